Context: an optimization exercise on an open-source flow, tuned for small area. The choices shown serve that exercise and are no tape-out recipe. At most, simulation tests tie the RTL to the original design; equivalence was not proved. Order is by start time. A run may have started before the one above it ended, and the first run may already hold edits. The series may have gaps, and a smaller design here may also do less where the tests do not look. The RTL of runs 3 to 5 and 8 to 10 was laid out without a check of its function. No activity file was given, so power comes from the tool's default toggle rates.

==> flow/design.v <==
module M0_Share1(
    i_in1,
    o_out1
);
input wire [0:15] i_in1;
output wire [0:15] o_out1;
assign o_out1[ 0] = i_in1[4] ^ i_in1[ 8] ^ i_in1[12];
assign o_out1[ 1] = i_in1[1] ^ i_in1[ 9] ^ i_in1[13];
assign o_out1[ 2] = i_in1[2] ^ i_in1[ 6] ^ i_in1[14];
assign o_out1[ 3] = i_in1[3] ^ i_in1[ 7] ^ i_in1[11];
assign o_out1[ 4] = i_in1[0] ^ i_in1[ 4] ^ i_in1[ 8];
assign o_out1[ 5] = i_in1[5] ^ i_in1[ 9] ^ i_in1[13];
assign o_out1[ 6] = i_in1[2] ^ i_in1[10] ^ i_in1[14];
assign o_out1[ 7] = i_in1[3] ^ i_in1[ 7] ^ i_in1[15];
assign o_out1[ 8] = i_in1[0] ^ i_in1[ 4] ^ i_in1[12];
assign o_out1[ 9] = i_in1[1] ^ i_in1[ 5] ^ i_in1[ 9];
assign o_out1[10] = i_in1[6] ^ i_in1[10] ^ i_in1[14];
assign o_out1[11] = i_in1[3] ^ i_in1[11] ^ i_in1[15];
assign o_out1[12] = i_in1[0] ^ i_in1[ 8] ^ i_in1[12];
assign o_out1[13] = i_in1[1] ^ i_in1[ 5] ^ i_in1[13];
assign o_out1[14] = i_in1[2] ^ i_in1[ 6] ^ i_in1[10];
assign o_out1[15] = i_in1[7] ^ i_in1[11] ^ i_in1[15];
endmodule
module M1_Share1(
    i_in1,
    o_out1
);
input wire [0:15] i_in1;
output wire [0:15] o_out1;
assign o_out1[ 0] = i_in1[0] ^ i_in1[ 4] ^ i_in1[ 8];
assign o_out1[ 1] = i_in1[5] ^ i_in1[ 9] ^ i_in1[13];
assign o_out1[ 2] = i_in1[2] ^ i_in1[10] ^ i_in1[14];
assign o_out1[ 3] = i_in1[3] ^ i_in1[ 7] ^ i_in1[15];
assign o_out1[ 4] = i_in1[0] ^ i_in1[ 4] ^ i_in1[12];
assign o_out1[ 5] = i_in1[1] ^ i_in1[ 5] ^ i_in1[ 9];
assign o_out1[ 6] = i_in1[6] ^ i_in1[10] ^ i_in1[14];
assign o_out1[ 7] = i_in1[3] ^ i_in1[11] ^ i_in1[15];
assign o_out1[ 8] = i_in1[0] ^ i_in1[ 8] ^ i_in1[12];
assign o_out1[ 9] = i_in1[1] ^ i_in1[ 5] ^ i_in1[13];
assign o_out1[10] = i_in1[2] ^ i_in1[ 6] ^ i_in1[10];
assign o_out1[11] = i_in1[7] ^ i_in1[11] ^ i_in1[15];
assign o_out1[12] = i_in1[4] ^ i_in1[ 8] ^ i_in1[12];
assign o_out1[13] = i_in1[1] ^ i_in1[ 9] ^ i_in1[13];
assign o_out1[14] = i_in1[2] ^ i_in1[ 6] ^ i_in1[14];
assign o_out1[15] = i_in1[3] ^ i_in1[ 7] ^ i_in1[11];
endmodule
module Mprime_cir(
    in,
    out
);
input wire [0:63] in;
output wire [0:63] out;
M0_Share1 m00_Share1(
    .i_in1 (in[0:15]),
    .o_out1 (out[0:15])
);
M1_Share1 m10_Share1(
    .i_in1 (in[16:31]),
    .o_out1 (out[16:31])
);
M1_Share1 m11_Share1(
    .i_in1 (in[32:47]),
    .o_out1 (out[32:47])
);
M0_Share1 m01_Share1(
    .i_in1 (in[48:63]),
    .o_out1 (out[48:63])
);
endmodule
module affine_2sh(
    in1,
    in2,
    out1,
    out2
);
parameter N=64;
input wire [N - 1 : 0] in1;
input wire [N - 1 : 0] in2;
output wire [N - 1 : 0] out1;
output wire [N - 1 : 0] out2;
genvar i;
generate
for (i=0; i<16; i= i + 1) begin : SHARE1
    affine_share1 sh1(
        .i_in1 (in1[3 + i * 4  : i * 4]),
        .o_out1 (out1[3 + i * 4  : i * 4])
    );
end
endgenerate
generate
for (i=0; i<16; i= i + 1) begin : SHARE2
    affine_share2 sh2(
        .i_in2 (in2[3 + i * 4  : i * 4]),
        .o_out2 (out2[3 + i * 4  : i * 4])
    );
end
endgenerate
endmodule
module affine_share1 (
    i_in1,
    o_out1
);        
    input wire [0:3] i_in1;
    output wire [0:3] o_out1;
    wire x1, w1, v1, u1;
    assign x1 = i_in1[0];
    assign w1 = i_in1[1];
    assign v1 = i_in1[2];
    assign u1 = i_in1[3];
    assign o_out1[3] = 1 ^ v1 ;
    assign o_out1[2] = u1 ^ v1 ^ w1 ;
    assign o_out1[1] = 1 ^ x1 ;
    assign o_out1[0] = w1 ;
endmodule
module affine_share2 (
    i_in2,
    o_out2
);         
    input wire [0:3] i_in2;
    output wire [0:3] o_out2;
    wire x2, w2, v2, u2;
    assign x2 = i_in2[0];
    assign w2 = i_in2[1];
    assign v2 = i_in2[2];
    assign u2 = i_in2[3];
    assign o_out2[3] = v2 ;
    assign o_out2[2] = u2 ^ v2 ^ w2 ;
    assign o_out2[1] = x2 ;
    assign o_out2[0] = w2 ;
endmodule
module inv_sr_2sh(
    in1,
    in2,
    out1,
    out2
);
    parameter N = 64;
    input wire [N - 1 : 0] in1;
    input wire [N - 1 : 0] in2;
    output wire [N - 1 : 0] out1;
    output wire [N - 1 : 0] out2;
    inv_sr_cir sh1(
        .in   (in1),
        .out (out1)
    );
    inv_sr_cir sh2(
        .in   (in2),
        .out (out2)
    );
endmodule
module inv_sr_cir(
    in,
    out
);
input wire [0 : 63] in;
output wire [0 : 63] out;
genvar  i;
generate
  for  ( i  =  0 ;  i  <  16 ;  i  =  i + 1 )
    begin  :  mix
       assign  out[((20*i) % 64):((20*i) % 64) + 3] = in[i*4 : i*4 + 3];
    end
endgenerate
endmodule
module mprime_cir_2sh(
    in1,
    in2,
    out1,
    out2
);
    parameter N = 64;
    input wire [N - 1 : 0] in1;
    input wire [N - 1 : 0] in2;
    output wire [N - 1 : 0] out1;
    output wire [N - 1 : 0] out2;
    Mprime_cir sh1(
        .in   (in1),
        .out (out1)
    );
    Mprime_cir sh2(
        .in   (in2),
        .out (out2)
    );
endmodule
module mux_cir(
    sel,
    a,
    b,
    out
);
parameter N = 64;
input wire sel;
input wire [N - 1 : 0] a;
input wire [N - 1 : 0] b;
output wire [N - 1 : 0] out;
assign out = sel? a : b;
endmodule
module mux_cir_2sh(
    sel,
    a1,
    a2,
    b1,
    b2,
    out1,
    out2
);
    parameter N = 64;
    input wire sel;
    input wire [N - 1 : 0] a1;
    input wire [N - 1 : 0] a2;
    input wire [N - 1 : 0] b1;
    input wire [N - 1 : 0] b2;
    output wire [N - 1 : 0] out1;
    output wire [N - 1 : 0] out2;
    mux_cir sh1(
        .sel (sel),
        .a   (a1),
        .b   (b1),
        .out (out1)
    );
    mux_cir sh2(
        .sel (sel),
        .a   (a2),
        .b   (b2),
        .out (out2)
    );
endmodule
module out_key_share_flip(
    in_key,
    out_key
);
input wire [63 : 0] in_key;
output wire [63 : 0] out_key;
assign out_key = {in_key[0], in_key[63 : 2], in_key[1] ^ in_key[63]};
endmodule
module s (
  in1,
  in2,
  out1,
  out2,
  out3,
  out4
);
    input wire [3:0] in1;
    input wire [3:0] in2;
    output wire [7:0] out1;
    output wire [7:0] out2;
    output wire [7:0] out3;
    output wire [7:0] out4;
    s_bit1 sb1_inst (
      .in1 (in1),
      .in2 (in2),
      .out (out1)
    );
    s_bit2 sb2_inst (
      .in1 (in1),
      .in2 (in2),
      .out (out2)
    );
    s_bit3 sb3_inst (
      .in1 (in1),
      .in2 (in2),
      .out (out3)
    );
    s_bit4 sb4_inst (
      .in1 (in1),
      .in2 (in2),
      .out (out4)
    );
endmodule
module s_bit1 (
  in1,
  in2,
  out
);
    input wire [3:0] in1;
    input wire [3:0] in2;
    output wire [7:0] out;
    wire x1, y1, z1, w1;
    wire x2, y2, z2, w2;
    assign x1 = in1[3];
    assign x2 = in2[3];
    assign y1 = in1[2];
    assign y2 = in2[2];
    assign z1 = in1[1];
    assign z2 = in2[1];
    assign w1 = in1[0];
    assign w2 = in2[0];
    s_bit1_sh1 s_bit11_inst (
      .w1 (w1),
      .z1 (z1),
      .y1 (y1),
      .x1 (x1),
      .out1 (out[0])
    );
    s_bit1_sh2 s_bit12_inst (
      .w2 (w2),
      .z2 (z2),
      .y1 (y1),
      .x1 (x1),
      .out2 (out[1])
    );
    s_bit1_sh3 s_bit13_inst (
      .y2 (y2),
      .z1 (z1),
      .w2 (w2),
      .x1 (x1),
      .out3 (out[2])
    );
    s_bit1_sh4 s_bit14_inst (
      .y2 (y2),
      .w1 (w1),
      .z2 (z2),
      .out4 (out[3])
    );
    s_bit1_sh5 s_bit15_inst (
      .x2 (x2),
      .w2 (w2),
      .y1 (y1),
      .z1 (z1),
      .out5 (out[4])
    );
    s_bit1_sh6 s_bit16_inst (
      .x2 (x2),
      .w1 (w1),
      .y1 (y1),
      .z2 (z2),
      .out6 (out[5])
    );
    s_bit1_sh7 s_bit17_inst (
      .x2 (x2),
      .y2 (y2),
      .w1 (w1),
      .z1 (z1),
      .out7 (out[6])
    );
    s_bit1_sh8 s_bit18_inst (
      .y2 (y2),
      .w2 (w2),
      .z2 (z2),
      .out8 (out[7])
    );
endmodule
module s_bit1_sh1 (
  w1,
  z1,
  y1,
  x1,
  out1
);
    input wire w1;
    input wire z1;
    input wire y1;
    input wire x1;
    output wire out1;
    assign out1 = 1'b1 ^ y1 ^ x1 ^ z1 & w1 ^ y1 & z1 ^ x1 & w1 ^ x1 & y1 ^ y1 & z1 & w1 ;
endmodule
module s_bit1_sh2 (
  w2,
  z2,
  y1,
  x1,
  out2
);
    input wire w2;
    input wire z2;
    input wire y1;
    input wire x1;
    output wire out2;
    assign out2 = z2 & w2 ^ y1 & z2 ^ x1 & w2 ^ y1 & z2 & w2 ;
endmodule
module s_bit1_sh3 (
  y2,
  z1,
  w2,
  x1,
  out3
);
    input wire y2;
    input wire z1;
    input wire w2;
    input wire x1;
    output wire out3;
    assign out3 = y2 ^ z1 & w2 ^ y2 & z1 ^ x1 & y2 ^ y2 & z1 & w2 ;
endmodule
module s_bit1_sh4 (
  y2,
  w1,
  z2,
  out4
);
    input wire y2;
    input wire w1;
    input wire z2;
    output wire out4;
    assign out4 = z2 & w1 ^ y2 & z2 ^ y2 & z2 & w1 ;
endmodule
module s_bit1_sh5 (
  x2,
  w2,
  y1,
  z1,
  out5
);
    input wire x2;
    input wire w2;
    input wire y1;
    input wire z1;
    output wire out5;
    assign out5 = x2 ^ x2 & w2 ^ x2 & y1 ^ y1 & z1 & w2 ;
endmodule
module s_bit1_sh6 (
  x2,
  w1,
  y1,
  z2,
  out6
);
    input wire x2;
    input wire w1;
    input wire y1;
    input wire z2;
    output wire out6;
    assign out6 = x2 & w1 ^ y1 & z2 & w1 ;
endmodule
module s_bit1_sh7 (
  x2,
  y2,
  w1,
  z1,
  out7
);
    input wire x2;
    input wire y2;
    input wire w1;
    input wire z1;
    output wire out7;
    assign out7 = x2 & y2 ^ y2 & z1 & w1 ;
endmodule
module s_bit1_sh8 (
  y2,
  w2,
  z2,
  out8
);
    input wire y2;
    input wire w2;
    input wire z2;
    output wire out8;
    assign out8 = y2 & z2 & w2 ;
endmodule
module s_bit2 (
  in1,
  in2,
  out
);
    input wire [3:0] in1;
    input wire [3:0] in2;
    output wire [7:0] out;
    wire x1, y1, z1, w1;
    wire x2, y2, z2, w2;
    assign x1 = in1[3];
    assign x2 = in2[3];
    assign y1 = in1[2];
    assign y2 = in2[2];
    assign z1 = in1[1];
    assign z2 = in2[1];
    assign w1 = in1[0];
    assign w2 = in2[0];
    s_bit2_sh1 s_bit21_inst (
      .w1 (w1),
      .z1 (z1),
      .y1 (y1),
      .x1 (x1),
      .out1 (out[0])
    );
    s_bit2_sh2 s_bit22_inst (
      .w2 (w2),
      .y1 (y1),
      .z2 (z2),
      .x1 (x1),
      .out2 (out[1])
    );
    s_bit2_sh3 s_bit23_inst (
      .y2 (y2),
      .w2 (w2),
      .z1 (z1),
      .x1 (x1),
      .out3 (out[2])
    );
    s_bit2_sh4 s_bit24_inst (
      .y2 (y2),
      .w1 (w1),
      .z2 (z2),
      .x1 (x1),
      .out4 (out[3])
    );
    s_bit2_sh5 s_bit25_inst (
      .x2 (x2),
      .z1 (z1),
      .y1 (y1),
      .w2 (w2),
      .out5 (out[4])
    );
    s_bit2_sh6 s_bit26_inst (
      .x2 (x2),
      .w1 (w1),
      .z2 (z2),
      .y1 (y1),
      .out6 (out[5])
    );
    s_bit2_sh7 s_bit27_inst (
      .x2 (x2),
      .y2 (y2),
      .w1 (w1),
      .z1 (z1),
      .out7 (out[6])
    );
    s_bit2_sh8 s_bit28_inst (
      .x2 (x2),
      .y2 (y2),
      .w2 (w2),
      .z2 (z2),
      .out8 (out[7])
    );
endmodule
module s_bit2_sh1 (
  w1,
  z1,
  y1,
  x1,
  out1
);
    input wire w1;
    input wire z1;
    input wire y1;
    input wire x1;
    output wire out1;
    assign out1 = 1'b1 ^ y1 & w1 ^ y1 & z1 ^ x1 & z1 ^ y1 & z1 & w1 ^ x1 & y1 & z1 ;
endmodule
module s_bit2_sh2 (
  w2,
  y1,
  z2,
  x1,
  out2
);
    input wire w2;
    input wire y1;
    input wire z2;
    input wire x1;
    output wire out2;
    assign out2 = y1 & w2 ^ y1 & z2 ^ x1 & z2 ^ y1 & z2 & w2 ^ x1 & y1 & z2 ;
endmodule
module s_bit2_sh3 (
  y2,
  w2,
  z1,
  x1,
  out3
);
    input wire y2;
    input wire w2;
    input wire z1;
    input wire x1;
    output wire out3;
    assign out3 = y2 & w2 ^ y2 & z1 ^ y2 & z1 & w2 ^ x1 & y2 & z1 ;
endmodule
module s_bit2_sh4 (
  y2,
  w1,
  z2,
  x1,
  out4
);
    input wire y2;
    input wire w1;
    input wire z2;
    input wire x1;
    output wire out4;
    assign out4 = y2 & w1 ^ y2 & z2 ^ y2 & z2 & w1 ^ x1 & y2 & z2 ;
endmodule
module s_bit2_sh5 (
  x2,
  z1,
  y1,
  w2,
  out5
);
    input wire x2;
    input wire z1;
    input wire y1;
    input wire w2;
    output wire out5;
    assign out5 = x2 & z1 ^ y1 & z1 & w2 ^ x2 & y1 & z1 ;
endmodule
module s_bit2_sh6 (
  x2,
  w1,
  z2,
  y1,
  out6
);
    input wire x2;
    input wire w1;
    input wire z2;
    input wire y1;
    output wire out6;
    assign out6 = x2 & z2 ^ y1 & z2 & w1 ^ x2 & y1 & z2 ;
endmodule
module s_bit2_sh7 (
  x2,
  y2,
  w1,
  z1,
  out7
);
    input wire x2;
    input wire y2;
    input wire w1;
    input wire z1;
    output wire out7;
    assign out7 = y2 & z1 & w1 ^ x2 & y2 & z1 ;
endmodule
module s_bit2_sh8 (
  x2,
  y2,
  w2,
  z2,
  out8
);
    input wire x2;
    input wire y2;
    input wire w2;
    input wire z2;
    output wire out8;
    assign out8 = y2 & z2 & w2 ^ x2 & y2 & z2 ;
endmodule
module s_bit3 (
  in1,
  in2,
  out
);
    input wire [3:0] in1;
    input wire [3:0] in2;
    output wire [7:0] out;
    wire x1, y1, z1, w1;
    wire x2, y2, z2, w2;
    assign x1 = in1[3];
    assign x2 = in2[3];
    assign y1 = in1[2];
    assign y2 = in2[2];
    assign z1 = in1[1];
    assign z2 = in2[1];
    assign w1 = in1[0];
    assign w2 = in2[0];
    s_bit3_sh1 s_bit31_inst (
      .w1 (w1),
      .z1 (z1),
      .y1 (y1),
      .x1 (x1),
      .out1 (out[0])
    );
    s_bit3_sh2 s_bit32_inst (
      .w2 (w2),
      .z2 (z2),
      .y1 (y1),
      .x1 (x1),
      .out2 (out[1])
    );
    s_bit3_sh3 s_bit33_inst (
      .y2 (y2),
      .z1 (z1),
      .w2 (w2),
      .x1 (x1),
      .out3 (out[2])
    );
    s_bit3_sh4 s_bit34_inst (
      .y2 (y2),
      .w1 (w1),
      .z2 (z2),
      .x1 (x1),
      .out4 (out[3])
    );
    s_bit3_sh5 s_bit35_inst (
      .x2 (x2),
      .w2 (w2),
      .z1 (z1),
      .y1 (y1),
      .out5 (out[4])
    );
    s_bit3_sh6 s_bit36_inst (
      .x2 (x2),
      .w1 (w1),
      .z2 (z2),
      .y1 (y1),
      .out6 (out[5])
    );
    s_bit3_sh7 s_bit37_inst (
      .x2 (x2),
      .y2 (y2),
      .w1 (w1),
      .z1 (z1),
      .out7 (out[6])
    );
    s_bit3_sh8 s_bit38_inst (
      .x2 (x2),
      .y2 (y2),
      .w2 (w2),
      .z2 (z2),
      .out8 (out[7])
    );
endmodule
module s_bit3_sh1 (
  w1,
  z1,
  y1,
  x1,
  out1
);
    input wire w1;
    input wire z1;
    input wire y1;
    input wire x1;
    output wire out1;
    assign out1 = w1 ^ x1 ^ z1 & w1 ^ x1 & w1 ^ x1 & z1 ^ x1 & z1 & w1 ^ x1 & y1 & z1 ;
endmodule
module s_bit3_sh2 (
  w2,
  z2,
  y1,
  x1,
  out2
);
    input wire w2;
    input wire z2;
    input wire y1;
    input wire x1;
    output wire out2;
    assign out2 = w2 ^ z2 & w2 ^ x1 & w2 ^ x1 & z2 ^ x1 & z2 & w2 ^ x1 & y1 & z2 ;
endmodule
module s_bit3_sh3 (
  y2,
  z1,
  w2,
  x1,
  out3
);
    input wire y2;
    input wire z1;
    input wire w2;
    input wire x1;
    output wire out3;
    assign out3 = z1 & w2 ^ x1 & z1 & w2 ^ x1 & y2 & z1 ;
endmodule
module s_bit3_sh4 (
  y2,
  w1,
  z2,
  x1,
  out4
);
    input wire y2;
    input wire w1;
    input wire z2;
    input wire x1;
    output wire out4;
    assign out4 = z2 & w1 ^ x1 & z2 & w1 ^ x1 & y2 & z2 ;
endmodule
module s_bit3_sh5 (
  x2,
  w2,
  z1,
  y1,
  out5
);
    input wire x2;
    input wire w2;
    input wire z1;
    input wire y1;
    output wire out5;
    assign out5 = x2 ^ x2 & w2 ^ x2 & z1 ^ x2 & z1 & w2 ^ x2 & y1 & z1 ;
endmodule
module s_bit3_sh6 (
  x2,
  w1,
  z2,
  y1,
  out6
);
    input wire x2;
    input wire w1;
    input wire z2;
    input wire y1;
    output wire out6;
    assign out6 = x2 & w1 ^ x2 & z2 ^ x2 & z2 & w1 ^ x2 & y1 & z2 ;
endmodule
module s_bit3_sh7 (
  x2,
  y2,
  w1,
  z1,
  out7
);
    input wire x2;
    input wire y2;
    input wire w1;
    input wire z1;
    output wire out7;
    assign out7 = x2 & z1 & w1 ^ x2 & y2 & z1 ;
endmodule
module s_bit3_sh8 (
  x2,
  y2,
  w2,
  z2,
  out8
);
    input wire x2;
    input wire y2;
    input wire w2;
    input wire z2;
    output wire out8;
    assign out8 = x2 & z2 & w2 ^ x2 & y2 & z2 ;
endmodule
module s_bit4 (
  in1,
  in2,
  out
);
    input wire [3:0] in1;
    input wire [3:0] in2;
    output wire [7:0] out;
    wire x1, y1, z1, w1;
    wire x2, y2, z2, w2;
    assign x1 = in1[3];
    assign x2 = in2[3];
    assign y1 = in1[2];
    assign y2 = in2[2];
    assign z1 = in1[1];
    assign z2 = in2[1];
    assign w1 = in1[0];
    assign w2 = in2[0];
    s_bit4_sh1 s_bit41_inst (
      .w1 (w1),
      .z1 (z1),
      .y1 (y1),
      .x1 (x1),
      .out1 (out[0])
    );
    s_bit4_sh2 s_bit42_inst (
      .w2 (w2),
      .z2 (z2),
      .y1 (y1),
      .x1 (x1),
      .out2 (out[1])
    );
    s_bit4_sh3 s_bit43_inst (
      .y2 (y2),
      .z1 (z1),
      .w2 (w2),
      .x1 (x1),
      .out3 (out[2])
    );
    s_bit4_sh4 s_bit44_inst (
      .y2 (y2),
      .w1 (w1),
      .z2 (z2),
      .x1 (x1),
      .out4 (out[3])
    );
    s_bit4_sh5 s_bit45_inst (
      .x2 (x2),
      .z1 (z1),
      .y1 (y1),
      .w2 (w2),
      .out5 (out[4])
    );
    s_bit4_sh6 s_bit46_inst (
      .x2 (x2),
      .w1 (w1),
      .y1 (y1),
      .z2 (z2),
      .out6 (out[5])
    );
    s_bit4_sh7 s_bit47_inst (
      .x2 (x2),
      .y2 (y2),
      .w1 (w1),
      .z1 (z1),
      .out7 (out[6])
    );
    s_bit4_sh8 s_bit48_inst (
      .x2 (x2),
      .y2 (y2),
      .w2 (w2),
      .z2 (z2),
      .out8 (out[7])
    );
endmodule
module s_bit4_sh1 (
  w1,
  z1,
  y1,
  x1,
  out1
);
    input wire w1;
    input wire z1;
    input wire y1;
    input wire x1;
    output wire out1;
    assign out1 = 1'b1 ^ z1 ^ x1 ^ y1 & z1 ^ x1 & y1 ^ y1 & z1 & w1 ^ x1 & z1 & w1 ^ x1 & y1 & w1 ;
endmodule
module s_bit4_sh2 (
  w2,
  z2,
  y1,
  x1,
  out2
);
    input wire w2;
    input wire z2;
    input wire y1;
    input wire x1;
    output wire out2;
    assign out2 = z2 ^ y1 & z2 ^ y1 & z2 & w2 ^ x1 & z2 & w2 ^ x1 & y1 & w2 ;
endmodule
module s_bit4_sh3 (
  y2,
  z1,
  w2,
  x1,
  out3
);
    input wire y2;
    input wire z1;
    input wire w2;
    input wire x1;
    output wire out3;
    assign out3 = y2 & z1 ^ x1 & y2 ^ y2 & z1 & w2 ^ x1 & z1 & w2 ^ x1 & y2 & w2 ;
endmodule
module s_bit4_sh4 (
  y2,
  w1,
  z2,
  x1,
  out4
);
    input wire y2;
    input wire w1;
    input wire z2;
    input wire x1;
    output wire out4;
    assign out4 = y2 & z2 ^ y2 & z2 & w1 ^ x1 & z2 & w1 ^ x1 & y2 & w1 ;
endmodule
module s_bit4_sh5 (
  x2,
  z1,
  y1,
  w2,
  out5
);
    input wire x2;
    input wire z1;
    input wire y1;
    input wire w2;
    output wire out5;
    assign out5 = x2 ^ x2 & y1 ^ y1 & z1 & w2 ^ x2 & z1 & w2 ^ x2 & y1 & w2 ;
endmodule
module s_bit4_sh6 (
  x2,
  w1,
  y1,
  z2,
  out6
);
    input wire x2;
    input wire w1;
    input wire y1;
    input wire z2;
    output wire out6;
    assign out6 = y1 & z2 & w1 ^ x2 & z2 & w1 ^ x2 & y1 & w1 ;
endmodule
module s_bit4_sh7 (
  x2,
  y2,
  w1,
  z1,
  out7
);
    input wire x2;
    input wire y2;
    input wire w1;
    input wire z1;
    output wire out7;
    assign out7 = x2 & y2 ^ y2 & z1 & w1 ^ x2 & z1 & w1 ^ x2 & y2 & w1 ;
endmodule
module s_bit4_sh8 (
  x2,
  y2,
  w2,
  z2,
  out8
);
    input wire x2;
    input wire y2;
    input wire w2;
    input wire z2;
    output wire out8;
    assign out8 = y2 & z2 & w2 ^ x2 & z2 & w2 ^ x2 & y2 & w2 ;
endmodule
module sbox_rmsk (
    in1,
    in2,
    in3,
    in4,
    in_rand,
    out1,
    out2,
    out3,
    out4
);
input wire [7 : 0] in1;
input wire [7 : 0] in2;
input wire [7 : 0] in3;
input wire [7 : 0] in4;
input wire [11 : 0] in_rand;
output wire [7 : 0] out1;
output wire [7 : 0] out2;
output wire [7 : 0] out3;
output wire [7 : 0] out4;
wire [2 : 0] r1;
wire [2 : 0] r2;
wire [2 : 0] r3;
wire [2 : 0] r4;
wire [2 : 0] r1_inv;
wire [2 : 0] r2_inv;
wire [2 : 0] r3_inv;
wire [2 : 0] r4_inv;
assign r1 = in_rand[2 : 0];
assign r2 = in_rand[5 : 3];
assign r3 = in_rand[8 : 6];
assign r4 = in_rand[11 : 9];
assign r1_inv = {r1[0],r1[1],r1[2]};
assign r2_inv = {r2[0],r2[1],r2[2]};
assign r3_inv = {r3[0],r3[1],r3[2]};
assign r4_inv = {r4[0],r4[1],r4[2]};
  assign out1 = {in1[7], in1[6:4] ^ r1, in1[3:1] ^ r1_inv, in1[0]};
  assign out2 = {in2[7], in2[6:4] ^ r2, in2[3:1] ^ r2_inv, in2[0]};
  assign out3 = {in3[7], in3[6:4] ^ r3, in3[3:1] ^ r3_inv, in3[0]};
  assign out4 = {in4[7], in4[6:4] ^ r4, in4[3:1] ^ r4_inv, in4[0]};
endmodule
module share_reg(
    i_clk,
    i_d,
    o_q
);
input wire i_clk;
input wire i_d;
output wire o_q;
reg state;
always @(posedge i_clk )
begin
        state <= i_d;
end
assign o_q = state;
endmodule
module sr_2sh(
    in1,
    in2,
    out1,
    out2
);
    parameter N = 64;
    input wire [N - 1 : 0] in1;
    input wire [N - 1 : 0] in2;
    output wire [N - 1 : 0] out1;
    output wire [N - 1 : 0] out2;
    sr_cir sh1(
        .in   (in1),
        .out (out1)
    );
    sr_cir sh2(
        .in   (in2),
        .out (out2)
    );
endmodule
module sr_cir(
    in,
    out
);
input wire [0 : 63] in;
output wire [0 : 63] out;
genvar  i;
generate
  for  ( i  =  0 ;  i  <  16 ;  i  =  i + 1 )
    begin  :  mix
       assign  out[((52*i) % 64):((52*i) % 64) + 3] = in[i*4 : i*4 + 3];
    end
endgenerate
endmodule
module xor_cir(
    a,
    b,
    out
);
parameter N = 64;
input wire [N - 1 : 0] a;
input wire [N - 1 : 0] b;
output wire [N - 1 : 0] out;
assign out = a ^ b;
endmodule
module xor_cir4(
    in1,
    in2,
    in3,
    in4,
    out
);
parameter N = 1;
input wire [N - 1 : 0] in1;
input wire [N - 1 : 0] in2;
input wire [N - 1 : 0] in3;
input wire [N - 1 : 0] in4;
output wire [N - 1 : 0] out;
  assign out = in1 ^ in2 ^ in3 ^ in4;
endmodule
module xor_cir_2sh(
    a1,
    a2,
    b1,
    b2,
    out1,
    out2
);
    parameter N = 64;
    input wire [N - 1 : 0] a1;
    input wire [N - 1 : 0] a2;
    input wire [N - 1 : 0] b1;
    input wire [N - 1 : 0] b2;
    output wire [N - 1 : 0] out1;
    output wire [N - 1 : 0] out2;
    xor_cir sh1(
        .a   (a1),
        .b   (b1),
        .out (out1)
    );
    xor_cir sh2(
        .a   (a2),
        .b   (b2),
        .out (out2)
    );
endmodule
module top_module_d11(
    i_clk,
    i_reset,
    i_start,
    i_load,
    i_enc_dec,
    i_pt1,
    i_pt2,
    i_key1,
    i_key2,
    i_r,
    o_ct1,
    o_ct2,
    o_done
);
input  i_start;
input  i_clk;
input  i_reset;
input  i_enc_dec;
input  i_load;
input  [191 : 0] i_r;
input  [63 : 0] i_pt1;
input  [63 : 0] i_pt2;
input  [127 : 0] i_key1;
input  [127 : 0] i_key2;
output wire [63 : 0] o_ct1;
output wire [63 : 0] o_ct2;
output wire o_done;
parameter IDLE = 2'b0, ROUND_FW = 2'b10, ROUND_BW = 2'b11, HALT = 2'b01;
reg [3 : 0] rnd_cnt;
reg [3 : 0] rnd_next;
reg  subrnd_cnt;
reg  subrnd_next;
reg [1 : 0] state;
reg [1 : 0] next_state;
reg done_reg;
reg done_next;
reg sel1, sel2, sel3, sel4;
reg [3 : 0] rc_sel;
wire rk_sel;
wire [3 : 0] rc_in_xor;
reg enc_dec_reg;
reg enc_dec_next;
wire  [63:0] RCarray [15 : 0];
reg [63 : 0] RC_in;
assign  RCarray[0]  =  64'h0;
assign  RCarray[1]  =  64'h0;
assign  RCarray[2]  =  64'h0;
assign  RCarray[3]  =  64'h13198a2e03707344;
assign  RCarray[4]  =  64'ha4093822299f31d0;
assign  RCarray[5]  =  64'h082efa98ec4e6c89;
assign  RCarray[6]  =  64'h452821e638d01377;
assign  RCarray[7]  =  64'hbe5466cf34e90c6c;
assign  RCarray[8]  =  64'h7ef84f78fd955cb1;
assign  RCarray[9]  =  64'h85840851f1ac43aa;
assign  RCarray[10] =  64'hc882d32f25323c54;
assign  RCarray[11] =  64'h64a51195e0e3610d;
assign  RCarray[12] =  64'hd3b5a399ca0c2399;
assign  RCarray[13] =  64'hc0ac29b7c97c50dd;
assign  RCarray[14]  =  64'h0;
assign  RCarray[15]  =  64'h0;
always @(rc_sel or RCarray[12] or RCarray[13] or RCarray[2] or
         RCarray[3] or RCarray[4] or RCarray[5] or RCarray[6] or 
         RCarray[7] or RCarray[8] or RCarray[9] or RCarray[10] or 
         RCarray[11] or RCarray[0] or RCarray[1] or RCarray[14] or 
         RCarray[15])
    RC_in = RCarray[rc_sel];
wire [63 : 0] in_reg_next1;
wire [63 : 0] in_reg_next2;
wire [63 : 0] in_reg_out1;
wire [63 : 0] in_reg_out2;
wire [15 : 0] sbox_out1_b1;
wire [15 : 0] sbox_out2_b1;
wire [15 : 0] sbox_out3_b1;
wire [15 : 0] sbox_out4_b1;
wire [15 : 0] sbox_out5_b1;
wire [15 : 0] sbox_out6_b1;
wire [15 : 0] sbox_out7_b1;
wire [15 : 0] sbox_out8_b1;
wire [15 : 0] sbox_out1_b2;
wire [15 : 0] sbox_out2_b2;
wire [15 : 0] sbox_out3_b2;
wire [15 : 0] sbox_out4_b2;
wire [15 : 0] sbox_out5_b2;
wire [15 : 0] sbox_out6_b2;
wire [15 : 0] sbox_out7_b2;
wire [15 : 0] sbox_out8_b2;
wire [15 : 0] sbox_out1_b3;
wire [15 : 0] sbox_out2_b3;
wire [15 : 0] sbox_out3_b3;
wire [15 : 0] sbox_out4_b3;
wire [15 : 0] sbox_out5_b3;
wire [15 : 0] sbox_out6_b3;
wire [15 : 0] sbox_out7_b3;
wire [15 : 0] sbox_out8_b3;
wire [15 : 0] sbox_out1_b4;
wire [15 : 0] sbox_out2_b4;
wire [15 : 0] sbox_out3_b4;
wire [15 : 0] sbox_out4_b4;
wire [15 : 0] sbox_out5_b4;
wire [15 : 0] sbox_out6_b4;
wire [15 : 0] sbox_out7_b4;
wire [15 : 0] sbox_out8_b4;
wire [15 : 0] out_b1_reg_next1;
wire [15 : 0] out_b1_reg_next2;
wire [15 : 0] out_b1_reg_next3;
wire [15 : 0] out_b1_reg_next4;
wire [15 : 0] out_b1_reg_next5;
wire [15 : 0] out_b1_reg_next6;
wire [15 : 0] out_b1_reg_next7;
wire [15 : 0] out_b1_reg_next8;
wire [15 : 0] out_b2_reg_next1;
wire [15 : 0] out_b2_reg_next2;
wire [15 : 0] out_b2_reg_next3;
wire [15 : 0] out_b2_reg_next4;
wire [15 : 0] out_b2_reg_next5;
wire [15 : 0] out_b2_reg_next6;
wire [15 : 0] out_b2_reg_next7;
wire [15 : 0] out_b2_reg_next8;
wire [15 : 0] out_b3_reg_next1;
wire [15 : 0] out_b3_reg_next2;
wire [15 : 0] out_b3_reg_next3;
wire [15 : 0] out_b3_reg_next4;
wire [15 : 0] out_b3_reg_next5;
wire [15 : 0] out_b3_reg_next6;
wire [15 : 0] out_b3_reg_next7;
wire [15 : 0] out_b3_reg_next8;
wire [15 : 0] out_b4_reg_next1;
wire [15 : 0] out_b4_reg_next2;
wire [15 : 0] out_b4_reg_next3;
wire [15 : 0] out_b4_reg_next4;
wire [15 : 0] out_b4_reg_next5;
wire [15 : 0] out_b4_reg_next6;
wire [15 : 0] out_b4_reg_next7;
wire [15 : 0] out_b4_reg_next8;
wire [15 : 0] out_b1_reg_out1;
wire [15 : 0] out_b1_reg_out2;
wire [15 : 0] out_b1_reg_out3;
wire [15 : 0] out_b1_reg_out4;
wire [15 : 0] out_b1_reg_out5;
wire [15 : 0] out_b1_reg_out6;
wire [15 : 0] out_b1_reg_out7;
wire [15 : 0] out_b1_reg_out8;
wire [15 : 0] out_b2_reg_out1;
wire [15 : 0] out_b2_reg_out2;
wire [15 : 0] out_b2_reg_out3;
wire [15 : 0] out_b2_reg_out4;
wire [15 : 0] out_b2_reg_out5;
wire [15 : 0] out_b2_reg_out6;
wire [15 : 0] out_b2_reg_out7;
wire [15 : 0] out_b2_reg_out8;
wire [15 : 0] out_b3_reg_out1;
wire [15 : 0] out_b3_reg_out2;
wire [15 : 0] out_b3_reg_out3;
wire [15 : 0] out_b3_reg_out4;
wire [15 : 0] out_b3_reg_out5;
wire [15 : 0] out_b3_reg_out6;
wire [15 : 0] out_b3_reg_out7;
wire [15 : 0] out_b3_reg_out8;
wire [15 : 0] out_b4_reg_out1;
wire [15 : 0] out_b4_reg_out2;
wire [15 : 0] out_b4_reg_out3;
wire [15 : 0] out_b4_reg_out4;
wire [15 : 0] out_b4_reg_out5;
wire [15 : 0] out_b4_reg_out6;
wire [15 : 0] out_b4_reg_out7;
wire [15 : 0] out_b4_reg_out8;
reg [63 : 0] key0_next1;
reg [63 : 0] key0_next2;
wire [63 : 0] key0_reg_out1;
wire [63 : 0] key0_reg_out2;
reg [63 : 0] key1_next1;
reg [63 : 0] key1_next2;
wire [63 : 0] key1_reg_out1;
wire [63 : 0] key1_reg_out2;
wire [63 : 0] comp_sh1;
wire [63 : 0] comp_sh2;
wire [63 : 0] fwd_rnd_mux1_in1;
wire [63 : 0] fwd_rnd_mux1_in2;
wire [63 : 0] outaff_out1;
wire [63 : 0] outaff_out2;
wire [63 : 0] rk_out1;
wire [63 : 0] rk_out2;
wire [63 : 0] k1_out1;
wire [63 : 0] k1_out2;
wire [63 : 0] invkeyadd_out1;
wire [63 : 0] invkeyadd_out2;
wire [63 : 0] inv_sr_out1;
wire [63 : 0] inv_sr_out2;
wire [63 : 0] bkwd_rnd_mux1_in1;
wire [63 : 0] bkwd_rnd_mux1_in2;
wire [63 : 0] mux1_out1;
wire [63 : 0] mux1_out2;
wire [63 : 0] mprime_out1;
wire [63 : 0] mprime_out2;
wire [63 : 0] mux2_in1 [1 : 0];
wire [63 : 0] mux2_in2 [1 : 0];
wire [63 : 0] in_key1;
wire [63 : 0] in_key2;
wire [63 : 0] in_wkey1;
wire [63 : 0] in_wkey2;
wire [63 : 0] in_wkey_out1;
wire [63 : 0] in_wkey_out2;
wire [63 : 0] wkey_inv_out1;
wire [63 : 0] wkey_inv_out2;
wire [63 : 0] mux2_out1;
wire [63 : 0] mux2_out2;
wire [63 : 0] srows_out1;
wire [63 : 0] srows_out2;
wire [63 : 0] fwdkey_out1;
wire [63 : 0] fwdkey_out2;
wire [63 : 0] inaff_out1;
wire [63 : 0] inaff_out2;
wire [63 : 0] mux3_in1 [1 : 0];
wire [63 : 0] mux3_in2 [1 : 0];
wire [63 : 0] mux3_out1;
wire [63 : 0] mux3_out2;
wire [63 : 0] mux4_in1 [1 : 0];
wire [63 : 0] mux4_in2 [1 : 0];
wire [63 : 0] mux4_out1;
wire [63 : 0] mux4_out2;
wire [63 : 0] key0_out1;
wire [63 : 0] key0_out2;
wire [63 : 0] out_wkey1;
wire [63 : 0] out_wkey2;
genvar i;
generate
for(i=0; i<64; i = i + 1) begin: KEY0_REG_INST1
    share_reg in_reg1(
        .i_clk (i_clk),
        .i_d   (key0_next1[i]),
        .o_q   (key0_reg_out1[i])
    );
end
endgenerate
generate
for(i=0; i<64; i = i + 1) begin: KEY0_REG_INST2
    share_reg in_reg2(
        .i_clk (i_clk),
        .i_d   (key0_next2[i]),
        .o_q   (key0_reg_out2[i])
    );
end
endgenerate
generate
for(i=0; i<64; i = i + 1) begin: KEY1_REG_INST1
    share_reg in_reg1(
        .i_clk (i_clk),
        .i_d   (key1_next1[i]),
        .o_q   (key1_reg_out1[i])
    );
end
endgenerate
generate
for(i=0; i<64; i = i + 1) begin: KEY1_REG_INST2
    share_reg in_reg2(
        .i_clk (i_clk),
        .i_d   (key1_next2[i]),
        .o_q   (key1_reg_out2[i])
    );
end
endgenerate
generate
for(i=0; i<64; i = i + 1) begin: IN_REG_INST1
    share_reg in_reg1(
        .i_clk (i_clk),
        .i_d   (in_reg_next1[i]),
        .o_q   (in_reg_out1[i])
    );
end
endgenerate
generate
for(i=0; i<64; i = i + 1) begin: IN_REG_INST2
    share_reg in_reg2(
        .i_clk (i_clk),
        .i_d   (in_reg_next2[i]),
        .o_q   (in_reg_out2[i])
    );
end
endgenerate
generate
for(i=0; i<16; i = i + 1) begin: OUT_REG_INST_B1_S1
    share_reg out_reg_b1_s1(
        .i_clk (i_clk),
        .i_d   (out_b1_reg_next1[i]),
        .o_q   (out_b1_reg_out1[i])
    );
end
endgenerate
generate
for(i=0; i<16; i = i + 1) begin: OUT_REG_INST_B1_S2
    share_reg out_reg_b1_s2(
        .i_clk (i_clk),
        .i_d   (out_b1_reg_next2[i]),
        .o_q   (out_b1_reg_out2[i])
    );
end
endgenerate
generate
for(i=0; i<16; i = i + 1) begin: OUT_REG_INST_B1_S3
    share_reg out_reg_b1_s3(
        .i_clk (i_clk),
        .i_d   (out_b1_reg_next3[i]),
        .o_q   (out_b1_reg_out3[i])
    );
end
endgenerate
generate
for(i=0; i<16; i = i + 1) begin: OUT_REG_INST_B1_S4
    share_reg out_reg_b1_s4(
        .i_clk (i_clk),
        .i_d   (out_b1_reg_next4[i]),
        .o_q   (out_b1_reg_out4[i])
    );
end
endgenerate
generate
for(i=0; i<16; i = i + 1) begin: OUT_REG_INST_B1_S5
    share_reg out_reg_b1_s5(
        .i_clk (i_clk),
        .i_d   (out_b1_reg_next5[i]),
        .o_q   (out_b1_reg_out5[i])
    );
end
endgenerate
generate
for(i=0; i<16; i = i + 1) begin: OUT_REG_INST_B1_S6
    share_reg out_reg_b1_s6(
        .i_clk (i_clk),
        .i_d   (out_b1_reg_next6[i]),
        .o_q   (out_b1_reg_out6[i])
    );
end
endgenerate
generate
for(i=0; i<16; i = i + 1) begin: OUT_REG_INST_B1_S7
    share_reg out_reg_b1_s7(
        .i_clk (i_clk),
        .i_d   (out_b1_reg_next7[i]),
        .o_q   (out_b1_reg_out7[i])
    );
end
endgenerate
generate
for(i=0; i<16; i = i + 1) begin: OUT_REG_INST_B1_S8
    share_reg out_reg_b1_s8(
        .i_clk (i_clk),
        .i_d   (out_b1_reg_next8[i]),
        .o_q   (out_b1_reg_out8[i])
    );
end
endgenerate
generate
for(i=0; i<16; i = i + 1) begin: OUT_REG_INST_B2_S1
    share_reg out_reg_b2_s1(
        .i_clk (i_clk),
        .i_d   (out_b2_reg_next1[i]),
        .o_q   (out_b2_reg_out1[i])
    );
end
endgenerate
generate
for(i=0; i<16; i = i + 1) begin: OUT_REG_INST_B2_S2
    share_reg out_reg_b2_s2(
        .i_clk (i_clk),
        .i_d   (out_b2_reg_next2[i]),
        .o_q   (out_b2_reg_out2[i])
    );
end
endgenerate
generate
for(i=0; i<16; i = i + 1) begin: OUT_REG_INST_B2_S3
    share_reg out_reg_b2_s3(
        .i_clk (i_clk),
        .i_d   (out_b2_reg_next3[i]),
        .o_q   (out_b2_reg_out3[i])
    );
end
endgenerate
generate
for(i=0; i<16; i = i + 1) begin: OUT_REG_INST_B2_S4
    share_reg out_reg_b2_s4(
        .i_clk (i_clk),
        .i_d   (out_b2_reg_next4[i]),
        .o_q   (out_b2_reg_out4[i])
    );
end
endgenerate
generate
for(i=0; i<16; i = i + 1) begin: OUT_REG_INST_B2_S5
    share_reg out_reg_b2_s5(
        .i_clk (i_clk),
        .i_d   (out_b2_reg_next5[i]),
        .o_q   (out_b2_reg_out5[i])
    );
end
endgenerate
generate
for(i=0; i<16; i = i + 1) begin: OUT_REG_INST_B2_S6
    share_reg out_reg_b2_s6(
        .i_clk (i_clk),
        .i_d   (out_b2_reg_next6[i]),
        .o_q   (out_b2_reg_out6[i])
    );
end
endgenerate
generate
for(i=0; i<16; i = i + 1) begin: OUT_REG_INST_B2_S7
    share_reg out_reg_b2_s7(
        .i_clk (i_clk),
        .i_d   (out_b2_reg_next7[i]),
        .o_q   (out_b2_reg_out7[i])
    );
end
endgenerate
generate
for(i=0; i<16; i = i + 1) begin: OUT_REG_INST_B2_S8
    share_reg out_reg_b2_s8(
        .i_clk (i_clk),
        .i_d   (out_b2_reg_next8[i]),
        .o_q   (out_b2_reg_out8[i])
    );
end
endgenerate
generate
for(i=0; i<16; i = i + 1) begin: OUT_REG_INST_B3_S1
    share_reg out_reg_b3_s1(
        .i_clk (i_clk),
        .i_d   (out_b3_reg_next1[i]),
        .o_q   (out_b3_reg_out1[i])
    );
end
endgenerate
generate
for(i=0; i<16; i = i + 1) begin: OUT_REG_INST_B3_S2
    share_reg out_reg_b3_s2(
        .i_clk (i_clk),
        .i_d   (out_b3_reg_next2[i]),
        .o_q   (out_b3_reg_out2[i])
    );
end
endgenerate
generate
for(i=0; i<16; i = i + 1) begin: OUT_REG_INST_B3_S3
    share_reg out_reg_b3_s3(
        .i_clk (i_clk),
        .i_d   (out_b3_reg_next3[i]),
        .o_q   (out_b3_reg_out3[i])
    );
end
endgenerate
generate
for(i=0; i<16; i = i + 1) begin: OUT_REG_INST_B3_S4
    share_reg out_reg_b3_s4(
        .i_clk (i_clk),
        .i_d   (out_b3_reg_next4[i]),
        .o_q   (out_b3_reg_out4[i])
    );
end
endgenerate
generate
for(i=0; i<16; i = i + 1) begin: OUT_REG_INST_B3_S5
    share_reg out_reg_b3_s5(
        .i_clk (i_clk),
        .i_d   (out_b3_reg_next5[i]),
        .o_q   (out_b3_reg_out5[i])
    );
end
endgenerate
generate
for(i=0; i<16; i = i + 1) begin: OUT_REG_INST_B3_S6
    share_reg out_reg_b3_s6(
        .i_clk (i_clk),
        .i_d   (out_b3_reg_next6[i]),
        .o_q   (out_b3_reg_out6[i])
    );
end
endgenerate
generate
for(i=0; i<16; i = i + 1) begin: OUT_REG_INST_B3_S7
    share_reg out_reg_b3_s7(
        .i_clk (i_clk),
        .i_d   (out_b3_reg_next7[i]),
        .o_q   (out_b3_reg_out7[i])
    );
end
endgenerate
generate
for(i=0; i<16; i = i + 1) begin: OUT_REG_INST_B3_S8
    share_reg out_reg_b3_s8(
        .i_clk (i_clk),
        .i_d   (out_b3_reg_next8[i]),
        .o_q   (out_b3_reg_out8[i])
    );
end
endgenerate
generate
for(i=0; i<16; i = i + 1) begin: OUT_REG_INST_B4_S1
    share_reg out_reg_b4_s1(
        .i_clk (i_clk),
        .i_d   (out_b4_reg_next1[i]),
        .o_q   (out_b4_reg_out1[i])
    );
end
endgenerate
generate
for(i=0; i<16; i = i + 1) begin: OUT_REG_INST_B4_S2
    share_reg out_reg_b4_s2(
        .i_clk (i_clk),
        .i_d   (out_b4_reg_next2[i]),
        .o_q   (out_b4_reg_out2[i])
    );
end
endgenerate
generate
for(i=0; i<16; i = i + 1) begin: OUT_REG_INST_B4_S3
    share_reg out_reg_b4_s3(
        .i_clk (i_clk),
        .i_d   (out_b4_reg_next3[i]),
        .o_q   (out_b4_reg_out3[i])
    );
end
endgenerate
generate
for(i=0; i<16; i = i + 1) begin: OUT_REG_INST_B4_S4
    share_reg out_reg_b4_s4(
        .i_clk (i_clk),
        .i_d   (out_b4_reg_next4[i]),
        .o_q   (out_b4_reg_out4[i])
    );
end
endgenerate
generate
for(i=0; i<16; i = i + 1) begin: OUT_REG_INST_B4_S5
    share_reg out_reg_b4_s5(
        .i_clk (i_clk),
        .i_d   (out_b4_reg_next5[i]),
        .o_q   (out_b4_reg_out5[i])
    );
end
endgenerate
generate
for(i=0; i<16; i = i + 1) begin: OUT_REG_INST_B4_S6
    share_reg out_reg_b4_s6(
        .i_clk (i_clk),
        .i_d   (out_b4_reg_next6[i]),
        .o_q   (out_b4_reg_out6[i])
    );
end
endgenerate
generate
for(i=0; i<16; i = i + 1) begin: OUT_REG_INST_B4_S7
    share_reg out_reg_b4_s7(
        .i_clk (i_clk),
        .i_d   (out_b4_reg_next7[i]),
        .o_q   (out_b4_reg_out7[i])
    );
end
endgenerate
generate
for(i=0; i<16; i = i + 1) begin: OUT_REG_INST_B4_S8
    share_reg out_reg_b4_s8(
        .i_clk (i_clk),
        .i_d   (out_b4_reg_next8[i]),
        .o_q   (out_b4_reg_out8[i])
    );
end
endgenerate
assign rk_sel = (rnd_cnt == 4'h2)? 1'b1 : 1'b0;
mux_cir_2sh rk_mux(
    .sel (rk_sel),
    .a1  (i_key1[63 : 0]),
    .a2  (i_key2[63 : 0]),
    .b1  (key1_reg_out1),
    .b2  (key1_reg_out2),
    .out1 (k1_out1),
    .out2 (k1_out2)
);
xor_cir rc_add(
    .a (k1_out1),
    .b (RC_in),
    .out (rk_out1)
);
assign rk_out2 = k1_out2;
assign rc_in_xor = (rnd_cnt == 4'h2)? {i_enc_dec, i_enc_dec, i_enc_dec, i_enc_dec} : {enc_dec_reg, enc_dec_reg, enc_dec_reg, enc_dec_reg};
always @(rnd_cnt or rc_in_xor) begin
    rc_sel = rnd_cnt ^ rc_in_xor;
end
generate 
for (i=0; i<16; i = i+1)begin : COMPRESS11
    xor_cir4 #(.N(1)) comp_b1_s1(
        .in1 (out_b1_reg_out1[i]),
        .in2 (out_b1_reg_out2[i]),
        .in3 (out_b1_reg_out3[i]),
        .in4 (out_b1_reg_out4[i]),
        .out (comp_sh1[0 + 4*i])
    );
end
endgenerate
generate 
for (i=0; i<16; i = i+1)begin : COMPRESS12
    xor_cir4 #(.N(1)) comp_b1_s2(
        .in1 (out_b1_reg_out5[i]),
        .in2 (out_b1_reg_out6[i]),
        .in3 (out_b1_reg_out7[i]),
        .in4 (out_b1_reg_out8[i]),
        .out (comp_sh2[0 + 4*i])
    );
end
endgenerate
generate 
for (i=0; i<16; i = i+1)begin : COMPRESS2
    xor_cir4 #(.N(1)) comp_b2_s1(
        .in1 (out_b2_reg_out1[i]),
        .in2 (out_b2_reg_out2[i]),
        .in3 (out_b2_reg_out3[i]),
        .in4 (out_b2_reg_out4[i]),
        .out (comp_sh1[1 + 4*i])
    );
    xor_cir4 #(.N(1)) comp_b2_s2(
        .in1 (out_b2_reg_out5[i]),
        .in2 (out_b2_reg_out6[i]),
        .in3 (out_b2_reg_out7[i]),
        .in4 (out_b2_reg_out8[i]),
        .out (comp_sh2[1 + 4*i])
    );
end
endgenerate
generate 
for (i=0; i<16; i = i+1)begin : COMPRESS3
    xor_cir4 #(.N(1)) comp_b3_s1(
        .in1 (out_b3_reg_out1[i]),
        .in2 (out_b3_reg_out2[i]),
        .in3 (out_b3_reg_out3[i]),
        .in4 (out_b3_reg_out4[i]),
        .out (comp_sh1[2 + 4*i])
    );
    xor_cir4 #(.N(1)) comp_b3_s2(
        .in1 (out_b3_reg_out5[i]),
        .in2 (out_b3_reg_out6[i]),
        .in3 (out_b3_reg_out7[i]),
        .in4 (out_b3_reg_out8[i]),
        .out (comp_sh2[2 + 4*i])
    );
end
endgenerate
generate 
for (i=0; i<16; i = i+1)begin : COMPRESS4
    xor_cir4 #(.N(1)) comp_b4_s1(
        .in1 (out_b4_reg_out1[i]),
        .in2 (out_b4_reg_out2[i]),
        .in3 (out_b4_reg_out3[i]),
        .in4 (out_b4_reg_out4[i]),
        .out (comp_sh1[3 + 4*i])
    );
    xor_cir4 #(.N(1)) comp_b4_s2(
        .in1 (out_b4_reg_out5[i]),
        .in2 (out_b4_reg_out6[i]),
        .in3 (out_b4_reg_out7[i]),
        .in4 (out_b4_reg_out8[i]),
        .out (comp_sh2[3 + 4*i])
    );
end
endgenerate
assign fwd_rnd_mux1_in1 = comp_sh1;
assign fwd_rnd_mux1_in2 = comp_sh2;
affine_2sh outaff(
    .in1  (comp_sh1),
    .in2  (comp_sh2),
    .out1 (outaff_out1),
    .out2 (outaff_out2)
);
xor_cir_2sh inv_keyadd(
    .a1   (outaff_out1),
    .a2   (outaff_out2),
    .b1   (rk_out1),
    .b2   (rk_out2),
    .out1 (invkeyadd_out1),
    .out2 (invkeyadd_out2)
);
inv_sr_2sh invsr(
    .in1  (invkeyadd_out1),
    .in2  (invkeyadd_out2),
    .out1 (inv_sr_out1),
    .out2 (inv_sr_out2)
);
assign bkwd_rnd_mux1_in1 = inv_sr_out1;
assign bkwd_rnd_mux1_in2 = inv_sr_out2;
mux_cir_2sh mux1(
    .sel (sel1),
    .a1 (fwd_rnd_mux1_in1),
    .a2 (fwd_rnd_mux1_in2),
    .b1 (bkwd_rnd_mux1_in1),
    .b2 (bkwd_rnd_mux1_in2),
    .out1 (mux1_out1),
    .out2 (mux1_out2)
);
mprime_cir_2sh mprime(
    .in1 (mux1_out1),
    .in2 (mux1_out2),
    .out1 (mprime_out1),
    .out2 (mprime_out2)
);
assign mux2_in1[1] = mprime_out1;
assign mux2_in2[1] = mprime_out2;
out_key_share_flip in_ok1(
    .in_key (i_key1[127 : 64]),
    .out_key (in_key1)
);
out_key_share_flip in_ok2(
    .in_key (i_key2[127 : 64]),
    .out_key (in_key2)
);
mux_cir_2sh in_key(
    .sel (i_enc_dec),
    .a1  (in_key1),
    .a2  (in_key2),
    .b1  (i_key1[127 : 64]),
    .b2  (i_key2[127 : 64]),
    .out1 (in_wkey1),
    .out2 (in_wkey2)
);
xor_cir_2sh inwkey_add(
    .a1   (i_pt1),
    .a2   (i_pt2),
    .b1   (in_wkey1),
    .b2   (in_wkey2),
    .out1 (in_wkey_out1),
    .out2 (in_wkey_out2)
);
inv_sr_2sh wkey_invsr(
    .in1  (in_wkey_out1),
    .in2  (in_wkey_out2),
    .out1 (wkey_inv_out1),
    .out2 (wkey_inv_out2)
);
assign mux2_in1[0] = wkey_inv_out1;
assign mux2_in2[0] = wkey_inv_out2;
mux_cir_2sh mux2(
    .sel (sel2),
    .a1 (mux2_in1[1]),
    .a2 (mux2_in2[1]),
    .b1 (mux2_in1[0]),
    .b2 (mux2_in2[0]),
    .out1 (mux2_out1),
    .out2 (mux2_out2)
);
sr_2sh srows(
    .in1  (mux2_out1),
    .in2  (mux2_out2),
    .out1 (srows_out1),
    .out2 (srows_out2)
);
xor_cir_2sh fwdkey_add(
    .a1   (srows_out1),
    .a2   (srows_out2),
    .b1   (rk_out1),
    .b2   (rk_out2),
    .out1 (fwdkey_out1),
    .out2 (fwdkey_out2)
);
affine_2sh inaff(
    .in1  (mux2_out1),
    .in2  (mux2_out2),
    .out1 (inaff_out1),
    .out2 (inaff_out2)
);
assign mux3_in1[1] = fwdkey_out1;
assign mux3_in2[1] = fwdkey_out2;
assign mux3_in1[0] = inaff_out1;
assign mux3_in2[0] = inaff_out2;
mux_cir_2sh mux3(
    .sel (sel3),
    .a1 (mux3_in1[1]),
    .a2 (mux3_in2[1]),
    .b1 (mux3_in1[0]),
    .b2 (mux3_in2[0]),
    .out1 (mux3_out1),
    .out2 (mux3_out2)
);
assign mux4_in1[1] = mux3_out1;
assign mux4_in2[1] = mux3_out2;
assign mux4_in1[0] = in_reg_out1;
assign mux4_in2[0] = in_reg_out2;
mux_cir_2sh mux4(
    .sel (sel4),
    .a1 (mux4_in1[1]),
    .a2 (mux4_in2[1]),
    .b1 (mux4_in1[0]),
    .b2 (mux4_in2[0]),
    .out1 (mux4_out1),
    .out2 (mux4_out2)
);
assign in_reg_next1 = mux4_out1;
assign in_reg_next2 = mux4_out2;
generate
for (i=0; i<16; i= i+1) begin: SBOX_INST
    s SBOX_ITK(
        .in1 (in_reg_out1[4*i + 3: 4*i]),
        .in2 (in_reg_out2[4*i + 3: 4*i]),
        .out1({sbox_out8_b1[i],sbox_out7_b1[i],sbox_out6_b1[i],sbox_out5_b1[i],sbox_out4_b1[i],sbox_out3_b1[i],sbox_out2_b1[i],sbox_out1_b1[i]}),
        .out2({sbox_out8_b2[i],sbox_out7_b2[i],sbox_out6_b2[i],sbox_out5_b2[i],sbox_out4_b2[i],sbox_out3_b2[i],sbox_out2_b2[i],sbox_out1_b2[i]}),
        .out3({sbox_out8_b3[i],sbox_out7_b3[i],sbox_out6_b3[i],sbox_out5_b3[i],sbox_out4_b3[i],sbox_out3_b3[i],sbox_out2_b3[i],sbox_out1_b3[i]}),
        .out4({sbox_out8_b4[i],sbox_out7_b4[i],sbox_out6_b4[i],sbox_out5_b4[i],sbox_out4_b4[i],sbox_out3_b4[i],sbox_out2_b4[i],sbox_out1_b4[i]})
    );
end
endgenerate
generate
for (i=0; i<16; i= i+1) begin: REMASKING
    sbox_rmsk srmsk(
        .in1({sbox_out8_b1[i],sbox_out7_b1[i],sbox_out6_b1[i],sbox_out5_b1[i],sbox_out4_b1[i],sbox_out3_b1[i],sbox_out2_b1[i],sbox_out1_b1[i]}),
        .in2({sbox_out8_b2[i],sbox_out7_b2[i],sbox_out6_b2[i],sbox_out5_b2[i],sbox_out4_b2[i],sbox_out3_b2[i],sbox_out2_b2[i],sbox_out1_b2[i]}),
        .in3({sbox_out8_b3[i],sbox_out7_b3[i],sbox_out6_b3[i],sbox_out5_b3[i],sbox_out4_b3[i],sbox_out3_b3[i],sbox_out2_b3[i],sbox_out1_b3[i]}),
        .in4({sbox_out8_b4[i],sbox_out7_b4[i],sbox_out6_b4[i],sbox_out5_b4[i],sbox_out4_b4[i],sbox_out3_b4[i],sbox_out2_b4[i],sbox_out1_b4[i]}),
        .in_rand (i_r[(11 + 12*i): (12*i)]),
        .out1({out_b1_reg_next8[i],out_b1_reg_next7[i],out_b1_reg_next6[i],out_b1_reg_next5[i],out_b1_reg_next4[i],out_b1_reg_next3[i],out_b1_reg_next2[i],out_b1_reg_next1[i]}),
        .out2({out_b2_reg_next8[i],out_b2_reg_next7[i],out_b2_reg_next6[i],out_b2_reg_next5[i],out_b2_reg_next4[i],out_b2_reg_next3[i],out_b2_reg_next2[i],out_b2_reg_next1[i]}),
        .out3({out_b3_reg_next8[i],out_b3_reg_next7[i],out_b3_reg_next6[i],out_b3_reg_next5[i],out_b3_reg_next4[i],out_b3_reg_next3[i],out_b3_reg_next2[i],out_b3_reg_next1[i]}),
        .out4({out_b4_reg_next8[i],out_b4_reg_next7[i],out_b4_reg_next6[i],out_b4_reg_next5[i],out_b4_reg_next4[i],out_b4_reg_next3[i],out_b4_reg_next2[i],out_b4_reg_next1[i]})
    );
end
endgenerate
out_key_share_flip ok1(
    .in_key (key0_reg_out1),
    .out_key (key0_out1)
);
out_key_share_flip ok2(
    .in_key (key0_reg_out2),
    .out_key (key0_out2)
);
mux_cir_2sh mux_out(
    .sel (enc_dec_reg),
    .a1 (key0_reg_out1),
    .a2 (key0_reg_out2),
    .b1 (key0_out1),
    .b2 (key0_out2),
    .out1 (out_wkey1),
    .out2 (out_wkey2)
);
xor_cir_2sh outkey_add(
    .a1 (out_wkey1),
    .a2 (out_wkey2),
    .b1 (invkeyadd_out1),
    .b2 (invkeyadd_out2),
    .out1 (o_ct1),
    .out2 (o_ct2)
);
assign o_done = done_reg;
always @(i_start or i_load or state or i_pt1 or i_pt2 or i_key1 or i_key2 or rnd_cnt or subrnd_cnt or key0_reg_out1 or key0_reg_out2 or key1_reg_out1 or key1_reg_out2 or in_reg_out1 or in_reg_out2 or out_b1_reg_out1 or out_b1_reg_out2 or out_b1_reg_out3 or out_b1_reg_out4 or out_b1_reg_out5 or out_b1_reg_out6 or out_b1_reg_out7 or out_b1_reg_out8 or out_b2_reg_out1 or out_b2_reg_out2 or out_b2_reg_out3 or out_b2_reg_out4 or out_b2_reg_out5 or out_b2_reg_out6 or out_b2_reg_out7 or out_b2_reg_out8 or out_b3_reg_out1 or out_b3_reg_out2 or out_b3_reg_out3 or out_b3_reg_out4 or out_b3_reg_out5 or out_b3_reg_out6 or out_b3_reg_out7 or out_b3_reg_out8 or out_b4_reg_out1 or out_b4_reg_out2 or out_b4_reg_out3 or out_b4_reg_out4 or out_b4_reg_out5 or out_b4_reg_out6 or out_b4_reg_out7 or out_b4_reg_out8)
begin
    next_state = state;
    sel1 = 1'b1;
    sel2 = 2'b1;
    sel3 = 1'b1;
    sel4 = 2'b1;
    key0_next1 = key0_reg_out1;
    key0_next2 = key0_reg_out2;
    key1_next1 = key1_reg_out1;
    key1_next2 = key1_reg_out2;
    rnd_next = rnd_cnt;
    subrnd_next = subrnd_cnt + 1'b1;
    enc_dec_next = enc_dec_reg;
    done_next = 1'b0;
    case(state) 
        IDLE :  begin
        if (i_load == 1'b1) begin
            key0_next1 = i_key1[127 : 64];
            key0_next2 = i_key2[127 : 64];
            key1_next1 = i_key1[63 : 0];
            key1_next2 = i_key2[63 : 0];
            next_state = IDLE;
            enc_dec_next = i_enc_dec;
            sel2  = 1'b0;
            sel3 = 1'b1;
            sel4 = 1'b1;
        end else if (i_start == 1'b1) begin
            next_state = ROUND_FW;
            rnd_next = 4'h2;
            subrnd_next = 1'b1;
            sel4 = 1'b0;
        end else begin
            sel4 = 1'b0;
            next_state = IDLE;
        end
    end
        ROUND_FW: begin
            sel1 = 1'b1;
            sel2 = 1'b1;
            sel3 = 1'b1;
            sel4 = 1'b1;
            next_state = ROUND_FW;
            subrnd_next = subrnd_cnt + 1'b1;
            rnd_next = rnd_cnt;
            if (subrnd_cnt == 1'b1) begin
                sel4 = 1'b0;
                if (rnd_cnt == 4'h7 ) begin
                    rnd_next = rnd_cnt;
                    next_state = ROUND_BW;
                end else begin
                    rnd_next = rnd_cnt + 4'h1;
                    sel3 = 1'b0;
                end
            end else begin
                sel4 = 1'b1;
                if (rnd_cnt == 4'h7) begin
                end
            end
        end
        ROUND_BW: begin
            sel1 = 1'b0;
            sel2 = 1'b1;
            sel3 = 1'b0;
            sel4 = 1'b1;
            subrnd_next = subrnd_cnt + 1'b1;
            rnd_next = rnd_cnt;
            next_state = ROUND_BW;
            if (rnd_cnt == 4'h7) begin
                sel1 = 1'b1;
                sel2 = 1'b1;
                sel3 = 1'b0;
                sel4 = 1'b1;
            end
            if (subrnd_cnt == 1'b1) begin
                sel4 = 1'b0;
                rnd_next = rnd_cnt + 4'h1;
                if (rnd_cnt == 4'hC) begin
                    next_state = HALT;
                    done_next = 1'b1;
                end
            end else begin
                sel4 = 1'b1;
            end
        end
        HALT: begin
            next_state = HALT;
            done_next = 1'b0;
            if (i_start == 0) begin
                next_state = IDLE;
                done_next = 1'b0;
                rnd_next = 4'h2;
                subrnd_next = 2'h0;
            end
        end
        default: begin
            next_state = IDLE;
        end
    endcase
end
always @(posedge i_clk or posedge i_reset)
begin
    if (i_reset == 1'b1) begin
        state <= IDLE;
        rnd_cnt <= 4'h2;
        subrnd_cnt <= 2'h0;
        done_reg <= 1'h0;
        enc_dec_reg <= 1'h0;
    end else begin
        state <= next_state;
        rnd_cnt <= rnd_next;
        subrnd_cnt <= subrnd_next;
        done_reg <= done_next;
        enc_dec_reg <= enc_dec_next;
    end
end
endmodule
==> flow/run.sh <==
#!/bin/bash
# synth_recipe.tcl (not shown) runs the flow's synth.tcl, then flattens the netlist and writes it again
# the make line also repeats each setting of config.mk as NAME=value (left out here)
make -C /OpenROAD-flow-scripts/flow DESIGN_CONFIG=/design/flow/config.mk WORK_HOME=/design/flow/orfs CLKGATE_MAP_FILE= SYNTH_SCRIPT=/design/flow/synth_recipe.tcl finish
==> flow/config.mk <==
export PLATFORM = sky130hd
export DESIGN_NAME = top_module_d11
export DESIGN_NICKNAME = top_module_d11
export VERILOG_FILES = /design/flow/design.v
export SDC_FILE = /design/flow/constraint.sdc
export NUM_CORES = 4
export LEC_CHECK = 0
export CAP_MARGIN = 20
export CORE_MARGIN = 2
export CORE_UTILIZATION = 40
export SETUP_SLACK_MARGIN = 0.1
export SLEW_MARGIN = 20
==> flow/constraint.sdc <==
create_clock -name core_clock -period 6.0 [get_ports {i_clk}]
set_input_delay 1.2000 -clock core_clock [delete_from_list [all_inputs] [get_ports {i_clk}]]
set_output_delay 1.2000 -clock core_clock [all_outputs]
set_load 0.01 [all_outputs]
==> impl_metrics.yaml, run 1 <==
placement:
  place_hpwl_um: 203000
  gp_congestion: 1.04
  dp.cells: 8319
  portBuffers: 709
route:
  initialDrtViolationCount: 5161
  via_count: 46900
  drt_wl_total_um: 254000
  drc: 0
  final_antenna_net_count: 0
  viasPerCell: 5.49
  wl_per_cell_um: 29.7
  dr.pass1.iters: 6
finish:
  final_cell_mix: "xnor2_1 (1266), clkdlybuf4s50_1 (708), xor2_1 (586), nand2_1 (532), dfxtp_1 (512)"
  nNetsFinal: 7146
  post-route-util: 0.493
  drive_gt1_frac: 0.0704
  final_cells: 8539
  area_growth_pct: 22.2
  final_common_cell: "xnor2_1"
synthesis:
  synthArstFlopShare: 0.00994
  syn-cell-area_um2: 58100
  synth.net_count: 6564
  avgSynthCellArea_um2: 9.78
  syn_inst: 5945
  synthFlopType: "dfxtp_1"
  yosysUniqueCellTypes: 106
  synth_edf_count: 384
  ys_seq_elements: 905
  yosys_warnings: 2
  seq_area_frac_synth: 0.379
critical_path:
  start_kind: "register"
  critPathArrivalTime_ps: 4610
  rr_worst_depth: 12
  path_max_fanout: 9
  critical_path_class: "register to output pin"
  regToRegStartpoint: "rnd_cnt[1]"
  reg2reg_to: "IN_REG_INST1[49].in_reg1.state"
  cp.required_ps: 4800
  r2r_setup_slack_ps: 980
  cp-end-kind: "output pin"
timing:
  slew_headroom: 0.0974
  final.setup.tns_ps: 0
  maxSlewViolCount: 0
  hold_viol_final: 0
  finalSetupViolations: 0
  tightest_slew_ps: 1340
  finalCriticalPeriod_ps: 5810
  max_freq_mhz: 172
  fin_worst_skew_ps: 29.4
  rsz0062_at_grt: "false"
  min_period_over_period: 0.968
die:
  core_region_area_um2: 144000
  std_cell_rows: 139
  die_w_um: 385
  die_y_um: 385
  ios: 710
  fp.dieArea_um2: 148000
  initial_utilization: 0.404
grt:
  grt-ovfl-total: 0
  grt_max_degree: 93
  first_global_vias: 44500
  antenna_found_initial: 28
  grtUsageTotal: 0.330
  grt_pass1_wl_um: 343000
cts:
  clk_latency_ps: 740
  cts.reportedPaths.clkPinSlew_ps: 60
  htreeDepth: 3
  cts_tree: "yes"
  numClockSinks: 905
  hold_buffers: 0
  numCtsBuffers: 108
  cts-root-buf: "clkbuf_16"
  cts_buffer_depth: 3
hold_path:
  timing.hold.worst.start: "subrnd_cnt"
  hold_class: "register to register"
  worstHoldEndpoint: "subrnd_cnt"
  hold_depth: 1
status:
  outcome: "finished clean"
flow_run:
  cap_violations: 0
worst max-delay path by stage:
stage          startpoint                        endpoint  slack [ps]  cells after the start
2_1_floorplan      i_load  IN_REG_INST1[29].in_reg1.state        1030                      8
3_3_place_gp    i_enc_dec                       o_ct1[18]         310                     10
3_5_place_dp    i_enc_dec                       o_ct1[18]         340                     10
4_1_cts        rnd_cnt[0]                       o_ct1[19]          30                      9
5_1_grt        rnd_cnt[2]                       o_ct1[53]         100                     10
6_report       rnd_cnt[2]                       o_ct1[33]         190                     10
through the flow:
step                area [µm²]  hold slack (ps)  worst slack [ps]
global placement         67300              522               314
detailed placement       67300              533               343
CTS                      70900              544              34.3
global route             71000              564               103
finish                   71000              547               190
floorplan                58100              488              1030
metal layers:
metal,share of wire,vias to the layer above,track usage,wire length [µm]
li1,-,21200,-,-
met1,0.41,22900,0.434,105000
met2,0.45,2334,0.520,113000
met3,0.084,430,0.0590,21300
met4,0.056,12,0.162,14200
met5,0.00030,-,0,75
critical path: stages (launching register included):
cell and delay [ps]:
dfrtp_1 390, inv_2 140, ha_2 410, buf_4 220, nand3_1 110, nand2_1 370
a21oi_1 140, nor4_4 560, xnor3_1 540, xor2_1 370, clkdlybuf4s50_1 620
logic make-up after synthesis:
kind of cell | count (synthesis) | share of synthesized area
xor+xnor | 1907 | 0.297
simple gates | 1184 | 0.0941
compound gates | 941 | 0.0961
flops | 905 | 0.379
mux | 512 | 0.0895
buf+inv | 443 | 0.0338
fa+ha+maj | 53 | 0.0108
cells in the mapped netlist (all sizes together), types with 7 or more instances:
| cell | count | area share |
|---|---|---|
| nand2b | 43 | 0.0046 |
| ha | 38 | 0.0082 |
| nor3 | 28 | 0.0026 |
| o211ai | 51 | 0.0068 |
| dfxtp | 512 | 0.18 |
| nand4 | 7 | 0.00075 |
| nor3b | 22 | 0.0030 |
| xor2 | 587 | 0.088 |
| nor4 | 7 | 0.0014 |
| a21oi | 260 | 0.023 |
| and2 | 28 | 0.0030 |
| a21o | 7 | 0.00090 |
| nand3 | 86 | 0.0074 |
| inv | 59 | 0.0038 |
| mux2i | 468 | 0.081 |
| clkbuf | 291 | 0.019 |
| xnor3 | 28 | 0.011 |
| nor2b | 99 | 0.011 |
| xor3 | 10 | 0.0041 |
| edfxtp | 384 | 0.20 |
| or3 | 9 | 0.0011 |
| maj3 | 15 | 0.0026 |
| xnor2 | 1282 | 0.19 |
| o21ai | 449 | 0.039 |
| a211oi | 27 | 0.0039 |
| o31ai | 10 | 0.0020 |
| o21a | 36 | 0.0047 |
| o22ai | 14 | 0.0019 |
| a21boi | 21 | 0.0030 |
| buf | 90 | 0.011 |
| nor2 | 252 | 0.017 |
| a31oi | 7 | 0.00097 |
| nand2 | 537 | 0.035 |
| dfrtp | 8 | 0.0034 |
| a22oi | 10 | 0.0014 |
| mux2 | 44 | 0.0085 |
| and3 | 39 | 0.0042 |
timing repair:
action / 4_1_cts / 5_1_grt
setup endpoints to repair: 7 / 13
resized for setup: 1 / 3
endpoints found under the hold margin: 0 / 0
cloned: 0 / 1
setup buffers: 0 / 0
pin swaps: 1 / 1
final cells by class:
type                            count  area (µm²)
Fill cell                       13500       73000
Multi-Input combinational cell   4598       34300
Sequential cell                   905       22000
Timing Repair Buffer              854        8380
Clock buffer                      169        3290
Tap cell                         1903        2380
Clock inverter                     34         369
Inverter                           60         233
Antenna cell                       16        40.0
Power of run 1 is left out: the tool's default activity adds up to more than one toggle a clock period on the data nets, which glitch-free logic cannot reach.
==> run 2, diff against run 1 <==
==> flow/design.v (replaced) <==
module M0_Share1(
    i_in1,
    o_out1
);
input wire [0:15] i_in1;
output wire [0:15] o_out1;
assign o_out1[ 0] = i_in1[4] ^ i_in1[ 8] ^ i_in1[12];
assign o_out1[ 1] = i_in1[1] ^ i_in1[ 9] ^ i_in1[13];
assign o_out1[ 2] = i_in1[2] ^ i_in1[ 6] ^ i_in1[14];
assign o_out1[ 3] = i_in1[3] ^ i_in1[ 7] ^ i_in1[11];
assign o_out1[ 4] = i_in1[0] ^ i_in1[ 4] ^ i_in1[ 8];
assign o_out1[ 5] = i_in1[5] ^ i_in1[ 9] ^ i_in1[13];
assign o_out1[ 6] = i_in1[2] ^ i_in1[10] ^ i_in1[14];
assign o_out1[ 7] = i_in1[3] ^ i_in1[ 7] ^ i_in1[15];
assign o_out1[ 8] = i_in1[0] ^ i_in1[ 4] ^ i_in1[12];
assign o_out1[ 9] = i_in1[1] ^ i_in1[ 5] ^ i_in1[ 9];
assign o_out1[10] = i_in1[6] ^ i_in1[10] ^ i_in1[14];
assign o_out1[11] = i_in1[3] ^ i_in1[11] ^ i_in1[15];
assign o_out1[12] = i_in1[0] ^ i_in1[ 8] ^ i_in1[12];
assign o_out1[13] = i_in1[1] ^ i_in1[ 5] ^ i_in1[13];
assign o_out1[14] = i_in1[2] ^ i_in1[ 6] ^ i_in1[10];
assign o_out1[15] = i_in1[7] ^ i_in1[11] ^ i_in1[15];
endmodule
module M1_Share1(
    i_in1,
    o_out1
);
input wire [0:15] i_in1;
output wire [0:15] o_out1;
assign o_out1[ 0] = i_in1[0] ^ i_in1[ 4] ^ i_in1[ 8];
assign o_out1[ 1] = i_in1[5] ^ i_in1[ 9] ^ i_in1[13];
assign o_out1[ 2] = i_in1[2] ^ i_in1[10] ^ i_in1[14];
assign o_out1[ 3] = i_in1[3] ^ i_in1[ 7] ^ i_in1[15];
assign o_out1[ 4] = i_in1[0] ^ i_in1[ 4] ^ i_in1[12];
assign o_out1[ 5] = i_in1[1] ^ i_in1[ 5] ^ i_in1[ 9];
assign o_out1[ 6] = i_in1[6] ^ i_in1[10] ^ i_in1[14];
assign o_out1[ 7] = i_in1[3] ^ i_in1[11] ^ i_in1[15];
assign o_out1[ 8] = i_in1[0] ^ i_in1[ 8] ^ i_in1[12];
assign o_out1[ 9] = i_in1[1] ^ i_in1[ 5] ^ i_in1[13];
assign o_out1[10] = i_in1[2] ^ i_in1[ 6] ^ i_in1[10];
assign o_out1[11] = i_in1[7] ^ i_in1[11] ^ i_in1[15];
assign o_out1[12] = i_in1[4] ^ i_in1[ 8] ^ i_in1[12];
assign o_out1[13] = i_in1[1] ^ i_in1[ 9] ^ i_in1[13];
assign o_out1[14] = i_in1[2] ^ i_in1[ 6] ^ i_in1[14];
assign o_out1[15] = i_in1[3] ^ i_in1[ 7] ^ i_in1[11];
endmodule
module Mprime_cir(
    in,
    out
);
input wire [0:63] in;
output wire [0:63] out;
M0_Share1 m00_Share1(
    .i_in1 (in[0:15]),
    .o_out1 (out[0:15])
);
M1_Share1 m10_Share1(
    .i_in1 (in[16:31]),
    .o_out1 (out[16:31])
);
M1_Share1 m11_Share1(
    .i_in1 (in[32:47]),
    .o_out1 (out[32:47])
);
M0_Share1 m01_Share1(
    .i_in1 (in[48:63]),
    .o_out1 (out[48:63])
);
endmodule
module affine_2sh(
    in1,
    in2,
    out1,
    out2
);
parameter N=64;
input wire [N - 1 : 0] in1;
input wire [N - 1 : 0] in2;
output wire [N - 1 : 0] out1;
output wire [N - 1 : 0] out2;
genvar i;
generate
for (i=0; i<16; i= i + 1) begin : SHARE1
    affine_share1 sh1(
        .i_in1 (in1[3 + i * 4  : i * 4]),
        .o_out1 (out1[3 + i * 4  : i * 4])
    );
end
endgenerate
generate
for (i=0; i<16; i= i + 1) begin : SHARE2
    affine_share2 sh2(
        .i_in2 (in2[3 + i * 4  : i * 4]),
        .o_out2 (out2[3 + i * 4  : i * 4])
    );
end
endgenerate
endmodule
module affine_share1 (
    i_in1,
    o_out1
);        
    input wire [0:3] i_in1;
    output wire [0:3] o_out1;
    wire x1, w1, v1, u1;
    assign x1 = i_in1[0];
    assign w1 = i_in1[1];
    assign v1 = i_in1[2];
    assign u1 = i_in1[3];
    assign o_out1[3] = 1 ^ v1 ;
    assign o_out1[2] = u1 ^ v1 ^ w1 ;
    assign o_out1[1] = 1 ^ x1 ;
    assign o_out1[0] = w1 ;
endmodule
module affine_share2 (
    i_in2,
    o_out2
);         
    input wire [0:3] i_in2;
    output wire [0:3] o_out2;
    wire x2, w2, v2, u2;
    assign x2 = i_in2[0];
    assign w2 = i_in2[1];
    assign v2 = i_in2[2];
    assign u2 = i_in2[3];
    assign o_out2[3] = v2 ;
    assign o_out2[2] = u2 ^ v2 ^ w2 ;
    assign o_out2[1] = x2 ;
    assign o_out2[0] = w2 ;
endmodule
module inv_sr_2sh(
    in1,
    in2,
    out1,
    out2
);
    parameter N = 64;
    input wire [N - 1 : 0] in1;
    input wire [N - 1 : 0] in2;
    output wire [N - 1 : 0] out1;
    output wire [N - 1 : 0] out2;
    inv_sr_cir sh1(
        .in   (in1),
        .out (out1)
    );
    inv_sr_cir sh2(
        .in   (in2),
        .out (out2)
    );
endmodule
module inv_sr_cir(
    in,
    out
);
input wire [0 : 63] in;
output wire [0 : 63] out;
genvar  i;
generate
  for  ( i  =  0 ;  i  <  16 ;  i  =  i + 1 )
    begin  :  mix
       assign  out[((20*i) % 64):((20*i) % 64) + 3] = in[i*4 : i*4 + 3];
    end
endgenerate
endmodule
module mprime_cir_2sh(
    in1,
    in2,
    out1,
    out2
);
    parameter N = 64;
    input wire [N - 1 : 0] in1;
    input wire [N - 1 : 0] in2;
    output wire [N - 1 : 0] out1;
    output wire [N - 1 : 0] out2;
    Mprime_cir sh1(
        .in   (in1),
        .out (out1)
    );
    Mprime_cir sh2(
        .in   (in2),
        .out (out2)
    );
endmodule
module mux_cir(
    sel,
    a,
    b,
    out
);
parameter N = 64;
input wire sel;
input wire [N - 1 : 0] a;
input wire [N - 1 : 0] b;
output wire [N - 1 : 0] out;
assign out = sel? a : b;
endmodule
module mux_cir_2sh(
    sel,
    a1,
    a2,
    b1,
    b2,
    out1,
    out2
);
    parameter N = 64;
    input wire sel;
    input wire [N - 1 : 0] a1;
    input wire [N - 1 : 0] a2;
    input wire [N - 1 : 0] b1;
    input wire [N - 1 : 0] b2;
    output wire [N - 1 : 0] out1;
    output wire [N - 1 : 0] out2;
    mux_cir sh1(
        .sel (sel),
        .a   (a1),
        .b   (b1),
        .out (out1)
    );
    mux_cir sh2(
        .sel (sel),
        .a   (a2),
        .b   (b2),
        .out (out2)
    );
endmodule
module out_key_share_flip(
    in_key,
    out_key
);
input wire [63 : 0] in_key;
output wire [63 : 0] out_key;
assign out_key = {in_key[0], in_key[63 : 2], in_key[1] ^ in_key[63]};
endmodule
module s (
  in1,
  in2,
  out1,
  out2,
  out3,
  out4
);
    input wire [3:0] in1;
    input wire [3:0] in2;
    output wire [7:0] out1;
    output wire [7:0] out2;
    output wire [7:0] out3;
    output wire [7:0] out4;
    s_bit1 sb1_inst (
      .in1 (in1),
      .in2 (in2),
      .out (out1)
    );
    s_bit2 sb2_inst (
      .in1 (in1),
      .in2 (in2),
      .out (out2)
    );
    s_bit3 sb3_inst (
      .in1 (in1),
      .in2 (in2),
      .out (out3)
    );
    s_bit4 sb4_inst (
      .in1 (in1),
      .in2 (in2),
      .out (out4)
    );
endmodule
module s_bit1 (
  in1,
  in2,
  out
);
    input wire [3:0] in1;
    input wire [3:0] in2;
    output wire [7:0] out;
    wire x1, y1, z1, w1;
    wire x2, y2, z2, w2;
    assign x1 = in1[3];
    assign x2 = in2[3];
    assign y1 = in1[2];
    assign y2 = in2[2];
    assign z1 = in1[1];
    assign z2 = in2[1];
    assign w1 = in1[0];
    assign w2 = in2[0];
    s_bit1_sh1 s_bit11_inst (
      .w1 (w1),
      .z1 (z1),
      .y1 (y1),
      .x1 (x1),
      .out1 (out[0])
    );
    s_bit1_sh2 s_bit12_inst (
      .w2 (w2),
      .z2 (z2),
      .y1 (y1),
      .x1 (x1),
      .out2 (out[1])
    );
    s_bit1_sh3 s_bit13_inst (
      .y2 (y2),
      .z1 (z1),
      .w2 (w2),
      .x1 (x1),
      .out3 (out[2])
    );
    s_bit1_sh4 s_bit14_inst (
      .y2 (y2),
      .w1 (w1),
      .z2 (z2),
      .out4 (out[3])
    );
    s_bit1_sh5 s_bit15_inst (
      .x2 (x2),
      .w2 (w2),
      .y1 (y1),
      .z1 (z1),
      .out5 (out[4])
    );
    s_bit1_sh6 s_bit16_inst (
      .x2 (x2),
      .w1 (w1),
      .y1 (y1),
      .z2 (z2),
      .out6 (out[5])
    );
    s_bit1_sh7 s_bit17_inst (
      .x2 (x2),
      .y2 (y2),
      .w1 (w1),
      .z1 (z1),
      .out7 (out[6])
    );
    s_bit1_sh8 s_bit18_inst (
      .y2 (y2),
      .w2 (w2),
      .z2 (z2),
      .out8 (out[7])
    );
endmodule
module s_bit1_sh1 (
  w1,
  z1,
  y1,
  x1,
  out1
);
    input wire w1;
    input wire z1;
    input wire y1;
    input wire x1;
    output wire out1;
    assign out1 = 1'b1 ^ y1 ^ x1 ^ z1 & w1 ^ y1 & z1 ^ x1 & w1 ^ x1 & y1 ^ y1 & z1 & w1 ;
endmodule
module s_bit1_sh2 (
  w2,
  z2,
  y1,
  x1,
  out2
);
    input wire w2;
    input wire z2;
    input wire y1;
    input wire x1;
    output wire out2;
    assign out2 = z2 & w2 ^ y1 & z2 ^ x1 & w2 ^ y1 & z2 & w2 ;
endmodule
module s_bit1_sh3 (
  y2,
  z1,
  w2,
  x1,
  out3
);
    input wire y2;
    input wire z1;
    input wire w2;
    input wire x1;
    output wire out3;
    assign out3 = y2 ^ z1 & w2 ^ y2 & z1 ^ x1 & y2 ^ y2 & z1 & w2 ;
endmodule
module s_bit1_sh4 (
  y2,
  w1,
  z2,
  out4
);
    input wire y2;
    input wire w1;
    input wire z2;
    output wire out4;
    assign out4 = z2 & w1 ^ y2 & z2 ^ y2 & z2 & w1 ;
endmodule
module s_bit1_sh5 (
  x2,
  w2,
  y1,
  z1,
  out5
);
    input wire x2;
    input wire w2;
    input wire y1;
    input wire z1;
    output wire out5;
    assign out5 = x2 ^ x2 & w2 ^ x2 & y1 ^ y1 & z1 & w2 ;
endmodule
module s_bit1_sh6 (
  x2,
  w1,
  y1,
  z2,
  out6
);
    input wire x2;
    input wire w1;
    input wire y1;
    input wire z2;
    output wire out6;
    assign out6 = x2 & w1 ^ y1 & z2 & w1 ;
endmodule
module s_bit1_sh7 (
  x2,
  y2,
  w1,
  z1,
  out7
);
    input wire x2;
    input wire y2;
    input wire w1;
    input wire z1;
    output wire out7;
    assign out7 = x2 & y2 ^ y2 & z1 & w1 ;
endmodule
module s_bit1_sh8 (
  y2,
  w2,
  z2,
  out8
);
    input wire y2;
    input wire w2;
    input wire z2;
    output wire out8;
    assign out8 = y2 & z2 & w2 ;
endmodule
module s_bit2 (
  in1,
  in2,
  out
);
    input wire [3:0] in1;
    input wire [3:0] in2;
    output wire [7:0] out;
    wire x1, y1, z1, w1;
    wire x2, y2, z2, w2;
    assign x1 = in1[3];
    assign x2 = in2[3];
    assign y1 = in1[2];
    assign y2 = in2[2];
    assign z1 = in1[1];
    assign z2 = in2[1];
    assign w1 = in1[0];
    assign w2 = in2[0];
    s_bit2_sh1 s_bit21_inst (
      .w1 (w1),
      .z1 (z1),
      .y1 (y1),
      .x1 (x1),
      .out1 (out[0])
    );
    s_bit2_sh2 s_bit22_inst (
      .w2 (w2),
      .y1 (y1),
      .z2 (z2),
      .x1 (x1),
      .out2 (out[1])
    );
    s_bit2_sh3 s_bit23_inst (
      .y2 (y2),
      .w2 (w2),
      .z1 (z1),
      .x1 (x1),
      .out3 (out[2])
    );
    s_bit2_sh4 s_bit24_inst (
      .y2 (y2),
      .w1 (w1),
      .z2 (z2),
      .x1 (x1),
      .out4 (out[3])
    );
    s_bit2_sh5 s_bit25_inst (
      .x2 (x2),
      .z1 (z1),
      .y1 (y1),
      .w2 (w2),
      .out5 (out[4])
    );
    s_bit2_sh6 s_bit26_inst (
      .x2 (x2),
      .w1 (w1),
      .z2 (z2),
      .y1 (y1),
      .out6 (out[5])
    );
    s_bit2_sh7 s_bit27_inst (
      .x2 (x2),
      .y2 (y2),
      .w1 (w1),
      .z1 (z1),
      .out7 (out[6])
    );
    s_bit2_sh8 s_bit28_inst (
      .x2 (x2),
      .y2 (y2),
      .w2 (w2),
      .z2 (z2),
      .out8 (out[7])
    );
endmodule
module s_bit2_sh1 (
  w1,
  z1,
  y1,
  x1,
  out1
);
    input wire w1;
    input wire z1;
    input wire y1;
    input wire x1;
    output wire out1;
    assign out1 = 1'b1 ^ y1 & w1 ^ y1 & z1 ^ x1 & z1 ^ y1 & z1 & w1 ^ x1 & y1 & z1 ;
endmodule
module s_bit2_sh2 (
  w2,
  y1,
  z2,
  x1,
  out2
);
    input wire w2;
    input wire y1;
    input wire z2;
    input wire x1;
    output wire out2;
    assign out2 = y1 & w2 ^ y1 & z2 ^ x1 & z2 ^ y1 & z2 & w2 ^ x1 & y1 & z2 ;
endmodule
module s_bit2_sh3 (
  y2,
  w2,
  z1,
  x1,
  out3
);
    input wire y2;
    input wire w2;
    input wire z1;
    input wire x1;
    output wire out3;
    assign out3 = y2 & w2 ^ y2 & z1 ^ y2 & z1 & w2 ^ x1 & y2 & z1 ;
endmodule
module s_bit2_sh4 (
  y2,
  w1,
  z2,
  x1,
  out4
);
    input wire y2;
    input wire w1;
    input wire z2;
    input wire x1;
    output wire out4;
    assign out4 = y2 & w1 ^ y2 & z2 ^ y2 & z2 & w1 ^ x1 & y2 & z2 ;
endmodule
module s_bit2_sh5 (
  x2,
  z1,
  y1,
  w2,
  out5
);
    input wire x2;
    input wire z1;
    input wire y1;
    input wire w2;
    output wire out5;
    assign out5 = x2 & z1 ^ y1 & z1 & w2 ^ x2 & y1 & z1 ;
endmodule
module s_bit2_sh6 (
  x2,
  w1,
  z2,
  y1,
  out6
);
    input wire x2;
    input wire w1;
    input wire z2;
    input wire y1;
    output wire out6;
    assign out6 = x2 & z2 ^ y1 & z2 & w1 ^ x2 & y1 & z2 ;
endmodule
module s_bit2_sh7 (
  x2,
  y2,
  w1,
  z1,
  out7
);
    input wire x2;
    input wire y2;
    input wire w1;
    input wire z1;
    output wire out7;
    assign out7 = y2 & z1 & w1 ^ x2 & y2 & z1 ;
endmodule
module s_bit2_sh8 (
  x2,
  y2,
  w2,
  z2,
  out8
);
    input wire x2;
    input wire y2;
    input wire w2;
    input wire z2;
    output wire out8;
    assign out8 = y2 & z2 & w2 ^ x2 & y2 & z2 ;
endmodule
module s_bit3 (
  in1,
  in2,
  out
);
    input wire [3:0] in1;
    input wire [3:0] in2;
    output wire [7:0] out;
    wire x1, y1, z1, w1;
    wire x2, y2, z2, w2;
    assign x1 = in1[3];
    assign x2 = in2[3];
    assign y1 = in1[2];
    assign y2 = in2[2];
    assign z1 = in1[1];
    assign z2 = in2[1];
    assign w1 = in1[0];
    assign w2 = in2[0];
    s_bit3_sh1 s_bit31_inst (
      .w1 (w1),
      .z1 (z1),
      .y1 (y1),
      .x1 (x1),
      .out1 (out[0])
    );
    s_bit3_sh2 s_bit32_inst (
      .w2 (w2),
      .z2 (z2),
      .y1 (y1),
      .x1 (x1),
      .out2 (out[1])
    );
    s_bit3_sh3 s_bit33_inst (
      .y2 (y2),
      .z1 (z1),
      .w2 (w2),
      .x1 (x1),
      .out3 (out[2])
    );
    s_bit3_sh4 s_bit34_inst (
      .y2 (y2),
      .w1 (w1),
      .z2 (z2),
      .x1 (x1),
      .out4 (out[3])
    );
    s_bit3_sh5 s_bit35_inst (
      .x2 (x2),
      .w2 (w2),
      .z1 (z1),
      .y1 (y1),
      .out5 (out[4])
    );
    s_bit3_sh6 s_bit36_inst (
      .x2 (x2),
      .w1 (w1),
      .z2 (z2),
      .y1 (y1),
      .out6 (out[5])
    );
    s_bit3_sh7 s_bit37_inst (
      .x2 (x2),
      .y2 (y2),
      .w1 (w1),
      .z1 (z1),
      .out7 (out[6])
    );
    s_bit3_sh8 s_bit38_inst (
      .x2 (x2),
      .y2 (y2),
      .w2 (w2),
      .z2 (z2),
      .out8 (out[7])
    );
endmodule
module s_bit3_sh1 (
  w1,
  z1,
  y1,
  x1,
  out1
);
    input wire w1;
    input wire z1;
    input wire y1;
    input wire x1;
    output wire out1;
    assign out1 = w1 ^ x1 ^ z1 & w1 ^ x1 & w1 ^ x1 & z1 ^ x1 & z1 & w1 ^ x1 & y1 & z1 ;
endmodule
module s_bit3_sh2 (
  w2,
  z2,
  y1,
  x1,
  out2
);
    input wire w2;
    input wire z2;
    input wire y1;
    input wire x1;
    output wire out2;
    assign out2 = w2 ^ z2 & w2 ^ x1 & w2 ^ x1 & z2 ^ x1 & z2 & w2 ^ x1 & y1 & z2 ;
endmodule
module s_bit3_sh3 (
  y2,
  z1,
  w2,
  x1,
  out3
);
    input wire y2;
    input wire z1;
    input wire w2;
    input wire x1;
    output wire out3;
    assign out3 = z1 & w2 ^ x1 & z1 & w2 ^ x1 & y2 & z1 ;
endmodule
module s_bit3_sh4 (
  y2,
  w1,
  z2,
  x1,
  out4
);
    input wire y2;
    input wire w1;
    input wire z2;
    input wire x1;
    output wire out4;
    assign out4 = z2 & w1 ^ x1 & z2 & w1 ^ x1 & y2 & z2 ;
endmodule
module s_bit3_sh5 (
  x2,
  w2,
  z1,
  y1,
  out5
);
    input wire x2;
    input wire w2;
    input wire z1;
    input wire y1;
    output wire out5;
    assign out5 = x2 ^ x2 & w2 ^ x2 & z1 ^ x2 & z1 & w2 ^ x2 & y1 & z1 ;
endmodule
module s_bit3_sh6 (
  x2,
  w1,
  z2,
  y1,
  out6
);
    input wire x2;
    input wire w1;
    input wire z2;
    input wire y1;
    output wire out6;
    assign out6 = x2 & w1 ^ x2 & z2 ^ x2 & z2 & w1 ^ x2 & y1 & z2 ;
endmodule
module s_bit3_sh7 (
  x2,
  y2,
  w1,
  z1,
  out7
);
    input wire x2;
    input wire y2;
    input wire w1;
    input wire z1;
    output wire out7;
    assign out7 = x2 & z1 & w1 ^ x2 & y2 & z1 ;
endmodule
module s_bit3_sh8 (
  x2,
  y2,
  w2,
  z2,
  out8
);
    input wire x2;
    input wire y2;
    input wire w2;
    input wire z2;
    output wire out8;
    assign out8 = x2 & z2 & w2 ^ x2 & y2 & z2 ;
endmodule
module s_bit4 (
  in1,
  in2,
  out
);
    input wire [3:0] in1;
    input wire [3:0] in2;
    output wire [7:0] out;
    wire x1, y1, z1, w1;
    wire x2, y2, z2, w2;
    assign x1 = in1[3];
    assign x2 = in2[3];
    assign y1 = in1[2];
    assign y2 = in2[2];
    assign z1 = in1[1];
    assign z2 = in2[1];
    assign w1 = in1[0];
    assign w2 = in2[0];
    s_bit4_sh1 s_bit41_inst (
      .w1 (w1),
      .z1 (z1),
      .y1 (y1),
      .x1 (x1),
      .out1 (out[0])
    );
    s_bit4_sh2 s_bit42_inst (
      .w2 (w2),
      .z2 (z2),
      .y1 (y1),
      .x1 (x1),
      .out2 (out[1])
    );
    s_bit4_sh3 s_bit43_inst (
      .y2 (y2),
      .z1 (z1),
      .w2 (w2),
      .x1 (x1),
      .out3 (out[2])
    );
    s_bit4_sh4 s_bit44_inst (
      .y2 (y2),
      .w1 (w1),
      .z2 (z2),
      .x1 (x1),
      .out4 (out[3])
    );
    s_bit4_sh5 s_bit45_inst (
      .x2 (x2),
      .z1 (z1),
      .y1 (y1),
      .w2 (w2),
      .out5 (out[4])
    );
    s_bit4_sh6 s_bit46_inst (
      .x2 (x2),
      .w1 (w1),
      .y1 (y1),
      .z2 (z2),
      .out6 (out[5])
    );
    s_bit4_sh7 s_bit47_inst (
      .x2 (x2),
      .y2 (y2),
      .w1 (w1),
      .z1 (z1),
      .out7 (out[6])
    );
    s_bit4_sh8 s_bit48_inst (
      .x2 (x2),
      .y2 (y2),
      .w2 (w2),
      .z2 (z2),
      .out8 (out[7])
    );
endmodule
module s_bit4_sh1 (
  w1,
  z1,
  y1,
  x1,
  out1
);
    input wire w1;
    input wire z1;
    input wire y1;
    input wire x1;
    output wire out1;
    assign out1 = 1'b1 ^ z1 ^ x1 ^ y1 & z1 ^ x1 & y1 ^ y1 & z1 & w1 ^ x1 & z1 & w1 ^ x1 & y1 & w1 ;
endmodule
module s_bit4_sh2 (
  w2,
  z2,
  y1,
  x1,
  out2
);
    input wire w2;
    input wire z2;
    input wire y1;
    input wire x1;
    output wire out2;
    assign out2 = z2 ^ y1 & z2 ^ y1 & z2 & w2 ^ x1 & z2 & w2 ^ x1 & y1 & w2 ;
endmodule
module s_bit4_sh3 (
  y2,
  z1,
  w2,
  x1,
  out3
);
    input wire y2;
    input wire z1;
    input wire w2;
    input wire x1;
    output wire out3;
    assign out3 = y2 & z1 ^ x1 & y2 ^ y2 & z1 & w2 ^ x1 & z1 & w2 ^ x1 & y2 & w2 ;
endmodule
module s_bit4_sh4 (
  y2,
  w1,
  z2,
  x1,
  out4
);
    input wire y2;
    input wire w1;
    input wire z2;
    input wire x1;
    output wire out4;
    assign out4 = y2 & z2 ^ y2 & z2 & w1 ^ x1 & z2 & w1 ^ x1 & y2 & w1 ;
endmodule
module s_bit4_sh5 (
  x2,
  z1,
  y1,
  w2,
  out5
);
    input wire x2;
    input wire z1;
    input wire y1;
    input wire w2;
    output wire out5;
    assign out5 = x2 ^ x2 & y1 ^ y1 & z1 & w2 ^ x2 & z1 & w2 ^ x2 & y1 & w2 ;
endmodule
module s_bit4_sh6 (
  x2,
  w1,
  y1,
  z2,
  out6
);
    input wire x2;
    input wire w1;
    input wire y1;
    input wire z2;
    output wire out6;
    assign out6 = y1 & z2 & w1 ^ x2 & z2 & w1 ^ x2 & y1 & w1 ;
endmodule
module s_bit4_sh7 (
  x2,
  y2,
  w1,
  z1,
  out7
);
    input wire x2;
    input wire y2;
    input wire w1;
    input wire z1;
    output wire out7;
    assign out7 = x2 & y2 ^ y2 & z1 & w1 ^ x2 & z1 & w1 ^ x2 & y2 & w1 ;
endmodule
module s_bit4_sh8 (
  x2,
  y2,
  w2,
  z2,
  out8
);
    input wire x2;
    input wire y2;
    input wire w2;
    input wire z2;
    output wire out8;
    assign out8 = y2 & z2 & w2 ^ x2 & z2 & w2 ^ x2 & y2 & w2 ;
endmodule
module sbox_rmsk (
    in1,
    in2,
    in3,
    in4,
    in_rand,
    out1,
    out2,
    out3,
    out4
);
input wire [7 : 0] in1;
input wire [7 : 0] in2;
input wire [7 : 0] in3;
input wire [7 : 0] in4;
input wire [11 : 0] in_rand;
output wire [7 : 0] out1;
output wire [7 : 0] out2;
output wire [7 : 0] out3;
output wire [7 : 0] out4;
wire [2 : 0] r1;
wire [2 : 0] r2;
wire [2 : 0] r3;
wire [2 : 0] r4;
wire [2 : 0] r1_inv;
wire [2 : 0] r2_inv;
wire [2 : 0] r3_inv;
wire [2 : 0] r4_inv;
assign r1 = in_rand[2 : 0];
assign r2 = in_rand[5 : 3];
assign r3 = in_rand[8 : 6];
assign r4 = in_rand[11 : 9];
assign r1_inv = {r1[0],r1[1],r1[2]};
assign r2_inv = {r2[0],r2[1],r2[2]};
assign r3_inv = {r3[0],r3[1],r3[2]};
assign r4_inv = {r4[0],r4[1],r4[2]};
  assign out1 = {in1[7], in1[6:4] ^ r1, in1[3:1] ^ r1_inv, in1[0]};
  assign out2 = {in2[7], in2[6:4] ^ r2, in2[3:1] ^ r2_inv, in2[0]};
  assign out3 = {in3[7], in3[6:4] ^ r3, in3[3:1] ^ r3_inv, in3[0]};
  assign out4 = {in4[7], in4[6:4] ^ r4, in4[3:1] ^ r4_inv, in4[0]};
endmodule
module share_reg(
    i_clk,
    i_d,
    o_q
);
input wire i_clk;
input wire i_d;
output wire o_q;
reg state;
always @(posedge i_clk )
begin
        state <= i_d;
end
assign o_q = state;
endmodule
module sr_2sh(
    in1,
    in2,
    out1,
    out2
);
    parameter N = 64;
    input wire [N - 1 : 0] in1;
    input wire [N - 1 : 0] in2;
    output wire [N - 1 : 0] out1;
    output wire [N - 1 : 0] out2;
    sr_cir sh1(
        .in   (in1),
        .out (out1)
    );
    sr_cir sh2(
        .in   (in2),
        .out (out2)
    );
endmodule
module sr_cir(
    in,
    out
);
input wire [0 : 63] in;
output wire [0 : 63] out;
genvar  i;
generate
  for  ( i  =  0 ;  i  <  16 ;  i  =  i + 1 )
    begin  :  mix
       assign  out[((52*i) % 64):((52*i) % 64) + 3] = in[i*4 : i*4 + 3];
    end
endgenerate
endmodule
module xor_cir(
    a,
    b,
    out
);
parameter N = 64;
input wire [N - 1 : 0] a;
input wire [N - 1 : 0] b;
output wire [N - 1 : 0] out;
assign out = a ^ b;
endmodule
module xor_cir4(
    in1,
    in2,
    in3,
    in4,
    out
);
parameter N = 1;
input wire [N - 1 : 0] in1;
input wire [N - 1 : 0] in2;
input wire [N - 1 : 0] in3;
input wire [N - 1 : 0] in4;
output wire [N - 1 : 0] out;
  assign out = in1 ^ in2 ^ in3 ^ in4;
endmodule
module xor_cir_2sh(
    a1,
    a2,
    b1,
    b2,
    out1,
    out2
);
    parameter N = 64;
    input wire [N - 1 : 0] a1;
    input wire [N - 1 : 0] a2;
    input wire [N - 1 : 0] b1;
    input wire [N - 1 : 0] b2;
    output wire [N - 1 : 0] out1;
    output wire [N - 1 : 0] out2;
    xor_cir sh1(
        .a   (a1),
        .b   (b1),
        .out (out1)
    );
    xor_cir sh2(
        .a   (a2),
        .b   (b2),
        .out (out2)
    );
endmodule
module top_module_d11(
    i_clk,
    i_reset,
    i_start,
    i_load,
    i_enc_dec,
    i_pt1,
    i_pt2,
    i_key1,
    i_key2,
    i_r,
    o_ct1,
    o_ct2,
    o_done
);
input  i_start;
input  i_clk;
input  i_reset;
input  i_enc_dec;
input  i_load;
input  [191 : 0] i_r;
input  [63 : 0] i_pt1;
input  [63 : 0] i_pt2;
input  [127 : 0] i_key1;
input  [127 : 0] i_key2;
output wire [63 : 0] o_ct1;
output wire [63 : 0] o_ct2;
output wire o_done;
localparam [2:0] P_IDLE = 3'd0, P_W0 = 3'd1, P_SP = 3'd2, P_MX = 3'd3,
                 P_SRF = 3'd4, P_SRB = 3'd5, P_WT = 3'd6, P_BP = 3'd7;
reg [2:0] phase;
reg [3:0] rnd;
reg [4:0] cnt;
reg [3:0] c16;
reg [4:0] c17;
reg       dec;
reg       done_reg;
reg [3:0] s1 [0:15];    
reg [3:0] s2 [0:15];
reg [3:0] ka1 [0:15];   
reg [3:0] ka2 [0:15];
reg [3:0] kb1 [0:16];   
reg [3:0] kb2 [0:16];
wire idle  = (phase == P_IDLE);
wire ld    = idle & i_load;
wire st_sp = (phase == P_SP);
wire st_bp = (phase == P_BP);
wire st_mx = (phase == P_MX);
wire st_sr = (phase == P_SRF) | (phase == P_SRB);
reg sr_big;
always @(*) begin
    case (cnt[3:0])
        4'd1, 4'd2, 4'd3: sr_big = 1'b1;
        4'd6:             sr_big = 1'b1;
        4'd7, 4'd11:      sr_big = (phase == P_SRF);
        4'd5, 4'd9:       sr_big = (phase == P_SRB);
        default:          sr_big = 1'b0;
    endcase
end
wire mx_h   = st_mx & (cnt[2:0] == 3'd0);
wire mx_big = st_mx & (cnt[2:0] != 3'd0) & (cnt[2:0] <= 3'd4);
wire mh_off = cnt[4] ^ cnt[3];
wire big    = st_sp | st_bp | mx_big | (st_sr & sr_big);
wire hi_rnd = (rnd > 4'd5);
wire a_en   = hi_rnd & (st_sp | st_bp);
wire key_en = (st_sp & ~hi_rnd) | st_bp;
wire w_en   = ((rnd == 4'd0) & st_sp) | ((rnd == 4'd11) & st_bp);
wire use_kp = dec ^ (rnd == 4'd11);
wire align  = (c17 == 5'd16);
wire align16 = (c16 == 4'd15);
wire [2:0] rc_m = hi_rnd ? (4'd11 - rnd) : rnd[2:0];
wire       rc_flip = hi_rnd ^ dec;
reg  [63:0] rc_row;
always @(*) begin
    case (rc_m)
        3'd1: rc_row = 64'h13198a2e03707344;
        3'd2: rc_row = 64'ha4093822299f31d0;
        3'd3: rc_row = 64'h082efa98ec4e6c89;
        3'd4: rc_row = 64'h452821e638d01377;
        3'd5: rc_row = 64'hbe5466cf34e90c6c;
        default: rc_row = 64'h0;
    endcase
end
wire [63:0] rc_full = rc_row ^ (rc_flip ? 64'hc0ac29b7c97c50dd : 64'h0);
wire [3:0]  rc_nib  = rc_full[63 - 4*c17[3:0] -: 4];
function [3:0] aff;    
    input [3:0] n;
    aff = {n[2], n[3], n[0] ^ n[1] ^ n[2], n[1]};
endfunction
wire [3:0] x1 = s1[0];
wire [3:0] x2 = s2[0];
wire [3:0] xa1 = a_en ? (aff(x1) ^ 4'b0101) : x1;
wire [3:0] xa2 = a_en ? aff(x2) : x2;
wire [3:0] kp1 = {ka1[15][0], ka1[0][3:1]} ^ {3'b0, (c17[3:0] == 4'd15) & ka1[1][3]};
wire [3:0] kp2 = {ka2[15][0], ka2[0][3:1]} ^ {3'b0, (c17[3:0] == 4'd15) & ka2[1][3]};
wire [3:0] w1 = use_kp ? kp1 : ka1[0];
wire [3:0] w2 = use_kp ? kp2 : ka2[0];
wire [3:0] xk1 = xa1 ^ (key_en ? (kb1[0] ^ rc_nib) : 4'b0) ^ (w_en ? w1 : 4'b0);
wire [3:0] xk2 = xa2 ^ (key_en ? kb2[0] : 4'b0) ^ (w_en ? w2 : 4'b0);
wire [7:0] so1, so2, so3, so4;
wire [7:0] sm1, sm2, sm3, sm4;
s SBOX (
    .in1 (xk1),
    .in2 (xk2),
    .out1 (so1),
    .out2 (so2),
    .out3 (so3),
    .out4 (so4)
);
sbox_rmsk RMSK (
    .in1 (so1),
    .in2 (so2),
    .in3 (so3),
    .in4 (so4),
    .in_rand (i_r[11 : 0]),
    .out1 (sm1),
    .out2 (sm2),
    .out3 (sm3),
    .out4 (sm4)
);
reg [7:0] p1, p2, p3, p4;
always @(posedge i_clk) begin
    p1 <= sm1;
    p2 <= sm2;
    p3 <= sm3;
    p4 <= sm4;
end
wire [3:0] c1 = {^p4[3:0], ^p3[3:0], ^p2[3:0], ^p1[3:0]};
wire [3:0] c2 = {^p4[7:4], ^p3[7:4], ^p2[7:4], ^p1[7:4]};
wire [3:0] lk1 = st_sp ? c1 : xk1;
wire [3:0] lk2 = st_sp ? c2 : xk2;
function [15:0] mhat;    
    input [15:0] x;
    input        off;
    reg [3:0] col [0:3];
    reg [3:0] t, y;
    integer r, b;
    begin
        col[0] = x[15:12]; col[1] = x[11:8]; col[2] = x[7:4]; col[3] = x[3:0];
        t = col[0] ^ col[1] ^ col[2] ^ col[3];
        for (r = 0; r < 4; r = r + 1) begin
            for (b = 0; b < 4; b = b + 1)
                y[3 - b] = t[3 - b] ^ col[(b - r - off) & 3][3 - b];
            mhat[15 - 4*r -: 4] = y;
        end
    end
endfunction
wire [15:0] my1 = mhat({s1[0], s1[1], s1[2], s1[3]}, mh_off);
wire [15:0] my2 = mhat({s2[0], s2[1], s2[2], s2[3]}, mh_off);
integer q;
always @(posedge i_clk) begin
    for (q = 0; q < 16; q = q + 1) begin
        if (ld) begin
            s1[q] <= i_pt1[63 - 4*q -: 4];
            s2[q] <= i_pt2[63 - 4*q -: 4];
        end else if (mx_h && q < 4) begin
            s1[q] <= my1[15 - 4*((q + 1) & 3) -: 4];
            s2[q] <= my2[15 - 4*((q + 1) & 3) -: 4];
        end else if ((q & 3) != 3) begin
            s1[q] <= s1[q + 1];
            s2[q] <= s2[q + 1];
        end else if (!big) begin
            s1[q] <= s1[q - 3];
            s2[q] <= s2[q - 3];
        end else if (q != 15) begin
            s1[q] <= s1[q + 1];
            s2[q] <= s2[q + 1];
        end else begin
            s1[q] <= lk1;
            s2[q] <= lk2;
        end
    end
end
always @(posedge i_clk) begin
    for (q = 0; q < 16; q = q + 1) begin
        if (ld) begin
            ka1[q] <= i_key1[127 - 4*q -: 4];
            ka2[q] <= i_key2[127 - 4*q -: 4];
            kb1[q] <= i_key1[63 - 4*q -: 4];
            kb2[q] <= i_key2[63 - 4*q -: 4];
        end else begin
            ka1[q] <= ka1[(q + 1) & 15];
            ka2[q] <= ka2[(q + 1) & 15];
            kb1[q] <= kb1[q + 1];
            kb2[q] <= kb2[q + 1];
        end
    end
    kb1[16] <= kb1[0];
    kb2[16] <= kb2[0];
end
always @(posedge i_clk) begin
    if (ld) begin
        c16 <= 4'd0;
        c17 <= 5'd0;
        dec <= i_enc_dec;
    end else begin
        c16 <= c16 + 4'd1;
        c17 <= align ? 5'd0 : c17 + 5'd1;
    end
end
always @(posedge i_clk or posedge i_reset) begin
    if (i_reset) begin
        phase <= P_IDLE;
        done_reg <= 1'b0;
    end else begin
        done_reg <= 1'b0;
        case (phase)
            P_IDLE: if (!i_load && i_start) phase <= P_W0;
            P_W0:   if (align && align16) phase <= P_SP;
            P_SP:   if (cnt == 5'd16) begin
                        if (!hi_rnd) phase <= P_MX;
                        else if (align) phase <= P_BP;
                        else phase <= P_WT;
                    end
            P_MX:   if (cnt == 5'd31) begin
                        if (rnd < 4'd5) phase <= P_SRF;
                        else phase <= P_SP;
                    end
            P_SRF:  if (cnt == 5'd15) begin
                        if (align) phase <= P_SP;
                        else phase <= P_WT;
                    end
            P_SRB:  if (cnt == 5'd15) phase <= P_MX;
            P_WT:   if (cnt[1:0] == 2'd3 && align && (rnd != 4'd11 || align16))
                        phase <= hi_rnd ? P_BP : P_SP;
            P_BP:   if (cnt == 5'd15) begin
                        if (rnd == 4'd11) begin
                            phase <= P_IDLE;
                            done_reg <= 1'b1;
                        end else
                            phase <= P_SRB;
                    end
        endcase
    end
end
wire phase_end = (st_sp & (cnt == 5'd16)) | (st_mx & (cnt == 5'd31)) |
                 ((st_sr | st_bp) & (cnt == 5'd15)) |
                 ((phase == P_WT) & (cnt[1:0] == 2'd3) & align & (rnd != 4'd11 || align16)) |
                 ((phase == P_W0) & align & align16);
always @(posedge i_clk) begin
    if (idle) begin
        cnt <= 5'd0;
        rnd <= 4'd0;
    end else begin
        cnt <= phase_end ? 5'd0 : cnt + 5'd1;
        if ((st_mx & (cnt == 5'd31) & (rnd == 4'd5)) |
            ((phase == P_SRF) & (cnt == 5'd15)) |
            (st_bp & (cnt == 5'd15)))
            rnd <= rnd + 4'd1;
    end
end
genvar g;
generate
for (g = 0; g < 16; g = g + 1) begin : OUT
    assign o_ct1[63 - 4*g -: 4] = s1[g];
    assign o_ct2[63 - 4*g -: 4] = s2[g];
end
endgenerate
assign o_done = done_reg;
endmodule
==> run 2 against run 1 <==
Effect of this change: wire length fell by 72%; die area fell by 65%; final area fell by 61%; global-route usage fell by 7.0 points; maximum frequency rose by 10%; core utilization rose by 5.7 points; synthesized cell count fell by 55%; first-iteration DRC count fell by 71%; non-clock buffer count fell by 291; still clean on timing, DRC and antenna.
==> impl_metrics.yaml, run 2 <==
status:
  outcome: "finished clean"
grt:
  grt_max_degree: 172
  grt-ovfl-total: 0
  grtUsageTotal: 0.260
  first_global_vias: 18400
  antenna_found_initial: 25
  grt_pass1_wl_um: 107000
synthesis:
  synthFlopType: "dfxtp_1"
  yosysUniqueCellTypes: 96
  synth_top_family_by_area: "simple AND/OR/NAND/NOR gates"
  yosys.area.top_type_share: 0.441
  synth_most_common_cell: "nand2_1"
  synth_area_leaders: "dfxtp_1 (44%), nand2_1 (21%), xnor2_1 (4.1%)"
  synth_edf_count: 1
  synth.net_count: 3242
  seq_area_frac_synth: 0.448
  synthArstFlopShare: 0.00895
  muxShareOfSynthArea: 0.0273
  synthSimpleGateAreaFrac: 0.295
  synth_fa_ha_area_frac: 0.00986
  yosysTopAreaCell: "dfxtp_1"
  syn_inst: 2646
  synthTopCellsByCount: "nand2_1 (1122), dfxtp_1 (442), nor2_1 (171)"
  yosys_warnings: 9
  synth_compound_area_frac: 0.107
  syn-cell-area_um2: 20100
  ys_seq_elements: 447
  synth_xor_area_frac: 0.0716
  avgSynthCellArea_um2: 7.58
finish:
  nFillCells: 4859
  area_growth_pct: 36.8
  final_cell_mix: "nand2_1 (1121), clkdlybuf4s50_1 (529), dfxtp_1 (442), nor2_1 (171), xnor2_1 (93)"
  drive_gt1_frac: 0.0470
  post-route-util: 0.550
  regArea_um2: 8980
  nNetsFinal: 3681
  reg_top3: "kb1: 68 flops, kb2: 68 flops"
  multi_input_area_um2: 10300
  final_common_cell: "nand2_1"
die:
  die_y_um: 228
  fp.dieArea_um2: 51900
  initial_utilization: 0.402
  ios: 710
  core_region_area_um2: 49900
  die_w_um: 228
  std_cell_rows: 82
cts:
  cts.reportedPaths.clkPinSlew_ps: 60
  numClockSinks: 447
  hold_buffers: 0
  cts_tree: "yes"
  cts-root-buf: "clkbuf_16"
  numCtsBuffers: 50
  post-cts-setup-buffers: 0
  ctsResizeCount: 0
  cts_buffer_depth: 3
  clk_latency_ps: 600
  htreeDepth: 2
timing:
  min_period_over_period: 0.877
  final.setup.tns_ps: 0
  maxSlewViolCount: 0
  tightest_slew_ps: 1050
  finalCriticalPeriod_ps: 5260
  fin_worst_skew_ps: 30.6
  hold_viol_final: 0
  rsz0062_at_grt: "false"
  finalSetupViolations: 0
  slew_headroom: 0.295
  holdWs_ps: 356
  max_freq_mhz: 190
hold_path:
  hold_class: "register to register"
route:
  initialDrtViolationCount: 1483
  viasPerCell: 5.01
  wl_per_cell_um: 18.4
  final_antenna_net_count: 0
  drc: 0
  drt_wl_total_um: 69900
  via_count: 19100
  dr.pass1.iters: 7
power:
  p_per_area_nw_per_um2: 605
  ir_worst_vdd_mv: 0.281
  p_leak_nw: 12.0
critical_path:
  critPathArrivalTime_ps: 5780
  cp.required_ps: 6520
  path_max_fanout: 21
  cp-end-kind: "register"
  start_kind: "register"
  critical_path_class: "register to register"
placement:
  portBuffers: 529
  place_hpwl_um: 51400
  gp_congestion: 0.918
flow_run:
  cap_violations: 0
## run 2: worst max-delay path: stages (launching register included)
cell	delay (ps)
dfxtp_1	310
buf_4	190
inv_1	200
ha_1	530
nand4bb_1	230
o211a_1	490
buf_4	300
xnor2_1	130
mux2i_1	90
a221oi_1	470
or2_1	200
o2111ai_1	190
nor2_2	580
inv_2	140
ha_1	380
xnor3_1	420
mux2i_1	180
xor2_1	160
## run 2: final cells by class
cell class,count,area share
sequential,447,0.327
clock inverter,13,0.00584
multi-input combinational,1998,0.375
timing repair buffer,563,0.204
tap,672,0.0307
clock buffer,79,0.0525
inverter,25,0.00370
antenna,13,0.00119
## run 2: path summary, 6_finish.rpt
path	startpoint	endpoint	slack, ps	depth (start not counted)
min in group asynchronous	i_reset	phase[0]	830	2
hold reg to reg	kb2[0][1]	kb2[16][1]	360	0
setup / recovery	rnd[0]	p2[1]	740	17
hold / removal	kb2[0][1]	kb2[16][1]	360	0
max in group asynchronous	i_reset	done_reg	5020	2
setup reg to reg	rnd[0]	p2[1]	740	17
## run 2: stage by stage
stage / std cells / area, µm² / setup WS, ps / total power [W]
2_1_floorplan: 2646 / 20100 / 1490 / 0.0107
3_3_place_gp: 3705 / 25800 / 870 / 0.0135
3_5_place_dp: 3705 / 25800 / 797 / 0.0136
4_1_cts: 3797 / 27400 / 782 / 0.0167
5_1_grt: 3806 / 27400 / 292 / 0.0178
6_report: 3810 / 27400 / 738 / 0.0166
## run 2: kinds of logic (layout without fill, tap and decap cells)
logic type / count (synthesis) / in the layout
DFF: 447 / 447
other: 0 / 13
adders and majority gates: 16 / 16
buffers and inverters: 201 / 680
and+or+nand+nor: 1462 / 1462
xor gates and xnor gates: 157 / 157
muxes: 54 / 54
AOI/OAI and AO/OA: 309 / 309
## run 2: layer usage
layer  GRT usage  vias to the layer above  routed length, µm
met5           0                        -                175
met4      0.0823                       24               1820
met3      0.0690                      130               5270
met2       0.427                      620              32800
met1       0.333                     8856              29800
li1            -                     9460                  -
## run 2: power by group
group / switching [W] / internal (W)
sequential: 0.000984 / 0.00452
combinational: 0.00449 / 0.00363
clock: 0.00127 / 0.00170
==> run 3, diff against run 2 <==
--- a/flow/design.v
+++ b/flow/design.v
@@ -1226,15 +1226,104 @@
 wire       rc_flip = hi_rnd ^ dec;
-reg  [63:0] rc_row;
+reg [3:0] rc_tab;
 always @(*) begin
-    case (rc_m)
-        3'd1: rc_row = 64'h13198a2e03707344;
-        3'd2: rc_row = 64'ha4093822299f31d0;
-        3'd3: rc_row = 64'h082efa98ec4e6c89;
-        3'd4: rc_row = 64'h452821e638d01377;
-        3'd5: rc_row = 64'hbe5466cf34e90c6c;
-        default: rc_row = 64'h0;
+    case ({rc_m, c17[3:0]})
+        7'd16: rc_tab = 4'h1;
+        7'd17: rc_tab = 4'h3;
+        7'd18: rc_tab = 4'h1;
+        7'd19: rc_tab = 4'h9;
+        7'd20: rc_tab = 4'h8;
+        7'd21: rc_tab = 4'ha;
+        7'd22: rc_tab = 4'h2;
+        7'd23: rc_tab = 4'he;
+        7'd25: rc_tab = 4'h3;
+        7'd26: rc_tab = 4'h7;
+        7'd28: rc_tab = 4'h7;
+        7'd29: rc_tab = 4'h3;
+        7'd30: rc_tab = 4'h4;
+        7'd31: rc_tab = 4'h4;
+        7'd32: rc_tab = 4'ha;
+        7'd33: rc_tab = 4'h4;
+        7'd35: rc_tab = 4'h9;
+        7'd36: rc_tab = 4'h3;
+        7'd37: rc_tab = 4'h8;
+        7'd38: rc_tab = 4'h2;
+        7'd39: rc_tab = 4'h2;
+        7'd40: rc_tab = 4'h2;
+        7'd41: rc_tab = 4'h9;
+        7'd42: rc_tab = 4'h9;
+        7'd43: rc_tab = 4'hf;
+        7'd44: rc_tab = 4'h3;
+        7'd45: rc_tab = 4'h1;
+        7'd46: rc_tab = 4'hd;
+        7'd49: rc_tab = 4'h8;
+        7'd50: rc_tab = 4'h2;
+        7'd51: rc_tab = 4'he;
+        7'd52: rc_tab = 4'hf;
+        7'd53: rc_tab = 4'ha;
+        7'd54: rc_tab = 4'h9;
+        7'd55: rc_tab = 4'h8;
+        7'd56: rc_tab = 4'he;
+        7'd57: rc_tab = 4'hc;
+        7'd58: rc_tab = 4'h4;
+        7'd59: rc_tab = 4'he;
+        7'd60: rc_tab = 4'h6;
+        7'd61: rc_tab = 4'hc;
+        7'd62: rc_tab = 4'h8;
+        7'd63: rc_tab = 4'h9;
+        7'd64: rc_tab = 4'h4;
+        7'd65: rc_tab = 4'h5;
+        7'd66: rc_tab = 4'h2;
+        7'd67: rc_tab = 4'h8;
+        7'd68: rc_tab = 4'h2;
+        7'd69: rc_tab = 4'h1;
+        7'd70: rc_tab = 4'he;
+        7'd71: rc_tab = 4'h6;
+        7'd72: rc_tab = 4'h3;
+        7'd73: rc_tab = 4'h8;
+        7'd74: rc_tab = 4'hd;
+        7'd76: rc_tab = 4'h1;
+        7'd77: rc_tab = 4'h3;
+        7'd78: rc_tab = 4'h7;
+        7'd79: rc_tab = 4'h7;
+        7'd80: rc_tab = 4'hb;
+        7'd81: rc_tab = 4'he;
+        7'd82: rc_tab = 4'h5;
+        7'd83: rc_tab = 4'h4;
+        7'd84: rc_tab = 4'h6;
+        7'd85: rc_tab = 4'h6;
+        7'd86: rc_tab = 4'hc;
+        7'd87: rc_tab = 4'hf;
+        7'd88: rc_tab = 4'h3;
+        7'd89: rc_tab = 4'h4;
+        7'd90: rc_tab = 4'he;
+        7'd91: rc_tab = 4'h9;
+        7'd93: rc_tab = 4'hc;
+        7'd94: rc_tab = 4'h6;
+        7'd95: rc_tab = 4'hc;
+        default: rc_tab = 4'h0;
     endcase
 end
-wire [63:0] rc_full = rc_row ^ (rc_flip ? 64'hc0ac29b7c97c50dd : 64'h0);
-wire [3:0]  rc_nib  = rc_full[63 - 4*c17[3:0] -: 4];
+reg [3:0] rc_alpha;
+always @(*) begin
+    case (c17[3:0])
+        4'd0: rc_alpha = 4'hc;
+        4'd1: rc_alpha = 4'h0;
+        4'd2: rc_alpha = 4'ha;
+        4'd3: rc_alpha = 4'hc;
+        4'd4: rc_alpha = 4'h2;
+        4'd5: rc_alpha = 4'h9;
+        4'd6: rc_alpha = 4'hb;
+        4'd7: rc_alpha = 4'h7;
+        4'd8: rc_alpha = 4'hc;
+        4'd9: rc_alpha = 4'h9;
+        4'd10: rc_alpha = 4'h7;
+        4'd11: rc_alpha = 4'hc;
+        4'd12: rc_alpha = 4'h5;
+        4'd13: rc_alpha = 4'h0;
+        4'd14: rc_alpha = 4'hd;
+        4'd15: rc_alpha = 4'hd;
+        default: rc_alpha = 4'h0;
+    endcase
+end
+wire [3:0] rc_nib = rc_tab ^ (rc_flip ? rc_alpha : 4'h0);
 function [3:0] aff;    
@@ -1307,19 +1396,19 @@
         if (ld) begin
-            s1[q] <= i_pt1[63 - 4*q -: 4];
-            s2[q] <= i_pt2[63 - 4*q -: 4];
+            s1[q] <= ~(i_pt1[63 - 4*q -: 4]);
+            s2[q] <= ~(i_pt2[63 - 4*q -: 4]);
         end else if (mx_h && q < 4) begin
-            s1[q] <= my1[15 - 4*((q + 1) & 3) -: 4];
-            s2[q] <= my2[15 - 4*((q + 1) & 3) -: 4];
+            s1[q] <= ~(my1[15 - 4*((q + 1) & 3) -: 4]);
+            s2[q] <= ~(my2[15 - 4*((q + 1) & 3) -: 4]);
         end else if ((q & 3) != 3) begin
-            s1[q] <= s1[q + 1];
-            s2[q] <= s2[q + 1];
+            s1[q] <= ~(s1[q + 1]);
+            s2[q] <= ~(s2[q + 1]);
         end else if (!big) begin
-            s1[q] <= s1[q - 3];
-            s2[q] <= s2[q - 3];
+            s1[q] <= ~(s1[q - 3]);
+            s2[q] <= ~(s2[q - 3]);
         end else if (q != 15) begin
-            s1[q] <= s1[q + 1];
-            s2[q] <= s2[q + 1];
+            s1[q] <= ~(s1[q + 1]);
+            s2[q] <= ~(s2[q + 1]);
         end else begin
-            s1[q] <= lk1;
-            s2[q] <= lk2;
+            s1[q] <= ~(lk1);
+            s2[q] <= ~(lk2);
         end
@@ -1330,15 +1419,15 @@
         if (ld) begin
-            ka1[q] <= i_key1[127 - 4*q -: 4];
-            ka2[q] <= i_key2[127 - 4*q -: 4];
-            kb1[q] <= i_key1[63 - 4*q -: 4];
-            kb2[q] <= i_key2[63 - 4*q -: 4];
+            ka1[q] <= ~(i_key1[127 - 4*q -: 4]);
+            ka2[q] <= ~(i_key2[127 - 4*q -: 4]);
+            kb1[q] <= ~(i_key1[63 - 4*q -: 4]);
+            kb2[q] <= ~(i_key2[63 - 4*q -: 4]);
         end else begin
-            ka1[q] <= ka1[(q + 1) & 15];
-            ka2[q] <= ka2[(q + 1) & 15];
-            kb1[q] <= kb1[q + 1];
-            kb2[q] <= kb2[q + 1];
+            ka1[q] <= ~(ka1[(q + 1) & 15]);
+            ka2[q] <= ~(ka2[(q + 1) & 15]);
+            kb1[q] <= ~(kb1[q + 1]);
+            kb2[q] <= ~(kb2[q + 1]);
         end
     end
-    kb1[16] <= kb1[0];
-    kb2[16] <= kb2[0];
+    kb1[16] <= ~(kb1[0]);
+    kb2[16] <= ~(kb2[0]);
 end
==> flow/flow/run.sh (new file) <==
#!/bin/bash
set -euo pipefail
export BUFFER_PORTS_ARGS="-buffer_cell sky130_fd_sc_hd__buf_1"
bash standard.sh > standard.log 2>&1
==> flow/standard.sh (new file) <==
#!/bin/bash
# synth_recipe.tcl (not shown) runs the flow's synth.tcl, then flattens the netlist and writes it again
# the make line also repeats each setting of config.mk as NAME=value (left out here)
make -C /OpenROAD-flow-scripts/flow DESIGN_CONFIG=/design/flow/config.mk WORK_HOME=/design/flow/orfs CLKGATE_MAP_FILE= SYNTH_SCRIPT=/design/flow/synth_recipe.tcl "${@:-finish}"
--- a/flow/config.mk
+++ b/flow/config.mk
@@ -7,5 +7,6 @@
 export LEC_CHECK = 0
+export ABC_AREA = 1
 export CAP_MARGIN = 20
 export CORE_MARGIN = 2
-export CORE_UTILIZATION = 40
+export CORE_UTILIZATION = 60
 export SETUP_SLACK_MARGIN = 0.1
removed: flow/run.sh
==> run 3 against run 2 <==
Effect of this change: the run now fails in 3_2_place_iop; area after synthesis fell by 9.1%; synthesized cell count fell by 28%.
==> impl_metrics.yaml, run 3 <==
synthesis:
  ys_seq_elements: 451
  synthArstFlopShare: 0.00887
  yosys.area.top_type_share: 0.490
  yosysUniqueCellTypes: 52
  syn_inst: 1903
  synth_most_common_cell: "dfxtp_1"
  synthTopCellsByCount: "dfxtp_1 (446), mux2i_1 (322), nand2_1 (310)"
  seq_area_frac_synth: 0.497
  synth.net_count: 2511
  syn-cell-area_um2: 18200
  synth_edf_count: 1
  synthFlopType: "dfxtp_1"
  synth_area_leaders: "dfxtp_1 (49%), mux2i_1 (18%), nand2_1 (6.4%)"
  yosysTopAreaCell: "dfxtp_1"
  yosys_warnings: 9
  avgSynthCellArea_um2: 9.58
die:
  die_y_um: 178
  initial_utilization: 0.612
  die_w_um: 178
  std_cell_rows: 63
status:
  outcome: "aborted with a tool error"
  outcome.stop_stage: "3_2_place_iop"
  stop_error: "[ERROR PPL-0024] Number of IO pins (710) exceeds maximum number of available positions (638). Increase the die perimeter from 713.12um to 965.60um."
==> run 3: logic make-up after synthesis <==
| family | share of synthesized area |
|---|---|
| mux | 0.177 |
| fa+ha+maj | 0.0185 |
| simple gates | 0.121 |
| compound gates | 0.0822 |
| xor+xnor | 0.0573 |
| buf+inv | 0.0473 |
| flops | 0.497 |
==> run 4, diff against run 3 <==
--- a/flow/config.mk
+++ b/flow/config.mk
@@ -11,2 +11,4 @@
 export CORE_UTILIZATION = 60
+export CTS_BUF_LIST = sky130_fd_sc_hd__clkbuf_2
+export CTS_CLUSTER_SIZE = 30
 export SETUP_SLACK_MARGIN = 0.1
==> run 4 against run 3 <==
Effect of this change: the flow again stops in 3_2_place_iop; synthesized cell count unchanged; area after synthesis unchanged.
==> impl_metrics.yaml, run 4 <==
synthesis:
  seq_area_frac_synth: 0.497
  syn_inst: 1903
  synthFlopType: "dfxtp_1"
  yosysUniqueCellTypes: 52
  yosys_warnings: 9
  synthArstFlopShare: 0.00887
  synth_compound_area_frac: 0.0822
  synth_edf_count: 1
  avgSynthCellArea_um2: 9.58
  synthSimpleGateAreaFrac: 0.121
  synth_fa_ha_area_frac: 0.0185
  yosysTopAreaCell: "dfxtp_1"
  synth.net_count: 2511
  synth_xor_area_frac: 0.0573
  yosys.area.top_type_share: 0.490
  synth_most_common_cell: "dfxtp_1"
  synth_area_leaders: "dfxtp_1 (49%), mux2i_1 (18%), nand2_1 (6.4%)"
  ys_seq_elements: 451
  muxShareOfSynthArea: 0.177
  synth_top_family_by_area: "multiplexers"
  syn-cell-area_um2: 18200
  synthTopCellsByCount: "dfxtp_1 (446), mux2i_1 (322), nand2_1 (310)"
status:
  stop_error: "[ERROR PPL-0024] Number of IO pins (710) exceeds maximum number of available positions (638). Increase the die perimeter from 713.12um to 965.60um."
  outcome: "aborted with a tool error"
  outcome.stop_stage: "3_2_place_iop"
die:
  std_cell_rows: 63
  initial_utilization: 0.612
  die_y_um: 178
  die_w_um: 178
[run 4: cell counts after synthesis]
Identical to the previous run, type by type.
[run 4: cell families after synthesis]
kind of cell	after synthesis
AOI/OAI and AO/OA	272
buffers and inverters	210
and+or+nand+nor	510
adders and majority gates	27
DFF	451
muxes	322
xor gates and xnor gates	111
==> run 5, diff against run 4 <==
--- a/flow/config.mk
+++ b/flow/config.mk
@@ -10,5 +10,3 @@
 export CORE_MARGIN = 2
-export CORE_UTILIZATION = 60
-export CTS_BUF_LIST = sky130_fd_sc_hd__clkbuf_2
-export CTS_CLUSTER_SIZE = 30
+export CORE_UTILIZATION = 40
 export SETUP_SLACK_MARGIN = 0.1
==> run 5 against run 4 <==
Effect of this change: the run now finishes clean; synthesized cell count did not move; area after synthesis is the same.
==> impl_metrics.yaml, run 5 <==
synthesis:
  synth_compound_area_frac: 0.0822
  yosys_warnings: 9
  yosysUniqueCellTypes: 52
  synthFlopType: "dfxtp_1"
  synth_top_family_by_area: "multiplexers"
  synth.net_count: 2511
  synthTopCellsByCount: "dfxtp_1 (446), mux2i_1 (322), nand2_1 (310)"
  synth_area_leaders: "dfxtp_1 (49%), mux2i_1 (18%), nand2_1 (6.4%)"
  synth_edf_count: 1
  seq_area_frac_synth: 0.497
  synth_xor_area_frac: 0.0573
  yosysTopAreaCell: "dfxtp_1"
  ys_seq_elements: 451
  yosys.area.top_type_share: 0.490
  synth_most_common_cell: "dfxtp_1"
  syn_inst: 1903
  synthArstFlopShare: 0.00887
  avgSynthCellArea_um2: 9.58
  muxShareOfSynthArea: 0.177
  synth_fa_ha_area_frac: 0.0185
  syn-cell-area_um2: 18200
  synthSimpleGateAreaFrac: 0.121
finish:
  nNetsFinal: 3020
  drive_gt1_frac: 0.0584
  nFillCells: 4357
  reg_top3: "kb1: 68 flops, kb2: 68 flops"
  area_growth_pct: 22.3
  multi_input_area_um2: 8310
  final_common_cell: "buf_1"
  regArea_um2: 9060
  final_cell_mix: "buf_1 (529), dfxtp_1 (446), mux2i_1 (322), nand2_1 (310), o21ai_0 (154)"
critical_path:
  regToRegStartpoint: "c17[0]"
  path_max_fanout: 11
  cp-end-kind: "register"
  reg2reg_to: "p4[1]"
  r2r_setup_slack_ps: 2400
  critical_path_class: "register to register"
  cp.required_ps: 6490
  crit_path_start: "c17[0]"
  start_kind: "register"
  critPathArrivalTime_ps: 4090
  rr_worst_depth: 17
placement:
  gp_congestion: 0.874
  place_hpwl_um: 41800
  portBuffers: 529
die:
  die_w_um: 217
  std_cell_rows: 78
  core_region_area_um2: 45200
  fp.dieArea_um2: 47300
  ios: 710
  die_y_um: 217
  initial_utilization: 0.403
power:
  ir_worst_vdd_mv: 0.332
  p_leak_nw: 8.94
  seqPwrFrac: 0.364
  power_frac_clock: 0.191
  p_comb_frac: 0.445
  intPower_w: 0.00908
  switching_share: 0.415
  p_total_w: 0.0155
  p_switching_w: 0.00643
  p_per_area_nw_per_um2: 696
hold_path:
  worstHoldEndpoint: "kb2[4][1]"
  hold_depth: 1
  hold_class: "register to register"
  timing.hold.worst.start: "kb2[5][1]"
cts:
  htreeDepth: 2
  hold_buffers: 0
  numClockSinks: 451
  post-cts-setup-buffers: 0
  numCtsBuffers: 48
  ctsResizeCount: 0
  cts-root-buf: "clkbuf_16"
  clk_latency_ps: 600
  cts_tree: "yes"
  cts_buffer_depth: 3
  cts.reportedPaths.clkPinSlew_ps: 60
grt:
  first_global_vias: 14400
  antenna_found_initial: 11
  busiest_layer: "met2"
  grtUsageMet2: 0.361
  grtUsageMet1: 0.267
  grt-ovfl-total: 0
  grt_max_degree: 149
  grt_pass1_wl_um: 80300
  grtUsageTotal: 0.220
  met3_usage: 0.0715
timing:
  final.setup.tns_ps: 0
  tightest_slew_ps: 1140
  finalCriticalPeriod_ps: 3600
  rsz0062_at_grt: "false"
  fin_worst_skew_ps: 17.9
  hold_viol_final: 0
  max_freq_mhz: 278
  slew_headroom: 0.243
  finalSetupViolations: 0
  min_period_over_period: 0.600
  maxSlewViolCount: 0
route:
  viasPerCell: 4.89
  via_count: 14900
  drt_wl_total_um: 54300
  wl_per_cell_um: 17.8
  drc: 0
  initialDrtViolationCount: 1129
  final_antenna_net_count: 0
  dr.pass1.iters: 6
flow_run:
  cap_violations: 0
status:
  outcome: "finished clean"
==> run 5: cell counts after synthesis <==
Identical to the previous run, type by type.
==> run 5: final cells by class <==
type / instances / area share
clock buffer: 69 / 0.0606
clock inverter: 18 / 0.0106
timing repair buffer: 539 / 0.0930
sequential: 451 / 0.406
antenna: 6 / 0.000674
inverter: 130 / 0.0221
multi-input combinational: 1242 / 0.373
tap: 600 / 0.0337
==> run 5: per-stage QoR <==
| step | setup WS (ps) | utilization | hold WS [ps] | area [µm²] | std cells |
|---|---|---|---|---|---|
| 4_1_cts | 2470 | 0.493 | 398 | 22300 | 3049 |
| 3_3_place_gp | 2450 | 0.458 | 388 | 20700 | 2962 |
| 5_1_grt | 2130 | 0.493 | 408 | 22300 | 3053 |
| 2_1_floorplan | 3190 | - | 353 | 18200 | 1903 |
| 6_report | 2400 | 0.493 | 393 | 22300 | 3055 |
| 3_5_place_dp | 2440 | 0.458 | 393 | 20700 | 2962 |
==> run 5: cell families (layout without fill, tap and decap cells) <==
kind of cell,after synthesis,count (layout)
AOI/OAI and AO/OA,272,272
xor gates and xnor gates,111,111
adders and majority gates,27,27
buffers and inverters,210,756
DFF,451,451
muxes,322,322
other,0,6
and+or+nand+nor,510,510
==> run 5: power groups by stage <==
stage	sequential [W]	combinational [W]	clock, W
finish	0.00564	0.00690	0.00296
global route	0.00579	0.00774	0.00316
CTS	0.00564	0.00689	0.00302
detailed placement	0.00568	0.00684	0
global placement	0.00566	0.00672	0
floorplan	0.00551	0.00500	0
==> run 5: how the worst max path moves through the flow <==
stage	slack (ps)	endpoint	cells after the start
5_1_grt	2130	p3[1]	18
3_3_place_gp	2450	kb2[14][2]	6
6_report	2400	p4[1]	17
2_1_floorplan	3190	p2[0]	21
3_5_place_dp	2440	kb2[14][2]	6
4_1_cts	2470	p4[1]	17
==> run 5: per-layer routing <==
metal,vias up,wire length (µm)
met5,-,60
met2,568,25200
met4,10,1690
met1,6847,22500
li1,7418,-
met3,96,4850
==> run 5: worst max-delay path: stages, from the launching register on <==
cell,delay [ps]
dfxtp_1,620
inv_1,230
ha_1,380
o21ai_0,380
a21o_1,130
nand2_1,40
nand3_1,70
nand2_1,80
nand2_1,90
nand2_1,80
nand3_1,100
nand2_1,60
nand2_1,330
ha_1,330
inv_1,100
nor2_1,140
xor2_1,180
xnor2_1,170
==> run 6, diff against run 5 <==
--- a/flow/design.v
+++ b/flow/design.v
@@ -1199,2 +1199,4 @@
 wire ld    = idle & i_load;
+reg  busy;              
+wire sh    = ~(i_load & ~busy);
 wire st_sp = (phase == P_SP);
@@ -1392,23 +1394,24 @@
 wire [15:0] my2 = mhat({s2[0], s2[1], s2[2], s2[3]}, mh_off);
+wire [3:0] ld4 = {4{ld}};
+wire [3:0] sh4 = {4{sh}};
+reg  [3:0] n1 [0:15];
+reg  [3:0] n2 [0:15];
 integer q;
-always @(posedge i_clk) begin
+always @(*) begin
     for (q = 0; q < 16; q = q + 1) begin
-        if (ld) begin
-            s1[q] <= ~(i_pt1[63 - 4*q -: 4]);
-            s2[q] <= ~(i_pt2[63 - 4*q -: 4]);
-        end else if (mx_h && q < 4) begin
-            s1[q] <= ~(my1[15 - 4*((q + 1) & 3) -: 4]);
-            s2[q] <= ~(my2[15 - 4*((q + 1) & 3) -: 4]);
+        if (mx_h && q < 4) begin
+            n1[q] = my1[15 - 4*((q + 1) & 3) -: 4];
+            n2[q] = my2[15 - 4*((q + 1) & 3) -: 4];
         end else if ((q & 3) != 3) begin
-            s1[q] <= ~(s1[q + 1]);
-            s2[q] <= ~(s2[q + 1]);
+            n1[q] = s1[q + 1];
+            n2[q] = s2[q + 1];
         end else if (!big) begin
-            s1[q] <= ~(s1[q - 3]);
-            s2[q] <= ~(s2[q - 3]);
+            n1[q] = s1[q - 3];
+            n2[q] = s2[q - 3];
         end else if (q != 15) begin
-            s1[q] <= ~(s1[q + 1]);
-            s2[q] <= ~(s2[q + 1]);
+            n1[q] = s1[q + 1];
+            n2[q] = s2[q + 1];
         end else begin
-            s1[q] <= ~(lk1);
-            s2[q] <= ~(lk2);
+            n1[q] = lk1;
+            n2[q] = lk2;
         end
@@ -1418,16 +1421,15 @@
     for (q = 0; q < 16; q = q + 1) begin
-        if (ld) begin
-            ka1[q] <= ~(i_key1[127 - 4*q -: 4]);
-            ka2[q] <= ~(i_key2[127 - 4*q -: 4]);
-            kb1[q] <= ~(i_key1[63 - 4*q -: 4]);
-            kb2[q] <= ~(i_key2[63 - 4*q -: 4]);
-        end else begin
-            ka1[q] <= ~(ka1[(q + 1) & 15]);
-            ka2[q] <= ~(ka2[(q + 1) & 15]);
-            kb1[q] <= ~(kb1[q + 1]);
-            kb2[q] <= ~(kb2[q + 1]);
-        end
+        s1[q] <= ~((sh4 | i_pt1[63 - 4*q -: 4]) & (ld4 | n1[q]));
+        s2[q] <= ~((sh4 | i_pt2[63 - 4*q -: 4]) & (ld4 | n2[q]));
+    end
+end
+always @(posedge i_clk) begin
+    for (q = 0; q < 16; q = q + 1) begin
+        ka1[q] <= ~((sh4 | i_key1[127 - 4*q -: 4]) & (ld4 | ka1[(q + 1) & 15]));
+        ka2[q] <= ~((sh4 | i_key2[127 - 4*q -: 4]) & (ld4 | ka2[(q + 1) & 15]));
+        kb1[q] <= ~((sh4 | i_key1[63 - 4*q -: 4]) & (ld4 | kb1[q + 1]));
+        kb2[q] <= ~((sh4 | i_key2[63 - 4*q -: 4]) & (ld4 | kb2[q + 1]));
     end
-    kb1[16] <= ~(kb1[0]);
-    kb2[16] <= ~(kb2[0]);
+    kb1[16] <= ~kb1[0];
+    kb2[16] <= ~kb2[0];
 end
@@ -1478,2 +1480,10 @@
 end
+always @(posedge i_clk or posedge i_reset) begin
+    if (i_reset)
+        busy <= 1'b0;
+    else if (!busy)
+        busy <= i_start & ~i_load;
+    else
+        busy <= ~(st_bp & (cnt == 5'd15) & (rnd == 4'd11));
+end
 wire phase_end = (st_sp & (cnt == 5'd16)) | (st_mx & (cnt == 5'd31)) |
==> run 6 against run 5 <==
Effect of this change: sequential cell count increased by 1; synthesized cell count grew 3.2%; register-to-register slack better by 30 ps; power decreased by 29%; first-iteration DRC count is 17% lower; critical endpoint is now p1[0]; largest power group is now sequential cells; highest routed layer unchanged.
==> impl_metrics.yaml, run 6 <==
grt:
  grt_max_degree: 209
  grt_pass1_wl_um: 91700
  grt-ovfl-total: 0
  first_global_vias: 15500
  antenna_found_initial: 5
  grtUsageTotal: 0.269
finish:
  final_cell_mix: "buf_1 (529), dfxtp_1 (446), o22ai_1 (362), nand2_1 (268), o21ai_0 (155)"
  area_growth_pct: 23.8
  final_cells: 3067
  nNetsFinal: 3046
  final_common_cell: "buf_1"
  reg_top3: "kb1: 68 flops, kb2: 68 flops"
  nFillCells: 4225
  drive_gt1_frac: 0.0670
route:
  drt_wl_total_um: 62900
  via_count: 16100
  dr.pass1.iters: 5
  initialDrtViolationCount: 939
  viasPerCell: 5.26
  wl_per_cell_um: 20.5
  final_antenna_net_count: 0
  drc: 0
die:
  core_region_area_um2: 42900
  die_w_um: 212
  initial_utilization: 0.404
  fp.dieArea_um2: 45000
  ios: 710
  die_y_um: 212
  std_cell_rows: 76
power:
  p_total_w: 0.0109
  power_frac_clock: 0.291
  seqPwrFrac: 0.407
  p_leak_nw: 8.86
  ir_worst_vdd_mv: 0.253
  switching_share: 0.356
  p_comb_frac: 0.302
  p_per_area_nw_per_um2: 510
  intPower_w: 0.00705
  p_switching_w: 0.00390
timing:
  max_freq_mhz: 280
  tightest_slew_ps: 1060
  final.setup.tns_ps: 0
  slew_headroom: 0.294
  maxSlewViolCount: 0
  hold_viol_final: 0
  finalCriticalPeriod_ps: 3570
  setup_ws_ps: 2430
  finalSetupViolations: 0
  holdWs_ps: 406
  min_period_over_period: 0.595
  rsz0062_at_grt: "false"
  fin_worst_skew_ps: 13.6
synthesis:
  yosysTopAreaCell: "dfxtp_1"
  seq_area_frac_synth: 0.524
  synth_most_common_cell: "dfxtp_1"
  syn_inst: 1963
  synthFlopType: "dfxtp_1"
  synth.net_count: 2571
  synthTopCellsByCount: "dfxtp_1 (446), o22ai_1 (362), nand2_1 (268)"
  syn-cell-area_um2: 17300
  yosys_warnings: 11
  synthArstFlopShare: 0.0111
  yosys.area.top_type_share: 0.515
  avgSynthCellArea_um2: 8.82
  ys_seq_elements: 452
  synth_area_leaders: "dfxtp_1 (52%), o22ai_1 (13%), nand2_1 (5.8%)"
  synth_edf_count: 1
  yosysUniqueCellTypes: 50
status:
  outcome: "finished clean"
placement:
  dp.cells: 2971
  portBuffers: 529
  gp_congestion: 0.917
  dp_slack_ps: 2390
  place_hpwl_um: 46900
critical_path:
  critPathArrivalTime_ps: 4100
  critical_path_class: "register to register"
  reg2reg_to: "p1[0]"
  regToRegStartpoint: "rnd[0]"
  start_kind: "register"
  path_max_fanout: 11
  r2r_setup_slack_ps: 2430
  cp-end-kind: "register"
  cp.required_ps: 6530
  rr_worst_depth: 17
cts:
  cts.reportedPaths.clkPinSlew_ps: 60
  ctsResizeCount: 0
  cts-root-buf: "clkbuf_16"
  clk_latency_ps: 580
  htreeDepth: 2
  post-cts-setup-buffers: 0
  numCtsBuffers: 50
  cts_tree: "yes"
  cts_buffer_depth: 3
  hold_buffers: 0
  numClockSinks: 452
hold_path:
  timing.hold.worst.start: "kb2[0][3]"
  hold_depth: 1
  worstHoldEndpoint: "kb2[16][3]"
  hold_class: "register to register"
flow_run:
  cap_violations: 0
## run 6: metal layers
metal,vias to the layer above,part of all wire,global-route usage
li1,7839,-,-
met1,7480,0.38,0.302
met2,677,0.48,0.456
met3,123,0.082,0.0710
met4,2,0.065,0.166
met5,-,0.00021,0
## run 6: layout make-up
class | count | area (µm²) | share of cell area
multi-input cells | 1229 | 7150 | 0.333
diodes | 4 | 10.0 | 0.000467
flip-flops and latches | 452 | 9080 | 0.424
clock inverters | 26 | 329 | 0.0153
inverters | 165 | 638 | 0.0298
clock buffers | 66 | 1400 | 0.0654
well taps | 585 | 732 | 0.0341
repair buffers | 540 | 2110 | 0.0982
## run 6: power by group through the flow
| stage | Combinational [W] | Clock, W | Sequential [W] |
|---|---|---|---|
| 2_1_floorplan | 0.00205 | 0 | 0.00449 |
| 3_3_place_gp | 0.00320 | 0 | 0.00449 |
| 3_5_place_dp | 0.00325 | 0 | 0.00451 |
| 4_1_cts | 0.00328 | 0.00324 | 0.00445 |
| 5_1_grt | 0.00366 | 0.00337 | 0.00454 |
| 6_report | 0.00330 | 0.00319 | 0.00446 |
## run 6: metrics by stage
stage / util / cell area, µm²
global route: 0.500 / 21400
floorplan: - / 17300
detailed placement: 0.460 / 19700
global placement: 0.460 / 19700
finish: 0.500 / 21400
CTS: 0.500 / 21400
## run 6: worst max-delay path by stage
stage,cells after the start,start,endpoint
floorplan,20,rnd[0],p1[0]
global placement,6,i_load,ka1[2][3]
detailed placement,6,i_load,ka1[2][3]
CTS,14,c17[0],p1[0]
global route,14,c17[0],p1[0]
finish,17,rnd[0],p1[0]
## run 6: kinds of logic (layout without fill, tap and decap cells)
kind of cell / count (synthesis) / count (layout) / synth area share
buf+inv: 282 / 797 / 0.0644
other cells: 0 / 4 / 0
xor+xnor: 99 / 99 / 0.0553
compound gates: 623 / 623 / 0.213
flops: 452 / 452 / 0.524
simple gates: 479 / 479 / 0.123
fa+ha+maj: 27 / 27 / 0.0195
mux: 1 / 1 / 0.000578
## run 6: worst max-delay path: stages (launching register included)
cell	delay (ps)
dfxtp_1	430
inv_1	140
ha_1	240
inv_1	70
nand2_2	60
nand2_4	120
nand2_4	100
inv_4	110
nand2_4	120
o21ai_1	320
xor2_1	220
nand4_1	160
nand2_1	410
ha_1	420
xor2_1	280
xor2_1	170
nand2_1	60
nand2_1	60
==> run 7, diff against run 6 <==
--- a/flow/config.mk
+++ b/flow/config.mk
@@ -11,2 +11,3 @@
 export CORE_UTILIZATION = 40
+export CTS_BUF_LIST = sky130_fd_sc_hd__clkbuf_4
 export SETUP_SLACK_MARGIN = 0.1
==> run 7 against run 6 <==
Effect of this change: sequential power barely moved; maximum frequency rose by 0.45%; highest routed layer unchanged; critical path depth did not move; final cell count rose by 4.2%; final area fell by 1.4%; still clean on timing, DRC and antenna.
==> impl_metrics.yaml, run 7 <==
cts:
  numClockSinks: 452
  cts-root-buf: "clkbuf_4"
  hold_buffers: 0
  cts_buffer_depth: 3
  htreeDepth: 3
  cts_tree: "yes"
  post-cts-setup-buffers: 0
  clk_latency_ps: 890
  cts.reportedPaths.clkPinSlew_ps: 70
  numCtsBuffers: 116
  ctsResizeCount: 0
placement:
  place_hpwl_um: 46900
  gp_congestion: 0.917
  portBuffers: 529
synthesis:
  synthArstFlopShare: 0.0111
  avgSynthCellArea_um2: 8.82
  synth_area_leaders: "dfxtp_1 (52%), o22ai_1 (13%), nand2_1 (5.8%)"
  yosysTopAreaCell: "dfxtp_1"
  synth_edf_count: 1
  synthTopCellsByCount: "dfxtp_1 (446), o22ai_1 (362), nand2_1 (268)"
  yosys.area.top_type_share: 0.515
  syn-cell-area_um2: 17300
  synthFlopType: "dfxtp_1"
  syn_inst: 1963
  yosysUniqueCellTypes: 50
  yosys_warnings: 11
  synth_most_common_cell: "dfxtp_1"
  ys_seq_elements: 452
  seq_area_frac_synth: 0.524
  synth.net_count: 2571
die:
  initial_utilization: 0.404
  fp.dieArea_um2: 45000
  std_cell_rows: 76
  core_region_area_um2: 42900
  die_y_um: 212
  ios: 710
  die_w_um: 212
timing:
  tightest_slew_ps: 1060
  fin_worst_skew_ps: 73.8
  finalCriticalPeriod_ps: 3560
  slew_headroom: 0.293
  max_freq_mhz: 281
  hold_viol_final: 0
  min_period_over_period: 0.593
  maxSlewViolCount: 0
  finalSetupViolations: 0
  final.setup.tns_ps: 0
  rsz0062_at_grt: "false"
flow_run:
  cap_violations: 0
route:
  drc: 0
  final_antenna_net_count: 0
  wl_per_cell_um: 20.0
  via_count: 16500
  dr.pass1.iters: 7
  initialDrtViolationCount: 1032
  drt_wl_total_um: 63900
  viasPerCell: 5.17
status:
  outcome: "finished clean"
critical_path:
  rr_worst_depth: 17
  critPathArrivalTime_ps: 4340
  crit_slowest_cell: "dfxtp_1"
  path_cells: "inv_1, ha_1, o21ai_0, o21ai_0, o211ai_1, nand2_1, nand3b_1, nand4_1, nand2_1, ha_1, nand2_1, inv_1, nand2_1, nand2_1, nand2_1, nand2_1, inv_1"
  max_stage_delay_ps: 530
  path_max_fanout: 11
  start_kind: "register"
  crit_path_start: "c17[0]"
  cp.required_ps: 6780
  cp_common_cell: "nand2_1"
  r2r_setup_slack_ps: 2440
  reg2reg_to: "p2[0]"
  cp-end-kind: "register"
  regToRegStartpoint: "c17[0]"
  crit_end: "p2[0]"
  critical_path_class: "register to register"
finish:
  nFillCells: 4346
  final_common_cell: "buf_1"
  reg_top3: "kb1: 68 flops, kb2: 68 flops"
  drive_gt1_frac: 0.0977
  area_growth_pct: 22.1
  final_cell_mix: "buf_1 (529), dfxtp_1 (446), o22ai_1 (362), nand2_1 (268), clkbuf_4 (157)"
  nNetsFinal: 3112
power:
  ir_worst_vdd_mv: 0.281
  p_leak_nw: 8.85
  p_per_area_nw_per_um2: 486
  p_total_w: 0.0103
grt:
  grtUsageTotal: 0.276
  antenna_found_initial: 9
  grt_max_degree: 209
  grt-ovfl-total: 0
  first_global_vias: 16100
  grt_pass1_wl_um: 93200
hold_path:
  hold_class: "input port to asynchronous set/reset pin"
==> run 7: metal layers <==
layer,part of all wire,vias up,global-route usage
li1,-,8059,-
met1,0.38,7591,0.301
met2,0.47,729,0.453
met3,0.090,149,0.0942
met4,0.063,2,0.185
met5,0.00020,-,0
==> run 7: layout make-up <==
class	count	area [µm²]	share of cell area
inverter	165	638	0.0302
tap	585	732	0.0346
antenna	12	30.0	0.00142
clock buffer	157	1180	0.0557
multi-input combinational	1229	7150	0.338
timing repair buffer	540	2110	0.0996
clock inverter	56	238	0.0112
sequential	452	9080	0.429
==> run 7: worst min-delay path by stage <==
stage / depth (start not counted) / start / slack (ps) / to
global placement: 1 / kb1[0][1] / 390 / kb1[16][1]
floorplan: 1 / kb2[0][0] / 350 / kb2[16][0]
CTS: 2 / i_reset / 160 / done_reg
detailed placement: 1 / kb2[0][3] / 400 / kb2[16][3]
global route: 2 / i_reset / 190 / done_reg
finish: 2 / i_reset / 220 / done_reg
==> run 7: kinds of logic (layout without fill, tap and decap cells) <==
family	Yosys count	after routing	synth area share
AND/OR/NAND/NOR	479	479	0.123
buffers and inverters	282	918	0.0644
flip-flops	452	452	0.524
multiplexers	1	1	0.000578
XOR/XNOR	99	99	0.0553
other	0	12	0
AO/OA/AOI/OAI	623	623	0.213
adder cells (fa/ha/maj)	27	27	0.0195
==> run 7: worst max-delay path, delay by kind of cell, from the launching register on <==
family | cells | cell delay [ps]
AO/OA/AOI/OAI | 3 | 570
adder cells (fa/ha/maj) | 2 | 840
buffers and inverters | 3 | 370
flip-flops | 1 | 530
AND/OR/NAND/NOR | 9 | 1130
==> run 7: power breakdown <==
group / internal [W] / switching [W]
Combinational: 0.00126 / 0.00206
Sequential: 0.00387 / 0.000582
Clock: 0.00123 / 0.00128
==> run 7: per-stage QoR <==
step	cells	setup WS, ps	utilization	hold WS [ps]	area [µm²]
2_1_floorplan	1963	3150	-	353	17300
3_3_place_gp	2971	2430	0.460	393	19700
3_5_place_dp	2971	2390	0.460	396	19700
4_1_cts	3184	2420	0.493	160	21100
5_1_grt	3194	2080	0.493	194	21100
6_report	3196	2440	0.493	216	21200
==> run 8, diff against run 7 <==
--- a/flow/design.v
+++ b/flow/design.v
@@ -1185,3 +1185,4 @@
 reg [2:0] phase;
-reg [3:0] rnd;
+reg       hi;      
+reg [2:0] rm;      
 reg [4:0] cnt;
@@ -1219,10 +1220,13 @@
 wire big    = st_sp | st_bp | mx_big | (st_sr & sr_big);
-wire hi_rnd = (rnd > 4'd5);
+wire hi_rnd = hi;
+wire r_first = ~hi & (rm == 3'd0);
+wire r_last  = hi & (rm == 3'd0);
+wire r_mid   = ~hi & (rm == 3'd5);
 wire a_en   = hi_rnd & (st_sp | st_bp);
 wire key_en = (st_sp & ~hi_rnd) | st_bp;
-wire w_en   = ((rnd == 4'd0) & st_sp) | ((rnd == 4'd11) & st_bp);
-wire use_kp = dec ^ (rnd == 4'd11);
+wire w_en   = (r_first & st_sp) | (r_last & st_bp);
+wire use_kp = dec ^ hi;
 wire align  = (c17 == 5'd16);
 wire align16 = (c16 == 4'd15);
-wire [2:0] rc_m = hi_rnd ? (4'd11 - rnd) : rnd[2:0];
+wire [2:0] rc_m = rm;
 wire       rc_flip = hi_rnd ^ dec;
@@ -1432,4 +1436,4 @@
     end
-    kb1[16] <= ~kb1[0];
-    kb2[16] <= ~kb2[0];
+    kb1[16] <= kb1[0];
+    kb2[16] <= kb2[0];
 end
@@ -1460,3 +1464,3 @@
             P_MX:   if (cnt == 5'd31) begin
-                        if (rnd < 4'd5) phase <= P_SRF;
+                        if (!hi && !r_mid) phase <= P_SRF;
                         else phase <= P_SP;
@@ -1468,6 +1472,6 @@
             P_SRB:  if (cnt == 5'd15) phase <= P_MX;
-            P_WT:   if (cnt[1:0] == 2'd3 && align && (rnd != 4'd11 || align16))
+            P_WT:   if (cnt[1:0] == 2'd3 && align && (!r_last || align16))
                         phase <= hi_rnd ? P_BP : P_SP;
             P_BP:   if (cnt == 5'd15) begin
-                        if (rnd == 4'd11) begin
+                        if (r_last) begin
                             phase <= P_IDLE;
@@ -1486,3 +1490,3 @@
     else
-        busy <= ~(st_bp & (cnt == 5'd15) & (rnd == 4'd11));
+        busy <= ~(st_bp & (cnt == 5'd15) & r_last);
 end
@@ -1490,3 +1494,3 @@
                  ((st_sr | st_bp) & (cnt == 5'd15)) |
-                 ((phase == P_WT) & (cnt[1:0] == 2'd3) & align & (rnd != 4'd11 || align16)) |
+                 ((phase == P_WT) & (cnt[1:0] == 2'd3) & align & (!r_last || align16)) |
                  ((phase == P_W0) & align & align16);
@@ -1495,9 +1499,12 @@
         cnt <= 5'd0;
-        rnd <= 4'd0;
+        hi <= 1'b0;
+        rm <= 3'd0;
     end else begin
         cnt <= phase_end ? 5'd0 : cnt + 5'd1;
-        if ((st_mx & (cnt == 5'd31) & (rnd == 4'd5)) |
-            ((phase == P_SRF) & (cnt == 5'd15)) |
-            (st_bp & (cnt == 5'd15)))
-            rnd <= rnd + 4'd1;
+        if (st_mx & (cnt == 5'd31) & r_mid)
+            hi <= 1'b1;
+        else if ((phase == P_SRF) & (cnt == 5'd15))
+            rm <= rm + 3'd1;
+        else if (st_bp & (cnt == 5'd15))
+            rm <= rm - 3'd1;
     end
--- a/flow/config.mk
+++ b/flow/config.mk
@@ -11,3 +11,5 @@
 export CORE_UTILIZATION = 40
-export CTS_BUF_LIST = sky130_fd_sc_hd__clkbuf_4
+export CTS_BUF_LIST = sky130_fd_sc_hd__clkbuf_8
+export CTS_CLUSTER_DIAMETER = 60
+export CTS_CLUSTER_SIZE = 20
 export SETUP_SLACK_MARGIN = 0.1
==> run 8 against run 7 <==
Effect of this change: combinational power increased by 96%; via count down 2.1%; sequential cell count is the same; clock skew decreased by 27 ps; final cell count shrank 3.8%; power up 38%; register-to-register slack worse by 350 ps; final area is 3.3% lower; largest power group is now combinational cells; critical path depth stayed put; core utilization down 1.6 points; hold slack improved by 150 ps; critical endpoint is now p1[0].
==> impl_metrics.yaml, run 8 <==
status:
  outcome: "finished clean"
power:
  power_frac_clock: 0.141
  ir_worst_vdd_mv: 0.325
  intPower_w: 0.00778
  seqPwrFrac: 0.398
  p_per_area_nw_per_um2: 692
  p_switching_w: 0.00638
  p_leak_nw: 8.38
  p_comb_frac: 0.461
  switching_share: 0.451
grt:
  grtUsageTotal: 0.280
  first_global_vias: 15400
  grt-ovfl-total: 0
  grt_pass1_wl_um: 93900
  antenna_found_initial: 7
  grt_max_degree: 193
finish:
  design_area_um2: 20500
  nNetsFinal: 3068
  nFillCells: 4389
  final_common_cell: "buf_1"
  final_cells: 3074
  area_growth_pct: 18.4
  final_cell_mix: "buf_1 (529), dfxtp_1 (446), o22ai_1 (359), nand2_1 (323), inv_1 (156)"
  reg_top3: "kb1: 68 flops, kb2: 68 flops"
  drive_gt1_frac: 0.0490
critical_path:
  reg2reg_to: "p1[0]"
  path_cells: "inv_1, a21oi_1, nand2_1, nand2_1, nand2_1, o211ai_1, nand2_1, nand2_1, nand4_1, nand2_1, inv_1, ha_1, xor2_1, nand3b_1, nand2_1, o21ai_1, nand2_1"
  crit_path_start: "c17[3]"
  regToRegStartpoint: "c17[3]"
  cp_common_cell: "nand2_1"
  path_max_fanout: 20
  r2r_setup_slack_ps: 2090
  worstSetupPathDepth: 17
  crit_family: "simple AND/OR/NAND/NOR gates"
  start_kind: "register"
  crit_buf_inv: 2
  critical_path_class: "register to register"
  max_stage_delay_ps: 810
  cp.required_ps: 6550
  crit_slowest_cell: "dfxtp_1"
  cp-end-kind: "register"
  critPathArrivalTime_ps: 4460
  rr_worst_depth: 17
cts:
  cts-root-buf: "clkbuf_8"
  hold_buffers: 0
  htreeDepth: 2
  numClockSinks: 452
  cts_buffer_depth: 3
  numCtsBuffers: 39
  ctsResizeCount: 0
  post-cts-setup-buffers: 0
  cts_tree: "yes"
  clk_latency_ps: 670
  cts.reportedPaths.clkPinSlew_ps: 110
placement:
  dp.cells: 3005
  place_hpwl_um: 49400
  portBuffers: 529
  placed_cell_area_um2: 19600
  dp_slack_ps: 2140
  gp_congestion: 0.931
hold_path:
  timing.hold.worst.start: "kb2[0][2]"
  hold_depth: 0
  hold_class: "register to register"
  worstHoldEndpoint: "kb2[16][2]"
route:
  drt_wl_total_um: 64900
  final_antenna_net_count: 0
  via_count: 16200
  dr.pass1.iters: 6
  drc: 0
  wl_per_cell_um: 21.1
  initialDrtViolationCount: 1157
  viasPerCell: 5.26
timing:
  tightest_slew_ps: 995
  hold_viol_final: 0
  max_freq_mhz: 256
  maxSlewViolCount: 0
  slew_headroom: 0.337
  fin_worst_skew_ps: 47.2
  finalSetupViolations: 0
  final.setup.tns_ps: 0
  setup_ws_ps: 2090
  rsz0062_at_grt: "false"
  min_period_over_period: 0.652
  finalCriticalPeriod_ps: 3910
die:
  core_region_area_um2: 42900
  die_w_um: 212
  die_y_um: 212
  fp.dieArea_um2: 44900
  ios: 710
  initial_utilization: 0.403
  std_cell_rows: 76
synthesis:
  avgSynthCellArea_um2: 8.63
  muxShareOfSynthArea: 0
  syn-cell-area_um2: 17300
  synth_top_family_by_area: "compound AO/OA/AOI/OAI gates"
  yosys.area.top_type_share: 0.517
  synth.net_count: 2610
  synth_compound_area_frac: 0.210
  seq_area_frac_synth: 0.526
  synth_fa_ha_area_frac: 0.0193
  ys_seq_elements: 452
  yosysUniqueCellTypes: 47
  synth_most_common_cell: "dfxtp_1"
  synth_edf_count: 1
  synthFlopType: "dfxtp_1"
  synthSimpleGateAreaFrac: 0.130
  synthArstFlopShare: 0.0111
  synth_xor_area_frac: 0.0477
  synth_area_leaders: "dfxtp_1 (52%), o22ai_1 (13%), nand2_1 (7.0%)"
  synthTopCellsByCount: "dfxtp_1 (446), o22ai_1 (359), nand2_1 (323)"
  yosys_warnings: 11
  yosysTopAreaCell: "dfxtp_1"
  syn_inst: 2003
flow_run:
  cap_violations: 0
==> run 8: changes by cell type in the layout (fill, tap and decap cells not counted), sizes merged, moves of 19 or more <==
cell    change
clkbuf    -116
clkinv     -48
inv        +22
nand2      +43
nor2       +19
==> run 8: routing by layer <==
metal	up-vias	GRT usage	wire length (µm)
met2	659	0.465	30300
met4	12	0.162	4310
met3	159	0.0868	5590
met5	-	0	83
met1	7477	0.318	24700
li1	7875	-	-
==> run 8: kinds of logic after synthesis <==
family	after synthesis
AND/OR/NAND/NOR	531
flip-flops	452
buffers and inverters	289
XOR/XNOR	88
AO/OA/AOI/OAI	617
adder cells (fa/ha/maj)	26
==> run 8: power by group through the flow <==
stage	Combinational, W	Clock (W)	Sequential, W
2_1_floorplan	0.00450	0	0.00549
3_3_place_gp	0.00635	0	0.00567
3_5_place_dp	0.00645	0	0.00568
4_1_cts	0.00648	0.00206	0.00564
5_1_grt	0.00728	0.00217	0.00578
6_report	0.00652	0.00200	0.00563
==> run 8: cell type report <==
class / count / area (µm²) / area share
clock buffers: 41 / 564 / 0.0276
well taps: 585 / 732 / 0.0358
multi-input cells: 1262 / 7040 / 0.344
diodes: 1 / 2.50 / 0.000122
flip-flops and latches: 452 / 9080 / 0.444
repair buffers: 538 / 2080 / 0.102
inverters: 168 / 638 / 0.0312
clock inverters: 27 / 320 / 0.0157
==> run 8: worst max-delay path by stage <==
stage	to	slack [ps]
2_1_floorplan	p1[0]	3220
3_3_place_gp	p1[0]	2160
3_5_place_dp	p1[0]	2140
4_1_cts	p1[0]	2140
5_1_grt	p1[0]	1700
6_report	p1[0]	2090
==> run 8: through the flow <==
| step | util | hold slack, ps | power (W) |
|---|---|---|---|
| finish | 0.477 | 364 | 0.0142 |
| global route | 0.477 | 379 | 0.0152 |
| CTS | 0.477 | 365 | 0.0142 |
| detailed placement | 0.456 | 343 | 0.0121 |
| global placement | 0.456 | 348 | 0.0120 |
| floorplan | - | 331 | 0.00999 |
==> run 9, diff against run 8 <==
--- a/flow/config.mk
+++ b/flow/config.mk
@@ -11,5 +11,5 @@
 export CORE_UTILIZATION = 40
-export CTS_BUF_LIST = sky130_fd_sc_hd__clkbuf_8
-export CTS_CLUSTER_DIAMETER = 60
-export CTS_CLUSTER_SIZE = 20
+export CTS_BUF_LIST = sky130_fd_sc_hd__clkbuf_4
+export CTS_CLUSTER_DIAMETER = 45
+export CTS_CLUSTER_SIZE = 10
 export SETUP_SLACK_MARGIN = 0.1
==> run 9 against run 8 <==
Effect of this change: non-clock buffer count stayed put; synthesized cell count unchanged; power fell by 1.3%; combinational power about the same; global-route usage is essentially flat; sequential cell count unchanged; worst setup slack improved by 30 ps; via count is 0.78% higher; wire length grew 0.52%; hold slack got worse by 77 ps; critical endpoint unchanged; largest cell class unchanged.
==> impl_metrics.yaml, run 9 <==
die:
  core_region_area_um2: 42900
  std_cell_rows: 76
  die_y_um: 212
  ios: 710
  fp.dieArea_um2: 44900
  initial_utilization: 0.403
  die_w_um: 212
timing:
  fin_worst_skew_ps: 52.0
  max_freq_mhz: 258
  hold_viol_final: 0
  tightest_slew_ps: 976
  rsz0062_at_grt: "false"
  holdWs_ps: 287
  setup_ws_ps: 2120
  maxSlewViolCount: 0
  final.setup.tns_ps: 0
  min_period_over_period: 0.647
  finalSetupViolations: 0
  slew_headroom: 0.349
  finalCriticalPeriod_ps: 3880
synthesis:
  synthTopCellsByCount: "dfxtp_1 (446), o22ai_1 (359), nand2_1 (323)"
  yosysTopAreaCell: "dfxtp_1"
  ys_seq_elements: 452
  synth_most_common_cell: "dfxtp_1"
  synth.net_count: 2610
  avgSynthCellArea_um2: 8.63
  syn_inst: 2003
  yosys_warnings: 11
  synthArstFlopShare: 0.0111
  seq_area_frac_synth: 0.526
  synth_area_leaders: "dfxtp_1 (52%), o22ai_1 (13%), nand2_1 (7.0%)"
  yosysUniqueCellTypes: 47
  syn-cell-area_um2: 17300
  synth_edf_count: 1
  synthFlopType: "dfxtp_1"
  yosys.area.top_type_share: 0.517
grt:
  grtUsageTotal: 0.280
  antenna_found_initial: 7
  grt_max_degree: 193
  grt-ovfl-total: 0
  first_global_vias: 15800
  grt_pass1_wl_um: 94200
finish:
  final_cell_mix: "buf_1 (529), dfxtp_1 (446), o22ai_1 (359), nand2_1 (323), inv_1 (154)"
  area_growth_pct: 17.7
  final_cells: 3098
  final_common_cell: "buf_1"
  nNetsFinal: 3089
  reg_top3: "kb1: 68 flops, kb2: 68 flops"
  drive_gt1_frac: 0.0569
  nFillCells: 4435
power:
  p_total_w: 0.0140
  p_per_area_nw_per_um2: 687
  ir_worst_vdd_mv: 0.274
  p_leak_nw: 8.35
cts:
  cts_buffer_depth: 3
  post-cts-setup-buffers: 0
  clk_latency_ps: 850
  cts_tree: "yes"
  htreeDepth: 2
  cts.reportedPaths.clkPinSlew_ps: 110
  cts-root-buf: "clkbuf_4"
  hold_buffers: 0
  numCtsBuffers: 60
  numClockSinks: 452
  ctsResizeCount: 0
critical_path:
  path_max_fanout: 12
  cp.required_ps: 6740
  rr_worst_depth: 16
  start_kind: "register"
  critPathArrivalTime_ps: 4620
  cp-end-kind: "register"
  r2r_setup_slack_ps: 2120
  critical_path_class: "register to register"
route:
  via_count: 16300
  drt_wl_total_um: 65300
  wl_per_cell_um: 21.1
  initialDrtViolationCount: 1085
  final_antenna_net_count: 0
  viasPerCell: 5.26
  dr.pass1.iters: 5
  drc: 0
placement:
  dp_slack_ps: 2140
  dp.cells: 3005
  gp_congestion: 0.931
  portBuffers: 529
  place_hpwl_um: 49400
status:
  outcome: "finished clean"
flow_run:
  cap_violations: 0
hold_path:
  hold_class: "input port to asynchronous set/reset pin"
[run 9: layout make-up]
class / count / area [µm²] / area share
multi-input cells: 1262 / 7040 / 0.346
diodes: 2 / 5.00 / 0.000246
inverters: 168 / 638 / 0.0314
well taps: 585 / 732 / 0.0360
flip-flops and latches: 452 / 9080 / 0.447
repair buffers: 538 / 2080 / 0.102
clock buffers: 68 / 510 / 0.0251
clock inverters: 23 / 243 / 0.0119
[run 9: report_power, final]
group / switching, W / total, W / internal (W)
Sequential: 0.000972 / 0.00563 / 0.00466
Clock: 0.00110 / 0.00183 / 0.000727
Combinational: 0.00417 / 0.00651 / 0.00234
Total: 0.00624 / 0.0140 / 0.00773
[run 9: metal layers]
layer  wire (µm)  vias to the layer above  GRT usage  part of all wire
li1            -                     7938          -                 -
met4        4680                       12      0.181             0.072
met2       30000                      682      0.464              0.46
met1       24800                     7497      0.311              0.38
met5          82                        -          0            0.0013
met3        5700                      180     0.0884             0.087
[run 9: cells by family (layout without fill, tap and decap cells)]
logic type                 Yosys count  in the layout  share of synthesized area
DFF                                452            452                      0.526
adders and majority gates           26             26                     0.0193
xor gates and xnor gates            88             88                     0.0477
buffers and inverters              289            797                     0.0668
AOI/OAI and AO/OA                  617            617                      0.210
and+or+nand+nor                    531            531                      0.130
other                                0              2                          0
[run 9: final timing paths]
| check | from | endpoint |
|---|---|---|
| min | i_reset | busy |
| max reg2reg | phase[2] | p1[0] |
| max in group asynchronous | i_reset | phase[0] |
| max | phase[2] | p1[0] |
| min reg2reg | kb2[0][0] | kb2[16][0] |
| min in group core_clock | kb2[0][0] | kb2[16][0] |
[run 9: per-stage QoR]
stage,utilization,cell area [µm²]
after CTS,0.474,20300
after floorplan,-,17300
final,0.474,20300
after detailed placement,0.456,19600
after global routing,0.474,20300
after global placement,0.456,19600
[run 9: worst max-delay path, stage by stage (launching register included)]
cell and delay, ps:
dfrtp_1 640, inv_1 120, nand3_1 420, nand2_1 190, nand2_1 320, nand2_1 80, o21ai_1 120, xnor2_1 170
nand4_1 190, nand2_1 460, inv_1 170, ha_1 330, xor2_1 210, nand3b_1 150, nand2_1 60, o21ai_1 70
nand2_1 90
==> run 10, diff against run 9 <==
--- a/flow/config.mk
+++ b/flow/config.mk
@@ -11,5 +11,5 @@
 export CORE_UTILIZATION = 40
-export CTS_BUF_LIST = sky130_fd_sc_hd__clkbuf_4
-export CTS_CLUSTER_DIAMETER = 45
-export CTS_CLUSTER_SIZE = 10
+export CTS_BUF_LIST = sky130_fd_sc_hd__clkbuf_4 sky130_fd_sc_hd__clkbuf_8
+export CTS_CLUSTER_DIAMETER = 40
+export CTS_CLUSTER_SIZE = 12
 export SETUP_SLACK_MARGIN = 0.1
==> run 10 against run 9 <==
Effect of this change: first-iteration DRC count grew 18%; power increased by 8.2%; sequential cell count did not move; via count rose by 1.2%; sequential power is essentially flat; final cell count up 0.94%; hold slack better by 75 ps; clock power grew about 60%; worst setup slack lost 22 ps; count of clock-buffer cells in the layout is 14 higher; wire length rose by 0.46%; largest cell class unchanged; largest power group unchanged; highest routed layer unchanged.
==> impl_metrics.yaml, run 10 <==
status:
  outcome: "finished clean"
finish:
  nNetsFinal: 3097
  multi_input_area_um2: 7040
  area_growth_pct: 22.4
  regArea_um2: 9080
  final_cells: 3127
  reg_top3: "kb1: 68 flops, kb2: 68 flops"
  final_common_cell: "buf_1"
  drive_gt1_frac: 0.0693
  nFillCells: 4342
  final_cell_mix: "buf_1 (529), dfxtp_1 (446), o22ai_1 (359), nand2_1 (323), inv_1 (154)"
critical_path:
  start_kind: "register"
  critPathArrivalTime_ps: 4450
  crit_slowest_cell: "dfxtp_1"
  crit_family: "simple AND/OR/NAND/NOR gates"
  path_cells: "inv_1, a21oi_1, nand2_1, nand2_1, nand2_1, o211ai_1, nand2_1, nand2_1, nand4_1, nand2_1, inv_1, ha_1, xor2_1, nand3b_1, nand2_1, o21ai_1, nand2_1"
  crit_buf_inv: 2
  cp.required_ps: 6550
  cp-end-kind: "register"
  cp_common_cell: "nand2_1"
  critical_path_class: "register to register"
  path_max_fanout: 20
  max_stage_delay_ps: 790
die:
  die_y_um: 212
  ios: 710
  std_cell_rows: 76
  initial_utilization: 0.403
  core_region_area_um2: 42900
  fp.dieArea_um2: 44900
  die_w_um: 212
flow_run:
  cap_violations: 0
cts:
  cts_buffer_depth: 3
  post-cts-setup-buffers: 0
  cts-root-buf: "clkbuf_8"
  htreeDepth: 3
  numClockSinks: 452
  cts_tree: "yes"
  cts.reportedPaths.clkPinSlew_ps: 80
  hold_buffers: 0
  numCtsBuffers: 68
  clk_latency_ps: 670
  ctsResizeCount: 0
grt:
  antenna_found_initial: 7
  grt_max_degree: 193
  first_global_vias: 15800
  grt-ovfl-total: 0
  grtUsageTotal: 0.283
  grt_pass1_wl_um: 94900
timing:
  max_freq_mhz: 256
  finalSetupViolations: 0
  hold_viol_final: 0
  min_period_over_period: 0.650
  finalCriticalPeriod_ps: 3900
  tightest_slew_ps: 983
  slew_headroom: 0.345
  rsz0062_at_grt: "false"
  fin_worst_skew_ps: 40.7
  final.setup.tns_ps: 0
  maxSlewViolCount: 0
hold_path:
  hold_class: "register to register"
route:
  initialDrtViolationCount: 1281
  wl_per_cell_um: 21.0
  via_count: 16500
  final_antenna_net_count: 0
  drt_wl_total_um: 65600
  drc: 0
  viasPerCell: 5.28
  dr.pass1.iters: 8
synthesis:
  syn_inst: 2003
  synth_edf_count: 1
  synthFlopType: "dfxtp_1"
  yosysTopAreaCell: "dfxtp_1"
  synth.net_count: 2610
  synth_most_common_cell: "dfxtp_1"
  yosysUniqueCellTypes: 47
  synthArstFlopShare: 0.0111
  syn-cell-area_um2: 17300
  yosys.area.top_type_share: 0.517
  avgSynthCellArea_um2: 8.63
  ys_seq_elements: 452
  seq_area_frac_synth: 0.526
  synth_area_leaders: "dfxtp_1 (52%), o22ai_1 (13%), nand2_1 (7.0%)"
  synthTopCellsByCount: "dfxtp_1 (446), o22ai_1 (359), nand2_1 (323)"
  yosys_warnings: 11
power:
  p_leak_nw: 8.71
  ir_worst_vdd_mv: 0.409
  p_per_area_nw_per_um2: 715
placement:
  place_hpwl_um: 49400
  portBuffers: 529
  dp.cells: 3005
  gp_congestion: 0.931
run 10: cell counts after synthesis:
No cell type changed its count.
run 10: per-stage QoR:
step / worst slack [ps] / cell area (µm²) / util / hold WS (ps) / total power, W
after floorplan: 3220 / 17300 / - / 331 / 0.00999
after global placement: 2160 / 19600 / 0.456 / 348 / 0.0120
after detailed placement: 2140 / 19600 / 0.456 / 343 / 0.0121
after CTS: 2140 / 21100 / 0.493 / 365 / 0.0151
after global routing: 1710 / 21100 / 0.493 / 372 / 0.0162
final: 2100 / 21100 / 0.493 / 362 / 0.0151
run 10: worst paths after layout:
kind	from	slack [ps]	to	cells past startpoint
max	c17[3]	2100	p1[0]	17
min	kb2[0][2]	360	kb2[16][2]	0
max reg2reg	c17[3]	2100	p1[0]	17
min reg2reg	kb2[0][2]	360	kb2[16][2]	0
max in group asynchronous	i_reset	5290	phase[1]	2
min in group asynchronous	i_reset	480	busy	2
run 10: worst reg2reg max path, stage by stage, from the launching register on:
cell and delay (ps):
dfxtp_1 790, inv_1 450, a21oi_1 320, nand2_1 80, nand2_1 70, nand2_1 60, o211ai_1 150, nand2_1 90
nand2_1 80, nand4_1 140, nand2_1 460, inv_1 180, ha_1 330, xor2_1 210, nand3b_1 150, nand2_1 70
o21ai_1 70, nand2_1 90
run 10: cells by family after synthesis:
family / Yosys count / share of synthesized area
XOR/XNOR: 88 / 0.0477
AO/OA/AOI/OAI: 617 / 0.210
AND/OR/NAND/NOR: 531 / 0.130
flip-flops: 452 / 0.526
buffers and inverters: 289 / 0.0668
adder cells (fa/ha/maj): 26 / 0.0193
run 10: per-layer routing:
| metal | global-route usage | wire length [µm] |
|---|---|---|
| met2 | 0.468 | 30500 |
| met4 | 0.182 | 4420 |
| met5 | 0 | 77 |
| met3 | 0.0844 | 5610 |
| met1 | 0.319 | 24900 |
run 10: power by group:
group | internal [W] | switching, W | leakage (nW) | total [W]
clock | 0.00158 | 0.00135 | 0.784 | 0.00293
combinational | 0.00234 | 0.00419 | 4.10 | 0.00653
sequential | 0.00467 | 0.000980 | 3.83 | 0.00565
total | 0.00859 | 0.00652 | 8.71 | 0.0151
run 10: area by class of cell:
| type | count | share of cell area |
|---|---|---|
| repair buffers | 538 | 0.0983 |
| clock inverters | 38 | 0.0236 |
| inverters | 168 | 0.0302 |
| multi-input cells | 1262 | 0.333 |
| well taps | 585 | 0.0346 |
| clock buffers | 82 | 0.0504 |
| diodes | 2 | 0.000237 |
| flip-flops and latches | 452 | 0.430 |
==> run 11, diff against run 10 <==
--- a/flow/design.v
+++ b/flow/design.v
@@ -1384,3 +1384,5 @@
     reg [3:0] col [0:3];
-    reg [3:0] t, y;
+    reg [3:0] p01, p23;
+    reg [3:0] ex [0:3];     
+    reg [3:0] y;
     integer r, b;
@@ -1388,6 +1390,11 @@
         col[0] = x[15:12]; col[1] = x[11:8]; col[2] = x[7:4]; col[3] = x[3:0];
-        t = col[0] ^ col[1] ^ col[2] ^ col[3];
+        p01 = col[0] ^ col[1];
+        p23 = col[2] ^ col[3];
+        ex[0] = col[1] ^ p23;
+        ex[1] = col[0] ^ p23;
+        ex[2] = col[3] ^ p01;
+        ex[3] = col[2] ^ p01;
         for (r = 0; r < 4; r = r + 1) begin
             for (b = 0; b < 4; b = b + 1)
-                y[3 - b] = t[3 - b] ^ col[(b - r - off) & 3][3 - b];
+                y[3 - b] = off ? ex[(b - r - 1) & 3][3 - b] : ex[(b - r) & 3][3 - b];
             mhat[15 - 4*r -: 4] = y;
--- a/flow/config.mk
+++ b/flow/config.mk
@@ -11,5 +11,5 @@
 export CORE_UTILIZATION = 40
-export CTS_BUF_LIST = sky130_fd_sc_hd__clkbuf_4 sky130_fd_sc_hd__clkbuf_8
-export CTS_CLUSTER_DIAMETER = 40
-export CTS_CLUSTER_SIZE = 12
+export CTS_BUF_LIST = sky130_fd_sc_hd__clkbuf_4
+export CTS_CLUSTER_DIAMETER = 45
+export CTS_CLUSTER_SIZE = 10
 export SETUP_SLACK_MARGIN = 0.1
==> run 11 against run 10 <==
Effect of this change: critical path depth increased by 5; sequential cell count unchanged; combinational power increased by 3.8%; maximum frequency increased by 0.83%; via count decreased by 3.6%; critical path type unchanged; sequential power increased by 1%; first-iteration DRC count decreased by 18%; sequential share of layout area increased by 2.1 points; hold slack got worse by 100 ps; still clean on timing, DRC and antenna; wire length decreased by 5.2%; worst setup slack improved by 32 ps.
==> impl_metrics.yaml, run 11 <==
power:
  seqPwrFrac: 0.400
  intPower_w: 0.00787
  switching_share: 0.449
  p_switching_w: 0.00641
  ir_worst_vdd_mv: 0.264
  p_per_area_nw_per_um2: 709
  p_leak_nw: 8.13
  p_comb_frac: 0.475
  power_frac_clock: 0.125
cts:
  numCtsBuffers: 60
  hold_buffers: 0
  clk_latency_ps: 850
  post-cts-setup-buffers: 0
  cts.reportedPaths.clkPinSlew_ps: 110
  cts_tree: "yes"
  cts-root-buf: "clkbuf_4"
  htreeDepth: 2
  ctsResizeCount: 0
  cts_buffer_depth: 3
  numClockSinks: 452
route:
  final_antenna_net_count: 0
  dr.pass1.iters: 6
  top_layer: "met5"
  drt_wl_total_um: 62200
  viasPerCell: 5.37
  wl_met2_um: 29100
  initialDrtViolationCount: 1051
  drc: 0
  drt-met1-wl_um: 24800
  via_count: 15900
  wl_met3_um: 4780
  wl_per_cell_um: 21.0
die:
  fp.dieArea_um2: 44300
  die_y_um: 210
  core_region_area_um2: 42000
  std_cell_rows: 75
  initial_utilization: 0.406
  die_w_um: 210
  ios: 710
synthesis:
  synth_top_family_by_area: "compound AO/OA/AOI/OAI gates"
  syn-cell-area_um2: 17000
  syn_inst: 1908
  yosys_warnings: 13
  yosysUniqueCellTypes: 45
  yosys.area.top_type_share: 0.524
  yosysTopAreaCell: "dfxtp_1"
  synth_fa_ha_area_frac: 0.0195
  synth.net_count: 2515
  avgSynthCellArea_um2: 8.93
  synth_edf_count: 1
  muxShareOfSynthArea: 0.00117
  synth_most_common_cell: "dfxtp_1"
  synthFlopType: "dfxtp_1"
  synth_area_leaders: "dfxtp_1 (52%), o22ai_1 (13%), nand2_1 (5.9%)"
  synthTopCellsByCount: "dfxtp_1 (446), o22ai_1 (367), nand2_1 (267)"
  synth_compound_area_frac: 0.202
  seq_area_frac_synth: 0.533
  synthSimpleGateAreaFrac: 0.123
  synthArstFlopShare: 0.0111
  ys_seq_elements: 452
  synth_xor_area_frac: 0.0622
timing:
  min_period_over_period: 0.645
  rsz0062_at_grt: "false"
  hold_viol_final: 0
  fin_worst_skew_ps: 57.8
  max_freq_mhz: 258
  slew_headroom: 0.315
  maxSlewViolCount: 0
  final.setup.tns_ps: 0
  finalSetupViolations: 0
  tightest_slew_ps: 1030
  finalCriticalPeriod_ps: 3870
hold_path:
  hold_class: "input port to asynchronous set/reset pin"
critical_path:
  critPathArrivalTime_ps: 4590
  critical_path_class: "register to register"
  cp.required_ps: 6720
  cp-end-kind: "register"
  start_kind: "register"
  path_max_fanout: 11
grt:
  grt-ovfl-total: 0
  first_global_vias: 15400
  grtUsageTotal: 0.270
  antenna_found_initial: 6
  grt_pass1_wl_um: 91600
  grt_max_degree: 245
finish:
  nNetsFinal: 3002
  final_common_cell: "buf_1"
  reg_top3: "kb1: 68 flops, kb2: 68 flops"
  final_cells: 2967
  final_cell_mix: "buf_1 (529), dfxtp_1 (446), o22ai_1 (367), nand2_1 (266), inv_1 (123)"
  drive_gt1_frac: 0.0681
  area_growth_pct: 18.1
flow_run:
  cap_violations: 0
placement:
  dp.cells: 2871
  gp_congestion: 0.919
  place_hpwl_um: 46600
  portBuffers: 529
status:
  outcome: "finished clean"
run 11: changes by cell type in the layout (fill, tap and decap cells not counted), moves of 10 or more:
cell and delta:
nand2_1 -57, o21ai_0 -43, clkbuf_4 +59, inv_1 -31, a21oi_1 -10, nand2_2 +10
xnor2_1 +17, xor2_1 +11, clkbuf_8 -72
run 11: final timing paths:
kind,startpoint,endpoint,slack [ps],cells after the start
hold / removal,i_reset,busy,260,2
setup / recovery,c17[0],p4[2],2130,22
min in group core_clock,kb1[0][2],kb1[16][2],360,0
setup reg to reg,c17[0],p4[2],2130,22
max in group asynchronous,i_reset,done_reg,5530,2
hold reg to reg,kb1[0][2],kb1[16][2],360,0
run 11: kinds of logic after synthesis:
group,count (synthesis)
flops,452
buf+inv,253
mux,2
xor+xnor,117
fa+ha+maj,26
compound gates,576
simple gates,482
run 11: final cells by class:
| cell class | instances | area [µm²] |
|---|---|---|
| fill | 4247 | 21900 |
| sequential | 452 | 9080 |
| multi-input combinational | 1203 | 6980 |
| timing repair buffer | 542 | 2150 |
| tap | 539 | 674 |
| clock buffer | 69 | 518 |
| inverter | 136 | 510 |
| clock inverter | 22 | 211 |
| antenna | 4 | 10.0 |
run 11: power by group through the flow:
stage	Combinational (W)	Clock (W)	Sequential [W]
6_report	0.00678	0.00179	0.00571
5_1_grt	0.00758	0.00196	0.00586
4_1_cts	0.00674	0.00184	0.00571
3_3_place_gp	0.00661	0	0.00576
3_5_place_dp	0.00670	0	0.00576
2_1_floorplan	0.00473	0	0.00556
run 11: metrics by stage:
stage	util	hold slack (ps)	power, W	setup slack (ps)	area [µm²]
after floorplan	-	331	0.0103	3230	17000
after global placement	0.461	342	0.0124	2110	19400
after detailed placement	0.461	345	0.0125	2170	19400
after CTS	0.478	187	0.0143	2140	20100
after global routing	0.479	241	0.0154	1700	20100
final	0.479	258	0.0143	2130	20100
run 11: critical path: stages (launching register included):
cell     delay [ps]
dfxtp_1         570
inv_1           250
ha_1            390
nand2_1         170
nand2_1          70
nand2_1          60
nand2_1          50
nor2_1           90
nand2_1          70
nand2_1         100
nand2_1          60
nand2_1          70
nand3_1          70
nand2_1          70
nand2_1         320
inv_1           370
ha_1            400
nand2_1         130
nand2_1         130
nand2_1          60
nand3_1          60
nand2_1          70
xor2_1          140
run 11: routing by layer:
| metal | track usage | vias up |
|---|---|---|
| met3 | 0.0703 | 133 |
| met5 | 0 | - |
| met2 | 0.446 | 674 |
| met4 | 0.146 | 4 |
| li1 | - | 7650 |
| met1 | 0.323 | 7459 |
==> run 12, diff against run 11 <==
--- a/flow/design.v
+++ b/flow/design.v
@@ -1182,3 +1182,3 @@
 output wire o_done;
-localparam [2:0] P_IDLE = 3'd0, P_W0 = 3'd1, P_SP = 3'd2, P_MX = 3'd3,
+localparam [2:0] P_IDLE = 3'd0, P_SP = 3'd2, P_MX = 3'd3,
                  P_SRF = 3'd4, P_SRB = 3'd5, P_WT = 3'd6, P_BP = 3'd7;
@@ -1230,2 +1230,4 @@
 wire align16 = (c16 == 4'd15);
+wire need16 = r_first | r_last;
+wire wt_end = (phase == P_WT) & align & (need16 ? align16 : (cnt[1:0] == 2'd3));
 wire [2:0] rc_m = rm;
@@ -1463,9 +1465,4 @@
         case (phase)
-            P_IDLE: if (!i_load && i_start) phase <= P_W0;
-            P_W0:   if (align && align16) phase <= P_SP;
-            P_SP:   if (cnt == 5'd16) begin
-                        if (!hi_rnd) phase <= P_MX;
-                        else if (align) phase <= P_BP;
-                        else phase <= P_WT;
-                    end
+            P_IDLE: if (!i_load && i_start) phase <= P_WT;
+            P_SP:   if (cnt == 5'd16) phase <= hi_rnd ? P_WT : P_MX;
             P_MX:   if (cnt == 5'd31) begin
@@ -1474,9 +1471,5 @@
                     end
-            P_SRF:  if (cnt == 5'd15) begin
-                        if (align) phase <= P_SP;
-                        else phase <= P_WT;
-                    end
+            P_SRF:  if (cnt == 5'd15) phase <= P_WT;
             P_SRB:  if (cnt == 5'd15) phase <= P_MX;
-            P_WT:   if (cnt[1:0] == 2'd3 && align && (!r_last || align16))
-                        phase <= hi_rnd ? P_BP : P_SP;
+            P_WT:   if (wt_end) phase <= hi_rnd ? P_BP : P_SP;
             P_BP:   if (cnt == 5'd15) begin
@@ -1501,4 +1494,3 @@
                  ((st_sr | st_bp) & (cnt == 5'd15)) |
-                 ((phase == P_WT) & (cnt[1:0] == 2'd3) & align & (!r_last || align16)) |
-                 ((phase == P_W0) & align & align16);
+                 wt_end;
 always @(posedge i_clk) begin
==> run 12 against run 11 <==
Effect of this change: highest routed layer unchanged; count of clock-buffer cells in the layout decreased by 5; wire length is 5.0% higher; sequential power fell by about 20%; critical path type unchanged; critical endpoint is now p1[0]; still clean.
==> impl_metrics.yaml, run 12 <==
finish:
  final_common_cell: "buf_1"
  reg_top3: "kb1: 68 flops, kb2: 68 flops"
  drive_gt1_frac: 0.0550
  nFillCells: 4256
  final_cell_mix: "buf_1 (529), dfxtp_1 (446), o22ai_1 (356), nand2_1 (317), inv_1 (109)"
  nNetsFinal: 2998
  area_growth_pct: 18.1
critical_path:
  path_max_fanout: 17
  critPathArrivalTime_ps: 4700
  start_kind: "register"
  cp-end-kind: "register"
  r2r_setup_slack_ps: 2100
  cp.required_ps: 6790
  reg2reg_to: "p1[0]"
  regToRegStartpoint: "c17[2]"
  critical_path_class: "register to register"
  rr_worst_depth: 12
power:
  ir_worst_vdd_mv: 0.210
  intPower_w: 0.00581
  p_leak_nw: 8.23
  seqPwrFrac: 0.478
  p_comb_frac: 0.339
  p_per_area_nw_per_um2: 480
  switching_share: 0.395
  p_switching_w: 0.00379
  power_frac_clock: 0.183
route:
  viasPerCell: 5.36
  wl_per_cell_um: 22.0
  drt_wl_total_um: 65300
  drc: 0
  dr.pass1.iters: 8
  final_antenna_net_count: 0
  initialDrtViolationCount: 1010
  via_count: 15900
timing:
  final.setup.tns_ps: 0
  max_freq_mhz: 256
  finalCriticalPeriod_ps: 3900
  maxSlewViolCount: 0
  holdWs_ps: 345
  fin_worst_skew_ps: 82.6
  rsz0062_at_grt: "false"
  tightest_slew_ps: 1130
  slew_headroom: 0.245
  setup_ws_ps: 2100
  min_period_over_period: 0.650
  finalSetupViolations: 0
  hold_viol_final: 0
die:
  die_y_um: 210
  die_w_um: 210
  ios: 710
  core_region_area_um2: 41900
  initial_utilization: 0.405
  std_cell_rows: 75
  fp.dieArea_um2: 44000
synthesis:
  seq_area_frac_synth: 0.536
  synth_most_common_cell: "dfxtp_1"
  synthFlopType: "dfxtp_1"
  yosys_warnings: 13
  yosysTopAreaCell: "dfxtp_1"
  synthArstFlopShare: 0.0111
  syn-cell-area_um2: 16900
  synth.net_count: 2511
  avgSynthCellArea_um2: 8.89
  yosysUniqueCellTypes: 47
  yosys.area.top_type_share: 0.527
  synth_edf_count: 1
  synth_area_leaders: "dfxtp_1 (53%), o22ai_1 (13%), nand2_1 (7.0%)"
  ys_seq_elements: 452
  synthTopCellsByCount: "dfxtp_1 (446), o22ai_1 (356), nand2_1 (317)"
  syn_inst: 1904
cts:
  ctsResizeCount: 0
  cts_tree: "yes"
  post-cts-setup-buffers: 0
  clk_latency_ps: 890
  numCtsBuffers: 59
  htreeDepth: 2
  cts_buffer_depth: 3
  hold_buffers: 0
  cts.reportedPaths.clkPinSlew_ps: 110
  numClockSinks: 452
  cts-root-buf: "clkbuf_4"
grt:
  grt-ovfl-total: 0
  grtUsageTotal: 0.286
  grt_pass1_wl_um: 94500
  first_global_vias: 15200
  grt_max_degree: 108
  antenna_found_initial: 6
placement:
  portBuffers: 529
  dp_slack_ps: 1960
  gp_congestion: 0.938
  place_hpwl_um: 49300
flow_run:
  cap_violations: 0
hold_path:
  hold_class: "input port to asynchronous set/reset pin"
status:
  outcome: "finished clean"
run 12: kinds of logic (layout without fill, tap and decap cells):
family | count (synthesis) | after routing | synth area share
DFF | 452 | 452 | 0.536
xor gates and xnor gates | 113 | 113 | 0.0598
other | 0 | 5 | 0
adders and majority gates | 26 | 26 | 0.0197
buffers and inverters | 234 | 746 | 0.0539
AOI/OAI and AO/OA | 562 | 562 | 0.200
and+or+nand+nor | 517 | 517 | 0.131
run 12: power groups by stage:
stage                     Combinational [W]  Clock, W  Sequential [W]
after global placement              0.00317         0         0.00463
after global routing                0.00355   0.00194         0.00467
after CTS                           0.00323   0.00182         0.00459
after detailed placement            0.00321         0         0.00464
final                               0.00326   0.00176         0.00459
after floorplan                     0.00188         0         0.00462
run 12: through the flow:
| stage | std cells | instance area, µm² | power, W | util |
|---|---|---|---|---|
| 2_1_floorplan | 1904 | 16900 | 0.00651 | - |
| 3_3_place_gp | 2868 | 19300 | 0.00781 | 0.460 |
| 3_5_place_dp | 2868 | 19300 | 0.00785 | 0.460 |
| 4_1_cts | 2954 | 20000 | 0.00964 | 0.477 |
| 5_1_grt | 2956 | 20000 | 0.0102 | 0.478 |
| 6_report | 2960 | 20000 | 0.00961 | 0.478 |
run 12: critical path, stage by stage, from the launching register on:
cell and delay, ps:
dfxtp_1 730, clkinv_1 450, nand2_1 220, a21oi_1 80, o31ai_1 480, nand3b_1 170
nand3_1 120, nand2_1 80, nand2_1 410, ha_1 430, xor2_1 220, xor2_1 190
xor2_1 270
run 12: worst max-delay path by stage:
| stage | from | end | slack (ps) | depth (start not counted) |
|---|---|---|---|---|
| after floorplan | c17[0] | p3[1] | 3170 | 18 |
| after global placement | i_load | rc_alpha[2] | 2040 | 12 |
| after detailed placement | i_load | rc_alpha[2] | 1960 | 12 |
| after CTS | c17[0] | p1[0] | 2130 | 14 |
| after global routing | phase[2] | s1[15][1] | 1840 | 9 |
| final | c17[2] | p1[0] | 2100 | 12 |
run 12: metal layers:
layer | vias up | share of wire | GRT usage
met4 | 2 | 0.066 | 0.176
met1 | 7381 | 0.38 | 0.319
met2 | 681 | 0.47 | 0.484
li1 | 7649 | - | -
met3 | 139 | 0.083 | 0.0835
met5 | - | 0.00018 | 0
run 12: cell type report:
type / count / area [µm²] / share of cell area
flip-flops and latches: 452 / 9080 / 0.454
repair buffers: 543 / 2130 / 0.106
well taps: 539 / 674 / 0.0337
diodes: 5 / 12.5 / 0.000626
multi-input cells: 1218 / 6960 / 0.348
inverters: 117 / 440 / 0.0220
clock buffers: 64 / 480 / 0.0240
clock inverters: 22 / 226 / 0.0113
==> run 13, diff against run 12 <==
--- a/flow/config.mk
+++ b/flow/config.mk
@@ -8,3 +8,3 @@
 export ABC_AREA = 1
-export CAP_MARGIN = 20
+export CAP_MARGIN = 0
 export CORE_MARGIN = 2
@@ -15,2 +15,2 @@
 export SETUP_SLACK_MARGIN = 0.1
-export SLEW_MARGIN = 20
+export SLEW_MARGIN = 0
==> run 13 against run 12 <==
Effect of this change: non-clock buffer count is 1 lower; clock skew is 7.1 ps lower; sequential cell count stayed put; worst setup slack worse by 14 ps; register-to-register slack hardly changed; critical endpoint unchanged; still clean; combinational power hardly changed; first-iteration DRC count is 9.9% higher; final cell count hardly changed.
==> impl_metrics.yaml, run 13 <==
status:
  outcome: "finished clean"
cts:
  ctsResizeCount: 0
  htreeDepth: 2
  numClockSinks: 452
  hold_buffers: 0
  clk_latency_ps: 880
  cts.reportedPaths.clkPinSlew_ps: 110
  cts_tree: "yes"
  cts-root-buf: "clkbuf_4"
  post-cts-setup-buffers: 0
  numCtsBuffers: 59
  cts_buffer_depth: 3
placement:
  gp_congestion: 0.938
  place_hpwl_um: 49300
  portBuffers: 529
  dp_slack_ps: 1960
route:
  drc: 0
  final_antenna_net_count: 0
  viasPerCell: 5.36
  initialDrtViolationCount: 1110
  via_count: 15900
  wl_per_cell_um: 22.1
  drt_wl_total_um: 65400
  dr.pass1.iters: 5
power:
  p_per_area_nw_per_um2: 481
  p_leak_nw: 8.22
  ir_worst_vdd_mv: 0.210
synthesis:
  synth_area_leaders: "dfxtp_1 (53%), o22ai_1 (13%), nand2_1 (7.0%)"
  synth_edf_count: 1
  synthFlopType: "dfxtp_1"
  yosysTopAreaCell: "dfxtp_1"
  syn-cell-area_um2: 16900
  synth.net_count: 2511
  yosys_warnings: 13
  syn_inst: 1904
  ys_seq_elements: 452
  yosys.area.top_type_share: 0.527
  synthArstFlopShare: 0.0111
  yosysUniqueCellTypes: 47
  seq_area_frac_synth: 0.536
  avgSynthCellArea_um2: 8.89
  synthTopCellsByCount: "dfxtp_1 (446), o22ai_1 (356), nand2_1 (317)"
  synth_most_common_cell: "dfxtp_1"
timing:
  finalCriticalPeriod_ps: 3920
  max_freq_mhz: 255
  setup_ws_ps: 2080
  maxSlewViolCount: 0
  tightest_slew_ps: 1200
  slew_headroom: 0.199
  finalSetupViolations: 0
  min_period_over_period: 0.653
  final.setup.tns_ps: 0
  fin_worst_skew_ps: 75.5
  hold_viol_final: 0
  rsz0062_at_grt: "false"
grt:
  antenna_found_initial: 6
  grt_pass1_wl_um: 94500
  grt-ovfl-total: 0
  grt_max_degree: 108
  first_global_vias: 15200
  grtUsageTotal: 0.286
critical_path:
  critPathArrivalTime_ps: 4700
  start_kind: "register"
  path_max_fanout: 17
  critical_path_class: "register to register"
  cp.required_ps: 6790
  r2r_setup_slack_ps: 2080
  cp-end-kind: "register"
finish:
  nFillCells: 4258
  final_cell_mix: "buf_1 (529), dfxtp_1 (446), o22ai_1 (356), nand2_1 (317), inv_1 (110)"
  reg_top3: "kb1: 68 flops, kb2: 68 flops"
  nNetsFinal: 2997
  final_common_cell: "buf_1"
  area_growth_pct: 18.0
  drive_gt1_frac: 0.0547
hold_path:
  hold_class: "input port to asynchronous set/reset pin"
die:
  std_cell_rows: 75
  fp.dieArea_um2: 44000
  die_y_um: 210
  core_region_area_um2: 41900
  initial_utilization: 0.405
  ios: 710
  die_w_um: 210
flow_run:
  cap_violations: 0
## run 13: cell count changes in the layout (fill, tap and decap cells not counted)
cell / delta
clkinv_1: -1
inv_1: +1
buf_12: -1
## run 13: path summary, 6_finish.rpt
kind                       cells past startpoint    endpoint       from
max                                           12       p1[0]     c17[2]
min                                            2    phase[0]    i_reset
max reg2reg                                   12       p1[0]     c17[2]
min reg2reg                                    0  kb2[16][2]  kb2[0][2]
max in group asynchronous                      2        busy    i_reset
min in group core_clock                        0  kb2[16][2]  kb2[0][2]
## run 13: stage by stage
stage	area [µm²]	hold slack [ps]	utilization	total power (W)	instances
floorplan	16900	331	-	0.00651	1904
global placement	19300	339	0.460	0.00781	2868
detailed placement	19300	341	0.460	0.00785	2868
CTS	20000	270	0.477	0.00964	2954
global route	20000	312	0.477	0.0102	2955
finish	20000	356	0.477	0.00961	2959
## run 13: logic make-up after synthesis
| kind of cell | synth area share |
|---|---|
| adders and majority gates | 0.0197 |
| DFF | 0.536 |
| xor gates and xnor gates | 0.0598 |
| buffers and inverters | 0.0539 |
| AOI/OAI and AO/OA | 0.200 |
| and+or+nand+nor | 0.131 |
## run 13: layout make-up
cell class                 instances  area [µm²]  area share
sequential                       452        9080       0.455
clock inverter                    22         226      0.0113
inverter                         117         440      0.0220
timing repair buffer             542        2110       0.106
multi-input combinational       1218        6960       0.348
antenna                            5        12.5    0.000626
clock buffer                      64         480      0.0240
tap                              539         674      0.0337
## run 13: power breakdown
| group | internal [W] | switching (W) |
|---|---|---|
| clock network | 0.000658 | 0.00110 |
| registers | 0.00392 | 0.000670 |
| logic | 0.00123 | 0.00202 |
| total | 0.00581 | 0.00379 |
## run 13: per-layer routing
layer  vias up  global-route usage  wire length [µm]
li1       7652                   -                 -
met1      7381               0.319             25000
met2       690               0.484             30800
met3       131              0.0835              5390
met4         2               0.176              4190
met5         -                   0                12
## run 13: worst max-delay path, cell delays in order (launching register included)
cell and delay (ps):
dfxtp_1 720, clkinv_1 440, nand2_1 220, a21oi_1 80, o31ai_1 480, nand3b_1 170
nand3_1 120, nand2_1 80, nand2_1 410, ha_1 430, xor2_1 220, xor2_1 190
xor2_1 280
==> run 14, diff against run 13 <==
--- a/flow/config.mk
+++ b/flow/config.mk
@@ -8,3 +8,3 @@
 export ABC_AREA = 1
-export CAP_MARGIN = 0
+export CAP_MARGIN = 10
 export CORE_MARGIN = 2
@@ -13,4 +13,4 @@
 export CTS_CLUSTER_DIAMETER = 45
-export CTS_CLUSTER_SIZE = 10
+export CTS_CLUSTER_SIZE = 11
 export SETUP_SLACK_MARGIN = 0.1
-export SLEW_MARGIN = 0
+export SLEW_MARGIN = 10
==> run 14 against run 13 <==
Effect of this change: sequential cell count unchanged; synthesized cell count unchanged; worst setup slack better by 53 ps; critical path depth unchanged; critical path type unchanged; sequential power about the same; still clean on timing, DRC and antenna; combinational power about the same.
==> impl_metrics.yaml, run 14 <==
die:
  initial_utilization: 0.405
  die_y_um: 210
  die_w_um: 210
  core_region_area_um2: 41900
  fp.dieArea_um2: 44000
  std_cell_rows: 75
  ios: 710
power:
  seqPwrFrac: 0.471
  p_leak_nw: 8.28
  p_per_area_nw_per_um2: 487
  intPower_w: 0.00594
  ir_worst_vdd_mv: 0.235
  power_frac_clock: 0.196
  p_comb_frac: 0.333
  switching_share: 0.391
  p_switching_w: 0.00382
timing:
  min_period_over_period: 0.644
  tightest_slew_ps: 1220
  fin_worst_skew_ps: 84.0
  max_freq_mhz: 259
  finalCriticalPeriod_ps: 3860
  setup_ws_ps: 2140
  finalSetupViolations: 0
  final.setup.tns_ps: 0
  slew_headroom: 0.184
  hold_viol_final: 0
  holdWs_ps: 355
  rsz0062_at_grt: "false"
  maxSlewViolCount: 0
finish:
  final_common_cell: "buf_1"
  reg_top3: "kb1: 68 flops, kb2: 68 flops"
  area_growth_pct: 18.5
  drive_gt1_frac: 0.0559
  nNetsFinal: 2995
  final_cells: 2959
  final_cell_mix: "buf_1 (529), dfxtp_1 (446), o22ai_1 (356), nand2_1 (317), inv_1 (110)"
  post-route-util: 0.480
flow_run:
  cap_violations: 0
placement:
  portBuffers: 529
  gp_congestion: 0.938
  dp.cells: 2868
  place_hpwl_um: 49300
  dp_slack_ps: 1960
synthesis:
  ys_seq_elements: 452
  synthArstFlopShare: 0.0111
  synthTopCellsByCount: "dfxtp_1 (446), o22ai_1 (356), nand2_1 (317)"
  yosys.area.top_type_share: 0.527
  avgSynthCellArea_um2: 8.89
  synth_edf_count: 1
  synthFlopType: "dfxtp_1"
  yosys_warnings: 13
  syn-cell-area_um2: 16900
  synth_most_common_cell: "dfxtp_1"
  seq_area_frac_synth: 0.536
  syn_inst: 1904
  synth.net_count: 2511
  yosysUniqueCellTypes: 47
  synth_area_leaders: "dfxtp_1 (53%), o22ai_1 (13%), nand2_1 (7.0%)"
  yosysTopAreaCell: "dfxtp_1"
cts:
  cts_buffer_depth: 3
  numCtsBuffers: 57
  numClockSinks: 452
  cts.reportedPaths.clkPinSlew_ps: 120
  clk_latency_ps: 870
  cts_tree: "yes"
  post-cts-setup-buffers: 0
  htreeDepth: 2
  hold_buffers: 0
  cts-root-buf: "clkbuf_4"
  ctsResizeCount: 0
hold_path:
  hold_class: "register to register"
grt:
  grtUsageTotal: 0.286
  grt_pass1_wl_um: 94600
  grt-ovfl-total: 0
  antenna_found_initial: 5
  grt_max_degree: 108
  first_global_vias: 15300
route:
  via_count: 15900
  final_antenna_net_count: 0
  drt_wl_total_um: 65500
  dr.pass1.iters: 5
  wl_per_cell_um: 22.1
  viasPerCell: 5.36
  drc: 0
  initialDrtViolationCount: 1077
critical_path:
  cp-end-kind: "register"
  critical_path_class: "register to register"
  path_cells: "clkinv_1, nand2_1, a21oi_1, o31ai_1, nand3b_1, nand3_1, nand2_1, nand2_1, ha_1, xor2_1, xor2_1, xor2_1"
  start_kind: "register"
  critPathArrivalTime_ps: 4650
  crit_slowest_cell: "dfxtp_1"
  max_stage_delay_ps: 740
  cp.required_ps: 6780
  path_max_fanout: 17
status:
  outcome: "finished clean"
[run 14: cell families after synthesis]
family / Yosys count / share of synthesized area
AO/OA/AOI/OAI: 562 / 0.200
XOR/XNOR: 113 / 0.0598
buffers and inverters: 234 / 0.0539
adder cells (fa/ha/maj): 26 / 0.0197
AND/OR/NAND/NOR: 517 / 0.131
flip-flops: 452 / 0.536
[run 14: stage by stage]
step | power, W | area [µm²]
global route | 0.0103 | 20100
floorplan | 0.00651 | 16900
finish | 0.00977 | 20100
global placement | 0.00781 | 19300
CTS | 0.00978 | 20100
detailed placement | 0.00785 | 19300
[run 14: critical path, delay by kind of cell, from the launching register on]
family | cells | cell delay [ps]
AO/OA/AOI/OAI | 2 | 550
XOR/XNOR | 3 | 660
adder cells (fa/ha/maj) | 1 | 430
buffers and inverters | 1 | 440
flip-flops | 1 | 740
AND/OR/NAND/NOR | 5 | 980
[run 14: final cells by class]
cell class | instances | area, µm²
antenna | 3 | 7.51
inverter | 117 | 440
fill | 4251 | 21800
multi-input combinational | 1218 | 6960
timing repair buffer | 542 | 2110
clock buffer | 62 | 465
tap | 539 | 674
clock inverter | 26 | 333
sequential | 452 | 9080
[run 14: power by group through the flow]
stage / logic [W] / clock network, W / registers [W]
final: 0.00326 / 0.00191 / 0.00460
after detailed placement: 0.00321 / 0 / 0.00464
after CTS: 0.00323 / 0.00196 / 0.00459
after global placement: 0.00317 / 0 / 0.00463
after global routing: 0.00355 / 0.00208 / 0.00467
after floorplan: 0.00188 / 0 / 0.00462
[run 14: final timing paths]
kind / from / to / slack, ps / cells after the start
hold / removal: kb2[0][2] / kb2[16][2] / 360 / 0
setup / recovery: c17[2] / p1[0] / 2140 / 12
setup reg to reg: c17[2] / p1[0] / 2140 / 12
max in group asynchronous: i_reset / done_reg / 5420 / 2
hold reg to reg: kb2[0][2] / kb2[16][2] / 360 / 0
min in group asynchronous: i_reset / busy / 370 / 2
[run 14: layer usage]
layer	share of wire	vias up	global-route usage
met5	0.00038	-	0
met4	0.065	4	0.178
met3	0.083	147	0.0804
met2	0.47	665	0.484
met1	0.38	7402	0.319
li1	-	7645	-
==> run 15, diff against run 14 <==
--- a/flow/config.mk
+++ b/flow/config.mk
@@ -8,3 +8,3 @@
 export ABC_AREA = 1
-export CAP_MARGIN = 10
+export CAP_MARGIN = 20
 export CORE_MARGIN = 2
@@ -12,5 +12,5 @@
 export CTS_BUF_LIST = sky130_fd_sc_hd__clkbuf_4
-export CTS_CLUSTER_DIAMETER = 45
-export CTS_CLUSTER_SIZE = 11
+export CTS_CLUSTER_DIAMETER = 30
+export CTS_CLUSTER_SIZE = 12
 export SETUP_SLACK_MARGIN = 0.1
-export SLEW_MARGIN = 10
+export SLEW_MARGIN = 20
==> run 15 against run 14 <==
Effect of this change: still clean; global-route usage up 0.24 points; die area stayed put; non-clock buffer count grew 1; wire length about the same; register-to-register slack worse by 90 ps; combinational power is essentially flat; sequential power about the same; sequential share of layout area fell by 1.9 points; hold slack lost 7.3 ps; area after synthesis unchanged.
==> impl_metrics.yaml, run 15 <==
timing:
  finalSetupViolations: 0
  holdWs_ps: 348
  max_freq_mhz: 253
  maxSlewViolCount: 0
  rsz0062_at_grt: "false"
  finalCriticalPeriod_ps: 3960
  min_period_over_period: 0.659
  hold_viol_final: 0
  slew_headroom: 0.254
  final.setup.tns_ps: 0
  tightest_slew_ps: 1110
  fin_worst_skew_ps: 68.0
synthesis:
  synth_most_common_cell: "dfxtp_1"
  syn_inst: 1904
  yosysUniqueCellTypes: 47
  seq_area_frac_synth: 0.536
  yosys_warnings: 13
  avgSynthCellArea_um2: 8.89
  yosysTopAreaCell: "dfxtp_1"
  syn-cell-area_um2: 16900
  synth_edf_count: 1
  synth_area_leaders: "dfxtp_1 (53%), o22ai_1 (13%), nand2_1 (7.0%)"
  synthTopCellsByCount: "dfxtp_1 (446), o22ai_1 (356), nand2_1 (317)"
  yosys.area.top_type_share: 0.527
  synth.net_count: 2511
  synthArstFlopShare: 0.0111
  synthFlopType: "dfxtp_1"
  ys_seq_elements: 452
placement:
  gp_congestion: 0.938
  place_hpwl_um: 49300
  portBuffers: 529
die:
  std_cell_rows: 75
  initial_utilization: 0.405
  die_y_um: 210
  die_w_um: 210
  fp.dieArea_um2: 44000
  ios: 710
  core_region_area_um2: 41900
critical_path:
  path_max_fanout: 17
  start_kind: "register"
  regToRegStartpoint: "c17[2]"
  critPathArrivalTime_ps: 4650
  crit_path_start: "c17[2]"
  path_cells: "clkinv_1, nand2_1, a21oi_1, o31ai_1, nand2_1, nand2_1, nand4_1, nand2_1, ha_1, xor2_1, xor2_1, xor2_1"
  critical_path_class: "register to register"
  cp_common_cell: "nand2_1"
  cp-end-kind: "register"
  crit_slowest_cell: "dfxtp_1"
  cp.required_ps: 6700
  max_stage_delay_ps: 730
grt:
  grt-ovfl-total: 0
  first_global_vias: 15600
  antenna_found_initial: 8
  grt_max_degree: 108
  grt_pass1_wl_um: 95200
  grtUsageTotal: 0.289
cts:
  cts-root-buf: "clkbuf_4"
  numCtsBuffers: 94
  cts_buffer_depth: 3
  ctsResizeCount: 0
  numClockSinks: 452
  clk_latency_ps: 830
  htreeDepth: 3
  cts.reportedPaths.clkPinSlew_ps: 90
  post-cts-setup-buffers: 0
  hold_buffers: 0
  cts_tree: "yes"
route:
  via_count: 16100
  wl_per_cell_um: 21.5
  dr.pass1.iters: 5
  drc: 0
  drt_wl_total_um: 65500
  initialDrtViolationCount: 1024
  final_antenna_net_count: 0
  viasPerCell: 5.27
finish:
  final_cell_mix: "buf_1 (529), dfxtp_1 (446), o22ai_1 (356), nand2_1 (317), inv_1 (109)"
  final_common_cell: "buf_1"
  reg_top3: "kb1: 68 flops, kb2: 68 flops"
  drive_gt1_frac: 0.0847
  area_growth_pct: 23.7
  nNetsFinal: 3033
power:
  p_per_area_nw_per_um2: 520
  ir_worst_vdd_mv: 0.230
  p_leak_nw: 8.72
status:
  outcome: "finished clean"
hold_path:
  timing.hold.worst.start: "kb2[0][2]"
  hold_class: "register to register"
flow_run:
  cap_violations: 0
[run 15: cell counts after synthesis]
Identical to the previous run, type by type.
[run 15: layer usage]
metal | wire length (µm) | vias up | global-route usage
met5 | 67 | - | 0
met4 | 4540 | 10 | 0.194
met3 | 5630 | 163 | 0.0925
met2 | 30700 | 710 | 0.482
met1 | 24500 | 7387 | 0.314
li1 | - | 7791 | -
[run 15: final timing paths]
kind	end	slack (ps)	cells after the start
max in group asynchronous	busy	5370	2
hold / removal	kb2[16][2]	350	0
hold reg to reg	kb2[16][2]	350	0
setup / recovery	p1[0]	2040	12
setup reg to reg	p1[0]	2040	12
min in group asynchronous	phase[0]	390	2
[run 15: final cells by class]
| class | instances | area [µm²] |
|---|---|---|
| Tap cell | 539 | 674 |
| Clock inverter | 69 | 853 |
| Sequential cell | 452 | 9080 |
| Multi-Input combinational cell | 1218 | 6960 |
| Inverter | 117 | 440 |
| Antenna cell | 2 | 5.00 |
| Fill cell | 4161 | 20900 |
| Clock buffer | 105 | 788 |
| Timing Repair Buffer | 543 | 2140 |
[run 15: report_power, final]
| group | internal, W | total [W] | switching, W |
|---|---|---|---|
| Clock | 0.00169 | 0.00304 | 0.00135 |
| Combinational | 0.00123 | 0.00326 | 0.00203 |
| Sequential | 0.00393 | 0.00459 | 0.000665 |
| Total | 0.00685 | 0.0109 | 0.00404 |
[run 15: kinds of logic after synthesis]
| logic type | synth area share |
|---|---|
| AOI/OAI and AO/OA | 0.200 |
| xor gates and xnor gates | 0.0598 |
| adders and majority gates | 0.0197 |
| buffers and inverters | 0.0539 |
| DFF | 0.536 |
| and+or+nand+nor | 0.131 |
[run 15: per-stage QoR]
step | instances | worst slack (ps) | power, W | cell area, µm² | util
floorplan | 1904 | 3170 | 0.00651 | 16900 | -
global route | 3044 | 1800 | 0.0115 | 20900 | 0.500
CTS | 3042 | 2090 | 0.0109 | 20900 | 0.499
global placement | 2868 | 2040 | 0.00781 | 19300 | 0.460
detailed placement | 2868 | 1960 | 0.00785 | 19300 | 0.460
finish | 3045 | 2040 | 0.0109 | 20900 | 0.500
[run 15: worst max-delay path, delay by kind of cell, from the launching register on]
family | cells | cell delay [ps]
AOI/OAI and AO/OA | 2 | 580
xor gates and xnor gates | 3 | 670
adders and majority gates | 1 | 430
buffers and inverters | 1 | 440
DFF | 1 | 730
and+or+nand+nor | 5 | 1020
==> run 16, diff against run 15 <==
--- a/flow/design.v
+++ b/flow/design.v
@@ -1182,4 +1182,4 @@
 output wire o_done;
-localparam [2:0] P_IDLE = 3'd0, P_SP = 3'd2, P_MX = 3'd3,
-                 P_SRF = 3'd4, P_SRB = 3'd5, P_WT = 3'd6, P_BP = 3'd7;
+localparam [2:0] P_IDLE = 3'd0, P_W0 = 3'd1, P_SP = 3'd2, P_MX = 3'd3,
+                 P_SRF = 3'd4, P_SRB = 3'd5, P_BP = 3'd7;
 reg [2:0] phase;
@@ -1187,13 +1187,13 @@
 reg [2:0] rm;      
-reg [4:0] cnt;
-reg [3:0] c16;
-reg [4:0] c17;
+reg [3:0] c16;     
+reg       half;    
 reg       dec;
 reg       done_reg;
-reg [3:0] s1 [0:15];    
-reg [3:0] s2 [0:15];
+reg [3:0] s1 [0:14];    
+reg [3:0] s2 [0:14];    
 reg [3:0] ka1 [0:15];   
 reg [3:0] ka2 [0:15];
-reg [3:0] kb1 [0:16];   
-reg [3:0] kb2 [0:16];
+reg [3:0] kb1 [0:15];   
+reg [3:0] kb2 [0:15];
+reg [7:0] p1, p2, p3, p4;   
 wire idle  = (phase == P_IDLE);
@@ -1206,5 +1206,6 @@
 wire st_sr = (phase == P_SRF) | (phase == P_SRB);
+wire last  = (c16 == 4'd15);
 reg sr_big;
 always @(*) begin
-    case (cnt[3:0])
+    case (c16)
         4'd1, 4'd2, 4'd3: sr_big = 1'b1;
@@ -1216,5 +1217,5 @@
 end
-wire mx_h   = st_mx & (cnt[2:0] == 3'd0);
-wire mx_big = st_mx & (cnt[2:0] != 3'd0) & (cnt[2:0] <= 3'd4);
-wire mh_off = cnt[4] ^ cnt[3];
+wire mx_h   = st_mx & (c16[2:0] == 3'd0);
+wire mx_big = st_mx & (c16[2:0] != 3'd0) & (c16[2:0] <= 3'd4);
+wire mh_off = half ^ c16[3];
 wire big    = st_sp | st_bp | mx_big | (st_sr & sr_big);
@@ -1228,6 +1229,2 @@
 wire use_kp = dec ^ hi;
-wire align  = (c17 == 5'd16);
-wire align16 = (c16 == 4'd15);
-wire need16 = r_first | r_last;
-wire wt_end = (phase == P_WT) & align & (need16 ? align16 : (cnt[1:0] == 2'd3));
 wire [2:0] rc_m = rm;
@@ -1236,3 +1233,3 @@
 always @(*) begin
-    case ({rc_m, c17[3:0]})
+    case ({rc_m, c16})
         7'd16: rc_tab = 4'h1;
@@ -1315,3 +1312,3 @@
 always @(*) begin
-    case (c17[3:0])
+    case (c16)
         4'd0: rc_alpha = 4'hc;
@@ -1344,4 +1341,4 @@
 wire [3:0] xa2 = a_en ? aff(x2) : x2;
-wire [3:0] kp1 = {ka1[15][0], ka1[0][3:1]} ^ {3'b0, (c17[3:0] == 4'd15) & ka1[1][3]};
-wire [3:0] kp2 = {ka2[15][0], ka2[0][3:1]} ^ {3'b0, (c17[3:0] == 4'd15) & ka2[1][3]};
+wire [3:0] kp1 = {ka1[15][0], ka1[0][3:1]} ^ {3'b0, last & ka1[1][3]};
+wire [3:0] kp2 = {ka2[15][0], ka2[0][3:1]} ^ {3'b0, last & ka2[1][3]};
 wire [3:0] w1 = use_kp ? kp1 : ka1[0];
@@ -1350,2 +1347,8 @@
 wire [3:0] xk2 = xa2 ^ (key_en ? kb2[0] : 4'b0) ^ (w_en ? w2 : 4'b0);
+wire [3:0] ld4 = {4{ld}};
+wire [3:0] sh4 = {4{sh}};
+wire [3:0] u1 = big ? xk1 : s1[12];
+wire [3:0] u2 = big ? xk2 : s2[12];
+wire [3:0] v1 = ~((sh4 | i_pt1[3:0]) & (ld4 | ~u1));
+wire [3:0] v2 = ~((sh4 | i_pt2[3:0]) & (ld4 | ~u2));
 wire [7:0] so1, so2, so3, so4;
@@ -1353,4 +1356,4 @@
 s SBOX (
-    .in1 (xk1),
-    .in2 (xk2),
+    .in1 (v1),
+    .in2 (v2),
     .out1 (so1),
@@ -1360,7 +1363,11 @@
 );
+wire [7:0] sb1 = st_sp ? so1 : {v2[0], 6'b0, v1[0]};
+wire [7:0] sb2 = st_sp ? so2 : {v2[1], 6'b0, v1[1]};
+wire [7:0] sb3 = st_sp ? so3 : {v2[2], 6'b0, v1[2]};
+wire [7:0] sb4 = st_sp ? so4 : {v2[3], 6'b0, v1[3]};
 sbox_rmsk RMSK (
-    .in1 (so1),
-    .in2 (so2),
-    .in3 (so3),
-    .in4 (so4),
+    .in1 (sb1),
+    .in2 (sb2),
+    .in3 (sb3),
+    .in4 (sb4),
     .in_rand (i_r[11 : 0]),
@@ -1371,3 +1378,2 @@
 );
-reg [7:0] p1, p2, p3, p4;
 always @(posedge i_clk) begin
@@ -1380,4 +1386,2 @@
 wire [3:0] c2 = {^p4[7:4], ^p3[7:4], ^p2[7:4], ^p1[7:4]};
-wire [3:0] lk1 = st_sp ? c1 : xk1;
-wire [3:0] lk2 = st_sp ? c2 : xk2;
 function [15:0] mhat;    
@@ -1407,9 +1411,7 @@
 wire [15:0] my2 = mhat({s2[0], s2[1], s2[2], s2[3]}, mh_off);
-wire [3:0] ld4 = {4{ld}};
-wire [3:0] sh4 = {4{sh}};
-reg  [3:0] n1 [0:15];
-reg  [3:0] n2 [0:15];
+reg  [3:0] n1 [0:14];
+reg  [3:0] n2 [0:14];
 integer q;
 always @(*) begin
-    for (q = 0; q < 16; q = q + 1) begin
+    for (q = 0; q < 15; q = q + 1) begin
         if (mx_h && q < 4) begin
@@ -1417,2 +1419,5 @@
             n2[q] = my2[15 - 4*((q + 1) & 3) -: 4];
+        end else if (q == 14) begin
+            n1[q] = c1;
+            n2[q] = c2;
         end else if ((q & 3) != 3) begin
@@ -1423,8 +1428,5 @@
             n2[q] = s2[q - 3];
-        end else if (q != 15) begin
+        end else begin
             n1[q] = s1[q + 1];
             n2[q] = s2[q + 1];
-        end else begin
-            n1[q] = lk1;
-            n2[q] = lk2;
         end
@@ -1433,3 +1435,3 @@
 always @(posedge i_clk) begin
-    for (q = 0; q < 16; q = q + 1) begin
+    for (q = 0; q < 15; q = q + 1) begin
         s1[q] <= ~((sh4 | i_pt1[63 - 4*q -: 4]) & (ld4 | n1[q]));
@@ -1442,7 +1444,5 @@
         ka2[q] <= ~((sh4 | i_key2[127 - 4*q -: 4]) & (ld4 | ka2[(q + 1) & 15]));
-        kb1[q] <= ~((sh4 | i_key1[63 - 4*q -: 4]) & (ld4 | kb1[q + 1]));
-        kb2[q] <= ~((sh4 | i_key2[63 - 4*q -: 4]) & (ld4 | kb2[q + 1]));
+        kb1[q] <= ~((sh4 | i_key1[63 - 4*q -: 4]) & (ld4 | kb1[(q + 1) & 15]));
+        kb2[q] <= ~((sh4 | i_key2[63 - 4*q -: 4]) & (ld4 | kb2[(q + 1) & 15]));
     end
-    kb1[16] <= kb1[0];
-    kb2[16] <= kb2[0];
 end
@@ -1451,8 +1451,5 @@
         c16 <= 4'd0;
-        c17 <= 5'd0;
         dec <= i_enc_dec;
-    end else begin
+    end else
         c16 <= c16 + 4'd1;
-        c17 <= align ? 5'd0 : c17 + 5'd1;
-    end
 end
@@ -1465,5 +1462,6 @@
         case (phase)
-            P_IDLE: if (!i_load && i_start) phase <= P_WT;
-            P_SP:   if (cnt == 5'd16) phase <= hi_rnd ? P_WT : P_MX;
-            P_MX:   if (cnt == 5'd31) begin
+            P_IDLE: if (!i_load && i_start) phase <= P_W0;
+            P_W0:   if (last) phase <= P_SP;
+            P_SP:   if (last) phase <= hi_rnd ? P_BP : P_MX;
+            P_MX:   if (last && half) begin
                         if (!hi && !r_mid) phase <= P_SRF;
@@ -1471,6 +1469,5 @@
                     end
-            P_SRF:  if (cnt == 5'd15) phase <= P_WT;
-            P_SRB:  if (cnt == 5'd15) phase <= P_MX;
-            P_WT:   if (wt_end) phase <= hi_rnd ? P_BP : P_SP;
-            P_BP:   if (cnt == 5'd15) begin
+            P_SRF:  if (last) phase <= P_SP;
+            P_SRB:  if (last) phase <= P_MX;
+            P_BP:   if (last) begin
                         if (r_last) begin
@@ -1481,2 +1478,3 @@
                     end
+            default: phase <= P_IDLE;
         endcase
@@ -1490,10 +1488,7 @@
     else
-        busy <= ~(st_bp & (cnt == 5'd15) & r_last);
+        busy <= ~(st_bp & last & r_last);
 end
-wire phase_end = (st_sp & (cnt == 5'd16)) | (st_mx & (cnt == 5'd31)) |
-                 ((st_sr | st_bp) & (cnt == 5'd15)) |
-                 wt_end;
 always @(posedge i_clk) begin
     if (idle) begin
-        cnt <= 5'd0;
+        half <= 1'b0;
         hi <= 1'b0;
@@ -1501,8 +1496,9 @@
     end else begin
-        cnt <= phase_end ? 5'd0 : cnt + 5'd1;
-        if (st_mx & (cnt == 5'd31) & r_mid)
+        if (st_mx & last)
+            half <= ~half;
+        if (st_mx & last & half & r_mid)
             hi <= 1'b1;
-        else if ((phase == P_SRF) & (cnt == 5'd15))
+        else if ((phase == P_SRF) & last)
             rm <= rm + 3'd1;
-        else if (st_bp & (cnt == 5'd15))
+        else if (st_bp & last)
             rm <= rm - 3'd1;
@@ -1512,3 +1508,3 @@
 generate
-for (g = 0; g < 16; g = g + 1) begin : OUT
+for (g = 0; g < 15; g = g + 1) begin : OUT
     assign o_ct1[63 - 4*g -: 4] = s1[g];
@@ -1517,2 +1513,4 @@
 endgenerate
+assign o_ct1[3:0] = c1;
+assign o_ct2[3:0] = c2;
 assign o_done = done_reg;
--- a/flow/config.mk
+++ b/flow/config.mk
@@ -12,4 +12,4 @@
 export CTS_BUF_LIST = sky130_fd_sc_hd__clkbuf_4
-export CTS_CLUSTER_DIAMETER = 30
-export CTS_CLUSTER_SIZE = 12
+export CTS_CLUSTER_DIAMETER = 45
+export CTS_CLUSTER_SIZE = 10
 export SETUP_SLACK_MARGIN = 0.1
==> run 16 against run 15 <==
Effect of this change: largest power group is now combinational cells; count of clock-buffer cells in the layout is 44 lower; global-route usage is 2.7 points lower; synthesized cell count is 4.7% lower; combinational power is 91% higher; core utilization is 2.2 points lower; sequential cell count is 25 lower.
==> impl_metrics.yaml, run 16 <==
synthesis:
  avgSynthCellArea_um2: 8.90
  synth_compound_area_frac: 0.212
  synthArstFlopShare: 0.0117
  syn-cell-area_um2: 16100
  yosys_warnings: 13
  yosysUniqueCellTypes: 48
  synth_top_family_by_area: "compound AO/OA/AOI/OAI gates"
  synth_area_leaders: "dfxtp_1 (52%), o22ai_1 (14%), nand2_1 (6.2%)"
  synthTopCellsByCount: "dfxtp_1 (421), o22ai_1 (358), nand2_1 (268)"
  synthFlopType: "dfxtp_1"
  ys_seq_elements: 427
  synthSimpleGateAreaFrac: 0.115
  yosys.area.top_type_share: 0.522
  synth_fa_ha_area_frac: 0.0144
  muxShareOfSynthArea: 0
  synth_xor_area_frac: 0.0646
  syn_inst: 1814
  synth_edf_count: 1
  synth_most_common_cell: "dfxtp_1"
  yosysTopAreaCell: "dfxtp_1"
  seq_area_frac_synth: 0.532
  synth.net_count: 2413
flow_run:
  cap_violations: 0
placement:
  portBuffers: 529
  placed_cell_area_um2: 18400
  gp_congestion: 0.931
  dp_slack_ps: 1750
  dp.cells: 2756
  place_hpwl_um: 42300
status:
  outcome: "finished clean"
critical_path:
  cp-end-kind: "register"
  crit_slowest_cell: "dfxtp_1"
  path_max_fanout: 53
  critPathArrivalTime_ps: 5000
  critical_path_class: "register to register"
  r2r_setup_slack_ps: 1660
  path_cells: "inv_1, o22ai_1, nand2_1, nand3_1, nand2_2, nand3_1, nand2_1, nand2_2, ha_1, inv_1, nor2_1, xor2_1, xor2_1, o21ai_0"
  regToRegStartpoint: "c16[3]"
  cp.required_ps: 6660
  start_kind: "register"
  rr_worst_depth: 14
  max_stage_delay_ps: 880
  reg2reg_to: "p4[0]"
timing:
  tightest_slew_ps: 1010
  slew_headroom: 0.327
  maxSlewViolCount: 0
  setup_ws_ps: 1660
  final.setup.tns_ps: 0
  hold_viol_final: 0
  max_freq_mhz: 230
  finalCriticalPeriod_ps: 4340
  fin_worst_skew_ps: 65.0
  rsz0062_at_grt: "false"
  finalSetupViolations: 0
  min_period_over_period: 0.723
cts:
  htreeDepth: 2
  cts-root-buf: "clkbuf_4"
  numCtsBuffers: 56
  ctsResizeCount: 0
  cts_tree: "yes"
  cts_buffer_depth: 3
  clk_latency_ps: 820
  hold_buffers: 0
  cts.reportedPaths.clkPinSlew_ps: 110
  post-cts-setup-buffers: 0
  numClockSinks: 427
finish:
  area_growth_pct: 18.0
  final_cell_mix: "buf_1 (529), dfxtp_1 (421), o22ai_1 (358), nand2_1 (267), inv_1 (113)"
  nNetsFinal: 2888
  design_area_um2: 19100
  final_cells: 2840
  final_common_cell: "buf_1"
  drive_gt1_frac: 0.0589
  nFillCells: 4042
grt:
  grtUsageTotal: 0.262
  grt_pass1_wl_um: 83800
  antenna_found_initial: 5
  grt_max_degree: 175
  grt-ovfl-total: 0
  first_global_vias: 14400
route:
  dr.pass1.iters: 5
  viasPerCell: 5.33
  final_antenna_net_count: 0
  via_count: 15100
  drt_wl_total_um: 57500
  drc: 0
  initialDrtViolationCount: 1015
  wl_per_cell_um: 20.3
die:
  fp.dieArea_um2: 42000
  core_region_area_um2: 39800
  ios: 710
  die_w_um: 205
  std_cell_rows: 73
  initial_utilization: 0.405
  die_y_um: 205
power:
  p_per_area_nw_per_um2: 698
  ir_worst_vdd_mv: 0.285
  p_leak_nw: 7.59
hold_path:
  hold_class: "input port to asynchronous set/reset pin"
==> run 16: cell count changes after synthesis, sizes merged, moves of 8 or more <==
cell and change:
xor2 +9, inv +10, nor2 -13, a21oi -9, nand2 -51, ha -8
o2bb2ai -10, o21ai +15, nand3 -15, buf +8, dfxtp -25
==> run 16: cells by family (layout without fill, tap and decap cells) <==
group | count (synthesis) | in the layout
adders and majority gates | 18 | 18
other | 0 | 5
xor gates and xnor gates | 119 | 119
buffers and inverters | 248 | 744
and+or+nand+nor | 436 | 436
DFF | 427 | 427
AOI/OAI and AO/OA | 566 | 566
==> run 16: metal layers <==
metal	wire (µm)	global-route usage	vias to the layer above
li1	-	-	7312
met1	23900	0.329	7071
met2	26800	0.419	623
met3	4340	0.0630	120
met4	2510	0.129	2
met5	13	0	-
==> run 16: where the power goes <==
group,internal [W],total [W],leakage (nW),switching (W)
Sequential,0.00440,0.00537,3.62,0.000969
Clock,0.000670,0.00168,0.379,0.00101
Combinational,0.00223,0.00624,3.59,0.00401
==> run 16: worst max-delay path: cells and delay by family (launching register included) <==
family	cells	cell delay [ps]
fa+ha+maj	1	330
simple gates	7	1640
buf+inv	2	620
compound gates	2	350
flops	1	880
xor+xnor	2	350
==> run 16: per-stage QoR <==
stage | hold WS (ps) | util | power [W]
final | 248 | 0.479 | 0.0133
after global routing | 179 | 0.478 | 0.0143
after CTS | 152 | 0.478 | 0.0133
after detailed placement | 407 | 0.461 | 0.0116
after global placement | 405 | 0.461 | 0.0115
after floorplan | 402 | - | 0.00955
==> run 16: worst max-delay path by stage <==
stage / start / end / slack, ps / cells after the start
after global routing: c16[3] / p1[0] / 1210 / 19
after CTS: c16[3] / p4[0] / 1680 / 14
final: c16[3] / p4[0] / 1660 / 14
after detailed placement: c16[3] / p3[1] / 1750 / 15
after floorplan: c16[0] / p1[0] / 3020 / 27
after global placement: c16[3] / p1[0] / 1750 / 19
==> run 16: cell type report <==
cell class	count	area [µm²]	share of cell area
repair buffers	539	2070	0.109
multi-input cells	1139	6570	0.345
inverters	126	484	0.0254
clock inverters	18	216	0.0114
diodes	5	12.5	0.000657
flip-flops and latches	427	8580	0.450
clock buffers	61	458	0.0240
well taps	525	657	0.0345
==> run 17, diff against run 16 <==
--- a/flow/config.mk
+++ b/flow/config.mk
@@ -11,3 +11,3 @@
 export CORE_UTILIZATION = 40
-export CTS_BUF_LIST = sky130_fd_sc_hd__clkbuf_4
+export CTS_BUF_LIST = sky130_fd_sc_hd__clkbuf_2 sky130_fd_sc_hd__clkbuf_4
 export CTS_CLUSTER_DIAMETER = 45
==> run 17 against run 16 <==
Effect of this change: still clean on timing, DRC and antenna; core utilization did not move; area after synthesis did not move; synthesized cell count did not move; wire length did not move; largest cell class unchanged; largest power group unchanged.
==> impl_metrics.yaml, run 17 <==
status:
  outcome: "finished clean"
power:
  ir_worst_vdd_mv: 0.285
  p_leak_nw: 7.59
  p_per_area_nw_per_um2: 698
cts:
  htreeDepth: 2
  ctsResizeCount: 0
  numCtsBuffers: 56
  cts_tree: "yes"
  clk_latency_ps: 820
  post-cts-setup-buffers: 0
  cts-root-buf: "clkbuf_4"
  cts.reportedPaths.clkPinSlew_ps: 110
  hold_buffers: 0
  numClockSinks: 427
  cts_buffer_depth: 3
timing:
  rsz0062_at_grt: "false"
  holdWs_ps: 248
  final.setup.tns_ps: 0
  tightest_slew_ps: 1010
  slew_headroom: 0.327
  finalSetupViolations: 0
  min_period_over_period: 0.723
  finalCriticalPeriod_ps: 4340
  maxSlewViolCount: 0
  max_freq_mhz: 230
  fin_worst_skew_ps: 65.0
  hold_viol_final: 0
grt:
  grt_pass1_wl_um: 83800
  antenna_found_initial: 5
  first_global_vias: 14400
  grtUsageTotal: 0.262
  grt-ovfl-total: 0
  grt_max_degree: 175
finish:
  area_growth_pct: 18.0
  drive_gt1_frac: 0.0589
  nNetsFinal: 2888
  final_common_cell: "buf_1"
  final_cell_mix: "buf_1 (529), dfxtp_1 (421), o22ai_1 (358), nand2_1 (267), inv_1 (113)"
  nFillCells: 4042
synthesis:
  yosys_warnings: 13
  seq_area_frac_synth: 0.532
  synth_edf_count: 1
  ys_seq_elements: 427
  yosysTopAreaCell: "dfxtp_1"
  synth.net_count: 2413
  synth_area_leaders: "dfxtp_1 (52%), o22ai_1 (14%), nand2_1 (6.2%)"
  yosys.area.top_type_share: 0.522
  synthArstFlopShare: 0.0117
  syn-cell-area_um2: 16100
  synthFlopType: "dfxtp_1"
  avgSynthCellArea_um2: 8.90
  synth_most_common_cell: "dfxtp_1"
  synthTopCellsByCount: "dfxtp_1 (421), o22ai_1 (358), nand2_1 (268)"
  syn_inst: 1814
  yosysUniqueCellTypes: 48
route:
  initialDrtViolationCount: 1015
  drc: 0
  dr.pass1.iters: 5
  wl_per_cell_um: 20.3
  final_antenna_net_count: 0
  drt_wl_total_um: 57500
  viasPerCell: 5.33
  via_count: 15100
die:
  die_y_um: 205
  ios: 710
  fp.dieArea_um2: 42000
  core_region_area_um2: 39800
  die_w_um: 205
  std_cell_rows: 73
  initial_utilization: 0.405
critical_path:
  cp.required_ps: 6660
  start_kind: "register"
  critical_path_class: "register to register"
  path_max_fanout: 53
  rr_worst_depth: 14
  critPathArrivalTime_ps: 5000
  cp-end-kind: "register"
flow_run:
  cap_violations: 0
placement:
  place_hpwl_um: 42300
  gp_congestion: 0.931
  portBuffers: 529
hold_path:
  hold_class: "input port to asynchronous set/reset pin"
[run 17: worst paths after layout]
| kind | startpoint | to | slack, ps |
|---|---|---|---|
| worst min-delay path | i_reset | done_reg | 250 |
| worst min register to register | ka2[6][0] | ka2[5][0] | 400 |
| worst max-delay path | c16[3] | p4[0] | 1660 |
| max in group asynchronous | i_reset | phase[2] | 5570 |
| worst max register to register | c16[3] | p4[0] | 1660 |
| min in group core_clock | ka2[6][0] | ka2[5][0] | 400 |
[run 17: critical path, stage by stage (launching register included)]
cell,delay (ps)
dfxtp_1,880
inv_1,460
o22ai_1,270
nand2_1,80
nand3_1,100
nand2_2,530
nand3_1,370
nand2_1,120
nand2_2,290
ha_1,330
inv_1,160
nor2_1,150
xor2_1,200
xor2_1,150
o21ai_0,80
[run 17: layout make-up]
type,instances,area (µm²),share of cell area
sequential,427,8580,0.450
tap,525,657,0.0345
multi-input combinational,1139,6570,0.345
clock buffer,61,458,0.0240
antenna,5,12.5,0.000657
timing repair buffer,539,2070,0.109
clock inverter,18,216,0.0114
inverter,126,484,0.0254
[run 17: cell families after synthesis]
kind of cell | Yosys count | share of synthesized area
AND/OR/NAND/NOR | 436 | 0.115
adder cells (fa/ha/maj) | 18 | 0.0144
AO/OA/AOI/OAI | 566 | 0.212
XOR/XNOR | 119 | 0.0646
flip-flops | 427 | 0.532
buffers and inverters | 248 | 0.0623
[run 17: per-stage QoR]
stage                     total power [W]  instance area [µm²]  utilization  instances  setup slack [ps]
after floorplan                   0.00955                16100            -       1814              3020
after global routing               0.0143                19100        0.478       2838              1210
final                              0.0133                19100        0.479       2840              1660
after detailed placement           0.0116                18400        0.461       2756              1750
after CTS                          0.0133                19000        0.478       2835              1680
after global placement             0.0115                18400        0.461       2756              1750
[run 17: per-layer routing]
layer,share of wire,up-vias,routed length (µm),global-route usage
li1,-,7312,-,-
met1,0.42,7071,23900,0.329
met2,0.47,623,26800,0.419
met3,0.075,120,4340,0.0630
met4,0.044,2,2510,0.129
met5,0.00023,-,13,0
[run 17: power breakdown]
| group | total (W) | switching, W | internal (W) |
|---|---|---|---|
| Sequential | 0.00537 | 0.000969 | 0.00440 |
| Combinational | 0.00624 | 0.00401 | 0.00223 |
| Clock | 0.00168 | 0.00101 | 0.000670 |
| Total | 0.0133 | 0.00599 | 0.00730 |
==> run 18, diff against run 17 <==
--- a/flow/design.v
+++ b/flow/design.v
@@ -1190,3 +1190,2 @@
 reg       dec;
-reg       done_reg;
 reg [3:0] s1 [0:14];    
@@ -1199,4 +1198,4 @@
 wire idle  = (phase == P_IDLE);
-wire ld    = idle & i_load;
 reg  busy;              
+wire ld    = idle & i_load & ~busy;
 wire sh    = ~(i_load & ~busy);
@@ -1458,7 +1457,5 @@
         phase <= P_IDLE;
-        done_reg <= 1'b0;
     end else begin
-        done_reg <= 1'b0;
         case (phase)
-            P_IDLE: if (!i_load && i_start) phase <= P_W0;
+            P_IDLE: if (!i_load && i_start && !busy) phase <= P_W0;
             P_W0:   if (last) phase <= P_SP;
@@ -1472,7 +1469,4 @@
             P_BP:   if (last) begin
-                        if (r_last) begin
-                            phase <= P_IDLE;
-                            done_reg <= 1'b1;
-                        end else
-                            phase <= P_SRB;
+                        if (r_last) phase <= P_IDLE;
+                        else phase <= P_SRB;
                     end
@@ -1488,3 +1482,3 @@
     else
-        busy <= ~(st_bp & last & r_last);
+        busy <= ~idle;
 end
@@ -1515,3 +1509,3 @@
 assign o_ct2[3:0] = c2;
-assign o_done = done_reg;
+assign o_done = idle & busy;    
 endmodule
--- a/flow/config.mk
+++ b/flow/config.mk
@@ -11,3 +11,3 @@
 export CORE_UTILIZATION = 40
-export CTS_BUF_LIST = sky130_fd_sc_hd__clkbuf_2 sky130_fd_sc_hd__clkbuf_4
+export CTS_BUF_LIST = sky130_fd_sc_hd__clkbuf_4
 export CTS_CLUSTER_DIAMETER = 45
==> run 18 against run 17 <==
Effect of this change: synthesized cell count down 0.72%; sequential cell count fell by 1; clock power about the same; via count decreased by 0.89%; area after synthesis decreased by 0.91%; count of clock-buffer cells in the layout decreased by 2; global-route usage grew 0.53 points; power rose by 1.6%; register-to-register slack improved by 140 ps; largest power group unchanged; highest routed layer unchanged.
==> impl_metrics.yaml, run 18 <==
route:
  initialDrtViolationCount: 1186
  viasPerCell: 5.32
  via_count: 15000
  wl_per_cell_um: 20.6
  final_antenna_net_count: 0
  drt_wl_total_um: 58200
  drc: 0
  dr.pass1.iters: 5
critical_path:
  r2r_setup_slack_ps: 1800
  rr_worst_depth: 15
  critPathArrivalTime_ps: 4910
  path_max_fanout: 51
  cp-end-kind: "register"
  regToRegStartpoint: "c16[0]"
  reg2reg_to: "p2[4]"
  critical_path_class: "register to register"
  cp.required_ps: 6710
  start_kind: "register"
placement:
  place_hpwl_um: 43000
  portBuffers: 529
  gp_congestion: 0.899
  dp.cells: 2741
cts:
  post-cts-setup-buffers: 0
  hold_buffers: 0
  clk_latency_ps: 840
  cts_buffer_depth: 3
  cts.reportedPaths.clkPinSlew_ps: 100
  htreeDepth: 2
  cts_tree: "yes"
  numCtsBuffers: 55
  ctsResizeCount: 0
  cts-root-buf: "clkbuf_4"
  numClockSinks: 426
synthesis:
  ys_seq_elements: 426
  synth_area_leaders: "dfxtp_1 (53%), o22ai_1 (14%), nand2_1 (6.0%)"
  synthFlopType: "dfxtp_1"
  synthTopCellsByCount: "dfxtp_1 (421), o22ai_1 (361), nand2_1 (255)"
  seq_area_frac_synth: 0.535
  yosys_warnings: 13
  yosysUniqueCellTypes: 42
  yosys.area.top_type_share: 0.527
  synthArstFlopShare: 0.00939
  synth_most_common_cell: "dfxtp_1"
  avgSynthCellArea_um2: 8.88
  syn-cell-area_um2: 16000
  synth.net_count: 2400
  synth_edf_count: 1
  yosysTopAreaCell: "dfxtp_1"
  syn_inst: 1801
finish:
  nNetsFinal: 2872
  final_common_cell: "buf_1"
  final_cell_mix: "buf_1 (529), dfxtp_1 (421), o22ai_1 (361), nand2_1 (254), inv_1 (107)"
  drive_gt1_frac: 0.0528
  final_cells: 2821
  area_growth_pct: 18.2
timing:
  finalCriticalPeriod_ps: 4200
  maxSlewViolCount: 0
  tightest_slew_ps: 1060
  rsz0062_at_grt: "false"
  finalSetupViolations: 0
  min_period_over_period: 0.700
  fin_worst_skew_ps: 74.3
  max_freq_mhz: 238
  hold_viol_final: 0
  slew_headroom: 0.294
  final.setup.tns_ps: 0
power:
  p_per_area_nw_per_um2: 714
  switching_share: 0.457
  power_frac_clock: 0.122
  ir_worst_vdd_mv: 0.280
  p_switching_w: 0.00618
  p_comb_frac: 0.481
  intPower_w: 0.00732
  p_leak_nw: 7.53
  seqPwrFrac: 0.397
die:
  initial_utilization: 0.404
  fp.dieArea_um2: 41600
  die_y_um: 204
  std_cell_rows: 73
  core_region_area_um2: 39600
  ios: 710
  die_w_um: 204
grt:
  grt_pass1_wl_um: 84800
  grt-ovfl-total: 0
  grt_max_degree: 225
  antenna_found_initial: 7
  grtUsageTotal: 0.267
  first_global_vias: 14300
status:
  outcome: "finished clean"
hold_path:
  hold_class: "input port to asynchronous set/reset pin"
flow_run:
  cap_violations: 0
==> run 18: cell count changes after synthesis, moves of 5 or more <==
cell,delta
a21oi_1,+10
buf_2,+5
inv_1,-6
nand2_1,-13
nand3_1,+10
nand4_1,-6
nor2_1,+5
o211ai_1,-6
o21ai_0,-7
o21ai_1,+8
xnor2_1,+6
xor2_1,-5
==> run 18: power groups by stage <==
stage	logic [W]	registers [W]	clock network, W
2_1_floorplan	0.00446	0.00521	0
3_3_place_gp	0.00629	0.00541	0
3_5_place_dp	0.00639	0.00541	0
4_1_cts	0.00643	0.00537	0.00171
5_1_grt	0.00715	0.00549	0.00181
6_report	0.00649	0.00536	0.00165
==> run 18: critical path, cell delays in order, from the launching register on <==
cell     delay (ps)
dfxtp_1         630
inv_1           280
ha_1            290
nand2_1         170
a31o_1          170
a31oi_1          50
nand2_2          80
buf_4           430
inv_1           390
nand2_1         150
nand3_1         100
o21ai_2         290
inv_1           330
a21oi_2         360
nand3_1         220
xor2_1          180
==> run 18: metal layers <==
layer | up-vias | wire, µm | part of all wire | GRT usage
met2 | 627 | 26700 | 0.46 | 0.432
met5 | - | 53 | 0.00091 | 0
met1 | 6953 | 24200 | 0.42 | 0.333
met4 | 8 | 2600 | 0.045 | 0.124
met3 | 118 | 4670 | 0.080 | 0.0687
li1 | 7288 | - | - | -
==> run 18: metrics by stage <==
step                worst slack, ps  hold WS, ps   util  power (W)  area [µm²]
floorplan                      2870          402      -    0.00966       16000
global placement               1360          404  0.460     0.0117       18200
detailed placement             1300          407  0.460     0.0118       18200
CTS                            1880          162  0.477     0.0135       18900
global route                   1520          224  0.477     0.0145       18900
finish                         1800          255  0.477     0.0135       18900
==> run 18: cell families (layout without fill, tap and decap cells) <==
group,after synthesis,count (layout),synth area share
XOR/XNOR,120,120,0.0657
AO/OA/AOI/OAI,575,575,0.215
flip-flops,426,426,0.535
AND/OR/NAND/NOR,418,418,0.109
buffers and inverters,244,735,0.0606
other,0,4,0
adder cells (fa/ha/maj),18,18,0.0145
==> run 18: worst max path at each step <==
| stage | start | endpoint | slack [ps] | cells after the start |
|---|---|---|---|---|
| floorplan | i_load | p1[0] | 2870 | 21 |
| global placement | i_load | p4[0] | 1360 | 17 |
| detailed placement | i_load | p4[0] | 1300 | 17 |
| CTS | c16[0] | p2[4] | 1880 | 15 |
| global route | c16[0] | p4[1] | 1520 | 15 |
| finish | c16[0] | p2[4] | 1800 | 15 |
==> run 18: area by class of cell <==
| type | count | area [µm²] |
|---|---|---|
| clock inverter | 17 | 208 |
| clock buffer | 59 | 443 |
| inverter | 120 | 458 |
| timing repair buffer | 539 | 2090 |
| sequential | 426 | 8560 |
| antenna | 4 | 10.0 |
| tap | 525 | 657 |
| multi-input combinational | 1131 | 6480 |
| fill | 4045 | 20700 |
==> run 19, diff against run 18 <==
--- a/flow/config.mk
+++ b/flow/config.mk
@@ -10,3 +10,3 @@
 export CORE_MARGIN = 2
-export CORE_UTILIZATION = 40
+export CORE_UTILIZATION = 50
 export CTS_BUF_LIST = sky130_fd_sc_hd__clkbuf_4
==> run 19 against run 18 <==
Effect of this change: the flow now stops in 3_2_place_iop; area after synthesis unchanged; synthesized cell count unchanged.
==> impl_metrics.yaml, run 19 <==
synthesis:
  yosys.area.top_type_share: 0.527
  syn-cell-area_um2: 16000
  synth_most_common_cell: "dfxtp_1"
  synthTopCellsByCount: "dfxtp_1 (421), o22ai_1 (361), nand2_1 (255)"
  yosysUniqueCellTypes: 42
  synthArstFlopShare: 0.00939
  synth_edf_count: 1
  synthFlopType: "dfxtp_1"
  synth_area_leaders: "dfxtp_1 (53%), o22ai_1 (14%), nand2_1 (6.0%)"
  yosysTopAreaCell: "dfxtp_1"
  avgSynthCellArea_um2: 8.88
  seq_area_frac_synth: 0.535
  syn_inst: 1801
  synth.net_count: 2400
  ys_seq_elements: 426
  yosys_warnings: 13
status:
  stop_error: "[ERROR PPL-0024] Number of IO pins (710) exceeds maximum number of available positions (656). Increase the die perimeter from 731.44um to 965.60um."
  outcome.stop_stage: "3_2_place_iop"
  outcome: "aborted with a tool error"
die:
  die_w_um: 183
  std_cell_rows: 65
  die_y_um: 183
  initial_utilization: 0.507
## run 19: cell counts after synthesis
No cell type changed its count.
## run 19: logic make-up after synthesis
| family | count (synthesis) | share of synthesized area |
|---|---|---|
| AOI/OAI and AO/OA | 575 | 0.215 |
| DFF | 426 | 0.535 |
| and+or+nand+nor | 418 | 0.109 |
| buffers and inverters | 244 | 0.0606 |
| xor gates and xnor gates | 120 | 0.0657 |
| adders and majority gates | 18 | 0.0145 |
==> run 20, diff against run 19 <==
--- a/flow/config.mk
+++ b/flow/config.mk
@@ -10,3 +10,3 @@
 export CORE_MARGIN = 2
-export CORE_UTILIZATION = 50
+export CORE_UTILIZATION = 45
 export CTS_BUF_LIST = sky130_fd_sc_hd__clkbuf_4
==> run 20 against run 19 <==
Effect of this change: synthesized cell count did not move; area after synthesis did not move; the flow again stops in 3_2_place_iop.
==> impl_metrics.yaml, run 20 <==
synthesis:
  synth_edf_count: 1
  yosysTopAreaCell: "dfxtp_1"
  ys_seq_elements: 426
  yosys_warnings: 13
  synthTopCellsByCount: "dfxtp_1 (421), o22ai_1 (361), nand2_1 (255)"
  yosys.area.top_type_share: 0.527
  synthFlopType: "dfxtp_1"
  yosysUniqueCellTypes: 42
  avgSynthCellArea_um2: 8.88
  seq_area_frac_synth: 0.535
  synth.net_count: 2400
  synthArstFlopShare: 0.00939
  syn-cell-area_um2: 16000
  synth_most_common_cell: "dfxtp_1"
  syn_inst: 1801
  synth_area_leaders: "dfxtp_1 (53%), o22ai_1 (14%), nand2_1 (6.0%)"
status:
  outcome: "aborted with a tool error"
  outcome.stop_stage: "3_2_place_iop"
  stop_error: "[ERROR PPL-0024] Number of IO pins (710) exceeds maximum number of available positions (690). Increase the die perimeter from 770.14um to 965.60um."
die:
  die_w_um: 193
  initial_utilization: 0.453
  die_y_um: 193
  std_cell_rows: 69
==> run 20: cell counts after synthesis <==
Identical to the previous run, type by type.
==> run 20: logic make-up after synthesis <==
kind of cell,Yosys count,synth area share
compound gates,575,0.215
simple gates,418,0.109
fa+ha+maj,18,0.0145
buf+inv,244,0.0606
flops,426,0.535
xor+xnor,120,0.0657

## what the ideal ports hide
Ports are ideal in the flow. The routed layouts listed here were re-timed in OpenROAD.
Step 1: set_driving_cell puts a clkbuf_16 on i_clk and a buf_2 on each other input, an assumption about the parent block.
Step 2 times the ports against the registers' clock, not the clock port: input delays grow and output delays shrink by t, the midpoint of the rising clock arrivals with the driver on.
Slacks: ideal ports / drivers / drivers and shift; pairs: ideal ports / drivers.
run	t, ns	setup WS [ns]	latest minus earliest clock arrival (ns)
run 1	0.808	0.190 / 0.105 / 0.409	0.030 / 0.030
run 2	0.649	0.738 / 0.738 / 0.738	0.031 / 0.031
run 5	0.645	2.401 / 2.401 / 2.333	0.019 / 0.019
run 6	0.633	2.429 / 2.429 / 2.376	0.014 / 0.014
run 7	0.905	2.445 / 2.445 / 2.386	0.077 / 0.076
run 8	0.694	2.090 / 2.090 / 2.090	0.047 / 0.048
run 9	0.871	2.121 / 2.121 / 2.121	0.060 / 0.060
run 10	0.698	2.099 / 2.099 / 2.099	0.043 / 0.043
run 11	0.879	2.131 / 2.131 / 2.131	0.065 / 0.065
run 12	0.894	2.098 / 2.098 / 1.965	0.100 / 0.100
run 13	0.891	2.084 / 2.084 / 1.919	0.089 / 0.089
run 14	0.880	2.138 / 2.138 / 1.918	0.092 / 0.092
run 15	0.846	2.044 / 2.044 / 1.960	0.072 / 0.072
run 16	0.841	1.659 / 1.659 / 1.659	0.065 / 0.065
run 17	0.841	1.659 / 1.659 / 1.659	0.065 / 0.065
run 18	0.857	1.801 / 1.801 / 1.177	0.074 / 0.074
After both steps setup and hold are still met in every run listed. The setup slack of run 18, which loses most, moves by 0.000 ns with the drivers and by -0.624 ns with both steps.
